What follows belongs to an exercise in optimizing a design on an open flow for small area; a production flow would make more cautious choices.
RTL that was checked went through simulation tests only; none was proved equivalent to the original.
Runs are listed by start time; runs that overlapped did not see each other's results, and the first one shown may already differ from the original design.
The series may have gaps, and a smaller design here may also do less where the tests do not look.
The RTL of runs 11 and 12 was laid out without a check of its function.
No driver is modelled on the clock port, so clocking that relies on it looks cheaper here than on a real chip.
Power and IR drop assume default switching activity.

File: design/flow/run.sh
#!/bin/bash
# synth_recipe.tcl (not shown) runs the flow's synth.tcl, then flattens the netlist and writes it again
# the make line also repeats each setting of config.mk as NAME=value (left out here)
make -C /OpenROAD-flow-scripts/flow DESIGN_CONFIG=/design/flow/config.mk WORK_HOME=/design/flow/orfs CLKGATE_MAP_FILE= SYNTH_SCRIPT=/design/flow/synth_recipe.tcl finish
File: design/flow/config.mk
export PLATFORM = sky130hd
export DESIGN_NAME = median_filter
export DESIGN_NICKNAME = median_filter
export VERILOG_FILES = /design/flow/design.v
export SDC_FILE = /design/flow/constraint.sdc
export NUM_CORES = 8
export LEC_CHECK = 0
export CAP_MARGIN = 20
export CORE_MARGIN = 2
export CORE_UTILIZATION = 15
export PLACE_DENSITY = 0.25
export SLEW_MARGIN = 20
File: design/flow/constraint.sdc
create_clock -name core_clock -period 50.0 [get_ports {clk}]
set_input_delay 10.0000 -clock core_clock [delete_from_list [all_inputs] [get_ports {clk}]]
set_output_delay 10.0000 -clock core_clock [all_outputs]
set_load 0.01 [all_outputs]
File: design/flow/design.v
module median_filter (
    input rst,
    input [7:0] image_input,
    input enable,
    input enable_process,
    input clk,
    output [7:0] image_output
);
    parameter [31:0] Depth = 8;  
    parameter [31:0] Width = 6;  
    parameter [31:0] filter_size = Width*Depth;
    reg [7:0] filtered_image [0:filter_size-1];
    reg [31:0] bits_in_filter;  
    reg [31:0] bit_to_return;  
    reg [7:0] replacement;
    reg [7:0] window [0:8];
    reg [7:0] pos_filled;
    reg [7:0] swap_in;
    integer i, j;
    always @(posedge clk, posedge rst) begin
        if(rst) begin 
            bits_in_filter = 0;
            bit_to_return = 0;
            pos_filled = 0;
        end else if (enable) begin
            pos_filled = 0;
            if(bits_in_filter < filter_size) begin
                filtered_image[bits_in_filter] = image_input;
                bits_in_filter = bits_in_filter + 1;
            end
        end else if (enable_process) begin
            if(bits_in_filter == filter_size) begin  
                window[0] = filtered_image[bit_to_return]; 
                pos_filled = 0;
                if((bit_to_return %  Depth) == 0) begin
                    window[1] = 0;
                    window[2] = 0;
                    window[3] = 0;
                    pos_filled[0] = 1;
                    pos_filled[1] = 1;
                    pos_filled[2] = 1;
                end
                if(bit_to_return < Depth) begin
                    window[1] = 0;
                    window[4] = 0;
                    window[6] = 0;
                    pos_filled[0] = 1;
                    pos_filled[3] = 1;
                    pos_filled[5] = 1;
                end
                if(bit_to_return > (filter_size - 1 - Depth)) begin
                    window[3] = 0;
                    window[5] = 0;
                    window[8] = 0;
                    pos_filled[2] = 1;
                    pos_filled[4] = 1;
                    pos_filled[7] = 1;
                end
                if((bit_to_return % Depth) == (Depth - 1)) begin
                    window[6] = 0;
                    window[7] = 0;
                    window[8] = 0;
                    pos_filled[5] = 1;
                    pos_filled[6] = 1;
                    pos_filled[7] = 1;
                end
                if(pos_filled[0] == 1'b0) begin
                    window[1] = filtered_image[bit_to_return-1-Depth];
                end
                if(pos_filled[1] == 1'b0) begin
                    window[2] = filtered_image[bit_to_return-1];
                end
                if(pos_filled[2] == 1'b0) begin
                    window[3] = filtered_image[bit_to_return-1+Depth];
                end
                if(pos_filled[3] == 1'b0) begin
                    window[4] = filtered_image[bit_to_return-Depth];
                end
                if(pos_filled[4] == 1'b0) begin
                    window[5] = filtered_image[bit_to_return+Depth];
                end
                if(pos_filled[5] == 1'b0) begin
                    window[6] = filtered_image[bit_to_return+1-Depth];
                end
                if(pos_filled[6] == 1'b0) begin
                    window[7] = filtered_image[bit_to_return+1];
                end
                if(pos_filled[7] == 1'b0) begin
                    window[8] = filtered_image[bit_to_return+1+Depth];
                end
                for(i = 0; i < 8; i = i+1) begin
                    for(j = 0; j < 8-i; j = j+1) begin
                        if(window[j] > window[j+1]) begin
                            swap_in = window[j];
                            window[j] = window[j+1];
                            window[j+1] = swap_in;
                        end
                    end
                end
                replacement = window[4];  
            end
            bit_to_return = bit_to_return + 1;
        end
    end
    assign image_output = replacement;
endmodule
==> flow_summary.ini, run 1 <==
[worst_setup_path]
slowest_stage = nand3_1
worst_ep_arrival_time_ns = 35.89
crit_end = replacement[3]
r2r_start = bit_to_return[0]
crit_fanout = 41
reg2regPathDepth = 121
startpoint_type = flip-flop
crit_required_ns = 50.56
path_common_cell = ha_1
reg2reg_to = replacement[3]
cpPeakStageDelay_ns = 0.92
criticalPathCategory = flip-flop to flip-flop
cp-end-kind = flip-flop
startpoint = bit_to_return[0]
rrSetupSlack_ns = 14.67

[synth]
synth.distinct_cells = 126
syn_area_mm2 = 0.0510
synth.area.top_cells = edfxtp_1 (23%), a221oi_1 (7.5%), a22oi_1 (7.4%)
synth_cells = 6222
synth-edff-count = 392
synth_nets = 6463
synth_flop_cell = edfxtp_1
ys_seq_area_share_pct = 26.2
yosys_warnings = 3
ys_seq_elements = 456
yosysTopAreaCellShare_pct = 23.1
syn_area_per_cell_um2 = 8.19
async_reset_ff_share_pct = 14.0
synth_top_cell_by_area = edfxtp_1

[placed_design]
place_congestion = 1.12
place.port_buffers = 19
dp_hpwl_um = 505000

[die]
rows = 214
initial_utilization_pct = 15.0
die_w_um = 587
pin_count = 20
die_h_um = 587
design.die.area_mm2 = 0.345
core_mm2 = 0.339

[sta]
finalCriticalPeriod_ns = 35.33
rsz0062_at_grt = no
fin_skew_ns = 0.0946
finalMaxSlewViolations = 0
clock.fmax_mhz = 28.3
final-hold-violation-count = 0
setup_violations = 0
final.period_utilization_pct = 70.7
tightest_slew_ns = 1.41
finalSetupTns_ns = 0
relSlewSlack_pct = 5.30

[global_routing]
gr-total-overflow = 0
antenna_found_initial = 133
grt_busiest_layer = met2
met2_usage_pct = 48.4
grt_start_max_net_pins = 53
met3_usage_pct = 16.0
grt_pass1_vias = 64679
grt_first_pass_wirelength_um = 816000
gr-usage-met1_pct = 46.9
track_usage_pct = 36.8

[flow_run]
maxCapViolCount = 0

[detailed_routing]
via_per_inst = 6.37
wire_per_inst_um = 59.4
ant_nets = 0
vias = 71084
remaining_drc_errors = 0
first_pass_iters = 10
wirelength_um = 662000
drtIter0Drc = 13810

[clock_network]
clkLatencyLatePin_ns = 0.85
cts.repair.resized = 0
cts_tree = done
postCtsHoldBufs = 0
clock_tree.buffer_depth = 4
cts_setup_buffers = 0
root_buffer = clkbuf_16
clock-sinks = 456
path_clk_slew_ns = 0.06
cts_made_buffers = 71
ctsHtreeMaxLevel = 3

[finish]
layout.nets = 6750
final_cell_mix = buf_4 (899), a22oi_1 (502), a221oi_1 (438), a22o_1 (420), edfxtp_1 (392)
syn_to_final_growth_pct = 26.1
drive_gt1_share_pct = 21.0
layout_commonest_cell = buf_4

[worst_hold_path]
hold_path_class = flip-flop to flip-flop

[run_status]
status = finished clean
## how the worst min path moves through the flow
stage | from | end | slack, ns | cells after the start
finish | bits_in_filter[16] | bits_in_filter[16] | 0.37 | 0
global route | bits_in_filter[10] | bits_in_filter[10] | 0.39 | 0
CTS | bits_in_filter[12] | bits_in_filter[12] | 0.38 | 0
detailed placement | bits_in_filter[21] | bits_in_filter[21] | 0.37 | 0
global placement | bits_in_filter[21] | bits_in_filter[21] | 0.37 | 0
floorplan | bits_in_filter[10] | bits_in_filter[10] | 0.43 | 1
## area by class of cell
class                      instances  area [µm²]
antenna                           70         175
clock buffer                      92        1940
clock inverter                    25         349
fill                           38110      275000
inverter                         256         962
multi-input combinational       4806       34900
sequential                       456       13400
tap                             4536        5680
timing repair buffer             918        6940
## stage by stage
| step | hold slack [ns] | cell area, µm² | instances | utilization (%) | worst slack (ns) |
|---|---|---|---|---|---|
| detailed placement | 0.366 | 61800 | 10972 | 18.2 | 14.79 |
| global route | 0.387 | 64200 | 11116 | 18.9 | 11.89 |
| finish | 0.374 | 64300 | 11159 | 19.0 | 14.67 |
| CTS | 0.380 | 64100 | 11089 | 18.9 | 14.62 |
| floorplan | 0.429 | 51000 | 6222 | - | 20.38 |
| global placement | 0.366 | 61700 | 10969 | 18.2 | 14.65 |
## kinds of logic after synthesis
| logic type | share of synthesized area [%] |
|---|---|
| flip-flops | 26.2 |
| adder cells (fa/ha/maj) | 5.70 |
| buffers and inverters | 7.23 |
| multiplexers | 5.29 |
| XOR/XNOR | 1.07 |
| AND/OR/NAND/NOR | 17.6 |
| AO/OA/AOI/OAI | 36.8 |
## cell usage after synthesis, drive strengths merged, types with 64 or more instances
library cell,number
edfxtp,392
nand3,198
a222oi,92
nor2,507
dfrtp,64
nor3,165
a22o,420
nand4,200
nor4,84
nand2,387
a21oi,257
inv,255
o21ai,234
clkbuf,439
ha,229
buf,265
a22oi,502
a21o,66
mux2i,207
a221oi,442
## critical path, delay by kind of cell, from the launching register on
kind	cells	cell delay, ns
AO/OA/AOI/OAI	54	15.48
adder cells (fa/ha/maj)	13	4.15
flip-flops	1	0.73
AND/OR/NAND/NOR	34	8.52
XOR/XNOR	1	0.67
multiplexers	9	3.54
buffers and inverters	10	1.87
## sequential cells by signal, indices dropped and copies added (netlist names)
signal,cells
replacement,8
bits_in_filter,32
filtered_image,384
bit_to_return,32
## layer usage
layer	part of all wire, %	wire [µm]
met2	37	247000
met4	8.9	58900
met1	42	275000
met3	12	81000
met5	0.096	635
Power of run 1 is left out: the tool's default activity adds up to more than one toggle a clock period on the data nets, which glitch-free logic cannot reach.
==> inputs of run 2 (changes only) <==
==> design/flow/design.v (replaced) <==
module median_filter (
    input rst,
    input [7:0] image_input,
    input enable,
    input enable_process,
    input clk,
    output [7:0] image_output
);
    localparam Depth = 8;  
    localparam Width = 6;  
    localparam N = Depth*Width;
    reg [7:0] ring [0:N-1];
    reg [5:0] k;
    integer j;
    always @(posedge clk) begin
        if (enable | enable_process) begin
            ring[0] <= enable ? image_input : ring[N-1];
            for (j = 1; j < N; j = j + 1)
                ring[j] <= ring[j-1];
        end
    end
    always @(posedge clk, posedge rst) begin
        if (rst)
            k <= 6'b111111;
        else if (enable_process)
            k <= k + 6'd1;
    end
    wire top    = (k[2:0] == 3'd0);
    wire bottom = (k[2:0] == 3'd7);
    wire left   = (k[5:3] == 3'd0);
    wire right  = (k[5:3] == 3'd5);
    wire [7:0] x [0:8];
    wire [8:0] valid;
    assign x[0] = ring[0];  assign valid[0] = 1'b1;               
    assign x[1] = ring[1];  assign valid[1] = ~top;               
    assign x[2] = ring[47]; assign valid[2] = ~bottom;            
    assign x[3] = ring[8];  assign valid[3] = ~left;              
    assign x[4] = ring[40]; assign valid[4] = ~right;             
    assign x[5] = ring[9];  assign valid[5] = ~(top | left);      
    assign x[6] = ring[7];  assign valid[6] = ~(bottom | left);   
    assign x[7] = ring[41]; assign valid[7] = ~(top | right);     
    assign x[8] = ring[39]; assign valid[8] = ~(bottom | right);  
    function maj9(input [8:0] v);
        reg lo0, lo1, lo2, me0, me1, me2, hi0, hi1, hi2;
        begin
            lo0 = v[0] & v[1] & v[2]; me0 = (v[0] & v[1]) | (v[0] & v[2]) | (v[1] & v[2]); hi0 = v[0] | v[1] | v[2];
            lo1 = v[3] & v[4] & v[5]; me1 = (v[3] & v[4]) | (v[3] & v[5]) | (v[4] & v[5]); hi1 = v[3] | v[4] | v[5];
            lo2 = v[6] & v[7] & v[8]; me2 = (v[6] & v[7]) | (v[6] & v[8]) | (v[7] & v[8]); hi2 = v[6] | v[7] | v[8];
            lo0 = lo0 | lo1 | lo2;
            me0 = (me0 & me1) | (me0 & me2) | (me1 & me2);
            hi0 = hi0 & hi1 & hi2;
            maj9 = (lo0 & me0) | (lo0 & hi0) | (me0 & hi0);
        end
    endfunction
    reg [8:0] e, free;
    reg [7:0] m;
    integer b, i;
    always @* begin
        free = valid;
        e = 9'd0;
        for (b = 7; b >= 0; b = b - 1) begin
            for (i = 0; i < 9; i = i + 1)
                if (free[i]) e[i] = x[i][b];
            m[b] = maj9(e);
            free = free & ~(e ^ {9{m[b]}});
        end
    end
    assign image_output = m;
endmodule
--- a/design/flow/config.mk
+++ b/design/flow/config.mk
@@ -5,8 +5,9 @@
 export SDC_FILE = /design/flow/constraint.sdc
 export NUM_CORES = 8
 export LEC_CHECK = 0
+export ABC_AREA = 1
 export CAP_MARGIN = 20
 export CORE_MARGIN = 2
-export CORE_UTILIZATION = 15
-export PLACE_DENSITY = 0.25
+export CORE_UTILIZATION = 50
+export PLACE_DENSITY = 0.6
 export SLEW_MARGIN = 20
==> run 2 against run 1 <==
Net effect: routed wire length decreased by 96%; critical path depth decreased by 48; synthesized cell count decreased by 79%; clock skew decreased by 0.086 ns; sequential share of layout area increased by 45 points; core utilization increased by 38 points; critical path type is now flip-flop to output pin; critical endpoint is now image_output[0]; worst hold slack improved by 0.038 ns; via count decreased by 87%; area after synthesis decreased by 69%; design area decreased by 72%.
==> flow_summary.ini, run 2 <==
[run_status]
status = finished clean

[clock_network]
path_clk_slew_ns = 0.06
clock_tree.buffer_depth = 3
postCtsHoldBufs = 0
cts_made_buffers = 39
ctsHtreeMaxLevel = 2
root_buffer = clkbuf_16
cts_tree = done
clkLatencyLatePin_ns = 0.53
cts.repair.resized = 0
clock-sinks = 390
cts_setup_buffers = 0

[placed_design]
place_congestion = 0.842
placed_area_mm2 = 0.0165
dp_hpwl_um = 17800
place.port_buffers = 19

[sta]
setup_violations = 0
rsz0062_at_grt = no
finalSetupTns_ns = 0
whs_ns = 0.412
relSlewSlack_pct = 29.4
final-hold-violation-count = 0
fin_skew_ns = 0.00893
finalCriticalPeriod_ns = 21.11
tightest_slew_ns = 1.06
final.period_utilization_pct = 42.2
clock.fmax_mhz = 47.4
finalMaxSlewViolations = 0

[worst_hold_path]
worst_hold_path.endpoint = ring[27][3]
min_path_cells = 0
min_from = ring[26][3]
hold_path_class = flip-flop to flip-flop

[global_routing]
met2_usage_pct = 24.0
gr-usage-met1_pct = 27.0
grt_pass1_vias = 8729
track_usage_pct = 17.1
antenna_found_initial = 0
grt_busiest_layer = met1
gr-total-overflow = 0
met3_usage_pct = 3.29
grt_first_pass_wirelength_um = 44900
grt_start_max_net_pins = 91

[detailed_routing]
vias = 9145
via_per_inst = 5.20
ant_nets = 0
remaining_drc_errors = 0
wirelength_um = 27600
drtIter0Drc = 643
first_pass_iters = 5
wire_per_inst_um = 15.7

[synth]
synth_flop_cell = edfxtp_1
syn_area_per_cell_um2 = 12.4
synth.area.top_cells = edfxtp_1 (73%), nand2_1 (7.6%), nand3_1 (4.2%)
yosys-top-cells-count = edfxtp_1 (384), nand2_1 (323), inv_1 (160)
yosysTopAreaCellShare_pct = 72.7
async_reset_ff_share_pct = 1.54
synth_top_cell_by_area = edfxtp_1
yosys.cell_count.top_type = edfxtp_1
synth-edff-count = 384
ys_seq_area_share_pct = 73.6
yosys_warnings = 2
synth_nets = 1292
ys_seq_elements = 390
synth_cells = 1277
syn_area_mm2 = 0.0159
synth.distinct_cells = 39

[flow_run]
maxCapViolCount = 0

[finish]
syn_to_final_growth_pct = 12.1
final_core_util_pct = 56.7
layout.nets = 1346
layout_commonest_cell = edfxtp_1
finalInstanceArea_mm2 = 0.0178
drive_gt1_share_pct = 9.14
final_cell_mix = edfxtp_1 (384), nand2_1 (322), inv_1 (160), nand3_1 (134), nand4_1 (53)
antenna_cells = 0
largest_reg_flops = 384

[die]
initial_utilization_pct = 50.6
core_mm2 = 0.0314
die_w_um = 182
rows = 65
die_h_um = 182
design.die.area_mm2 = 0.0332
pin_count = 20

[worst_setup_path]
criticalPathCategory = flip-flop to output pin
worst_ep_arrival_time_ns = 11.11
crit_fanout = 19
r2r_start = k[2]
cp-end-kind = output pin
slowest_stage = clkdlybuf4s50_1
crit_required_ns = 40.00
cpPeakStageDelay_ns = 0.55
rrSetupSlack_ns = 48.50
reg2reg_to = k[5]
startpoint_type = flip-flop
path_common_cell = nand2_1
reg2regPathDepth = 4
run 2: area by class of cell:
class                      count  area (µm²)
fill                        2577       13600
sequential                   390       11700
multi-input combinational    708        3460
clock buffer                  48        1010
inverter                     169         634
tap                          402         503
clock inverter                19         269
timing repair buffer          23         220
run 2: how the worst max path moves through the flow:
stage,startpoint,cells after the start,to
3_5_place_dp,k[0],73,image_output[0]
5_1_grt,k[0],75,image_output[0]
2_1_floorplan,enable_process,2,ring[0][0]
3_3_place_gp,k[0],73,image_output[0]
4_1_cts,k[0],73,image_output[0]
6_report,k[0],73,image_output[0]
run 2: per-stage QoR:
stage                     cells  setup WS (ns)
after floorplan            1277          30.96
after CTS                  1759          28.96
after detailed placement   1692          29.57
after global routing       1759          27.47
final                      1759          28.89
after global placement     1692          29.80
run 2: logic make-up (layout without fill, tap and decap cells):
kind of cell / after synthesis / count (layout) / share of synthesized area, %
simple gates: 610 / 610 / 18.1
compound gates: 91 / 91 / 3.22
buf+inv: 179 / 259 / 4.60
xor+xnor: 4 / 4 / 0.221
fa+ha+maj: 3 / 3 / 0.237
flops: 390 / 390 / 73.6
run 2: worst max-delay path, delay by kind of cell (launching register included):
| kind | cells | cell delay (ns) |
|---|---|---|
| adder cells (fa/ha/maj) | 2 | 0.40 |
| buffers and inverters | 8 | 1.22 |
| flip-flops | 1 | 0.38 |
| AO/OA/AOI/OAI | 6 | 1.28 |
| AND/OR/NAND/NOR | 57 | 7.30 |
run 2: layer usage:
| metal | vias up | share of wire (%) |
|---|---|---|
| met5 | - | 0 |
| met4 | 0 | 1.8 |
| met3 | 43 | 4.8 |
| met2 | 189 | 40 |
| met1 | 4356 | 53 |
| li1 | 4557 | - |
Power of run 2 is left out for the same reason.
==> inputs of run 3 (changes only) <==
--- a/design/flow/config.mk
+++ b/design/flow/config.mk
@@ -9,5 +9,6 @@
 export CAP_MARGIN = 20
 export CORE_MARGIN = 2
 export CORE_UTILIZATION = 50
+export CTS_BUF_LIST = sky130_fd_sc_hd__clkbuf_2
 export PLACE_DENSITY = 0.6
 export SLEW_MARGIN = 20
==> run 3 against run 2 <==
Net effect: clock-buffer cell count increased by 86; critical path depth unchanged; critical path type unchanged; sequential share of layout area grew 1.6 points.
==> flow_summary.ini, run 3 <==
[worst_hold_path]
min_from = ring[37][1]
hold_path_class = flip-flop to flip-flop
min_path_cells = 0
worst_hold_path.endpoint = ring[38][1]

[global_routing]
gr-total-overflow = 0
grt_first_pass_wirelength_um = 46100
antenna_found_initial = 2
track_usage_pct = 17.7
grt_start_max_net_pins = 91
grt_pass1_vias = 9261

[synth]
async_reset_ff_share_pct = 1.54
yosys.cell_count.top_type = edfxtp_1
synth.distinct_cells = 39
synth.area.top_cells = edfxtp_1 (73%), nand2_1 (7.6%), nand3_1 (4.2%)
synth_cells = 1277
syn_area_mm2 = 0.0159
yosysTopAreaCellShare_pct = 72.7
yosys-top-cells-count = edfxtp_1 (384), nand2_1 (323), inv_1 (160)
ys_seq_area_share_pct = 73.6
yosys_warnings = 2
synth_top_cell_by_area = edfxtp_1
synth_flop_cell = edfxtp_1
syn_area_per_cell_um2 = 12.4
ys_seq_elements = 390
synth_nets = 1292
synth-edff-count = 384

[sta]
fin_skew_ns = 0.0514
finalCriticalPeriod_ns = 21.59
rsz0062_at_grt = no
final-hold-violation-count = 0
finalMaxSlewViolations = 0
clock.fmax_mhz = 46.3
finalSetupTns_ns = 0
setup_violations = 0
final.period_utilization_pct = 43.2
tightest_slew_ns = 1.06
relSlewSlack_pct = 29.3

[clock_network]
clkLatencyLatePin_ns = 0.99
postCtsHoldBufs = 0
ctsHtreeMaxLevel = 3
cts.repair.resized = 0
cts_tree = done
root_buffer = clkbuf_2
clock_tree.buffer_depth = 3
cts_setup_buffers = 0
path_clk_slew_ns = 0.09
cts_made_buffers = 95
clock-sinks = 390

[placed_design]
dp_hpwl_um = 17800
place_congestion = 0.842
place.port_buffers = 19

[worst_setup_path]
reg2regPathDepth = 4
crit_required_ns = 40.00
rrSetupSlack_ns = 48.49
startpoint_type = flip-flop
worst_ep_arrival_time_ns = 11.59
cp-end-kind = output pin
r2r_start = k[2]
cpPeakStageDelay_ns = 0.55
path_common_cell = nand2_1
reg2reg_to = k[5]
slowest_stage = clkdlybuf4s50_1
crit_fanout = 19
criticalPathCategory = flip-flop to output pin

[finish]
syn_to_final_growth_pct = 9.32
regArea_mm2 = 0.0117
fill_cells = 2697
drive_gt1_share_pct = 14.9
largest_reg_flops = 384
layout_commonest_cell = edfxtp_1
final_cell_mix = edfxtp_1 (384), nand2_1 (322), inv_1 (160), nand3_1 (134), clkbuf_2 (134)
layout.nets = 1402
multi_input_area_mm2 = 0.00346

[die]
initial_utilization_pct = 50.6
die_w_um = 182
pin_count = 20
core_mm2 = 0.0314
rows = 65
die_h_um = 182
design.die.area_mm2 = 0.0332

[detailed_routing]
wire_per_inst_um = 15.3
vias = 9510
wirelength_um = 28300
remaining_drc_errors = 0
via_per_inst = 5.15
dr.max_layer_used = met4
drtIter0Drc = 678
first_pass_iters = 7
wl_met2_um = 11600
ant_nets = 0
wl_met1_um = 14600
dr_wl_met3_um = 1590

[run_status]
status = finished clean

[flow_run]
maxCapViolCount = 0
-- run 3: cell counts after synthesis --
Identical to the previous run, type by type.
-- run 3: cell families after synthesis --
kind of cell               synth area share, %
buffers and inverters                     4.60
adders and majority gates                0.237
xor gates and xnor gates                 0.221
and+or+nand+nor                           18.1
AOI/OAI and AO/OA                         3.22
DFF                                       73.6
-- run 3: stage by stage --
step	hold WS (ns)	util [%]	setup slack (ns)	cells	instance area, µm²
6_report	0.374	55.3	28.41	1848	17400
5_1_grt	0.375	55.3	26.91	1848	17400
4_1_cts	0.358	55.2	28.43	1844	17300
3_5_place_dp	0.405	52.6	29.57	1692	16500
3_3_place_gp	0.400	52.6	29.80	1692	16500
2_1_floorplan	0.400	-	30.96	1277	15900
-- run 3: critical path, delay by kind of cell (launching register included) --
| family | cells | cell delay (ns) |
|---|---|---|
| DFF | 1 | 0.39 |
| and+or+nand+nor | 57 | 7.30 |
| adders and majority gates | 2 | 0.41 |
| AOI/OAI and AO/OA | 6 | 1.30 |
| buffers and inverters | 8 | 1.22 |
-- run 3: worst max path at each step --
stage	from	to	slack [ns]	cells past startpoint
2_1_floorplan	enable_process	ring[0][0]	30.96	2
3_3_place_gp	k[0]	image_output[0]	29.80	73
3_5_place_dp	k[0]	image_output[0]	29.57	73
4_1_cts	k[0]	image_output[0]	28.43	74
5_1_grt	k[0]	image_output[0]	26.91	75
6_report	k[0]	image_output[0]	28.41	73
-- run 3: final cells by class --
type	instances	share of cell area [%]
sequential	390	67.4
multi-input combinational	708	19.9
clock buffer	134	3.87
inverter	169	3.66
tap	402	2.90
timing repair buffer	23	1.27
clock inverter	18	0.937
antenna	4	0.0577
-- run 3: metal layers --
metal / vias up / track usage (%)
met3: 56 / 4.63
li1: 4731 / -
met5: - / 0
met2: 265 / 24.3
met1: 4458 / 27.1
met4: 0 / 6.74
Power of run 3 is left out for the same reason.
==> inputs of run 4 (changes only) <==
--- a/design/flow/config.mk
+++ b/design/flow/config.mk
@@ -9,6 +9,6 @@
 export CAP_MARGIN = 20
 export CORE_MARGIN = 2
 export CORE_UTILIZATION = 50
-export CTS_BUF_LIST = sky130_fd_sc_hd__clkbuf_2
+export CTS_BUF_LIST = sky130_fd_sc_hd__clkbuf_4
 export PLACE_DENSITY = 0.6
 export SLEW_MARGIN = 20
==> run 4 against run 3 <==
Net effect: clock-buffer cell count is 8 higher; design area rose by 2.5%; via count is 0.78% higher; largest cell class unchanged.
==> flow_summary.ini, run 4 <==
[worst_setup_path]
r2r_start = k[2]
cp-end-kind = output pin
startpoint_type = flip-flop
startpoint = k[0]
slowest_stage = clkdlybuf4s50_1
worst_ep_arrival_time_ns = 11.35
crit_required_ns = 40.00
crit_fanout = 19
criticalPathCategory = flip-flop to output pin
path_common_cell = nand2_1
cpPeakStageDelay_ns = 0.55

[detailed_routing]
via_per_inst = 5.12
ant_nets = 0
first_pass_iters = 5
wirelength_um = 28400
drtIter0Drc = 657
wire_per_inst_um = 15.2
vias = 9584
remaining_drc_errors = 0

[sta]
relSlewSlack_pct = 28.1
final.period_utilization_pct = 42.7
tightest_slew_ns = 1.08
rsz0062_at_grt = no
finalMaxSlewViolations = 0
fin_skew_ns = 0.0263
final-hold-violation-count = 0
setup_violations = 0
finalSetupTns_ns = 0
worst_slack_ns = 28.65
finalCriticalPeriod_ns = 21.35
clock.fmax_mhz = 46.8

[synth]
ys_seq_area_share_pct = 73.6
yosys.cell_count.top_type = edfxtp_1
syn_area_mm2 = 0.0159
async_reset_ff_share_pct = 1.54
yosys-top-cells-count = edfxtp_1 (384), nand2_1 (323), inv_1 (160)
synth_nets = 1292
synth-edff-count = 384
syn_area_per_cell_um2 = 12.4
synth.distinct_cells = 39
yosysTopAreaCellShare_pct = 72.7
synth_cells = 1277
synth.area.top_cells = edfxtp_1 (73%), nand2_1 (7.6%), nand3_1 (4.2%)
ys_seq_elements = 390
yosys_warnings = 2
synth_flop_cell = edfxtp_1
synth_top_cell_by_area = edfxtp_1

[clock_network]
cts_made_buffers = 98
ctsHtreeMaxLevel = 3
postCtsHoldBufs = 0
clock-sinks = 390
clkLatencyLatePin_ns = 0.77
cts_setup_buffers = 0
cts.repair.resized = 0
root_buffer = clkbuf_4
cts_tree = done
path_clk_slew_ns = 0.07
clock_tree.buffer_depth = 3

[die]
pin_count = 20
core_mm2 = 0.0314
rows = 65
die_w_um = 182
initial_utilization_pct = 50.6
design.die.area_mm2 = 0.0332
die_h_um = 182

[placed_design]
dp_hpwl_um = 17800
dp_slack_ns = 29.57
place.port_buffers = 19
place_congestion = 0.842

[run_status]
status = finished clean

[worst_hold_path]
min_from = ring[32][6]
hold_path_class = flip-flop to flip-flop

[global_routing]
grt_first_pass_wirelength_um = 46300
track_usage_pct = 17.8
antenna_found_initial = 2
gr-total-overflow = 0
grt_pass1_vias = 9358
grt_start_max_net_pins = 91

[finish]
final_cell_mix = edfxtp_1 (384), nand2_1 (322), inv_1 (160), clkbuf_4 (142), nand3_1 (134)
layout_commonest_cell = edfxtp_1
layout.nets = 1405
drive_gt1_share_pct = 15.3
syn_to_final_growth_pct = 12.1
largest_reg_flops = 384

[flow_run]
maxCapViolCount = 0
-- run 4: changes by cell type in the layout (fill, tap and decap cells not counted), moves of 2 or more --
cell	before	now
clkbuf_4	0	142
clkbuf_2	134	0
clkinv_1	9	24
diode_2	4	2
clkinv_2	2	4
-- run 4: per-stage QoR --
stage          cells  hold slack, ns  util, %  cell area, µm²
2_1_floorplan   1277           0.400        -           15900
3_3_place_gp    1692           0.400     52.6           16500
3_5_place_dp    1692           0.405     52.6           16500
4_1_cts         1869           0.394     56.7           17800
5_1_grt         1871           0.394     56.7           17800
6_report        1871           0.401     56.7           17800
-- run 4: cells by family (layout without fill, tap and decap cells) --
| family | after synthesis | in the layout | share of synthesized area (%) |
|---|---|---|---|
| AOI/OAI and AO/OA | 91 | 91 | 3.22 |
| and+or+nand+nor | 610 | 610 | 18.1 |
| buffers and inverters | 179 | 369 | 4.60 |
| xor gates and xnor gates | 4 | 4 | 0.221 |
| other | 0 | 2 | 0 |
| adders and majority gates | 3 | 3 | 0.237 |
| DFF | 390 | 390 | 73.6 |
-- run 4: final timing paths --
kind,to,cells past startpoint,slack [ns]
worst max-delay path,image_output[0],73,28.65
worst min register to register,ring[33][6],0,0.40
worst max register to register,k[5],4,48.50
min in group asynchronous,k[2],2,9.69
worst min-delay path,ring[33][6],0,0.40
max in group asynchronous,k[4],2,40.28
-- run 4: cell type report --
cell class | instances | area (µm²)
Multi-Input combinational cell | 708 | 3460
Fill cell | 2636 | 13600
Sequential cell | 390 | 11700
Clock buffer | 142 | 1070
Inverter | 169 | 634
Tap cell | 402 | 503
Clock inverter | 35 | 213
Timing Repair Buffer | 23 | 220
Antenna cell | 2 | 5.00
-- run 4: layer usage --
metal	vias to the layer above	global-route usage [%]	part of all wire, %
met2	225	24.5	41
met1	4550	27.0	52
met5	-	0	0
met3	52	4.57	5.1
li1	4757	-	-
met4	0	7.58	2.2
-- run 4: critical path: cells and delay by family, from the launching register on --
kind,cells,cell delay (ns)
AND/OR/NAND/NOR,57,7.32
AO/OA/AOI/OAI,6,1.28
adder cells (fa/ha/maj),2,0.41
flip-flops,1,0.38
buffers and inverters,8,1.21
Power of run 4 is left out for the same reason.
==> inputs of run 5 (changes only) <==
--- a/design/flow/config.mk
+++ b/design/flow/config.mk
@@ -10,5 +10,7 @@
 export CORE_MARGIN = 2
 export CORE_UTILIZATION = 50
 export CTS_BUF_LIST = sky130_fd_sc_hd__clkbuf_4
+export CTS_CLUSTER_DIAMETER = 50
+export CTS_CLUSTER_SIZE = 12
 export PLACE_DENSITY = 0.6
 export SLEW_MARGIN = 20
==> run 5 against run 4 <==
Net effect: die area unchanged; fmax up 0.13%; core utilization down 2.5 points; first-iteration DRC count down 5.9%; clock-buffer cell count down 99; clock skew up 0.012 ns; area after synthesis unchanged; non-clock buffer count unchanged; worst setup slack better by 0.029 ns; design area down 4.4%; critical path depth unchanged; sequential cell count unchanged.
==> flow_summary.ini, run 5 <==
[worst_hold_path]
hold_path_class = flip-flop to flip-flop
min_from = ring[18][3]

[synth]
yosys_warnings = 2
synth_top_cell_by_area = edfxtp_1
yosys.cell_count.top_type = edfxtp_1
synth_cells = 1277
yosysTopAreaCellShare_pct = 72.7
yosys-top-cells-count = edfxtp_1 (384), nand2_1 (323), inv_1 (160)
synth_top_family_by_area = simple AND/OR/NAND/NOR gates
synth.distinct_cells = 39
async_reset_ff_share_pct = 1.54
synth-edff-count = 384
yosys.area_share.xor_xnor_pct = 0.221
ys_seq_elements = 390
ys_seq_area_share_pct = 73.6
synth_adder_area_share_pct = 0.236
synth_flop_cell = edfxtp_1
synth_compound_area_share_pct = 3.22
syn_area_mm2 = 0.0159
muxShareOfSynthArea_pct = 0
synth_nets = 1292
yosys.area_share.simple_pct = 18.1
synth.area.top_cells = edfxtp_1 (73%), nand2_1 (7.6%), nand3_1 (4.2%)
syn_area_per_cell_um2 = 12.4

[worst_setup_path]
rrSetupSlack_ns = 48.50
startpoint_type = flip-flop
criticalPathCategory = flip-flop to output pin
path_common_cell = nand2_1
cp-end-kind = output pin
crit_required_ns = 40.00
reg2reg_to = k[5]
reg2regPathDepth = 4
r2r_start = k[2]
slowest_stage = clkdlybuf4s50_1
worst_ep_arrival_time_ns = 11.32
crit_end = image_output[0]
startpoint = k[0]
cpPeakStageDelay_ns = 0.55
crit_fanout = 19

[clock_network]
cts_setup_buffers = 0
clock_tree.buffer_depth = 3
cts_tree = done
clock-sinks = 390
clkLatencyLatePin_ns = 0.69
cts_made_buffers = 42
cts.repair.resized = 0
path_clk_slew_ns = 0.11
ctsHtreeMaxLevel = 2
postCtsHoldBufs = 0
root_buffer = clkbuf_4

[global_routing]
gr-total-overflow = 0
grt_first_pass_wirelength_um = 44600
track_usage_pct = 16.9
grt_start_max_net_pins = 91
antenna_found_initial = 1
grt_pass1_vias = 8783

[placed_design]
place_congestion = 0.842
place.port_buffers = 19
placed_area_mm2 = 0.0165
dp_hpwl_um = 17800
dp_slack_ns = 29.57

[sta]
finalMaxSlewViolations = 0
tightest_slew_ns = 1.07
relSlewSlack_pct = 28.7
finalCriticalPeriod_ns = 21.32
final.period_utilization_pct = 42.6
fin_skew_ns = 0.0379
finalSetupTns_ns = 0
final-hold-violation-count = 0
rsz0062_at_grt = no
worst_slack_ns = 28.68
setup_violations = 0
clock.fmax_mhz = 46.9

[detailed_routing]
drtIter0Drc = 618
via_per_inst = 5.24
wirelength_um = 27400
vias = 9190
ant_nets = 0
first_pass_iters = 5
wire_per_inst_um = 15.6
remaining_drc_errors = 0

[finish]
layout.nets = 1349
final_cell_mix = edfxtp_1 (384), nand2_1 (322), inv_1 (160), nand3_1 (134), nand4_1 (53)
layout_commonest_cell = edfxtp_1
fill_cells = 2665
drive_gt1_share_pct = 9.12
syn_to_final_growth_pct = 7.13
largest_reg_flops = 384
finalInstanceArea_mm2 = 0.0170
final_core_util_pct = 54.2

[die]
rows = 65
die_h_um = 182
pin_count = 20
core_mm2 = 0.0314
design.die.area_mm2 = 0.0332
die_w_um = 182
initial_utilization_pct = 50.6

[flow_run]
maxCapViolCount = 0

[run_status]
status = finished clean
## run 5: layout make-up
type / instances / area (µm²) / share of cell area [%]
flip-flops and latches: 390 / 11700 / 68.7
multi-input cells: 708 / 3460 / 20.4
inverters: 169 / 634 / 3.73
well taps: 402 / 503 / 2.96
clock buffers: 43 / 323 / 1.90
repair buffers: 23 / 220 / 1.30
clock inverters: 16 / 168 / 0.986
diodes: 2 / 5.00 / 0.0294
## run 5: worst min-delay path by stage
stage	end	slack, ns	depth (start not counted)
2_1_floorplan	ring[11][0]	0.40	0
3_3_place_gp	ring[14][7]	0.40	0
3_5_place_dp	ring[11][2]	0.40	0
4_1_cts	ring[19][3]	0.40	0
5_1_grt	ring[3][0]	0.39	0
6_report	ring[19][3]	0.40	0
## run 5: routing by layer
| metal | global-route usage (%) | share of wire, % | vias up |
|---|---|---|---|
| met4 | 5.03 | 2.1 | 0 |
| met3 | 2.97 | 4.7 | 48 |
| met5 | 0 | 0 | - |
| met2 | 24.0 | 40 | 190 |
| li1 | - | - | 4569 |
| met1 | 26.7 | 53 | 4383 |
## run 5: through the flow
stage | hold WS (ns) | std cells
after CTS | 0.399 | 1751
after global routing | 0.393 | 1753
after global placement | 0.400 | 1692
after detailed placement | 0.405 | 1692
final | 0.405 | 1753
after floorplan | 0.400 | 1277
## run 5: kinds of logic after synthesis
logic type	count (synthesis)
compound gates	91
xor+xnor	4
fa+ha+maj	3
buf+inv	179
flops	390
simple gates	610
## run 5: worst max-delay path, delay by kind of cell, from the launching register on
| family | cells | cell delay, ns |
|---|---|---|
| AND/OR/NAND/NOR | 57 | 7.29 |
| adder cells (fa/ha/maj) | 2 | 0.40 |
| AO/OA/AOI/OAI | 6 | 1.29 |
| flip-flops | 1 | 0.40 |
| buffers and inverters | 8 | 1.22 |
Power of run 5 is left out for the same reason.
==> inputs of run 6 (changes only) <==
--- a/design/flow/design.v
+++ b/design/flow/design.v
@@ -9,16 +9,15 @@
     localparam Depth = 8;  
     localparam Width = 6;  
     localparam N = Depth*Width;
-    reg [7:0] ring [0:N-1];
+    reg [8*N-1:0] ring;
     reg [5:0] k;
-    integer j;
-    always @(posedge clk) begin
-        if (enable | enable_process) begin
-            ring[0] <= enable ? image_input : ring[N-1];
-            for (j = 1; j < N; j = j + 1)
-                ring[j] <= ring[j-1];
-        end
-    end
+    wire [8*N-1:0] ring_next;
+    wire [7:0] first = enable ? image_input : ring[8*N-1 -: 8];
+    wire shift = enable | enable_process;
+    ring_step #(.N(N)) step (.ring(ring), .first(first), .shift(shift),
+        .hold(~shift), .ring_next(ring_next));
+    always @(posedge clk)
+        ring <= ring_next;
     always @(posedge clk, posedge rst) begin
         if (rst)
             k <= 6'b111111;
@@ -31,15 +30,15 @@
     wire right  = (k[5:3] == 3'd5);
     wire [7:0] x [0:8];
     wire [8:0] valid;
-    assign x[0] = ring[0];  assign valid[0] = 1'b1;               
-    assign x[1] = ring[1];  assign valid[1] = ~top;               
-    assign x[2] = ring[47]; assign valid[2] = ~bottom;            
-    assign x[3] = ring[8];  assign valid[3] = ~left;              
-    assign x[4] = ring[40]; assign valid[4] = ~right;             
-    assign x[5] = ring[9];  assign valid[5] = ~(top | left);      
-    assign x[6] = ring[7];  assign valid[6] = ~(bottom | left);   
-    assign x[7] = ring[41]; assign valid[7] = ~(top | right);     
-    assign x[8] = ring[39]; assign valid[8] = ~(bottom | right);  
+    assign x[0] = ring[7:0];  assign valid[0] = 1'b1;               
+    assign x[1] = ring[15:8];  assign valid[1] = ~top;               
+    assign x[2] = ring[383:376]; assign valid[2] = ~bottom;            
+    assign x[3] = ring[71:64];  assign valid[3] = ~left;              
+    assign x[4] = ring[327:320]; assign valid[4] = ~right;             
+    assign x[5] = ring[79:72];  assign valid[5] = ~(top | left);      
+    assign x[6] = ring[63:56];  assign valid[6] = ~(bottom | left);   
+    assign x[7] = ring[335:328]; assign valid[7] = ~(top | right);     
+    assign x[8] = ring[319:312]; assign valid[8] = ~(bottom | right);  
     function maj9(input [8:0] v);
         reg lo0, lo1, lo2, me0, me1, me2, hi0, hi1, hi2;
         begin
@@ -67,3 +66,12 @@
     end
     assign image_output = m;
 endmodule
+module ring_step #(parameter N = 48) (
+    input [8*N-1:0] ring,
+    input [7:0] first,
+    input shift,
+    input hold,
+    output [8*N-1:0] ring_next
+);
+    assign ring_next = ({8*N{shift}} & {ring[8*N-9:0], first}) | ({8*N{hold}} & ring);
+endmodule
==> design/flow/flow/run.sh (new file) <==
#!/bin/bash
# Layout flow: the standard flow (standard.sh) with
#  - synthesis mapped by an area-oriented ABC script (flow/my_synth.tcl),
#  - clock tree synthesis without dummy loads, with small clock buffers,
#  - the smallest buffer for the port buffers.
# Each tool writes its full log under orfs/logs/; make's output goes to run.log.
set -euo pipefail
W=$PWD
export MY_ABC_SCRIPT=$W/flow/area.abc
export FLOW_SYNTH_TCL=$W/synth_recipe.tcl
CTS="-sink_clustering_enable -repair_clock_nets -dont_use_dummy_load -buf_list sky130_fd_sc_hd__clkbuf_4 -sink_clustering_size 12 -sink_clustering_max_diameter 50"
bash standard.sh SYNTH_SCRIPT=$W/flow/my_synth.tcl "CTS_ARGS=$CTS" \
  "BUFFER_PORTS_ARGS=-buffer_cell sky130_fd_sc_hd__buf_1" finish > run.log 2>&1
==> design/flow/flow/area.abc (new file) <==
strash
&get -n
&deepsyn -T 30
&st
&dch
&nf -R 1000
&put
topo
==> design/flow/flow/my_synth.tcl (new file) <==
# The standard synthesis (synth_recipe.tcl, sourced unchanged below) with
# one change: the final technology mapping (the abc command of ORFS's
# synth.tcl) uses the area-oriented ABC script MY_ABC_SCRIPT in place of
# ORFS's, without ABC's buffering and up-sizing. Registers are mapped before
# this step (dfflibmap), so they are the standard synthesis's.
proc abc {args} {
  set i [lsearch -exact $args -script]
  if {$i >= 0} { lset args [expr {$i + 1}] $::env(MY_ABC_SCRIPT) }
  puts "abc with $::env(MY_ABC_SCRIPT): $args"
  yosys abc {*}$args
}
source $::env(FLOW_SYNTH_TCL)
==> design/flow/standard.sh (new file) <==
#!/bin/bash
# synth_recipe.tcl (not shown) runs the flow's synth.tcl, then flattens the netlist and writes it again
# the make line also repeats each setting of config.mk as NAME=value (left out here)
make -C /OpenROAD-flow-scripts/flow DESIGN_CONFIG=/design/flow/config.mk WORK_HOME=/design/flow/orfs CLKGATE_MAP_FILE= SYNTH_SCRIPT=/design/flow/synth_recipe.tcl "${@:-finish}"
==> design/flow/config.mk (replaced) <==
export PLATFORM = sky130hd
export DESIGN_NAME = median_filter
export DESIGN_NICKNAME = median_filter
export VERILOG_FILES = /design/flow/design.v
export SDC_FILE = /design/flow/constraint.sdc
export NUM_CORES = 8
export LEC_CHECK = 0
export ABC_AREA = 1
export CAP_MARGIN = 20
export CORE_MARGIN = 2
export CORE_UTILIZATION = 60
export PLACE_DENSITY = 0.7
export SLEW_MARGIN = 20
export SYNTH_HIERARCHICAL = 1
removed: design/flow/run.sh
==> run 6 against run 5 <==
Net effect: clock skew increased by 0.0028 ns; cell count decreased by 12%; highest routed layer unchanged; routed wire length decreased by 12%; design area decreased by 15%; still clean; critical endpoint unchanged.
==> flow_summary.ini, run 6 <==
[clock_network]
cts_tree = done
cts.repair.resized = 0
clock_tree.buffer_depth = 3
postCtsHoldBufs = 0
clock-sinks = 390
root_buffer = clkbuf_4
cts_made_buffers = 39
clkLatencyLatePin_ns = 0.66
path_clk_slew_ns = 0.12
cts_setup_buffers = 0
ctsHtreeMaxLevel = 2

[sta]
rsz0062_at_grt = no
relSlewSlack_pct = 32.3
final-hold-violation-count = 0
setup_violations = 0
finalCriticalPeriod_ns = 26.19
whs_ns = 0.456
worst_slack_ns = 23.81
finalMaxSlewViolations = 0
tightest_slew_ns = 1.00
final.period_utilization_pct = 52.4
finalSetupTns_ns = 0
clock.fmax_mhz = 38.2
fin_skew_ns = 0.0407

[finish]
fill_cells = 1866
fin_cells = 1546
largest_reg_flops = 384
finalInstanceArea_mm2 = 0.0145
regArea_mm2 = 0.00785
multi_input_area_mm2 = 0.00576
syn_to_final_growth_pct = 5.68
layout_commonest_cell = a22o_1
drive_gt1_share_pct = 4.21
layout.nets = 1277
final_cell_mix = a22o_1 (385), dfxtp_1 (384), nand2_1 (62), nor2_1 (56), a21oi_1 (55)

[synth]
yosys.cell_count.top_type = a22o_1
synth_nets = 1211
async_reset_ff_share_pct = 1.54
yosys-top-cells-count = a22o_1 (385), dfxtp_1 (384), nand2_1 (62)
syn_area_mm2 = 0.0137
synth_cells = 1196
ys_seq_area_share_pct = 57.3
synth.distinct_cells = 45
synth_flop_cell = dfxtp_1
synth.area.top_cells = dfxtp_1 (56%), a22o_1 (25%), a21oi_1 (2.0%)
synth-edff-count = 0
ys_seq_elements = 390
yosysTopAreaCellShare_pct = 56.1
yosys_warnings = 7
synth_top_cell_by_area = dfxtp_1
syn_area_per_cell_um2 = 11.5

[flow_run]
maxCapViolCount = 0

[worst_setup_path]
crit_required_ns = 40.00
path_common_cell = maj3_1
criticalPathCategory = flip-flop to output pin
worst_ep_arrival_time_ns = 16.19
crit_fanout = 27
cp-end-kind = output pin
cpPeakStageDelay_ns = 0.79
startpoint_type = flip-flop
slowest_stage = o21ai_0

[detailed_routing]
via_per_inst = 6.07
vias = 9391
first_pass_iters = 5
remaining_drc_errors = 0
ant_nets = 0
wirelength_um = 24100
drtIter0Drc = 602
wire_per_inst_um = 15.6

[run_status]
status = finished clean

[placed_design]
placed_area_mm2 = 0.0142
dp_hpwl_um = 14500
place.port_buffers = 19
place_congestion = 0.849
dp_cells = 1506
dp_slack_ns = 24.63

[power]
power_frac_comb_pct = 26.8
power_switching_uw = 226
switching_share_pct = 31.6
power_density_mw_per_mm2 = 49.5
p_leak_nw = 5.80
p_clk_share_pct = 17.3
seqPwrFrac_pct = 55.8
p_int_uw = 490
peakVddDrop_mv = 0.0313

[global_routing]
gr-total-overflow = 0
grt_first_pass_wirelength_um = 41700
grt_pass1_vias = 8682
antenna_found_initial = 1
grt_start_max_net_pins = 186
track_usage_pct = 20.2

[worst_hold_path]
hold_path_class = flip-flop to flip-flop

[die]
die_w_um = 155
rows = 55
design.die.area_mm2 = 0.0241
die_h_um = 155
pin_count = 20
initial_utilization_pct = 60.9
core_mm2 = 0.0225
## run 6: changes by cell type after synthesis, sizes merged, moves of 24 or more
| cell | previous run | this run |
|---|---|---|
| inv | 168 | 0 |
| a21oi | 10 | 55 |
| nand4 | 54 | 3 |
| nand2 | 355 | 62 |
| o21ai | 72 | 46 |
| a22o | 0 | 385 |
| edfxtp | 384 | 0 |
| nand3 | 137 | 8 |
| dfxtp | 0 | 384 |
| clkinv | 1 | 25 |
## run 6: routing by layer
metal / track usage, % / share of wire (%) / vias up
li1: - / - / 4805
met1: 30.7 / 54 / 4400
met2: 28.8 / 40 / 127
met3: 3.45 / 3.8 / 59
met4: 7.63 / 2.7 / 0
met5: 0 / 0 / -
## run 6: layout make-up
type                            count  share of cell area (%)
Timing Repair Buffer               25                   0.804
Multi-Input combinational cell    781                    39.8
Sequential cell                   390                    54.2
Clock buffer                       39                    2.02
Tap cell                          285                    2.46
Inverter                           25                   0.700
Antenna cell                        1                  0.0173
## run 6: power by group through the flow
stage	Combinational (mW)	Sequential, mW	Clock [mW]
finish	0.192	0.400	0.124
global route	0.218	0.408	0.142
CTS	0.192	0.400	0.130
detailed placement	0.190	0.406	0
global placement	0.186	0.406	0
floorplan	0.158	0.397	0
## run 6: final timing paths
check | startpoint | endpoint | slack [ns] | cells after the start
worst max-delay path | k[0] | image_output[0] | 23.81 | 57
worst min-delay path | ring[236] | ring[244] | 0.46 | 1
worst max register to register | k[0] | k[2] | 48.66 | 3
worst min register to register | ring[236] | ring[244] | 0.46 | 1
max in group asynchronous | rst | k[5] | 40.58 | 2
min in group asynchronous | rst | k[4] | 9.38 | 2
## run 6: cells by family after synthesis
family / Yosys count / synth area share (%)
AOI/OAI and AO/OA: 535 / 31.1
DFF: 390 / 57.3
and+or+nand+nor: 175 / 5.73
muxes: 30 / 2.37
buffers and inverters: 25 / 0.685
xor gates and xnor gates: 23 / 1.47
adders and majority gates: 18 / 1.37
## run 6: worst max-delay path: cells and delay by family (launching register included)
kind / cells / cell delay [ns]
AOI/OAI and AO/OA: 21 / 4.83
xor gates and xnor gates: 3 / 0.55
adders and majority gates: 15 / 5.84
buffers and inverters: 3 / 0.52
DFF: 1 / 0.58
muxes: 2 / 0.74
and+or+nand+nor: 13 / 2.51
## run 6: stage by stage
stage               power, mW  utilization, %
floorplan               0.555               -
global placement        0.592            63.0
detailed placement      0.597            63.0
CTS                     0.722            64.3
global route            0.768            64.3
finish                  0.716            64.3
==> inputs of run 7 (changes only) <==
--- a/design/flow/flow/run.sh
+++ b/design/flow/flow/run.sh
@@ -8,6 +8,6 @@
 W=$PWD
 export MY_ABC_SCRIPT=$W/flow/area.abc
 export FLOW_SYNTH_TCL=$W/synth_recipe.tcl
-CTS="-sink_clustering_enable -repair_clock_nets -dont_use_dummy_load -buf_list sky130_fd_sc_hd__clkbuf_4 -sink_clustering_size 12 -sink_clustering_max_diameter 50"
+CTS="-sink_clustering_enable -repair_clock_nets -dont_use_dummy_load -buf_list sky130_fd_sc_hd__clkbuf_8 -sink_clustering_size 20 -sink_clustering_max_diameter 50"
 bash standard.sh SYNTH_SCRIPT=$W/flow/my_synth.tcl "CTS_ARGS=$CTS" \
   "BUFFER_PORTS_ARGS=-buffer_cell sky130_fd_sc_hd__buf_1" finish > run.log 2>&1
==> design/flow/flow/area.abc (replaced) <==
strash
&get -n
&deepsyn -I 4 -J 20 -S 1
&st
&dch
&nf -R 1000
&put
topo
==> run 7 against run 6 <==
Net effect: global-route usage shrank 0.59 points; clock-buffer cell count decreased by 10; design area up 0.48%; cell count decreased by 0.45%; critical path type unchanged; combinational power is 16% lower; die area is 0.35% lower; still clean on timing, DRC and antenna; via count decreased by 0.40%; synthesized cell count rose by 0.25%.
==> flow_summary.ini, run 7 <==
[run_status]
status = finished clean

[clock_network]
root_buffer = clkbuf_8
clock_tree.buffer_depth = 3
cts_made_buffers = 29
path_clk_slew_ns = 0.11
cts_setup_buffers = 0
cts.repair.resized = 0
clkLatencyLatePin_ns = 0.60
clock-sinks = 390
ctsHtreeMaxLevel = 1
postCtsHoldBufs = 0
cts_tree = done

[placed_design]
place_congestion = 0.859
placed_area_mm2 = 0.0141
dp_hpwl_um = 14600
dp_slack_ns = 23.63
place.port_buffers = 19

[die]
pin_count = 20
rows = 55
die_h_um = 155
die_w_um = 155
design.die.area_mm2 = 0.0240
core_mm2 = 0.0225
initial_utilization_pct = 60.7

[synth]
yosysTopAreaCellShare_pct = 56.3
synth_flop_cell = dfxtp_1
ys_seq_elements = 390
async_reset_ff_share_pct = 1.54
synth_top_cell_by_area = dfxtp_1
synth-edff-count = 0
yosys_warnings = 7
synth_cells = 1199
ys_seq_area_share_pct = 57.5
synth.distinct_cells = 38
yosys-top-cells-count = a22o_1 (386), dfxtp_1 (384), a21oi_1 (64)
syn_area_mm2 = 0.0137
synth_nets = 1214
synth.area.top_cells = dfxtp_1 (56%), a22o_1 (25%), a21oi_1 (2.3%)
yosys.cell_count.top_type = a22o_1
syn_area_per_cell_um2 = 11.4

[sta]
clock.fmax_mhz = 37.7
finalSetupTns_ns = 0
final.period_utilization_pct = 53.1
relSlewSlack_pct = 27.8
rsz0062_at_grt = no
setup_violations = 0
finalMaxSlewViolations = 0
fin_skew_ns = 0.0805
finalCriticalPeriod_ns = 26.54
tightest_slew_ns = 1.08
worst_slack_ns = 23.46
final-hold-violation-count = 0
whs_ns = 0.420

[detailed_routing]
wirelength_um = 24100
vias = 9353
drtIter0Drc = 726
first_pass_iters = 5
remaining_drc_errors = 0
ant_nets = 0
via_per_inst = 6.08
wire_per_inst_um = 15.7

[global_routing]
grt_pass1_vias = 8291
grt_start_max_net_pins = 199
track_usage_pct = 19.6
gr-total-overflow = 0
antenna_found_initial = 0
grt_first_pass_wirelength_um = 40800

[finish]
antenna_cells = 0
layout_commonest_cell = a22o_1
largest_reg_flops = 384
drive_gt1_share_pct = 3.67
final_cell_mix = a22o_1 (386), dfxtp_1 (384), nand2_1 (63), a21oi_1 (62), nor2_1 (54)
fill_cells = 1879
final_core_util_pct = 64.7
syn_to_final_growth_pct = 6.57
finalInstanceArea_mm2 = 0.0145
layout.nets = 1271

[worst_setup_path]
criticalPathCategory = flip-flop to output pin
crit_fanout = 27
worst_ep_arrival_time_ns = 16.54
startpoint_type = flip-flop
slowest_stage = a21oi_1
rrSetupSlack_ns = 48.66
reg2reg_to = k[2]
crit_required_ns = 40.00
r2r_start = k[0]
cp-end-kind = output pin
path_common_cell = maj3_1
cpPeakStageDelay_ns = 0.83
reg2regPathDepth = 3

[power]
power_density_mw_per_mm2 = 48.1
peakVddDrop_mv = 0.0350
p_leak_nw = 5.82

[flow_run]
maxCapViolCount = 0

[worst_hold_path]
worst_hold_path.endpoint = ring[103]
hold_path_class = flip-flop to flip-flop
min_from = ring[95]
min_path_cells = 1
## run 7: cell types whose count changed after synthesis, moves of 3 or more
cell,delta
nor3_1,+5
nor2b_1,+3
clkinv_1,+4
maj3_1,+3
or2_0,-6
a21oi_1,+9
or3_1,+3
mux2i_1,-4
o21a_1,-3
nand2b_1,-3
nand3_1,+6
## run 7: report_power, final
group	total [mW]	leakage [nW]	switching, mW	internal (mW)
combinational	0.161	2.41	0.0858	0.0756
sequential	0.400	3.20	0.0343	0.365
clock	0.139	0.209	0.0877	0.0516
total	0.700	5.82	0.208	0.493
## run 7: cell type report
type / instances / area [µm²] / area share, %
timing repair buffer: 26 / 124 / 0.851
tap: 285 / 357 / 2.45
multi-input combinational: 780 / 5710 / 39.2
inverter: 29 / 116 / 0.800
clock buffer: 29 / 399 / 2.74
sequential: 390 / 7850 / 53.9
## run 7: worst max-delay path: cells and delay by family (launching register included)
kind | cells | cell delay (ns)
compound gates | 25 | 6.72
fa+ha+maj | 14 | 5.36
flops | 1 | 0.57
xor+xnor | 1 | 0.12
simple gates | 19 | 2.23
buf+inv | 4 | 0.57
mux | 1 | 0.36
## run 7: worst max path at each step
stage | start | end | slack, ns | cells past startpoint
after floorplan | enable | ring[373] | 16.91 | 3
after global placement | k[0] | image_output[0] | 24.10 | 65
after detailed placement | k[0] | image_output[0] | 23.63 | 66
after CTS | k[0] | image_output[0] | 22.90 | 66
after global routing | k[0] | image_output[0] | 21.96 | 67
final | k[0] | image_output[0] | 23.46 | 64
## run 7: metal layers
metal / track usage (%) / routed length [µm]
met2: 27.6 / 9730
met3: 2.61 / 681
met5: 0 / 0
met1: 31.1 / 13100
met4: 6.08 / 602
## run 7: stage by stage
stage | total power [mW] | cells
after floorplan | 0.529 | 1199
after global placement | 0.560 | 1510
after detailed placement | 0.565 | 1510
after CTS | 0.705 | 1539
after global routing | 0.744 | 1539
final | 0.700 | 1539
## run 7: logic make-up (layout without fill, tap and decap cells)
| kind of cell | Yosys count | count (layout) | share of synthesized area [%] |
|---|---|---|---|
| adder cells (fa/ha/maj) | 21 | 21 | 1.59 |
| XOR/XNOR | 23 | 23 | 1.48 |
| AND/OR/NAND/NOR | 175 | 175 | 5.61 |
| AO/OA/AOI/OAI | 535 | 535 | 31.0 |
| multiplexers | 26 | 26 | 2.09 |
| flip-flops | 390 | 390 | 57.5 |
| buffers and inverters | 29 | 84 | 0.797 |
==> inputs of run 8 (changes only) <==
--- a/design/flow/flow/run.sh
+++ b/design/flow/flow/run.sh
@@ -8,6 +8,6 @@
 W=$PWD
 export MY_ABC_SCRIPT=$W/flow/area.abc
 export FLOW_SYNTH_TCL=$W/synth_recipe.tcl
-CTS="-sink_clustering_enable -repair_clock_nets -dont_use_dummy_load -buf_list sky130_fd_sc_hd__clkbuf_8 -sink_clustering_size 20 -sink_clustering_max_diameter 50"
+CTS="-sink_clustering_enable -repair_clock_nets -dont_use_dummy_load -buf_list sky130_fd_sc_hd__clkbuf_16 -sink_clustering_size 40 -sink_clustering_max_diameter 60"
 bash standard.sh SYNTH_SCRIPT=$W/flow/my_synth.tcl "CTS_ARGS=$CTS" \
   "BUFFER_PORTS_ARGS=-buffer_cell sky130_fd_sc_hd__buf_1" finish > run.log 2>&1
==> run 8 against run 7 <==
Net effect: synthesized cell count stayed put; core utilization up 1.1 points; non-clock buffer count is the same; design area is 1.7% higher; via count is 0.28% lower; cell count fell by 0.19%; area after synthesis unchanged; first-iteration DRC count down 5.8%; routed wire length hardly changed; fmax increased by 0.16%; critical endpoint unchanged; clock skew is 0.033 ns lower.
==> flow_summary.ini, run 8 <==
[synth]
yosys-top-cells-count = a22o_1 (386), dfxtp_1 (384), a21oi_1 (64)
synth_top_cell_by_area = dfxtp_1
synth.distinct_cells = 38
synth_flop_cell = dfxtp_1
syn_area_per_cell_um2 = 11.4
ys_seq_area_share_pct = 57.5
async_reset_ff_share_pct = 1.54
syn_area_mm2 = 0.0137
yosys.cell_count.top_type = a22o_1
yosys_warnings = 7
synth_nets = 1214
ys_seq_elements = 390
synth.area.top_cells = dfxtp_1 (56%), a22o_1 (25%), a21oi_1 (2.3%)
synth-edff-count = 0
yosysTopAreaCellShare_pct = 56.3
synth_cells = 1199

[detailed_routing]
via_per_inst = 6.07
ant_nets = 0
first_pass_iters = 4
drtIter0Drc = 684
vias = 9327
remaining_drc_errors = 0
wirelength_um = 24100
wire_per_inst_um = 15.7

[sta]
setup_violations = 0
finalCriticalPeriod_ns = 26.49
finalSetupTns_ns = 0
final-hold-violation-count = 0
relSlewSlack_pct = 29.6
final.period_utilization_pct = 53.0
tightest_slew_ns = 1.06
fin_skew_ns = 0.0475
finalMaxSlewViolations = 0
clock.fmax_mhz = 37.7
rsz0062_at_grt = no

[finish]
finalInstanceArea_mm2 = 0.0148
layout_commonest_cell = a22o_1
syn_to_final_growth_pct = 8.41
drive_gt1_share_pct = 3.44
layout.nets = 1268
final_core_util_pct = 65.8
largest_reg_flops = 384
fill_cells = 1824
antenna_cells = 0
final_cell_mix = a22o_1 (386), dfxtp_1 (384), nand2_1 (63), a21oi_1 (62), nor2_1 (54)

[worst_hold_path]
hold_path_class = flip-flop to flip-flop
min_path_cells = 1

[placed_design]
placed_area_mm2 = 0.0141
dp_hpwl_um = 14600
place.port_buffers = 19
place_congestion = 0.859

[clock_network]
cts_tree = done
path_clk_slew_ns = 0.10
clock_tree.buffer_depth = 3
root_buffer = clkbuf_16
clkLatencyLatePin_ns = 0.54
ctsHtreeMaxLevel = 1
cts.repair.resized = 0
cts_made_buffers = 26
clock-sinks = 390
postCtsHoldBufs = 0
cts_setup_buffers = 0

[run_status]
status = finished clean

[worst_setup_path]
cpPeakStageDelay_ns = 0.81
crit_fanout = 27
cp-end-kind = output pin
slowest_stage = a21oi_1
reg2regPathDepth = 3
worst_ep_arrival_time_ns = 16.49
criticalPathCategory = flip-flop to output pin
crit_required_ns = 40.00
path_common_cell = maj3_1
startpoint_type = flip-flop

[die]
core_mm2 = 0.0225
rows = 55
die_w_um = 155
die_h_um = 155
design.die.area_mm2 = 0.0240
pin_count = 20
initial_utilization_pct = 60.7

[global_routing]
grt_pass1_vias = 8308
track_usage_pct = 19.7
gr-total-overflow = 0
grt_start_max_net_pins = 199
grt_first_pass_wirelength_um = 40900
antenna_found_initial = 0

[power]
peakVddDrop_mv = 0.0375
power_density_mw_per_mm2 = 50.4
p_leak_nw = 5.93

[flow_run]
maxCapViolCount = 0
run 8: cell count changes in the layout (fill, tap and decap cells not counted):
cell,before,now
clkbuf_16,0,26
clkbuf_8,29,0
run 8: cell type report:
cell class / instances / area [µm²] / area share, %
well taps: 285 / 357 / 2.41
inverters: 29 / 116 / 0.786
multi-input cells: 780 / 5710 / 38.6
flip-flops and latches: 390 / 7850 / 53.0
repair buffers: 26 / 124 / 0.837
clock buffers: 26 / 651 / 4.40
run 8: path summary, 6_finish.rpt:
kind | start | end | slack [ns]
min in group asynchronous | rst | k[1] | 9.52
max in group asynchronous | rst | k[5] | 40.46
worst min register to register | ring[269] | ring[277] | 0.42
worst max register to register | k[0] | k[2] | 48.66
worst max-delay path | k[0] | image_output[0] | 23.51
worst min-delay path | ring[269] | ring[277] | 0.42
run 8: cells by family (layout without fill, tap and decap cells):
kind of cell               count (synthesis)  count (layout)  share of synthesized area [%]
xor gates and xnor gates                  23              23                           1.48
DFF                                      390             390                           57.5
AOI/OAI and AO/OA                        535             535                           31.0
adders and majority gates                 21              21                           1.59
buffers and inverters                     29              81                          0.797
muxes                                     26              26                           2.09
and+or+nand+nor                          175             175                           5.61
run 8: critical path: cells and delay by family (launching register included):
family	cells	cell delay [ns]
AOI/OAI and AO/OA	25	6.71
muxes	1	0.36
and+or+nand+nor	19	2.25
DFF	1	0.57
adders and majority gates	14	5.36
xor gates and xnor gates	1	0.12
buffers and inverters	4	0.57
run 8: routing by layer:
layer	wire, µm	global-route usage, %	up-vias
met1	13100	31.3	4407
met5	0	0	-
li1	-	-	4756
met4	371	5.03	0
met3	858	2.80	35
met2	9850	27.9	129
run 8: power by group:
| group | switching (mW) | internal (mW) | total [mW] |
|---|---|---|---|
| Sequential | 0.0343 | 0.366 | 0.400 |
| Clock | 0.0931 | 0.0916 | 0.185 |
| Combinational | 0.0860 | 0.0756 | 0.162 |
| Total | 0.213 | 0.533 | 0.746 |
run 8: stage by stage:
step	setup WS, ns	power, mW	hold WS (ns)	cells
2_1_floorplan	16.91	0.529	0.440	1199
6_report	23.51	0.746	0.421	1536
5_1_grt	22.01	0.790	0.437	1536
3_5_place_dp	23.63	0.565	0.453	1510
3_3_place_gp	24.10	0.560	0.445	1510
4_1_cts	22.97	0.751	0.421	1536
==> inputs of run 9 (changes only) <==
--- a/design/flow/flow/run.sh
+++ b/design/flow/flow/run.sh
@@ -8,6 +8,6 @@
 W=$PWD
 export MY_ABC_SCRIPT=$W/flow/area.abc
 export FLOW_SYNTH_TCL=$W/synth_recipe.tcl
-CTS="-sink_clustering_enable -repair_clock_nets -dont_use_dummy_load -buf_list sky130_fd_sc_hd__clkbuf_16 -sink_clustering_size 40 -sink_clustering_max_diameter 60"
+CTS="-sink_clustering_enable -repair_clock_nets -dont_use_dummy_load -buf_list sky130_fd_sc_hd__clkbuf_8 -sink_clustering_size 16 -sink_clustering_max_diameter 40"
 bash standard.sh SYNTH_SCRIPT=$W/flow/my_synth.tcl "CTS_ARGS=$CTS" \
   "BUFFER_PORTS_ARGS=-buffer_cell sky130_fd_sc_hd__buf_1" finish > run.log 2>&1
==> run 9 against run 8 <==
Net effect: clock power fell by 13%; sequential power barely moved; critical endpoint unchanged; first-iteration DRC count rose by 2.2%; clock skew rose by 0.015 ns; critical path depth did not move; via count rose by 0.40%; worst setup slack improved by 0.064 ns.
==> flow_summary.ini, run 9 <==
[sta]
relSlewSlack_pct = 30.0
clock.fmax_mhz = 37.8
setup_violations = 0
fin_skew_ns = 0.0625
finalMaxSlewViolations = 0
finalCriticalPeriod_ns = 26.43
final-hold-violation-count = 0
rsz0062_at_grt = no
whs_ns = 0.431
tightest_slew_ns = 1.05
final.period_utilization_pct = 52.9
finalSetupTns_ns = 0

[worst_setup_path]
startpoint_type = flip-flop
worst_ep_arrival_time_ns = 16.43
rrSetupSlack_ns = 48.66
cpPeakStageDelay_ns = 0.80
criticalPathCategory = flip-flop to output pin
cp-end-kind = output pin
crit_fanout = 27
path_common_cell = maj3_1
slowest_stage = a21oi_1
crit_required_ns = 40.00

[flow_run]
maxCapViolCount = 0

[clock_network]
path_clk_slew_ns = 0.08
cts_setup_buffers = 0
clkLatencyLatePin_ns = 0.55
root_buffer = clkbuf_8
clock-sinks = 390
cts_tree = done
ctsHtreeMaxLevel = 2
cts.repair.resized = 0
clock_tree.buffer_depth = 3
cts_made_buffers = 39
postCtsHoldBufs = 0

[global_routing]
grt_start_max_net_pins = 199
grt_first_pass_wirelength_um = 41100
track_usage_pct = 20.0
gr-total-overflow = 0
antenna_found_initial = 0
grt_pass1_vias = 8353

[detailed_routing]
wire_per_inst_um = 15.6
ant_nets = 0
first_pass_iters = 5
remaining_drc_errors = 0
via_per_inst = 6.05
drtIter0Drc = 699
vias = 9364
wirelength_um = 24200

[finish]
layout_commonest_cell = a22o_1
drive_gt1_share_pct = 4.43
largest_reg_flops = 384
final_core_util_pct = 65.3
layout.nets = 1281
finalInstanceArea_mm2 = 0.0147
syn_to_final_growth_pct = 7.58
fin_cells = 1549
final_cell_mix = a22o_1 (386), dfxtp_1 (384), nand2_1 (63), a21oi_1 (62), nor2_1 (54)
antenna_cells = 0

[placed_design]
dp_cells = 1510
placed_area_mm2 = 0.0141
place.port_buffers = 19
dp_hpwl_um = 14600
place_congestion = 0.859

[synth]
syn_area_per_cell_um2 = 11.4
yosys.cell_count.top_type = a22o_1
async_reset_ff_share_pct = 1.54
yosysTopAreaCellShare_pct = 56.3
synth_top_cell_by_area = dfxtp_1
synth.area.top_cells = dfxtp_1 (56%), a22o_1 (25%), a21oi_1 (2.3%)
synth_flop_cell = dfxtp_1
synth.distinct_cells = 38
ys_seq_elements = 390
ys_seq_area_share_pct = 57.5
synth_nets = 1214
synth_cells = 1199
yosys-top-cells-count = a22o_1 (386), dfxtp_1 (384), a21oi_1 (64)
syn_area_mm2 = 0.0137
synth-edff-count = 0
yosys_warnings = 7

[run_status]
status = finished clean

[die]
rows = 55
pin_count = 20
design.die.area_mm2 = 0.0240
die_w_um = 155
die_h_um = 155
core_mm2 = 0.0225
initial_utilization_pct = 60.7

[worst_hold_path]
hold_path_class = flip-flop to flip-flop

[power]
power_density_mw_per_mm2 = 49.2
p_leak_nw = 5.89
peakVddDrop_mv = 0.0293
[run 9: area by class of cell]
cell class                      instances  area, µm²
Timing Repair Buffer                   26        124
Fill cell                            1872       7820
Clock buffer                           39        537
Inverter                               29        116
Sequential cell                       390       7850
Tap cell                              285        357
Multi-Input combinational cell        780       5710
[run 9: critical path: cells and delay by family, from the launching register on]
kind | cells | cell delay (ns)
mux | 1 | 0.36
buf+inv | 4 | 0.56
simple gates | 19 | 2.24
compound gates | 25 | 6.67
flops | 1 | 0.57
fa+ha+maj | 14 | 5.36
xor+xnor | 1 | 0.12
[run 9: path summary, 6_finish.rpt]
check,start,end,cells after the start
max,k[0],image_output[0],64
min,ring[34],ring[42],1
max reg2reg,k[0],k[2],3
min reg2reg,ring[34],ring[42],1
max in group asynchronous,rst,k[5],2
min in group asynchronous,rst,k[1],2
[run 9: per-layer routing]
| metal | wire (µm) | share of wire, % | global-route usage [%] |
|---|---|---|---|
| met4 | 464 | 1.9 | 6.61 |
| met2 | 9880 | 41 | 27.7 |
| met5 | 0 | 0 | 0 |
| met3 | 881 | 3.6 | 3.56 |
| met1 | 13000 | 54 | 31.2 |
[run 9: cell families after synthesis]
logic type                 synth area share [%]
buffers and inverters                     0.797
and+or+nand+nor                            5.61
DFF                                        57.5
AOI/OAI and AO/OA                          31.0
muxes                                      2.09
xor gates and xnor gates                   1.48
adders and majority gates                  1.59
[run 9: per-stage QoR]
stage	setup WS [ns]	total power [mW]
finish	23.57	0.722
CTS	22.95	0.728
floorplan	16.91	0.529
detailed placement	23.63	0.565
global placement	24.10	0.560
global route	22.02	0.768
[run 9: report_power, final]
| part | total, mW | switching, mW | internal (mW) | leakage (nW) |
|---|---|---|---|---|
| sequential | 0.400 | 0.0344 | 0.366 | 3.20 |
| combinational | 0.161 | 0.0855 | 0.0756 | 2.41 |
| clock | 0.161 | 0.0914 | 0.0696 | 0.280 |
==> inputs of run 10 (changes only) <==
--- a/design/flow/flow/run.sh
+++ b/design/flow/flow/run.sh
@@ -8,6 +8,6 @@
 W=$PWD
 export MY_ABC_SCRIPT=$W/flow/area.abc
 export FLOW_SYNTH_TCL=$W/synth_recipe.tcl
-CTS="-sink_clustering_enable -repair_clock_nets -dont_use_dummy_load -buf_list sky130_fd_sc_hd__clkbuf_8 -sink_clustering_size 16 -sink_clustering_max_diameter 40"
+CTS="-sink_clustering_enable -repair_clock_nets -dont_use_dummy_load -buf_list sky130_fd_sc_hd__clkbuf_4 -sink_clustering_size 10 -sink_clustering_max_diameter 40"
 bash standard.sh SYNTH_SCRIPT=$W/flow/my_synth.tcl "CTS_ARGS=$CTS" \
   "BUFFER_PORTS_ARGS=-buffer_cell sky130_fd_sc_hd__buf_1" finish > run.log 2>&1
==> run 10 against run 9 <==
Net effect: routed wire length increased by 0.62%; area after synthesis unchanged; clock power decreased by 17%; clock skew increased by 0.0021 ns; critical path depth unchanged; sequential cell count unchanged.
==> flow_summary.ini, run 10 <==
[run_status]
status = finished clean

[die]
die_h_um = 155
pin_count = 20
die_w_um = 155
rows = 55
design.die.area_mm2 = 0.0240
initial_utilization_pct = 60.7
core_mm2 = 0.0225

[clock_network]
cts.repair.resized = 0
clock-sinks = 390
cts_tree = done
root_buffer = clkbuf_4
cts_made_buffers = 47
path_clk_slew_ns = 0.10
ctsHtreeMaxLevel = 2
clock_tree.buffer_depth = 3
cts_setup_buffers = 0
clkLatencyLatePin_ns = 0.69
postCtsHoldBufs = 0

[finish]
final_cell_mix = a22o_1 (386), dfxtp_1 (384), nand2_1 (63), a21oi_1 (62), nor2_1 (54)
largest_reg_flops = 384
multi_input_area_mm2 = 0.00571
fill_cells = 1907
layout_commonest_cell = a22o_1
syn_to_final_growth_pct = 6.25
drive_gt1_share_pct = 5.03
regArea_mm2 = 0.00785
layout.nets = 1289

[detailed_routing]
vias = 9397
first_pass_iters = 5
drtIter0Drc = 675
wirelength_um = 24300
remaining_drc_errors = 0
ant_nets = 0
via_per_inst = 6.03
wire_per_inst_um = 15.6

[synth]
synth_compound_area_share_pct = 31.0
yosys.area_share.xor_xnor_pct = 1.48
ys_seq_elements = 390
yosys-top-cells-count = a22o_1 (386), dfxtp_1 (384), a21oi_1 (64)
muxShareOfSynthArea_pct = 2.09
yosysTopAreaCellShare_pct = 56.3
syn_area_mm2 = 0.0137
synth.area.top_cells = dfxtp_1 (56%), a22o_1 (25%), a21oi_1 (2.3%)
synth-edff-count = 0
yosys.area_share.simple_pct = 5.61
ys_seq_area_share_pct = 57.5
synth_nets = 1214
synth_cells = 1199
synth_top_family_by_area = compound AO/OA/AOI/OAI gates
syn_area_per_cell_um2 = 11.4
synth_top_cell_by_area = dfxtp_1
synth_flop_cell = dfxtp_1
synth.distinct_cells = 38
async_reset_ff_share_pct = 1.54
synth_adder_area_share_pct = 1.59
yosys_warnings = 7
yosys.cell_count.top_type = a22o_1

[sta]
finalSetupTns_ns = 0
fin_skew_ns = 0.0646
final-hold-violation-count = 0
setup_violations = 0
finalMaxSlewViolations = 0
clock.fmax_mhz = 37.6
relSlewSlack_pct = 30.4
whs_ns = 0.417
finalCriticalPeriod_ns = 26.58
rsz0062_at_grt = no
tightest_slew_ns = 1.04
final.period_utilization_pct = 53.2

[placed_design]
place_congestion = 0.859
dp_hpwl_um = 14600
place.port_buffers = 19

[global_routing]
antenna_found_initial = 1
track_usage_pct = 20.2
grt_first_pass_wirelength_um = 41400
gr-total-overflow = 0
grt_pass1_vias = 8474
grt_start_max_net_pins = 199

[worst_setup_path]
criticalPathCategory = flip-flop to output pin
cpPeakStageDelay_ns = 0.80
worst_ep_arrival_time_ns = 16.58
rrSetupSlack_ns = 48.66
reg2regPathDepth = 3
reg2reg_to = k[2]
cp-end-kind = output pin
r2r_start = k[0]
crit_fanout = 27
path_common_cell = maj3_1
startpoint_type = flip-flop
slowest_stage = a21oi_1
crit_required_ns = 40.00

[flow_run]
maxCapViolCount = 0

[worst_hold_path]
min_from = ring[347]
hold_path_class = flip-flop to flip-flop
worst_hold_path.endpoint = ring[355]
min_path_cells = 1

[power]
peakVddDrop_mv = 0.0271
power_density_mw_per_mm2 = 47.8
p_leak_nw = 5.83
==> run 10: cell counts after synthesis <==
Identical to the previous run, type by type.
==> run 10: final cells by class <==
type | instances | area share (%)
Tap cell | 285 | 2.46
Sequential cell | 390 | 54.1
Timing Repair Buffer | 26 | 0.854
Antenna cell | 1 | 0.0173
Inverter | 29 | 0.802
Multi-Input combinational cell | 780 | 39.4
Clock buffer | 47 | 2.43
==> run 10: worst max path at each step <==
stage | start | end | slack (ns) | cells past startpoint
after floorplan | enable | ring[373] | 16.91 | 3
after global placement | k[0] | image_output[0] | 24.10 | 65
after detailed placement | k[0] | image_output[0] | 23.63 | 66
after CTS | k[0] | image_output[0] | 22.80 | 66
after global routing | k[0] | image_output[0] | 21.88 | 67
final | k[0] | image_output[0] | 23.42 | 64
==> run 10: where the power goes <==
part	total, mW	switching [mW]	leakage [nW]	internal (mW)
registers	0.400	0.0344	3.20	0.365
clock network	0.133	0.0897	0.216	0.0432
logic	0.161	0.0856	2.41	0.0756
==> run 10: critical path: cells and delay by family, from the launching register on <==
kind                       cells  cell delay (ns)
AOI/OAI and AO/OA             25             6.68
xor gates and xnor gates       1             0.12
adders and majority gates     14             5.37
buffers and inverters          4             0.56
DFF                            1             0.58
muxes                          1             0.36
and+or+nand+nor               19             2.22
==> run 10: metrics by stage <==
stage	utilization (%)	power, mW	worst slack (ns)	instances	instance area (µm²)
final	64.5	0.694	23.42	1558	14500
after detailed placement	62.8	0.565	23.63	1510	14100
after global routing	64.5	0.741	21.88	1558	14500
after CTS	64.4	0.700	22.80	1557	14500
after floorplan	-	0.529	16.91	1199	13700
after global placement	62.8	0.560	24.10	1510	14100
==> run 10: cells by family (layout without fill, tap and decap cells) <==
group / count (synthesis) / after routing
AOI/OAI and AO/OA: 535 / 535
DFF: 390 / 390
and+or+nand+nor: 175 / 175
buffers and inverters: 29 / 102
muxes: 26 / 26
xor gates and xnor gates: 23 / 23
adders and majority gates: 21 / 21
other: 0 / 1
==> run 10: per-layer routing <==
metal / up-vias / part of all wire (%) / track usage [%]
li1: 4812 / - / -
met1: 4395 / 54 / 31.3
met2: 145 / 40 / 27.6
met3: 45 / 3.9 / 3.81
met4: 0 / 2.3 / 7.67
met5: - / 0 / 0
==> inputs of run 11 (changes only) <==
--- a/design/flow/design.v
+++ b/design/flow/design.v
@@ -51,17 +51,18 @@
             maj9 = (lo0 & me0) | (lo0 & hi0) | (me0 & hi0);
         end
     endfunction
-    reg [8:0] e, free;
+    reg [8:0] e, lo, hi;
     reg [7:0] m;
-    integer b, i;
+    integer b;
     always @* begin
-        free = valid;
-        e = 9'd0;
+        lo = ~valid;
+        hi = 9'd0;
         for (b = 7; b >= 0; b = b - 1) begin
-            for (i = 0; i < 9; i = i + 1)
-                if (free[i]) e[i] = x[i][b];
+            e = hi | (~lo & {x[8][b], x[7][b], x[6][b], x[5][b], x[4][b],
+                             x[3][b], x[2][b], x[1][b], x[0][b]});
             m[b] = maj9(e);
-            free = free & ~(e ^ {9{m[b]}});
+            hi = hi | (e & {9{~m[b]}});
+            lo = lo | (~e & {9{m[b]}});
         end
     end
     assign image_output = m;
--- a/design/flow/flow/run.sh
+++ b/design/flow/flow/run.sh
@@ -8,6 +8,6 @@
 W=$PWD
 export MY_ABC_SCRIPT=$W/flow/area.abc
 export FLOW_SYNTH_TCL=$W/synth_recipe.tcl
-CTS="-sink_clustering_enable -repair_clock_nets -dont_use_dummy_load -buf_list sky130_fd_sc_hd__clkbuf_4 -sink_clustering_size 10 -sink_clustering_max_diameter 40"
+CTS="-sink_clustering_enable -repair_clock_nets -dont_use_dummy_load -buf_list sky130_fd_sc_hd__clkbuf_4 -sink_clustering_size 12 -sink_clustering_max_diameter 60"
 bash standard.sh SYNTH_SCRIPT=$W/flow/my_synth.tcl "CTS_ARGS=$CTS" \
   "BUFFER_PORTS_ARGS=-buffer_cell sky130_fd_sc_hd__buf_1" finish > run.log 2>&1
==> run 11 against run 10 <==
Net effect: global-route usage grew 1.3 points; highest routed layer unchanged; cell count rose by 0.51%; still clean; sequential cell count is the same.
==> flow_summary.ini, run 11 <==
[finish]
fill_cells = 1834
multi_input_area_mm2 = 0.00569
final_cell_mix = a22o_1 (390), dfxtp_1 (384), nand2_1 (132), o21ai_0 (41), clkbuf_4 (39)
layout.nets = 1296
final_core_util_pct = 64.4
largest_reg_flops = 384
syn_to_final_growth_pct = 6.13
drive_gt1_share_pct = 4.46
layout_commonest_cell = a22o_1
regArea_mm2 = 0.00785

[global_routing]
grt_first_pass_wirelength_um = 43200
antenna_found_initial = 1
grt_pass1_vias = 8644
grt_start_max_net_pins = 166
track_usage_pct = 21.4
gr-total-overflow = 0

[detailed_routing]
wirelength_um = 25700
ant_nets = 0
drtIter0Drc = 750
wire_per_inst_um = 16.4
remaining_drc_errors = 0
first_pass_iters = 5
via_per_inst = 6.20
vias = 9706

[synth]
ys_seq_area_share_pct = 57.6
synth.area.top_cells = dfxtp_1 (56%), a22o_1 (25%), nand2_1 (3.6%)
synth-edff-count = 0
synth_nets = 1226
synth_cells = 1211
synth_top_cell_by_area = dfxtp_1
muxShareOfSynthArea_pct = 0.579
ys_seq_elements = 390
syn_area_per_cell_um2 = 11.2
synth_adder_area_share_pct = 1.75
synth_top_family_by_area = compound AO/OA/AOI/OAI gates
synth_flop_cell = dfxtp_1
yosys.area_share.xor_xnor_pct = 0.257
yosys_warnings = 7
yosys.cell_count.top_type = a22o_1
synth_compound_area_share_pct = 32.1
syn_area_mm2 = 0.0136
yosysTopAreaCellShare_pct = 56.4
synth.distinct_cells = 38
yosys.area_share.simple_pct = 7.08
yosys-top-cells-count = a22o_1 (390), dfxtp_1 (384), nand2_1 (132)
async_reset_ff_share_pct = 1.54

[die]
pin_count = 20
die_w_um = 155
initial_utilization_pct = 60.7
design.die.area_mm2 = 0.0239
core_mm2 = 0.0224
rows = 55
die_h_um = 155

[clock_network]
cts_made_buffers = 39
clock-sinks = 390
cts_setup_buffers = 0
ctsHtreeMaxLevel = 2
path_clk_slew_ns = 0.12
clkLatencyLatePin_ns = 0.68
postCtsHoldBufs = 0
clock_tree.buffer_depth = 3
cts.repair.resized = 0
cts_tree = done
root_buffer = clkbuf_4

[sta]
finalMaxSlewViolations = 0
whs_ns = 0.444
setup_violations = 0
tightest_slew_ns = 1.04
rsz0062_at_grt = no
relSlewSlack_pct = 30.6
finalCriticalPeriod_ns = 25.59
final-hold-violation-count = 0
worst_slack_ns = 24.41
final.period_utilization_pct = 51.2
clock.fmax_mhz = 39.1
finalSetupTns_ns = 0
fin_skew_ns = 0.0589

[worst_setup_path]
path_buf_inv = 8
path_common_cell = maj3_1
rrSetupSlack_ns = 48.66
crit_fanout = 19
crit_family = compound AO/OA/AOI/OAI gates
slowest_stage = a31oi_1
cpPeakStageDelay_ns = 0.63
reg2reg_to = k[2]
startpoint_type = flip-flop
criticalPathCategory = flip-flop to output pin
r2r_start = k[0]
worst_ep_arrival_time_ns = 15.59
cp-end-kind = output pin
reg2regPathDepth = 3
crit_required_ns = 40.00

[power]
total_power_uw = 759
power_density_mw_per_mm2 = 52.5
p_leak_nw = 5.79
peakVddDrop_mv = 0.0309

[worst_hold_path]
worst_hold_path.endpoint = ring[51]
min_path_cells = 1
hold_path_class = flip-flop to flip-flop
min_from = ring[43]

[run_status]
status = finished clean

[placed_design]
place_congestion = 0.855
dp_hpwl_um = 15900
place.port_buffers = 19
dp_slack_ns = 25.29

[flow_run]
maxCapViolCount = 0
-- run 11: cell count changes after synthesis, moves of 9 or more --
cell and delta:
o211ai_1 +17, mux2_1 -13, a32oi_1 +9, nand2_1 +69, a31oi_1 +11, a21oi_1 -43, xnor2_1 -13, nor2_1 -22
-- run 11: report_power, final --
part	internal, mW	switching, mW	leakage (nW)
Clock	0.0362	0.0885	0.179
Combinational	0.0965	0.140	2.41
Sequential	0.365	0.0332	3.20
Total	0.498	0.261	5.79
-- run 11: kinds of logic after synthesis --
logic type | after synthesis
buffers and inverters | 23
DFF | 390
adders and majority gates | 23
muxes | 7
xor gates and xnor gates | 4
AOI/OAI and AO/OA | 536
and+or+nand+nor | 228
-- run 11: layout make-up --
type	instances	area share, %
clock buffers	39	2.03
flip-flops and latches	390	54.3
inverters	23	0.649
diodes	2	0.0346
multi-input cells	798	39.4
well taps	285	2.47
repair buffers	29	1.18
-- run 11: metal layers --
metal / vias up / GRT usage, % / wire length, µm
met5: - / 0 / 0
met3: 57 / 3.42 / 1130
li1: 4893 / - / -
met2: 180 / 30.1 / 10400
met4: 0 / 7.05 / 631
met1: 4576 / 33.5 / 13500
-- run 11: how the worst max path moves through the flow --
| stage | cells after the start | endpoint | slack [ns] | from |
|---|---|---|---|---|
| 2_1_floorplan | 3 | ring[373] | 16.91 | enable |
| 4_1_cts | 60 | image_output[0] | 24.56 | k[0] |
| 3_3_place_gp | 60 | image_output[0] | 25.49 | k[0] |
| 5_1_grt | 62 | image_output[0] | 22.77 | k[0] |
| 6_report | 60 | image_output[0] | 24.41 | k[0] |
| 3_5_place_dp | 60 | image_output[0] | 25.29 | k[0] |
-- run 11: through the flow --
stage	std cells	instance area, µm²
3_3_place_gp	1524	14100
3_5_place_dp	1524	14100
2_1_floorplan	1211	13600
6_report	1566	14500
4_1_cts	1563	14400
5_1_grt	1566	14500
-- run 11: worst reg2reg max path, delay by kind of cell, from the launching register on --
| family | cells | cell delay, ns |
|---|---|---|
| flops | 1 | 0.58 |
| fa+ha+maj | 2 | 0.43 |
| mux | 1 | 0.29 |
==> inputs of run 12 (changes only) <==
--- a/design/flow/flow/run.sh
+++ b/design/flow/flow/run.sh
@@ -8,6 +8,6 @@
 W=$PWD
 export MY_ABC_SCRIPT=$W/flow/area.abc
 export FLOW_SYNTH_TCL=$W/synth_recipe.tcl
-CTS="-sink_clustering_enable -repair_clock_nets -dont_use_dummy_load -buf_list sky130_fd_sc_hd__clkbuf_4 -sink_clustering_size 12 -sink_clustering_max_diameter 60"
+CTS="-sink_clustering_enable -repair_clock_nets -dont_use_dummy_load -buf_list sky130_fd_sc_hd__clkbuf_4 "
 bash standard.sh SYNTH_SCRIPT=$W/flow/my_synth.tcl "CTS_ARGS=$CTS" \
   "BUFFER_PORTS_ARGS=-buffer_cell sky130_fd_sc_hd__buf_1" finish > run.log 2>&1
==> run 12 against run 11 <==
Net effect: still clean; critical endpoint unchanged; first-iteration DRC count is 0.27% lower; worst setup slack better by 0.11 ns; clock-buffer cell count grew 55; combinational power barely moved.
==> flow_summary.ini, run 12 <==
[finish]
drive_gt1_share_pct = 8.33
layout_commonest_cell = a22o_1
layout.nets = 1350
final_cell_mix = a22o_1 (390), dfxtp_1 (384), nand2_1 (132), clkbuf_4 (94), o21ai_0 (41)
final_core_util_pct = 66.1
largest_reg_flops = 384
syn_to_final_growth_pct = 8.96

[synth]
synth.area.top_cells = dfxtp_1 (56%), a22o_1 (25%), nand2_1 (3.6%)
synth-edff-count = 0
yosys.cell_count.top_type = a22o_1
ys_seq_elements = 390
synth_top_family_by_area = compound AO/OA/AOI/OAI gates
synth_adder_area_share_pct = 1.75
yosys.area_share.xor_xnor_pct = 0.257
yosysTopAreaCellShare_pct = 56.4
synth_flop_cell = dfxtp_1
yosys.area_share.simple_pct = 7.08
syn_area_mm2 = 0.0136
synth_top_cell_by_area = dfxtp_1
yosys-top-cells-count = a22o_1 (390), dfxtp_1 (384), nand2_1 (132)
yosys_warnings = 7
synth_nets = 1226
synth_compound_area_share_pct = 32.1
ys_seq_area_share_pct = 57.6
muxShareOfSynthArea_pct = 0.579
async_reset_ff_share_pct = 1.54
syn_area_per_cell_um2 = 11.2
synth_cells = 1211
synth.distinct_cells = 38

[placed_design]
place.port_buffers = 19
dp_slack_ns = 25.29
dp_hpwl_um = 15900
place_congestion = 0.855

[sta]
finalSetupTns_ns = 0
final.period_utilization_pct = 51.0
finalCriticalPeriod_ns = 25.48
clock.fmax_mhz = 39.2
fin_skew_ns = 0.0859
tightest_slew_ns = 1.04
relSlewSlack_pct = 30.4
finalMaxSlewViolations = 0
final-hold-violation-count = 0
rsz0062_at_grt = no
worst_slack_ns = 24.52
setup_violations = 0

[power]
p_int_uw = 547
p_clk_share_pct = 22.6
total_power_uw = 821
power_density_mw_per_mm2 = 55.3
power_switching_uw = 273
switching_share_pct = 33.3
peakVddDrop_mv = 0.0289
p_leak_nw = 6.03
power_frac_comb_pct = 28.7
seqPwrFrac_pct = 48.7

[worst_setup_path]
crit_required_ns = 40.00
startpoint = k[0]
crit_fanout = 19
startpoint_type = flip-flop
worst_ep_arrival_time_ns = 15.48
path_common_cell = maj3_1
r2r_start = k[0]
rrSetupSlack_ns = 48.70
cpPeakStageDelay_ns = 0.62
cp-end-kind = output pin
slowest_stage = a31oi_1
criticalPathCategory = flip-flop to output pin

[run_status]
status = finished clean

[clock_network]
root_buffer = clkbuf_4
clock-sinks = 390
postCtsHoldBufs = 0
cts_made_buffers = 94
clock_tree.buffer_depth = 3
cts_setup_buffers = 0
ctsHtreeMaxLevel = 3
path_clk_slew_ns = 0.07
cts.repair.resized = 0
cts_tree = done
clkLatencyLatePin_ns = 0.68

[flow_run]
maxCapViolCount = 0

[global_routing]
grt_pass1_vias = 9146
grt_start_max_net_pins = 166
grt_first_pass_wirelength_um = 44200
gr-total-overflow = 0
antenna_found_initial = 1
track_usage_pct = 22.0

[worst_hold_path]
min_from = ring[31]
hold_path_class = flip-flop to flip-flop

[detailed_routing]
first_pass_iters = 5
via_per_inst = 6.13
ant_nets = 0
wire_per_inst_um = 16.1
vias = 9937
wirelength_um = 26100
remaining_drc_errors = 0
drtIter0Drc = 748

[die]
rows = 55
design.die.area_mm2 = 0.0239
initial_utilization_pct = 60.7
die_h_um = 155
core_mm2 = 0.0224
pin_count = 20
die_w_um = 155
-- run 12: cells by family after synthesis --
| group | Yosys count |
|---|---|
| simple gates | 228 |
| mux | 7 |
| compound gates | 536 |
| buf+inv | 23 |
| flops | 390 |
| fa+ha+maj | 23 |
| xor+xnor | 4 |
-- run 12: stage by stage --
stage,instance area (µm²),instances,hold WS [ns]
finish,14800,1620,0.401
global route,14800,1620,0.415
CTS,14800,1618,0.410
detailed placement,14100,1524,0.450
global placement,14100,1524,0.447
floorplan,13600,1211,0.440
-- run 12: final timing paths --
path,to,cells past startpoint
worst max-delay path,image_output[0],60
worst min-delay path,ring[39],1
worst max register to register,k[2],3
worst min register to register,ring[39],1
max in group asynchronous,k[0],2
min in group asynchronous,k[5],2
-- run 12: per-layer routing --
metal | global-route usage, % | up-vias | share of wire, %
li1 | - | 5017 | -
met1 | 33.2 | 4675 | 53
met2 | 30.7 | 196 | 41
met3 | 4.26 | 49 | 3.9
met4 | 9.30 | 0 | 2.1
met5 | 0 | - | 0
-- run 12: cell type report --
cell class	instances	area, µm²
Fill cell	1818	7600
Timing Repair Buffer	28	143
Antenna cell	2	5.00
Sequential cell	390	7850
Inverter	23	93.8
Clock buffer	94	706
Tap cell	285	357
Multi-Input combinational cell	798	5690
-- run 12: power groups by stage --
stage          combinational (mW)  clock [mW]  sequential (mW)
2_1_floorplan               0.186           0            0.395
3_3_place_gp                0.232           0            0.404
3_5_place_dp                0.233           0            0.405
4_1_cts                     0.235       0.194            0.399
5_1_grt                     0.269       0.209            0.406
6_report                    0.236       0.185            0.400
-- run 12: worst max-delay path: cells and delay by family, from the launching register on --
family                   cells  cell delay, ns
AO/OA/AOI/OAI               23            5.70
adder cells (fa/ha/maj)     12            4.29
buffers and inverters        8            2.08
flip-flops                   1            0.56
AND/OR/NAND/NOR             17            2.25
==> inputs of run 13 (changes only) <==
--- a/design/flow/design.v
+++ b/design/flow/design.v
@@ -12,10 +12,11 @@
     reg [8*N-1:0] ring;
     reg [5:0] k;
     wire [8*N-1:0] ring_next;
-    wire [7:0] first = enable ? image_input : ring[8*N-1 -: 8];
+    wire rotate = enable_process & ~enable;  
     wire shift = enable | enable_process;
-    ring_step #(.N(N)) step (.ring(ring), .first(first), .shift(shift),
-        .hold(~shift), .ring_next(ring_next));
+    ring_step #(.N(N)) step (.ring(ring), .image_input(image_input),
+        .load(enable), .rotate(rotate), .shift(shift), .hold(~shift),
+        .ring_next(ring_next));
     always @(posedge clk)
         ring <= ring_next;
     always @(posedge clk, posedge rst) begin
@@ -69,10 +70,14 @@
 endmodule
 module ring_step #(parameter N = 48) (
     input [8*N-1:0] ring,
-    input [7:0] first,
+    input [7:0] image_input,
+    input load,
+    input rotate,
     input shift,
     input hold,
     output [8*N-1:0] ring_next
 );
-    assign ring_next = ({8*N{shift}} & {ring[8*N-9:0], first}) | ({8*N{hold}} & ring);
+    assign ring_next[7:0] = ({8{load}} & image_input) | ({8{rotate}} & ring[8*N-1 -: 8]) |
+                            ({8{hold}} & ring[7:0]);
+    assign ring_next[8*N-1:8] = ({8*N-8{shift}} & ring[8*N-9:0]) | ({8*N-8{hold}} & ring[8*N-1:8]);
 endmodule
--- a/design/flow/flow/run.sh
+++ b/design/flow/flow/run.sh
@@ -8,6 +8,6 @@
 W=$PWD
 export MY_ABC_SCRIPT=$W/flow/area.abc
 export FLOW_SYNTH_TCL=$W/synth_recipe.tcl
-CTS="-sink_clustering_enable -repair_clock_nets -dont_use_dummy_load -buf_list sky130_fd_sc_hd__clkbuf_4 "
+CTS="-sink_clustering_enable -repair_clock_nets -dont_use_dummy_load -buf_list sky130_fd_sc_hd__clkbuf_16 -sink_clustering_size 30 -sink_clustering_max_diameter 100"
 bash standard.sh SYNTH_SCRIPT=$W/flow/my_synth.tcl "CTS_ARGS=$CTS" \
   "BUFFER_PORTS_ARGS=-buffer_cell sky130_fd_sc_hd__buf_1" finish > run.log 2>&1
--- a/design/flow/config.mk
+++ b/design/flow/config.mk
@@ -9,6 +9,8 @@
 export CAP_MARGIN = 20
 export CORE_MARGIN = 2
 export CORE_UTILIZATION = 60
+export GPL_ROUTABILITY_DRIVEN = 0
+export GPL_TIMING_DRIVEN = 0
 export PLACE_DENSITY = 0.7
 export SLEW_MARGIN = 20
 export SYNTH_HIERARCHICAL = 1
==> run 13 against run 12 <==
Net effect: worst hold slack better by 0.053 ns; power about the same; synthesized cell count down 1.2%; sequential power about the same; worst setup slack worse by 0.71 ns; sequential share of layout area up 0.70 points; routed wire length down 7.1%; register-to-register slack worse by 0.06 ns.
==> flow_summary.ini, run 13 <==
[sta]
finalMaxSlewViolations = 0
finalSetupTns_ns = 0
setup_violations = 0
clock.fmax_mhz = 38.2
finalCriticalPeriod_ns = 26.20
relSlewSlack_pct = 43.2
tightest_slew_ns = 0.850
fin_skew_ns = 0.0295
worst_slack_ns = 23.80
final.period_utilization_pct = 52.4
rsz0062_at_grt = no
final-hold-violation-count = 0

[synth]
ys_seq_area_share_pct = 58.0
syn_area_per_cell_um2 = 11.3
synth.distinct_cells = 36
yosys-top-cells-count = dfxtp_1 (384), a22o_1 (383), nand2_1 (106)
synth_cells = 1196
synth_nets = 1211
synth-edff-count = 0
async_reset_ff_share_pct = 1.54
syn_area_mm2 = 0.0135
yosys.cell_count.top_type = dfxtp_1
synth.area.top_cells = dfxtp_1 (57%), a22o_1 (25%), nand2_1 (2.9%)
ys_seq_elements = 390
yosys_warnings = 7
synth_flop_cell = dfxtp_1
yosysTopAreaCellShare_pct = 56.8
synth_top_cell_by_area = dfxtp_1

[finish]
fill_cells = 1749
layout.nets = 1260
largest_reg_flops = 384
regArea_mm2 = 0.00785
layout_commonest_cell = dfxtp_1
drive_gt1_share_pct = 3.06
final_cell_mix = dfxtp_1 (384), a22o_1 (383), nand2_1 (106), o21ai_0 (42), clkinv_1 (34)
syn_to_final_growth_pct = 8.26
antenna_cells = 0
multi_input_area_mm2 = 0.00556

[die]
rows = 54
core_mm2 = 0.0220
die_w_um = 154
initial_utilization_pct = 61.6
die_h_um = 154
design.die.area_mm2 = 0.0238
pin_count = 20

[clock_network]
path_clk_slew_ns = 0.11
clkLatencyLatePin_ns = 0.52
cts.repair.resized = 0
clock_tree.buffer_depth = 3
cts_setup_buffers = 0
clock-sinks = 390
cts_tree = done
ctsHtreeMaxLevel = 1
postCtsHoldBufs = 0
cts_made_buffers = 16
root_buffer = clkbuf_16

[global_routing]
track_usage_pct = 20.5
grt_pass1_vias = 8644
grt_first_pass_wirelength_um = 42000
antenna_found_initial = 0
grt_start_max_net_pins = 112
gr-total-overflow = 0

[worst_setup_path]
worst_ep_arrival_time_ns = 16.20
criticalPathCategory = flip-flop to output pin
rrSetupSlack_ns = 48.64
path_common_cell = maj3_1
cpPeakStageDelay_ns = 0.71
crit_fanout = 18
crit_required_ns = 40.00
slowest_stage = a21boi_1
cp-end-kind = output pin
startpoint_type = flip-flop
reg2regPathDepth = 3

[placed_design]
dp_hpwl_um = 15300
dp_slack_ns = 24.61
place.port_buffers = 19

[power]
power_frac_comb_pct = 33.3
p_int_uw = 537
power_switching_uw = 283
p_leak_nw = 5.89
seqPwrFrac_pct = 48.9
switching_share_pct = 34.5
peakVddDrop_mv = 0.0372
p_clk_share_pct = 17.8
power_density_mw_per_mm2 = 56.0

[detailed_routing]
remaining_drc_errors = 0
drtIter0Drc = 668
wirelength_um = 24300
wire_per_inst_um = 15.9
first_pass_iters = 6
ant_nets = 0
vias = 9414
via_per_inst = 6.18

[worst_hold_path]
min_path_cells = 1
hold_path_class = flip-flop to flip-flop

[run_status]
status = finished clean

[flow_run]
maxCapViolCount = 0
[run 13: changes by cell type after synthesis, sizes merged, moves of 3 or more]
cell and change:
a21oi +7, o21a +11, a222oi +8, mux2 -6
nand2 -26, and2 -3, a31oi +3, a22o -7
clkinv +12, or2 -3, a21o +7, o211ai -9
[run 13: cells by family (layout without fill, tap and decap cells)]
kind of cell,Yosys count,count (layout),synth area share (%)
AOI/OAI and AO/OA,549,549,32.9
DFF,390,390,58.0
and+or+nand+nor,194,194,6.03
buffers and inverters,35,82,0.971
adders and majority gates,23,23,1.76
xor gates and xnor gates,4,4,0.259
muxes,1,1,0.0832
[run 13: per-stage QoR]
stage / total power, mW / hold slack [ns] / instance area, µm² / cells / util, %
floorplan: 0.610 / 0.440 / 13500 / 1196 / -
global placement: 0.665 / 0.446 / 13900 / 1495 / 63.5
detailed placement: 0.678 / 0.448 / 14200 / 1507 / 64.9
CTS: 0.825 / 0.446 / 14600 / 1523 / 66.7
global route: 0.876 / 0.478 / 14600 / 1523 / 66.7
finish: 0.820 / 0.454 / 14600 / 1523 / 66.7
[run 13: area by class of cell]
type,instances,share of cell area (%)
Clock buffer,16,2.73
Inverter,35,0.931
Multi-Input combinational cell,771,38.0
Sequential cell,390,53.6
Timing Repair Buffer,31,2.39
Tap cell,280,2.39
[run 13: metal layers]
layer	global-route usage [%]	part of all wire, %	up-vias
li1	-	-	4787
met1	31.7	54	4483
met2	30.8	41	114
met3	2.06	2.4	30
met4	5.03	2.3	0
met5	0	0	-
[run 13: worst paths after layout]
path                       startpoint         endpoint
setup / recovery                 k[0]  image_output[0]
hold / removal              ring[298]        ring[306]
setup reg to reg                 k[0]             k[2]
hold reg to reg             ring[298]        ring[306]
max in group asynchronous         rst             k[2]
min in group asynchronous         rst             k[3]
[run 13: power by group through the flow]
stage / logic (mW) / registers [mW] / clock network, mW
floorplan: 0.212 / 0.398 / 0
global placement: 0.258 / 0.406 / 0
detailed placement: 0.270 / 0.407 / 0
global route: 0.307 / 0.409 / 0.160
CTS: 0.272 / 0.401 / 0.152
finish: 0.273 / 0.401 / 0.146
[run 13: worst max-delay path, delay by kind of cell (launching register included)]
| kind | cells | cell delay, ns |
|---|---|---|
| AOI/OAI and AO/OA | 25 | 6.83 |
| adders and majority gates | 11 | 3.99 |
| and+or+nand+nor | 15 | 2.17 |
| buffers and inverters | 8 | 2.11 |
| DFF | 1 | 0.58 |
==> inputs of run 14 (changes only) <==
--- a/design/flow/flow/run.sh
+++ b/design/flow/flow/run.sh
@@ -8,6 +8,6 @@
 W=$PWD
 export MY_ABC_SCRIPT=$W/flow/area.abc
 export FLOW_SYNTH_TCL=$W/synth_recipe.tcl
-CTS="-sink_clustering_enable -repair_clock_nets -dont_use_dummy_load -buf_list sky130_fd_sc_hd__clkbuf_16 -sink_clustering_size 30 -sink_clustering_max_diameter 100"
+CTS="-sink_clustering_enable -repair_clock_nets -dont_use_dummy_load -buf_list sky130_fd_sc_hd__clkbuf_8 -sink_clustering_size 18 -sink_clustering_max_diameter 80"
 bash standard.sh SYNTH_SCRIPT=$W/flow/my_synth.tcl "CTS_ARGS=$CTS" \
   "BUFFER_PORTS_ARGS=-buffer_cell sky130_fd_sc_hd__buf_1" finish > run.log 2>&1
==> run 14 against run 13 <==
Net effect: critical endpoint unchanged; sequential share of layout area is 0.21 points higher; largest cell class unchanged; routed wire length fell by 0.28%; clock power decreased by 9.6%; power shrank 1.6%; worst hold slack worse by 0.0036 ns; synthesized cell count unchanged; fmax is 0.36% lower.
==> flow_summary.ini, run 14 <==
[worst_setup_path]
path_common_cell = maj3_1
cpPeakStageDelay_ns = 0.72
path_buf_inv = 9
r2r_start = k[0]
crit_fanout = 18
worst_ep_arrival_time_ns = 16.29
rrSetupSlack_ns = 48.64
reg2reg_to = k[2]
crit_family = compound AO/OA/AOI/OAI gates
slowest_stage = a21boi_1
reg2regPathDepth = 3
cp-end-kind = output pin
criticalPathCategory = flip-flop to output pin
crit_required_ns = 40.00
startpoint_type = flip-flop

[sta]
setup_violations = 0
finalMaxSlewViolations = 0
finalSetupTns_ns = 0
fin_skew_ns = 0.0232
clock.fmax_mhz = 38.0
rsz0062_at_grt = no
finalCriticalPeriod_ns = 26.29
relSlewSlack_pct = 42.8
final-hold-violation-count = 0
final.period_utilization_pct = 52.6
tightest_slew_ns = 0.856
worst_slack_ns = 23.71

[synth]
synth_cells = 1196
syn_area_per_cell_um2 = 11.3
yosysTopAreaCellShare_pct = 56.8
ys_seq_area_share_pct = 58.0
yosys_warnings = 7
synth.distinct_cells = 36
synth_top_cell_by_area = dfxtp_1
yosys-top-cells-count = dfxtp_1 (384), a22o_1 (383), nand2_1 (106)
synth_top_family_by_area = compound AO/OA/AOI/OAI gates
yosys.area_share.xor_xnor_pct = 0.259
yosys.area_share.simple_pct = 6.03
syn_area_mm2 = 0.0135
muxShareOfSynthArea_pct = 0.0832
synth_compound_area_share_pct = 32.9
async_reset_ff_share_pct = 1.54
synth-edff-count = 0
ys_seq_elements = 390
synth.area.top_cells = dfxtp_1 (57%), a22o_1 (25%), nand2_1 (2.9%)
synth_flop_cell = dfxtp_1
yosys.cell_count.top_type = dfxtp_1
synth_nets = 1211
synth_adder_area_share_pct = 1.76

[worst_hold_path]
hold_path_class = flip-flop to flip-flop
min_path_cells = 1
worst_hold_path.endpoint = ring[199]
min_from = ring[191]

[finish]
layout.nets = 1269
largest_reg_flops = 384
antenna_cells = 0
regArea_mm2 = 0.00785
drive_gt1_share_pct = 3.75
multi_input_area_mm2 = 0.00556
fill_cells = 1744
final_cell_mix = dfxtp_1 (384), a22o_1 (383), nand2_1 (106), o21ai_0 (42), clkinv_1 (34)
layout_commonest_cell = dfxtp_1
syn_to_final_growth_pct = 7.84

[global_routing]
grt_start_max_net_pins = 112
grt_pass1_vias = 8650
antenna_found_initial = 0
track_usage_pct = 20.4
grt_first_pass_wirelength_um = 41900
gr-total-overflow = 0

[power]
power_density_mw_per_mm2 = 55.3
power_switching_uw = 283
p_leak_nw = 5.88
seqPwrFrac_pct = 49.7
switching_share_pct = 35.0
power_frac_comb_pct = 33.9
p_int_uw = 524
p_clk_share_pct = 16.4
peakVddDrop_mv = 0.0349

[clock_network]
cts_setup_buffers = 0
clock-sinks = 390
ctsHtreeMaxLevel = 1
cts.repair.resized = 0
root_buffer = clkbuf_8
cts_made_buffers = 25
path_clk_slew_ns = 0.11
cts_tree = done
postCtsHoldBufs = 0
clock_tree.buffer_depth = 3
clkLatencyLatePin_ns = 0.55

[detailed_routing]
vias = 9421
drtIter0Drc = 647
wirelength_um = 24200
wire_per_inst_um = 15.8
first_pass_iters = 5
ant_nets = 0
remaining_drc_errors = 0
via_per_inst = 6.15

[placed_design]
place.port_buffers = 19
dp_hpwl_um = 15300
dp_slack_ns = 24.61

[die]
pin_count = 20
die_h_um = 154
die_w_um = 154
design.die.area_mm2 = 0.0238
rows = 54
core_mm2 = 0.0220
initial_utilization_pct = 61.6

[flow_run]
maxCapViolCount = 0

[run_status]
status = finished clean
-- run 14: cell counts after synthesis --
Identical to the previous run, type by type.
-- run 14: per-stage QoR --
stage,power [mW],area (µm²),util (%),instances,hold WS [ns]
final,0.807,14600,66.4,1532,0.450
after global routing,0.863,14600,66.4,1532,0.470
after CTS,0.812,14600,66.4,1532,0.453
after detailed placement,0.678,14200,64.9,1507,0.448
after global placement,0.665,13900,63.5,1495,0.446
after floorplan,0.610,13500,-,1196,0.440
-- run 14: cells by family (layout without fill, tap and decap cells) --
logic type	Yosys count	after routing
AOI/OAI and AO/OA	549	549
xor gates and xnor gates	4	4
adders and majority gates	23	23
buffers and inverters	35	91
DFF	390	390
muxes	1	1
and+or+nand+nor	194	194
-- run 14: cell type report --
class / count / area share [%]
clock buffer: 25 / 2.36
inverter: 35 / 0.935
multi-input combinational: 771 / 38.1
sequential: 390 / 53.8
tap: 280 / 2.40
timing repair buffer: 31 / 2.40
-- run 14: power groups by stage --
stage	Combinational, mW	Clock, mW	Sequential (mW)
floorplan	0.212	0	0.398
global placement	0.258	0	0.406
detailed placement	0.270	0	0.407
CTS	0.272	0.139	0.401
global route	0.306	0.148	0.409
finish	0.273	0.132	0.401
-- run 14: worst max-delay path by stage --
stage / cells past startpoint / endpoint / startpoint
2_1_floorplan: 4 / ring[0] / enable
4_1_cts: 58 / image_output[0] / k[0]
3_5_place_dp: 60 / image_output[0] / k[0]
5_1_grt: 63 / image_output[0] / k[0]
6_report: 61 / image_output[0] / k[0]
3_3_place_gp: 5 / ring[6] / enable
-- run 14: routing by layer --
metal	global-route usage, %	part of all wire (%)	up-vias
met4	4.45	1.4	0
li1	-	-	4809
met5	0	0	-
met2	30.3	40	141
met1	31.6	54	4442
met3	2.79	3.8	29
==> inputs of run 15 (changes only) <==
==> design/flow/flow/run.sh (replaced) <==
#!/bin/bash
# Layout flow: the standard flow (standard.sh) with
#  - synthesis mapped by an area-oriented ABC script (flow/my_synth.tcl,
#    flow/area.abc); registers are the standard synthesis's,
#  - clock tree synthesis without dummy loads, with small clock buffers,
#  - the smallest buffer for the port buffers,
#  - no large buffers or inverters in the resizer's repairs (flow/small_bufs.tcl).
# Each tool writes its full log under orfs/logs/; make's output goes to run.log.
set -euo pipefail
W=$PWD
export MY_ABC_SCRIPT=$W/flow/area.abc
export FLOW_SYNTH_TCL=$W/synth_recipe.tcl
CTS="-sink_clustering_enable -repair_clock_nets -dont_use_dummy_load -buf_list sky130_fd_sc_hd__clkbuf_4 -sink_clustering_size 11 -sink_clustering_max_diameter 45"
HOOK=$W/flow/small_bufs.tcl
bash standard.sh SYNTH_SCRIPT=$W/flow/my_synth.tcl "CTS_ARGS=$CTS" \
  "BUFFER_PORTS_ARGS=-buffer_cell sky130_fd_sc_hd__buf_1" \
  PRE_GLOBAL_PLACE_TCL=$HOOK PRE_RESIZE_TCL=$HOOK PRE_CTS_TCL=$HOOK \
  PRE_GLOBAL_ROUTE_TCL=$HOOK PRE_DETAIL_ROUTE_TCL=$HOOK finish > run.log 2>&1
==> design/flow/flow/small_bufs.tcl (new file) <==
set_dont_use [get_lib_cells {sky130_fd_sc_hd__buf_6 sky130_fd_sc_hd__buf_8 sky130_fd_sc_hd__buf_12 sky130_fd_sc_hd__buf_16 sky130_fd_sc_hd__bufinv_8 sky130_fd_sc_hd__bufinv_16 sky130_fd_sc_hd__bufbuf_8 sky130_fd_sc_hd__bufbuf_16 sky130_fd_sc_hd__inv_8 sky130_fd_sc_hd__inv_12 sky130_fd_sc_hd__inv_16}]
--- a/design/flow/config.mk
+++ b/design/flow/config.mk
@@ -9,8 +9,6 @@
 export CAP_MARGIN = 20
 export CORE_MARGIN = 2
 export CORE_UTILIZATION = 60
-export GPL_ROUTABILITY_DRIVEN = 0
-export GPL_TIMING_DRIVEN = 0
 export PLACE_DENSITY = 0.7
 export SLEW_MARGIN = 20
 export SYNTH_HIERARCHICAL = 1
==> run 15 against run 14 <==
Net effect: routed wire length rose by 4.6%; still clean on timing, DRC and antenna; highest routed layer unchanged; critical path depth rose by 1; largest power group unchanged; cell count rose by 1.1%; clock skew rose by 0.033 ns.
==> flow_summary.ini, run 15 <==
[run_status]
status = finished clean

[synth]
synth_top_family_by_area = compound AO/OA/AOI/OAI gates
synth.distinct_cells = 36
yosys.area_share.simple_pct = 6.03
synth_cells = 1196
synth-edff-count = 0
syn_area_per_cell_um2 = 11.3
synth.area.top_cells = dfxtp_1 (57%), a22o_1 (25%), nand2_1 (2.9%)
synth_adder_area_share_pct = 1.76
synth_flop_cell = dfxtp_1
ys_seq_elements = 390
yosys_warnings = 7
async_reset_ff_share_pct = 1.54
yosysTopAreaCellShare_pct = 56.8
syn_area_mm2 = 0.0135
synth_nets = 1211
synth_compound_area_share_pct = 32.9
yosys.cell_count.top_type = dfxtp_1
muxShareOfSynthArea_pct = 0.0832
synth_top_cell_by_area = dfxtp_1
yosys-top-cells-count = dfxtp_1 (384), a22o_1 (383), nand2_1 (106)
ys_seq_area_share_pct = 58.0
yosys.area_share.xor_xnor_pct = 0.259

[clock_network]
path_clk_slew_ns = 0.11
postCtsHoldBufs = 0
cts.repair.resized = 0
cts_setup_buffers = 0
cts_made_buffers = 43
cts_tree = done
clock-sinks = 390
clkLatencyLatePin_ns = 0.67

[placed_design]
place.port_buffers = 19
dp_cells = 1504
dp_hpwl_um = 15700
place_congestion = 0.846

[finish]
final_cell_mix = dfxtp_1 (384), a22o_1 (383), nand2_1 (106), o21ai_0 (43), clkbuf_4 (43)
fill_cells = 1788
syn_to_final_growth_pct = 6.34
largest_reg_flops = 384
fin_cells = 1549
layout_commonest_cell = dfxtp_1
layout.nets = 1285
drive_gt1_share_pct = 4.73

[sta]
tightest_slew_ns = 1.02
final-hold-violation-count = 0
fin_skew_ns = 0.0561
relSlewSlack_pct = 32.2
clock.fmax_mhz = 39.0
finalMaxSlewViolations = 0
final.period_utilization_pct = 51.2
finalSetupTns_ns = 0
setup_violations = 0
rsz0062_at_grt = no
finalCriticalPeriod_ns = 25.62

[die]
core_mm2 = 0.0220
die_h_um = 154
design.die.area_mm2 = 0.0238
pin_count = 20
die_w_um = 154
rows = 54
initial_utilization_pct = 61.6

[global_routing]
grt_pass1_vias = 8669
track_usage_pct = 21.2
antenna_found_initial = 1
grt_start_max_net_pins = 131
gr-total-overflow = 0
grt_first_pass_wirelength_um = 42800

[power]
p_leak_nw = 5.81
power_density_mw_per_mm2 = 55.7
peakVddDrop_mv = 0.0286

[worst_hold_path]
min_from = ring[196]
hold_path_class = flip-flop to flip-flop

[detailed_routing]
ant_nets = 0
first_pass_iters = 5
remaining_drc_errors = 0
via_per_inst = 6.16
wirelength_um = 25300
drtIter0Drc = 755
vias = 9541
wire_per_inst_um = 16.3

[worst_setup_path]
path_common_cell = o21ai_0
r2r_start = k[0]
crit_required_ns = 40.00
crit_fanout = 19
startpoint_type = flip-flop
cp-end-kind = output pin
worst_ep_arrival_time_ns = 15.62
slowest_stage = o31ai_4
rrSetupSlack_ns = 48.59
criticalPathCategory = flip-flop to output pin
cpPeakStageDelay_ns = 0.62
startpoint = k[0]

[flow_run]
maxCapViolCount = 0
-- run 15: through the flow --
step	cell area [µm²]	setup slack [ns]	power, mW	hold WS (ns)	utilization [%]
floorplan	13500	17.15	0.610	0.440	-
global placement	14000	25.21	0.670	0.446	63.8
detailed placement	14000	24.95	0.674	0.451	63.8
CTS	14300	24.14	0.805	0.449	65.3
global route	14400	22.61	0.861	0.462	65.5
finish	14400	24.38	0.801	0.450	65.5
-- run 15: final timing paths --
path / endpoint / depth (start not counted)
max in group asynchronous: k[4] / 2
hold / removal: ring[204] / 1
hold reg to reg: ring[204] / 1
min in group asynchronous: k[0] / 2
setup reg to reg: k[2] / 3
setup / recovery: image_output[0] / 62
-- run 15: per-layer routing --
layer	part of all wire, %	global-route usage (%)	wire length [µm]	vias up
met3	3.9	3.35	985	53
met2	41	29.9	10400	144
li1	-	-	-	4849
met5	0	0	0	-
met1	53	32.9	13300	4495
met4	2.3	7.08	581	0
-- run 15: final cells by class --
| type | instances | area (µm²) | area share (%) |
|---|---|---|---|
| multi-input cells | 771 | 5570 | 38.7 |
| repair buffers | 29 | 156 | 1.09 |
| diodes | 1 | 2.50 | 0.0174 |
| clock buffers | 43 | 323 | 2.24 |
| inverters | 35 | 136 | 0.948 |
| flip-flops and latches | 390 | 7850 | 54.5 |
| well taps | 280 | 350 | 2.44 |
-- run 15: cell families (layout without fill, tap and decap cells) --
family / count (synthesis) / in the layout
AO/OA/AOI/OAI: 549 / 549
XOR/XNOR: 4 / 4
adder cells (fa/ha/maj): 23 / 23
buffers and inverters: 35 / 107
flip-flops: 390 / 390
multiplexers: 1 / 1
other: 0 / 1
AND/OR/NAND/NOR: 194 / 194
-- run 15: worst max-delay path, delay by kind of cell, from the launching register on --
family          cells  cell delay [ns]
compound gates     30             6.69
fa+ha+maj           9             3.24
buf+inv             8             2.38
flops               1             0.59
simple gates       15             2.03
-- run 15: where the power goes --
group | internal, mW | total (mW) | leakage [nW] | switching [mW]
clock network | 0.0397 | 0.129 | 0.198 | 0.0890
registers | 0.367 | 0.402 | 3.21 | 0.0349
logic | 0.109 | 0.270 | 2.40 | 0.161
==> inputs of run 16 (changes only) <==
--- a/design/flow/flow/run.sh
+++ b/design/flow/flow/run.sh
@@ -14,5 +14,5 @@
 HOOK=$W/flow/small_bufs.tcl
 bash standard.sh SYNTH_SCRIPT=$W/flow/my_synth.tcl "CTS_ARGS=$CTS" \
   "BUFFER_PORTS_ARGS=-buffer_cell sky130_fd_sc_hd__buf_1" \
-  PRE_GLOBAL_PLACE_TCL=$HOOK PRE_RESIZE_TCL=$HOOK PRE_CTS_TCL=$HOOK \
-  PRE_GLOBAL_ROUTE_TCL=$HOOK PRE_DETAIL_ROUTE_TCL=$HOOK finish > run.log 2>&1
+  \
+  finish > run.log 2>&1
==> run 16 against run 15 <==
Net effect: routed wire length is 0.62% higher; via count grew 0.34%; non-clock buffer count is 3 lower; critical path depth is 4 lower.
==> flow_summary.ini, run 16 <==
[detailed_routing]
via_per_inst = 6.19
first_pass_iters = 6
remaining_drc_errors = 0
ant_nets = 0
wire_per_inst_um = 16.5
drtIter0Drc = 638
wirelength_um = 25500
vias = 9573

[clock_network]
path_clk_slew_ns = 0.11
clkLatencyLatePin_ns = 0.66
cts.repair.resized = 0
ctsHtreeMaxLevel = 2
clock-sinks = 390
cts_setup_buffers = 0
root_buffer = clkbuf_4
cts_made_buffers = 43
postCtsHoldBufs = 0
clock_tree.buffer_depth = 3
cts_tree = done

[sta]
relSlewSlack_pct = 30.7
finalCriticalPeriod_ns = 25.36
setup_violations = 0
whs_ns = 0.464
final.period_utilization_pct = 50.7
rsz0062_at_grt = no
fin_skew_ns = 0.0484
finalSetupTns_ns = 0
finalMaxSlewViolations = 0
clock.fmax_mhz = 39.4
tightest_slew_ns = 1.04
final-hold-violation-count = 0

[finish]
layout.nets = 1282
final_cell_mix = dfxtp_1 (384), a22o_1 (383), nand2_1 (106), o21ai_0 (43), clkbuf_4 (43)
drive_gt1_share_pct = 4.74
largest_reg_flops = 384
fill_cells = 1826
layout_commonest_cell = dfxtp_1
syn_to_final_growth_pct = 6.11

[worst_hold_path]
hold_path_class = flip-flop to flip-flop

[worst_setup_path]
crit_required_ns = 40.00
cp-end-kind = output pin
crit_fanout = 19
worst_ep_arrival_time_ns = 15.36
criticalPathCategory = flip-flop to output pin
cpPeakStageDelay_ns = 0.67
path_common_cell = maj3_1
slowest_stage = a21boi_1
startpoint_type = flip-flop

[global_routing]
grt_start_max_net_pins = 188
grt_pass1_vias = 8679
gr-total-overflow = 0
track_usage_pct = 21.2
grt_first_pass_wirelength_um = 42800
antenna_found_initial = 1

[die]
design.die.area_mm2 = 0.0238
pin_count = 20
initial_utilization_pct = 61.6
die_w_um = 154
die_h_um = 154
core_mm2 = 0.0220
rows = 54

[synth]
synth.distinct_cells = 36
syn_area_per_cell_um2 = 11.3
yosys-top-cells-count = dfxtp_1 (384), a22o_1 (383), nand2_1 (106)
synth.area.top_cells = dfxtp_1 (57%), a22o_1 (25%), nand2_1 (2.9%)
synth_top_cell_by_area = dfxtp_1
yosys_warnings = 7
ys_seq_area_share_pct = 58.0
syn_area_mm2 = 0.0135
synth-edff-count = 0
synth_cells = 1196
ys_seq_elements = 390
yosysTopAreaCellShare_pct = 56.8
async_reset_ff_share_pct = 1.54
yosys.cell_count.top_type = dfxtp_1
synth_nets = 1211
synth_flop_cell = dfxtp_1

[power]
power_density_mw_per_mm2 = 55.8
p_leak_nw = 5.80
seqPwrFrac_pct = 50.2
power_frac_comb_pct = 33.7
peakVddDrop_mv = 0.0297
power_switching_uw = 286
p_int_uw = 515
p_clk_share_pct = 16.1
switching_share_pct = 35.7

[flow_run]
maxCapViolCount = 0

[placed_design]
place_congestion = 0.862
place.port_buffers = 19
dp_hpwl_um = 15800

[run_status]
status = finished clean
-- run 16: power by group through the flow --
stage	registers, mW	clock network, mW	logic [mW]
after floorplan	0.398	0	0.212
after global placement	0.407	0	0.261
after detailed placement	0.408	0	0.265
after CTS	0.402	0.136	0.267
after global routing	0.409	0.146	0.304
final	0.402	0.129	0.270
-- run 16: cells by family (layout without fill, tap and decap cells) --
group | after synthesis | after routing | share of synthesized area [%]
other | 0 | 1 | 0
XOR/XNOR | 4 | 4 | 0.259
buffers and inverters | 35 | 104 | 0.971
multiplexers | 1 | 1 | 0.0832
AO/OA/AOI/OAI | 549 | 549 | 32.9
adder cells (fa/ha/maj) | 23 | 23 | 1.76
AND/OR/NAND/NOR | 194 | 194 | 6.03
flip-flops | 390 | 390 | 58.0
-- run 16: layer usage --
metal	routed length (µm)	vias to the layer above	part of all wire [%]	global-route usage (%)
li1	-	4850	-	-
met1	13600	4537	53	32.8
met2	10500	148	41	30.2
met3	931	38	3.7	3.58
met4	430	0	1.7	6.68
met5	0	-	0	0
-- run 16: final cells by class --
cell class	instances	area, µm²	area share [%]
multi-input combinational	771	5570	38.8
clock buffer	43	323	2.25
timing repair buffer	26	124	0.863
inverter	35	139	0.967
sequential	390	7850	54.7
tap	280	350	2.44
antenna	1	2.50	0.0174
-- run 16: worst max-delay path: cells and delay by family, from the launching register on --
kind | cells | cell delay, ns
AOI/OAI and AO/OA | 24 | 6.15
adders and majority gates | 12 | 4.10
and+or+nand+nor | 15 | 2.05
buffers and inverters | 7 | 1.81
DFF | 1 | 0.58
-- run 16: final timing paths --
| path | startpoint | to | slack, ns | cells after the start |
|---|---|---|---|---|
| worst max-delay path | k[0] | image_output[0] | 24.64 | 58 |
| worst min-delay path | ring[45] | ring[53] | 0.46 | 1 |
| worst max register to register | k[0] | k[2] | 48.66 | 3 |
| worst min register to register | ring[45] | ring[53] | 0.46 | 1 |
| max in group asynchronous | rst | k[3] | 40.53 | 2 |
| min in group asynchronous | rst | k[2] | 9.39 | 2 |
-- run 16: through the flow --
step / area [µm²] / power (mW) / utilization [%] / std cells / worst slack (ns)
5_1_grt: 14400 / 0.860 / 65.4 / 1546 / 23.11
6_report: 14400 / 0.801 / 65.4 / 1546 / 24.64
3_3_place_gp: 14000 / 0.668 / 63.8 / 1502 / 25.01
4_1_cts: 14300 / 0.804 / 65.3 / 1545 / 23.92
3_5_place_dp: 14000 / 0.673 / 63.8 / 1502 / 24.69
2_1_floorplan: 13500 / 0.610 / - / 1196 / 17.15
==> inputs of run 17 (changes only) <==
==> design/flow/flow/run.sh (replaced) <==
#!/bin/bash
# Layout flow: the standard flow (standard.sh) with
#  - synthesis mapped by an area-oriented ABC script (flow/my_synth.tcl,
#    flow/area.abc); registers are the standard synthesis's,
#  - clock tree synthesis without dummy loads, with small clock buffers,
#  - the smallest buffer for the port buffers,
# Each tool writes its full log under orfs/logs/; make's output goes to run.log.
set -euo pipefail
W=$PWD
export MY_ABC_SCRIPT=$W/flow/area.abc
export FLOW_SYNTH_TCL=$W/synth_recipe.tcl
CTS="-sink_clustering_enable -repair_clock_nets -dont_use_dummy_load -buf_list sky130_fd_sc_hd__clkbuf_4 -sink_clustering_size 11 -sink_clustering_max_diameter 45"
bash standard.sh SYNTH_SCRIPT=$W/flow/my_synth.tcl "CTS_ARGS=$CTS" \
  "BUFFER_PORTS_ARGS=-buffer_cell sky130_fd_sc_hd__buf_1" \
  finish > run.log 2>&1
removed: design/flow/flow/small_bufs.tcl
==> run 17 against run 16 <==
Net effect: sequential share of layout area did not move; fmax did not move; critical path depth did not move; still clean on timing, DRC and antenna; design area did not move; cell count did not move; critical endpoint unchanged; largest cell class unchanged; synthesized cell count did not move.
==> flow_summary.ini, run 17 <==
[run_status]
status = finished clean

[detailed_routing]
ant_nets = 0
first_pass_iters = 6
remaining_drc_errors = 0
vias = 9573
drtIter0Drc = 638
via_per_inst = 6.19
wirelength_um = 25500
wire_per_inst_um = 16.5

[clock_network]
cts_setup_buffers = 0
cts.repair.resized = 0
clock_tree.buffer_depth = 3
postCtsHoldBufs = 0
clock-sinks = 390
cts_made_buffers = 43
cts_tree = done
ctsHtreeMaxLevel = 2
clkLatencyLatePin_ns = 0.66
path_clk_slew_ns = 0.11
root_buffer = clkbuf_4

[synth]
ys_seq_area_share_pct = 58.0
syn_area_per_cell_um2 = 11.3
yosys_warnings = 7
synth_flop_cell = dfxtp_1
synth_adder_area_share_pct = 1.76
yosys.area_share.simple_pct = 6.03
yosys-top-cells-count = dfxtp_1 (384), a22o_1 (383), nand2_1 (106)
synth_top_cell_by_area = dfxtp_1
synth_nets = 1211
yosys.cell_count.top_type = dfxtp_1
synth_top_family_by_area = compound AO/OA/AOI/OAI gates
synth_compound_area_share_pct = 32.9
synth-edff-count = 0
muxShareOfSynthArea_pct = 0.0832
yosysTopAreaCellShare_pct = 56.8
synth.distinct_cells = 36
ys_seq_elements = 390
synth_cells = 1196
syn_area_mm2 = 0.0135
synth.area.top_cells = dfxtp_1 (57%), a22o_1 (25%), nand2_1 (2.9%)
yosys.area_share.xor_xnor_pct = 0.259
async_reset_ff_share_pct = 1.54

[global_routing]
grt_start_max_net_pins = 188
grt_first_pass_wirelength_um = 42800
track_usage_pct = 21.2
antenna_found_initial = 1
gr-total-overflow = 0
grt_pass1_vias = 8679

[die]
design.die.area_mm2 = 0.0238
rows = 54
pin_count = 20
die_w_um = 154
core_mm2 = 0.0220
initial_utilization_pct = 61.6
die_h_um = 154

[flow_run]
maxCapViolCount = 0

[sta]
whs_ns = 0.464
finalCriticalPeriod_ns = 25.36
tightest_slew_ns = 1.04
relSlewSlack_pct = 30.7
setup_violations = 0
fin_skew_ns = 0.0484
worst_slack_ns = 24.64
rsz0062_at_grt = no
final-hold-violation-count = 0
final.period_utilization_pct = 50.7
finalMaxSlewViolations = 0
clock.fmax_mhz = 39.4
finalSetupTns_ns = 0

[power]
p_leak_nw = 5.80
power_density_mw_per_mm2 = 55.8
peakVddDrop_mv = 0.0297

[worst_setup_path]
cpPeakStageDelay_ns = 0.67
cp-end-kind = output pin
path_common_cell = maj3_1
crit_fanout = 19
criticalPathCategory = flip-flop to output pin
startpoint_type = flip-flop
worst_ep_arrival_time_ns = 15.36
crit_required_ns = 40.00
slowest_stage = a21boi_1

[finish]
largest_reg_flops = 384
finalInstanceArea_mm2 = 0.0144
final_cell_mix = dfxtp_1 (384), a22o_1 (383), nand2_1 (106), o21ai_0 (43), clkbuf_4 (43)
syn_to_final_growth_pct = 6.11
layout.nets = 1282
drive_gt1_share_pct = 4.74
layout_commonest_cell = dfxtp_1

[placed_design]
place_congestion = 0.862
dp_hpwl_um = 15800
dp_slack_ns = 24.69
place.port_buffers = 19
placed_area_mm2 = 0.0140

[worst_hold_path]
hold_path_class = flip-flop to flip-flop
run 17: worst paths after layout:
path | start | endpoint | slack, ns | cells past startpoint
max in group asynchronous | rst | k[3] | 40.53 | 2
worst max-delay path | k[0] | image_output[0] | 24.64 | 58
worst min-delay path | ring[45] | ring[53] | 0.46 | 1
worst min register to register | ring[45] | ring[53] | 0.46 | 1
min in group asynchronous | rst | k[2] | 9.39 | 2
worst max register to register | k[0] | k[2] | 48.66 | 3
run 17: cells by family after synthesis:
logic type / after synthesis
buf+inv: 35
mux: 1
simple gates: 194
flops: 390
xor+xnor: 4
compound gates: 549
fa+ha+maj: 23
run 17: critical path: cells and delay by family (launching register included):
kind	cells	cell delay [ns]
AO/OA/AOI/OAI	24	6.15
adder cells (fa/ha/maj)	12	4.10
buffers and inverters	7	1.81
flip-flops	1	0.58
AND/OR/NAND/NOR	15	2.05
run 17: metrics by stage:
| stage | instances | power [mW] | utilization, % |
|---|---|---|---|
| 6_report | 1546 | 0.801 | 65.4 |
| 4_1_cts | 1545 | 0.804 | 65.3 |
| 3_3_place_gp | 1502 | 0.668 | 63.8 |
| 5_1_grt | 1546 | 0.860 | 65.4 |
| 2_1_floorplan | 1196 | 0.610 | - |
| 3_5_place_dp | 1502 | 0.673 | 63.8 |
run 17: cell type report:
type                    count  area (µm²)
repair buffers             26         124
inverters                  35         139
clock buffers              43         323
diodes                      1        2.50
well taps                 280         350
fillers                  1826        7600
multi-input cells         771        5570
flip-flops and latches    390        7850
run 17: report_power, final:
| part | total [mW] | switching [mW] | internal [mW] |
|---|---|---|---|
| Combinational | 0.270 | 0.162 | 0.108 |
| Clock | 0.129 | 0.0890 | 0.0398 |
| Sequential | 0.402 | 0.0348 | 0.367 |
run 17: layer usage:
| layer | routed length [µm] | vias up | global-route usage (%) |
|---|---|---|---|
| li1 | - | 4850 | - |
| met1 | 13600 | 4537 | 32.8 |
| met2 | 10500 | 148 | 30.2 |
| met3 | 931 | 38 | 3.58 |
| met4 | 430 | 0 | 6.68 |
| met5 | 0 | - | 0 |
==> inputs of run 18 (changes only) <==
--- a/design/flow/flow/run.sh
+++ b/design/flow/flow/run.sh
@@ -9,7 +9,7 @@
 W=$PWD
 export MY_ABC_SCRIPT=$W/flow/area.abc
 export FLOW_SYNTH_TCL=$W/synth_recipe.tcl
-CTS="-sink_clustering_enable -repair_clock_nets -dont_use_dummy_load -buf_list sky130_fd_sc_hd__clkbuf_4 -sink_clustering_size 11 -sink_clustering_max_diameter 45"
+CTS="-sink_clustering_enable -repair_clock_nets -dont_use_dummy_load -buf_list sky130_fd_sc_hd__clkbuf_8 -sink_clustering_size 20 -sink_clustering_max_diameter 60"
 bash standard.sh SYNTH_SCRIPT=$W/flow/my_synth.tcl "CTS_ARGS=$CTS" \
   "BUFFER_PORTS_ARGS=-buffer_cell sky130_fd_sc_hd__buf_1" \
   finish > run.log 2>&1
==> run 18 against run 17 <==
Net effect: highest routed layer unchanged; still clean on timing, DRC and antenna; first-iteration DRC count is 6.0% lower; critical path type unchanged; power is 0.57% higher; worst hold slack worse by 0.034 ns; global-route usage fell by 0.33 points; via count down 1.7%; clock-buffer cell count fell by 17; non-clock buffer count stayed put; area after synthesis unchanged; sequential cell count is the same; sequential power about the same.
==> flow_summary.ini, run 18 <==
[run_status]
status = finished clean

[synth]
synth_top_cell_by_area = dfxtp_1
synth_nets = 1211
synth.distinct_cells = 36
synth.area.top_cells = dfxtp_1 (57%), a22o_1 (25%), nand2_1 (2.9%)
syn_area_mm2 = 0.0135
synth_cells = 1196
ys_seq_area_share_pct = 58.0
yosys_warnings = 7
synth_flop_cell = dfxtp_1
syn_area_per_cell_um2 = 11.3
synth-edff-count = 0
yosysTopAreaCellShare_pct = 56.8
yosys.cell_count.top_type = dfxtp_1
async_reset_ff_share_pct = 1.54
ys_seq_elements = 390
yosys-top-cells-count = dfxtp_1 (384), a22o_1 (383), nand2_1 (106)

[finish]
multi_input_area_mm2 = 0.00557
fin_cells = 1528
drive_gt1_share_pct = 3.45
finalInstanceArea_mm2 = 0.0144
final_cell_mix = dfxtp_1 (384), a22o_1 (383), nand2_1 (106), o21ai_0 (43), clkinv_1 (34)
largest_reg_flops = 384
fill_cells = 1818
syn_to_final_growth_pct = 6.35
layout_commonest_cell = dfxtp_1
antenna_cells = 0
layout.nets = 1265
regArea_mm2 = 0.00785

[placed_design]
place_congestion = 0.862
place.port_buffers = 19
dp_hpwl_um = 15800
placed_area_mm2 = 0.0140
dp_cells = 1502
dp_slack_ns = 24.69

[clock_network]
clock_tree.buffer_depth = 3
clock-sinks = 390
cts_made_buffers = 26
root_buffer = clkbuf_8
ctsHtreeMaxLevel = 1
cts_setup_buffers = 0
cts.repair.resized = 0
cts_tree = done
clkLatencyLatePin_ns = 0.60
path_clk_slew_ns = 0.11
postCtsHoldBufs = 0

[sta]
rsz0062_at_grt = no
tightest_slew_ns = 1.04
final-hold-violation-count = 0
clock.fmax_mhz = 39.6
worst_slack_ns = 24.78
finalMaxSlewViolations = 0
fin_skew_ns = 0.108
whs_ns = 0.431
final.period_utilization_pct = 50.4
relSlewSlack_pct = 30.8
finalCriticalPeriod_ns = 25.22
finalSetupTns_ns = 0
setup_violations = 0

[global_routing]
grt_pass1_vias = 8496
track_usage_pct = 20.9
antenna_found_initial = 0
grt_first_pass_wirelength_um = 42400
gr-total-overflow = 0
grt_start_max_net_pins = 188

[worst_setup_path]
rrSetupSlack_ns = 48.67
slowest_stage = a21boi_1
worst_ep_arrival_time_ns = 15.22
reg2reg_to = k[2]
crit_end = image_output[0]
cp-end-kind = output pin
startpoint = k[0]
path_common_cell = maj3_1
cpPeakStageDelay_ns = 0.67
r2r_start = k[0]
criticalPathCategory = flip-flop to output pin
startpoint_type = flip-flop
crit_fanout = 19
crit_required_ns = 40.00
reg2regPathDepth = 3

[worst_hold_path]
hold_path_class = flip-flop to flip-flop

[power]
p_leak_nw = 5.79
power_density_mw_per_mm2 = 56.0
peakVddDrop_mv = 0.0300

[detailed_routing]
remaining_drc_errors = 0
drtIter0Drc = 600
first_pass_iters = 5
via_per_inst = 6.16
wirelength_um = 25300
ant_nets = 0
wire_per_inst_um = 16.5
vias = 9415

[die]
initial_utilization_pct = 61.6
core_mm2 = 0.0220
die_w_um = 154
pin_count = 20
design.die.area_mm2 = 0.0238
die_h_um = 154
rows = 54

[flow_run]
maxCapViolCount = 0
[run 18: cell counts after synthesis]
Identical to the previous run, type by type.
[run 18: critical path, delay by kind of cell (launching register included)]
family / cells / cell delay (ns)
and+or+nand+nor: 15 / 2.06
DFF: 1 / 0.58
AOI/OAI and AO/OA: 24 / 6.17
buffers and inverters: 7 / 1.80
adders and majority gates: 12 / 4.08
[run 18: logic make-up (layout without fill, tap and decap cells)]
family / after synthesis / count (layout) / synth area share [%]
AOI/OAI and AO/OA: 549 / 549 / 32.9
DFF: 390 / 390 / 58.0
and+or+nand+nor: 194 / 194 / 6.03
buffers and inverters: 35 / 87 / 0.971
adders and majority gates: 23 / 23 / 1.76
xor gates and xnor gates: 4 / 4 / 0.259
muxes: 1 / 1 / 0.0832
[run 18: worst min path at each step]
stage	startpoint	to	slack, ns	depth (start not counted)
after floorplan	ring[92]	ring[100]	0.44	1
after global placement	ring[39]	ring[47]	0.45	1
after detailed placement	ring[310]	ring[318]	0.45	1
after CTS	ring[310]	ring[318]	0.43	1
after global routing	ring[310]	ring[318]	0.45	1
final	ring[198]	ring[206]	0.43	1
[run 18: layer usage]
layer / GRT usage [%] / routed length (µm) / up-vias
met2: 30.1 / 10300 / 121
met5: 0 / 0 / -
met1: 33.1 / 13700 / 4465
met3: 2.65 / 668 / 37
li1: - / - / 4792
met4: 5.21 / 550 / 0
[run 18: area by class of cell]
| type | count | share of cell area, % |
|---|---|---|
| Sequential cell | 390 | 54.5 |
| Tap cell | 280 | 2.44 |
| Multi-Input combinational cell | 771 | 38.7 |
| Inverter | 35 | 0.965 |
| Timing Repair Buffer | 26 | 0.861 |
| Clock buffer | 26 | 2.49 |
[run 18: power breakdown]
part	leakage, nW	internal [mW]	switching, mW
combinational	2.39	0.108	0.161
clock	0.187	0.0466	0.0870
sequential	3.21	0.367	0.0350
total	5.79	0.522	0.283
[run 18: stage by stage]
| step | util, % | total power, mW |
|---|---|---|
| 6_report | 65.5 | 0.806 |
| 2_1_floorplan | - | 0.610 |
| 4_1_cts | 65.5 | 0.808 |
| 3_3_place_gp | 63.8 | 0.668 |
| 3_5_place_dp | 63.8 | 0.673 |
| 5_1_grt | 65.5 | 0.863 |
==> inputs of run 19 (changes only) <==
--- a/design/flow/flow/run.sh
+++ b/design/flow/flow/run.sh
@@ -9,7 +9,7 @@
 W=$PWD
 export MY_ABC_SCRIPT=$W/flow/area.abc
 export FLOW_SYNTH_TCL=$W/synth_recipe.tcl
-CTS="-sink_clustering_enable -repair_clock_nets -dont_use_dummy_load -buf_list sky130_fd_sc_hd__clkbuf_8 -sink_clustering_size 20 -sink_clustering_max_diameter 60"
+CTS="-sink_clustering_enable -repair_clock_nets -dont_use_dummy_load -buf_list sky130_fd_sc_hd__clkbuf_4 -sink_clustering_size 12 -sink_clustering_max_diameter 55"
 bash standard.sh SYNTH_SCRIPT=$W/flow/my_synth.tcl "CTS_ARGS=$CTS" \
   "BUFFER_PORTS_ARGS=-buffer_cell sky130_fd_sc_hd__buf_1" \
   finish > run.log 2>&1
==> run 19 against run 18 <==
Net effect: sequential cell count unchanged; core utilization down 0.28 points; synthesized cell count unchanged; sequential power about the same; critical path depth unchanged; fmax down 0.67%; design area down 0.43%; area after synthesis unchanged; worst hold slack better by 0.024 ns; routed wire length up 0.82%; worst setup slack worse by 0.17 ns; sequential share of layout area up 0.24 points; still clean; critical endpoint unchanged.
==> flow_summary.ini, run 19 <==
[global_routing]
track_usage_pct = 21.2
grt_pass1_vias = 8630
grt_start_max_net_pins = 188
gr-total-overflow = 0
antenna_found_initial = 1
grt_first_pass_wirelength_um = 42600

[worst_setup_path]
cpPeakStageDelay_ns = 0.67
startpoint_type = flip-flop
crit_fanout = 19
cp-end-kind = output pin
crit_required_ns = 40.00
criticalPathCategory = flip-flop to output pin
slowest_stage = a21boi_1
rrSetupSlack_ns = 48.63
path_common_cell = maj3_1
worst_ep_arrival_time_ns = 15.39

[sta]
finalMaxSlewViolations = 0
setup_violations = 0
fin_skew_ns = 0.0777
whs_ns = 0.455
tightest_slew_ns = 1.01
finalSetupTns_ns = 0
clock.fmax_mhz = 39.4
finalCriticalPeriod_ns = 25.39
worst_slack_ns = 24.61
rsz0062_at_grt = no
relSlewSlack_pct = 32.6
final.period_utilization_pct = 50.8
final-hold-violation-count = 0

[finish]
largest_reg_flops = 384
syn_to_final_growth_pct = 5.89
final_core_util_pct = 65.2
final_cell_mix = dfxtp_1 (384), a22o_1 (383), nand2_1 (106), o21ai_0 (43), clkbuf_4 (39)
drive_gt1_share_pct = 4.44
layout_commonest_cell = dfxtp_1
fill_cells = 1834
fin_cells = 1542
layout.nets = 1278
finalInstanceArea_mm2 = 0.0143

[synth]
synth.area.top_cells = dfxtp_1 (57%), a22o_1 (25%), nand2_1 (2.9%)
yosys.cell_count.top_type = dfxtp_1
async_reset_ff_share_pct = 1.54
synth.distinct_cells = 36
syn_area_per_cell_um2 = 11.3
yosysTopAreaCellShare_pct = 56.8
ys_seq_area_share_pct = 58.0
synth_flop_cell = dfxtp_1
synth_top_cell_by_area = dfxtp_1
yosys_warnings = 7
ys_seq_elements = 390
synth-edff-count = 0
synth_cells = 1196
syn_area_mm2 = 0.0135
synth_nets = 1211
yosys-top-cells-count = dfxtp_1 (384), a22o_1 (383), nand2_1 (106)

[detailed_routing]
first_pass_iters = 5
drtIter0Drc = 614
vias = 9538
wire_per_inst_um = 16.5
ant_nets = 0
wirelength_um = 25500
remaining_drc_errors = 0
via_per_inst = 6.19

[power]
power_density_mw_per_mm2 = 55.7
switching_share_pct = 35.8
p_int_uw = 512
peakVddDrop_mv = 0.0309
total_power_uw = 797
p_clk_share_pct = 15.7
seqPwrFrac_pct = 50.4
p_leak_nw = 5.78
power_switching_uw = 285
power_frac_comb_pct = 33.9

[die]
design.die.area_mm2 = 0.0238
pin_count = 20
rows = 54
die_h_um = 154
core_mm2 = 0.0220
initial_utilization_pct = 61.6
die_w_um = 154

[clock_network]
clock-sinks = 390
path_clk_slew_ns = 0.12
cts_tree = done
cts_setup_buffers = 0
clock_tree.buffer_depth = 3
ctsHtreeMaxLevel = 2
clkLatencyLatePin_ns = 0.68
cts.repair.resized = 0
postCtsHoldBufs = 0
root_buffer = clkbuf_4
cts_made_buffers = 39

[placed_design]
place.port_buffers = 19
dp_slack_ns = 24.69
place_congestion = 0.862
placed_area_mm2 = 0.0140
dp_hpwl_um = 15800
dp_cells = 1502

[worst_hold_path]
hold_path_class = flip-flop to flip-flop

[run_status]
status = finished clean

[flow_run]
maxCapViolCount = 0
-- run 19: cell counts after synthesis --
No cell type changed its count.
-- run 19: path summary, 6_finish.rpt --
kind	cells past startpoint	start	end
max in group asynchronous	2	rst	k[4]
hold reg to reg	1	ring[207]	ring[215]
min in group asynchronous	2	rst	k[0]
setup reg to reg	3	k[0]	k[2]
hold / removal	1	ring[207]	ring[215]
setup / recovery	58	k[0]	image_output[0]
-- run 19: critical path, delay by kind of cell, from the launching register on --
| family | cells | cell delay, ns |
|---|---|---|
| AOI/OAI and AO/OA | 24 | 6.24 |
| adders and majority gates | 12 | 4.08 |
| buffers and inverters | 7 | 1.79 |
| DFF | 1 | 0.59 |
| and+or+nand+nor | 15 | 2.05 |
-- run 19: metal layers --
metal / GRT usage (%) / wire (µm) / vias up
met4: 6.59 / 531 / 0
li1: - / - / 4850
met2: 30.1 / 10400 / 126
met1: 32.8 / 13700 / 4514
met5: 0 / 0 / -
met3: 3.61 / 869 / 48
-- run 19: cell families after synthesis --
kind of cell,synth area share (%)
AOI/OAI and AO/OA,32.9
xor gates and xnor gates,0.259
and+or+nand+nor,6.03
DFF,58.0
adders and majority gates,1.76
buffers and inverters,0.971
muxes,0.0832
-- run 19: cell type report --
class	instances	area (µm²)	area share [%]
tap	280	350	2.45
timing repair buffer	26	124	0.865
clock buffer	39	293	2.04
sequential	390	7850	54.8
multi-input combinational	771	5570	38.9
antenna	1	2.50	0.0175
inverter	35	139	0.970
-- run 19: power groups by stage --
| stage | Clock (mW) | Sequential (mW) | Combinational (mW) |
|---|---|---|---|
| after floorplan | 0 | 0.398 | 0.212 |
| after global placement | 0 | 0.407 | 0.261 |
| after detailed placement | 0 | 0.408 | 0.265 |
| after CTS | 0.131 | 0.402 | 0.267 |
| after global routing | 0.142 | 0.409 | 0.304 |
| final | 0.125 | 0.402 | 0.270 |
==> inputs of run 20 (changes only) <==
--- a/design/flow/design.v
+++ b/design/flow/design.v
@@ -10,7 +10,8 @@
     localparam Width = 6;  
     localparam N = Depth*Width;
     reg [8*N-1:0] ring;
-    reg [5:0] k;
+    reg [3:0] row;
+    reg [2:0] col;
     wire [8*N-1:0] ring_next;
     wire rotate = enable_process & ~enable;  
     wire shift = enable | enable_process;
@@ -19,16 +20,20 @@
         .ring_next(ring_next));
     always @(posedge clk)
         ring <= ring_next;
+    wire top    = ~row[3] & ~row[0];
+    wire bottom = row[3] & ~row[2];
+    wire left   = ~col[2] & ~col[0];
+    wire right  = col[2] & ~col[1];
     always @(posedge clk, posedge rst) begin
-        if (rst)
-            k <= 6'b111111;
-        else if (enable_process)
-            k <= k + 6'd1;
+        if (rst) begin
+            row <= 4'b1000;
+            col <= 3'b100;
+        end else if (enable_process) begin
+            row <= {row[2:0], ~row[3]};
+            if (bottom)
+                col <= {col[1:0], ~col[2]};
+        end
     end
-    wire top    = (k[2:0] == 3'd0);
-    wire bottom = (k[2:0] == 3'd7);
-    wire left   = (k[5:3] == 3'd0);
-    wire right  = (k[5:3] == 3'd5);
     wire [7:0] x [0:8];
     wire [8:0] valid;
     assign x[0] = ring[7:0];  assign valid[0] = 1'b1;               
--- a/design/flow/flow/run.sh
+++ b/design/flow/flow/run.sh
@@ -9,7 +9,7 @@
 W=$PWD
 export MY_ABC_SCRIPT=$W/flow/area.abc
 export FLOW_SYNTH_TCL=$W/synth_recipe.tcl
-CTS="-sink_clustering_enable -repair_clock_nets -dont_use_dummy_load -buf_list sky130_fd_sc_hd__clkbuf_4 -sink_clustering_size 12 -sink_clustering_max_diameter 55"
+CTS="-sink_clustering_enable -repair_clock_nets -dont_use_dummy_load -buf_list sky130_fd_sc_hd__clkbuf_4 -sink_clustering_size 11 -sink_clustering_max_diameter 45"
 bash standard.sh SYNTH_SCRIPT=$W/flow/my_synth.tcl "CTS_ARGS=$CTS" \
   "BUFFER_PORTS_ARGS=-buffer_cell sky130_fd_sc_hd__buf_1" \
   finish > run.log 2>&1
==> run 20 against run 19 <==
Net effect: sequential cell count rose by 1; design area down 0.36%; via count down 0.61%; cell count shrank 0.32%; non-clock buffer count fell by 1; worst setup slack got worse by 0.020 ns; critical path depth up 5; die area decreased by 0.58%; fmax barely moved; combinational power fell by 22%; critical endpoint unchanged; largest power group unchanged.
==> flow_summary.ini, run 20 <==
[power]
total_power_uw = 743
peakVddDrop_mv = 0.0268
p_leak_nw = 5.70
power_density_mw_per_mm2 = 52.0

[clock_network]
clock-sinks = 391
path_clk_slew_ns = 0.11
cts_made_buffers = 44
cts_setup_buffers = 0
clkLatencyLatePin_ns = 0.63
root_buffer = clkbuf_4
cts.repair.resized = 0
postCtsHoldBufs = 0
clock_tree.buffer_depth = 3
cts_tree = done
ctsHtreeMaxLevel = 2

[finish]
finalInstanceArea_mm2 = 0.0143
syn_to_final_growth_pct = 6.14
final_core_util_pct = 65.2
final_cell_mix = dfxtp_1 (384), a22o_1 (379), nand2_1 (115), clkbuf_4 (44), a21oi_1 (38)
layout_commonest_cell = dfxtp_1
drive_gt1_share_pct = 4.30
largest_reg_flops = 384
fin_cells = 1537
layout.nets = 1270

[synth]
ys_seq_area_share_pct = 58.5
yosys.area_share.xor_xnor_pct = 0
synth_nets = 1199
synth.area.top_cells = dfxtp_1 (57%), a22o_1 (25%), nand2_1 (3.2%)
synth.distinct_cells = 35
syn_area_mm2 = 0.0134
yosys-top-cells-count = dfxtp_1 (384), a22o_1 (379), nand2_1 (115)
synth_top_family_by_area = compound AO/OA/AOI/OAI gates
synth_adder_area_share_pct = 1.19
yosysTopAreaCellShare_pct = 57.2
async_reset_ff_share_pct = 1.79
synth-edff-count = 0
muxShareOfSynthArea_pct = 0.419
synth_flop_cell = dfxtp_1
ys_seq_elements = 391
yosys_warnings = 7
synth_compound_area_share_pct = 32.9
yosys.cell_count.top_type = dfxtp_1
syn_area_per_cell_um2 = 11.3
synth_top_cell_by_area = dfxtp_1
synth_cells = 1187
yosys.area_share.simple_pct = 6.25

[sta]
worst_slack_ns = 24.59
finalSetupTns_ns = 0
finalCriticalPeriod_ns = 25.41
final.period_utilization_pct = 50.8
relSlewSlack_pct = 29.1
rsz0062_at_grt = no
clock.fmax_mhz = 39.3
tightest_slew_ns = 1.06
finalMaxSlewViolations = 0
final-hold-violation-count = 0
setup_violations = 0
whs_ns = 0.404
fin_skew_ns = 0.0622

[worst_setup_path]
path_buf_inv = 10
crit_required_ns = 40.00
worst_ep_arrival_time_ns = 15.41
startpoint_type = flip-flop
rrSetupSlack_ns = 48.65
r2r_start = row[3]
slowest_stage = a21oi_1
cpPeakStageDelay_ns = 0.81
criticalPathCategory = flip-flop to output pin
path_depth = 63
path_common_cell = maj3_1
reg2reg_to = col[1]
crit_end = image_output[0]
startpoint = row[3]
reg2regPathDepth = 3
cp-end-kind = output pin
crit_fanout = 19
crit_family = compound AO/OA/AOI/OAI gates

[die]
core_mm2 = 0.0219
design.die.area_mm2 = 0.0236
die_h_um = 154
pin_count = 20
die_w_um = 154
rows = 54
initial_utilization_pct = 61.4

[detailed_routing]
drtIter0Drc = 771
vias = 9480
wirelength_um = 25300
first_pass_iters = 7
wire_per_inst_um = 16.5
via_per_inst = 6.17
ant_nets = 0
remaining_drc_errors = 0

[global_routing]
gr-total-overflow = 0
grt_first_pass_wirelength_um = 43400
antenna_found_initial = 1
grt_start_max_net_pins = 259
track_usage_pct = 21.4
grt_pass1_vias = 8755

[placed_design]
dp_slack_ns = 25.35
place_congestion = 0.829
dp_hpwl_um = 15400
placed_area_mm2 = 0.0139
place.port_buffers = 19
dp_cells = 1492

[worst_hold_path]
hold_path_class = flip-flop to flip-flop

[flow_run]
maxCapViolCount = 0

[run_status]
status = finished clean
## run 20: changes by cell type after synthesis, moves of 5 or more
cell / previous run / this run
o21ai_0: 43 / 35
a21boi_0: 4 / 9
o221a_1: 0 / 7
a21o_1: 12 / 5
dfrtp_1: 0 / 5
nor3_1: 19 / 13
a21oi_1: 28 / 38
clkinv_1: 35 / 26
nand2_1: 106 / 115
## run 20: layout make-up
type                            count  area [µm²]
Sequential cell                   391        7870
Fill cell                        1793        7620
Clock buffer                       44         330
Antenna cell                        1        2.50
Tap cell                          280         350
Timing Repair Buffer               25         133
Multi-Input combinational cell    770        5490
Inverter                           26         105
## run 20: kinds of logic after synthesis
logic type               after synthesis
AO/OA/AOI/OAI                        547
buffers and inverters                 26
AND/OR/NAND/NOR                      202
adder cells (fa/ha/maj)               16
flip-flops                           391
multiplexers                           5
## run 20: power breakdown
group / switching, mW / internal [mW]
combinational: 0.121 / 0.0896
sequential: 0.0338 / 0.367
clock: 0.0901 / 0.0406
total: 0.245 / 0.497
## run 20: layer usage
metal / share of wire, % / track usage, % / vias to the layer above / routed length (µm)
met5: 0 / 0 / - / 0
met4: 2.1 / 6.29 / 0 / 531
met3: 3.5 / 3.58 / 45 / 891
met1: 54 / 33.5 / 4461 / 13600
li1: - / - / 4815 / -
met2: 41 / 30.2 / 159 / 10300
## run 20: worst min-delay path by stage
| stage | cells after the start | endpoint | slack (ns) | start |
|---|---|---|---|---|
| final | 1 | ring[198] | 0.40 | ring[190] |
| after global routing | 1 | ring[174] | 0.42 | ring[166] |
| after CTS | 1 | ring[174] | 0.42 | ring[166] |
| after detailed placement | 1 | ring[141] | 0.45 | ring[133] |
| after global placement | 1 | ring[223] | 0.45 | ring[215] |
| after floorplan | 1 | ring[100] | 0.44 | ring[92] |
==> inputs of run 21 (changes only) <==
--- a/design/flow/flow/run.sh
+++ b/design/flow/flow/run.sh
@@ -9,7 +9,7 @@
 W=$PWD
 export MY_ABC_SCRIPT=$W/flow/area.abc
 export FLOW_SYNTH_TCL=$W/synth_recipe.tcl
-CTS="-sink_clustering_enable -repair_clock_nets -dont_use_dummy_load -buf_list sky130_fd_sc_hd__clkbuf_4 -sink_clustering_size 11 -sink_clustering_max_diameter 45"
+CTS="-sink_clustering_enable -repair_clock_nets -dont_use_dummy_load -buf_list sky130_fd_sc_hd__clkbuf_8 -sink_clustering_size 16 -sink_clustering_max_diameter 35"
 bash standard.sh SYNTH_SCRIPT=$W/flow/my_synth.tcl "CTS_ARGS=$CTS" \
   "BUFFER_PORTS_ARGS=-buffer_cell sky130_fd_sc_hd__buf_1" \
   finish > run.log 2>&1
==> run 21 against run 20 <==
Net effect: clock power increased by 36%; clock-buffer cell count rose by 2; power is 6.5% higher; critical path type unchanged; worst setup slack better by 0.13 ns; still clean on timing, DRC and antenna; register-to-register slack better by 0.02 ns; largest power group unchanged; design area increased by 2.1%; core utilization is 1.4 points higher.
==> flow_summary.ini, run 21 <==
[worst_setup_path]
crit_required_ns = 40.00
path_depth = 61
cpPeakStageDelay_ns = 0.81
slowest_stage = a21oi_1
path_buf_inv = 10
worst_ep_arrival_time_ns = 15.29
path_common_cell = maj3_1
crit_family = compound AO/OA/AOI/OAI gates
startpoint_type = flip-flop
r2r_start = row[3]
cp-end-kind = output pin
crit_fanout = 19
reg2reg_to = col[1]
criticalPathCategory = flip-flop to output pin
rrSetupSlack_ns = 48.67
reg2regPathDepth = 3

[synth]
syn_area_mm2 = 0.0134
synth_flop_cell = dfxtp_1
yosys_warnings = 7
yosys-top-cells-count = dfxtp_1 (384), a22o_1 (379), nand2_1 (115)
synth.area.top_cells = dfxtp_1 (57%), a22o_1 (25%), nand2_1 (3.2%)
yosysTopAreaCellShare_pct = 57.2
syn_area_per_cell_um2 = 11.3
synth-edff-count = 0
synth_top_cell_by_area = dfxtp_1
yosys.cell_count.top_type = dfxtp_1
synth_nets = 1199
synth_cells = 1187
async_reset_ff_share_pct = 1.79
ys_seq_elements = 391
ys_seq_area_share_pct = 58.5
synth.distinct_cells = 35

[finish]
final_cell_mix = dfxtp_1 (384), a22o_1 (379), nand2_1 (115), clkbuf_8 (46), a21oi_1 (38)
regArea_mm2 = 0.00787
drive_gt1_share_pct = 4.45
antenna_cells = 0
multi_input_area_mm2 = 0.00549
syn_to_final_growth_pct = 8.37
largest_reg_flops = 384
layout_commonest_cell = dfxtp_1
layout.nets = 1272
fin_cells = 1538
fill_cells = 1756
finalInstanceArea_mm2 = 0.0146

[detailed_routing]
drtIter0Drc = 772
via_per_inst = 6.19
remaining_drc_errors = 0
first_pass_iters = 6
vias = 9515
wire_per_inst_um = 16.6
ant_nets = 0
wirelength_um = 25500

[clock_network]
postCtsHoldBufs = 0
root_buffer = clkbuf_8
cts.repair.resized = 0
path_clk_slew_ns = 0.09
cts_made_buffers = 46
clkLatencyLatePin_ns = 0.57
cts_setup_buffers = 0
clock-sinks = 391
ctsHtreeMaxLevel = 2
clock_tree.buffer_depth = 3
cts_tree = done

[die]
die_w_um = 154
pin_count = 20
die_h_um = 154
design.die.area_mm2 = 0.0236
rows = 54
initial_utilization_pct = 61.4
core_mm2 = 0.0219

[global_routing]
track_usage_pct = 21.6
met2_usage_pct = 31.1
grt_first_pass_wirelength_um = 43700
grt_busiest_layer = met1
antenna_found_initial = 0
met3_usage_pct = 3.72
grt_start_max_net_pins = 259
gr-usage-met1_pct = 33.2
gr-total-overflow = 0
grt_pass1_vias = 8832

[worst_hold_path]
worst_hold_path.endpoint = ring[305]
hold_path_class = flip-flop to flip-flop
min_from = ring[297]
min_path_cells = 1

[sta]
worst_slack_ns = 24.71
finalMaxSlewViolations = 0
final.period_utilization_pct = 50.6
relSlewSlack_pct = 28.8
final-hold-violation-count = 0
finalCriticalPeriod_ns = 25.29
whs_ns = 0.436
finalSetupTns_ns = 0
clock.fmax_mhz = 39.5
rsz0062_at_grt = no
fin_skew_ns = 0.0686
setup_violations = 0
tightest_slew_ns = 1.07

[placed_design]
dp_slack_ns = 25.35
placed_area_mm2 = 0.0139
dp_hpwl_um = 15400
place.port_buffers = 19
dp_cells = 1492
place_congestion = 0.829

[power]
p_leak_nw = 5.83
peakVddDrop_mv = 0.0315
power_density_mw_per_mm2 = 54.3

[run_status]
status = finished clean

[flow_run]
maxCapViolCount = 0
## run 21: changes by cell type in the layout (fill, tap and decap cells not counted), sizes merged
cell and delta:
clkbuf +2, diode -1
## run 21: routing by layer
metal / wire, µm / share of wire, %
met1: 13500 / 53
met3: 977 / 3.8
met4: 504 / 2.0
met5: 0 / 0
met2: 10500 / 41
## run 21: power by group
part | internal [mW] | total, mW | switching, mW
combinational | 0.0896 | 0.211 | 0.122
sequential | 0.367 | 0.401 | 0.0339
clock | 0.0814 | 0.178 | 0.0964
total | 0.539 | 0.791 | 0.252
## run 21: metrics by stage
step                      total power [mW]  utilization (%)
after global placement               0.611             63.7
after floorplan                      0.566                -
final                                0.791             66.6
after detailed placement             0.616             63.7
after CTS                            0.796             66.6
after global routing                 0.842             66.6
## run 21: layout make-up
type | instances | share of cell area, %
sequential | 391 | 54.0
multi-input combinational | 770 | 37.7
clock buffer | 46 | 4.34
tap | 280 | 2.40
timing repair buffer | 25 | 0.910
inverter | 26 | 0.721
## run 21: logic make-up after synthesis
group / share of synthesized area, %
multiplexers: 0.419
buffers and inverters: 0.726
AO/OA/AOI/OAI: 32.9
flip-flops: 58.5
AND/OR/NAND/NOR: 6.25
adder cells (fa/ha/maj): 1.19
## run 21: how the worst max path moves through the flow
stage | endpoint | slack, ns | startpoint
after global placement | image_output[0] | 25.69 | row[3]
final | image_output[0] | 24.71 | col[0]
after CTS | image_output[0] | 24.75 | row[3]
after global routing | image_output[0] | 22.95 | row[3]
after floorplan | ring[0] | 17.15 | enable
after detailed placement | image_output[0] | 25.35 | row[3]
==> inputs of run 22 (changes only) <==
--- a/design/flow/flow/run.sh
+++ b/design/flow/flow/run.sh
@@ -9,7 +9,7 @@
 W=$PWD
 export MY_ABC_SCRIPT=$W/flow/area.abc
 export FLOW_SYNTH_TCL=$W/synth_recipe.tcl
-CTS="-sink_clustering_enable -repair_clock_nets -dont_use_dummy_load -buf_list sky130_fd_sc_hd__clkbuf_8 -sink_clustering_size 16 -sink_clustering_max_diameter 35"
+CTS="-sink_clustering_enable -repair_clock_nets -dont_use_dummy_load -buf_list sky130_fd_sc_hd__clkbuf_8 -sink_clustering_size 20 -sink_clustering_max_diameter 40"
 bash standard.sh SYNTH_SCRIPT=$W/flow/my_synth.tcl "CTS_ARGS=$CTS" \
   "BUFFER_PORTS_ARGS=-buffer_cell sky130_fd_sc_hd__buf_1" \
   finish > run.log 2>&1
--- a/design/flow/config.mk
+++ b/design/flow/config.mk
@@ -8,7 +8,7 @@
 export ABC_AREA = 1
 export CAP_MARGIN = 20
 export CORE_MARGIN = 2
-export CORE_UTILIZATION = 60
-export PLACE_DENSITY = 0.7
+export CORE_UTILIZATION = 70
+export PLACE_DENSITY = 0.8
 export SLEW_MARGIN = 20
 export SYNTH_HIERARCHICAL = 1
==> run 22 against run 21 <==
Net effect: critical path type unchanged; cell count decreased by 3.9%; design area decreased by 1.9%; largest power group unchanged; non-clock buffer count increased by 1; largest cell class unchanged; sequential share of layout area increased by 1.0 points; sequential cell count unchanged; first-iteration DRC count decreased by 10%.
==> flow_summary.ini, run 22 <==
[synth]
ys_seq_elements = 391
synth_flop_cell = dfxtp_1
syn_area_mm2 = 0.0134
synth_top_cell_by_area = dfxtp_1
async_reset_ff_share_pct = 1.79
synth_cells = 1187
syn_area_per_cell_um2 = 11.3
synth.area.top_cells = dfxtp_1 (57%), a22o_1 (25%), nand2_1 (3.2%)
yosys.cell_count.top_type = dfxtp_1
yosysTopAreaCellShare_pct = 57.2
synth.distinct_cells = 35
synth-edff-count = 0
ys_seq_area_share_pct = 58.5
yosys_warnings = 7
yosys-top-cells-count = dfxtp_1 (384), a22o_1 (379), nand2_1 (115)
synth_nets = 1199

[clock_network]
clock_tree.buffer_depth = 3
postCtsHoldBufs = 0
ctsHtreeMaxLevel = 1
cts_setup_buffers = 0
root_buffer = clkbuf_8
clkLatencyLatePin_ns = 0.61
cts.repair.resized = 0
path_clk_slew_ns = 0.10
cts_made_buffers = 31
clock-sinks = 391
cts_tree = done

[worst_setup_path]
crit_required_ns = 40.00
crit_fanout = 19
cp-end-kind = output pin
path_common_cell = maj3_1
criticalPathCategory = flip-flop to output pin
startpoint_type = flip-flop
cpPeakStageDelay_ns = 0.82
slowest_stage = a21oi_1
worst_ep_arrival_time_ns = 15.91

[finish]
antenna_cells = 0
drive_gt1_share_pct = 3.38
finalInstanceArea_mm2 = 0.0143
syn_to_final_growth_pct = 6.35
layout_commonest_cell = dfxtp_1
largest_reg_flops = 384
layout.nets = 1258
final_cell_mix = dfxtp_1 (384), a22o_1 (379), nand2_1 (115), a21oi_1 (38), nor2_1 (37)
fill_cells = 1275

[global_routing]
grt_first_pass_wirelength_um = 41800
antenna_found_initial = 0
grt_pass1_vias = 8706
gr-total-overflow = 0
grt_start_max_net_pins = 180
track_usage_pct = 24.3

[flow_run]
maxCapViolCount = 0

[sta]
clock.fmax_mhz = 38.6
relSlewSlack_pct = 28.9
final-hold-violation-count = 0
tightest_slew_ns = 1.07
setup_violations = 0
finalCriticalPeriod_ns = 25.91
finalSetupTns_ns = 0
fin_skew_ns = 0.0928
finalMaxSlewViolations = 0
final.period_utilization_pct = 51.8
rsz0062_at_grt = no

[placed_design]
place_congestion = 0.881
place.port_buffers = 19
dp_hpwl_um = 15900
placed_area_mm2 = 0.0139

[power]
power_density_mw_per_mm2 = 52.9
peakVddDrop_mv = 0.0342
p_leak_nw = 5.72

[die]
rows = 50
core_mm2 = 0.0188
die_w_um = 143
pin_count = 20
initial_utilization_pct = 71.7
die_h_um = 143
design.die.area_mm2 = 0.0203

[detailed_routing]
drtIter0Drc = 694
first_pass_iters = 5
vias = 9555
wire_per_inst_um = 17.0
remaining_drc_errors = 0
via_per_inst = 6.46
ant_nets = 0
wirelength_um = 25100

[run_status]
status = finished clean

[worst_hold_path]
hold_path_class = flip-flop to flip-flop
run 22: cell count changes in the layout (fill, tap and decap cells not counted), sizes merged:
cell,before,now
clkbuf,46,31
buf,25,26
run 22: metrics by stage:
step	utilization (%)	instances	hold slack (ns)	power, mW	setup slack, ns
after floorplan	-	1187	0.440	0.566	17.15
after global placement	73.9	1447	0.446	0.608	25.27
after detailed placement	73.9	1447	0.450	0.616	24.87
after CTS	76.2	1478	0.430	0.757	24.22
after global routing	76.2	1478	0.426	0.801	22.57
final	76.2	1478	0.425	0.756	24.09
run 22: report_power, final:
part	internal [mW]	leakage [nW]	switching [mW]
clock	0.0550	0.223	0.0871
sequential	0.367	3.22	0.0347
combinational	0.0896	2.27	0.123
total	0.512	5.72	0.244
run 22: final cells by class:
cell class	count	area (µm²)	area share [%]
multi-input combinational	770	5490	38.4
sequential	391	7870	55.0
inverter	26	105	0.735
clock buffer	31	427	2.98
tap	234	293	2.05
timing repair buffer	26	124	0.866
run 22: worst max-delay path, delay by kind of cell (launching register included):
| family | cells | cell delay (ns) |
|---|---|---|
| fa+ha+maj | 10 | 3.58 |
| compound gates | 25 | 6.59 |
| simple gates | 16 | 2.06 |
| buf+inv | 9 | 2.54 |
| flops | 1 | 0.57 |
run 22: path summary, 6_finish.rpt:
path	start	end	slack [ns]	cells past startpoint
max reg2reg	row[3]	col[1]	48.64	3
min reg2reg	ring[45]	ring[53]	0.42	1
min	ring[45]	ring[53]	0.42	1
max in group asynchronous	rst	row[3]	40.44	2
max	col[2]	image_output[0]	24.09	60
min in group asynchronous	rst	col[1]	9.31	2
run 22: routing by layer:
metal / global-route usage, % / vias up / part of all wire (%)
met5: 0 / - / 0
met4: 6.88 / 0 / 2.2
met3: 3.33 / 47 / 3.3
met2: 36.9 / 173 / 44
met1: 36.5 / 4552 / 51
li1: - / 4783 / -
run 22: logic make-up after synthesis:
| group | after synthesis | synth area share [%] |
|---|---|---|
| fa+ha+maj | 16 | 1.19 |
| mux | 5 | 0.419 |
| buf+inv | 26 | 0.726 |
| compound gates | 547 | 32.9 |
| simple gates | 202 | 6.25 |
| flops | 391 | 58.5 |
==> inputs of run 23 (changes only) <==
--- a/design/flow/flow/run.sh
+++ b/design/flow/flow/run.sh
@@ -9,7 +9,7 @@
 W=$PWD
 export MY_ABC_SCRIPT=$W/flow/area.abc
 export FLOW_SYNTH_TCL=$W/synth_recipe.tcl
-CTS="-sink_clustering_enable -repair_clock_nets -dont_use_dummy_load -buf_list sky130_fd_sc_hd__clkbuf_8 -sink_clustering_size 20 -sink_clustering_max_diameter 40"
+CTS="-sink_clustering_enable -repair_clock_nets -dont_use_dummy_load -buf_list sky130_fd_sc_hd__clkbuf_4 -sink_clustering_size 12 -sink_clustering_max_diameter 40"
 bash standard.sh SYNTH_SCRIPT=$W/flow/my_synth.tcl "CTS_ARGS=$CTS" \
   "BUFFER_PORTS_ARGS=-buffer_cell sky130_fd_sc_hd__buf_1" \
   finish > run.log 2>&1
==> run 23 against run 22 <==
Net effect: critical endpoint unchanged; synthesized cell count stayed put; fmax is 0.76% lower; clock power is 12% lower; critical path depth stayed put.
==> flow_summary.ini, run 23 <==
[finish]
drive_gt1_share_pct = 4.15
largest_reg_flops = 384
layout.nets = 1268
syn_to_final_growth_pct = 5.48
fin_cells = 1489
layout_commonest_cell = dfxtp_1
final_cell_mix = dfxtp_1 (384), a22o_1 (379), nand2_1 (115), clkbuf_4 (41), a21oi_1 (38)

[global_routing]
grt_start_max_net_pins = 180
grt_first_pass_wirelength_um = 42000
antenna_found_initial = 1
track_usage_pct = 24.8
grt_pass1_vias = 8806
gr-total-overflow = 0

[die]
die_h_um = 143
die_w_um = 143
core_mm2 = 0.0188
pin_count = 20
design.die.area_mm2 = 0.0203
rows = 50
initial_utilization_pct = 71.7

[placed_design]
dp_cells = 1447
place_congestion = 0.881
dp_hpwl_um = 15900
place.port_buffers = 19

[detailed_routing]
remaining_drc_errors = 0
vias = 9601
ant_nets = 0
first_pass_iters = 5
drtIter0Drc = 653
via_per_inst = 6.45
wirelength_um = 25200
wire_per_inst_um = 16.9

[worst_setup_path]
cpPeakStageDelay_ns = 0.85
criticalPathCategory = flip-flop to output pin
crit_fanout = 19
startpoint_type = flip-flop
cp-end-kind = output pin
worst_ep_arrival_time_ns = 16.11
slowest_stage = a21oi_1
crit_required_ns = 40.00
path_common_cell = maj3_1

[synth]
synth_nets = 1199
synth_flop_cell = dfxtp_1
async_reset_ff_share_pct = 1.79
yosys.cell_count.top_type = dfxtp_1
synth-edff-count = 0
ys_seq_area_share_pct = 58.5
synth.area.top_cells = dfxtp_1 (57%), a22o_1 (25%), nand2_1 (3.2%)
synth_cells = 1187
synth.distinct_cells = 35
yosys_warnings = 7
syn_area_mm2 = 0.0134
ys_seq_elements = 391
synth_top_cell_by_area = dfxtp_1
yosysTopAreaCellShare_pct = 57.2
yosys-top-cells-count = dfxtp_1 (384), a22o_1 (379), nand2_1 (115)
syn_area_per_cell_um2 = 11.3

[sta]
setup_violations = 0
final.period_utilization_pct = 52.2
fin_skew_ns = 0.0692
finalSetupTns_ns = 0
finalCriticalPeriod_ns = 26.11
rsz0062_at_grt = no
final-hold-violation-count = 0
relSlewSlack_pct = 26.1
finalMaxSlewViolations = 0
tightest_slew_ns = 1.11
clock.fmax_mhz = 38.3

[clock_network]
root_buffer = clkbuf_4
postCtsHoldBufs = 0
cts_setup_buffers = 0
cts.repair.resized = 0
cts_tree = done
path_clk_slew_ns = 0.12
cts_made_buffers = 41
clock_tree.buffer_depth = 3
clock-sinks = 391
clkLatencyLatePin_ns = 0.65
ctsHtreeMaxLevel = 2

[flow_run]
maxCapViolCount = 0

[power]
peakVddDrop_mv = 0.0338
p_leak_nw = 5.69
power_density_mw_per_mm2 = 52.1

[run_status]
status = finished clean

[worst_hold_path]
hold_path_class = flip-flop to flip-flop
run 23: per-stage QoR:
step / cell area, µm² / setup WS (ns) / hold WS [ns] / total power [mW] / util, %
global placement: 13900 / 25.27 / 0.446 / 0.608 / 73.9
detailed placement: 13900 / 24.87 / 0.450 / 0.616 / 73.9
finish: 14200 / 23.89 / 0.404 / 0.738 / 75.6
floorplan: 13400 / 17.15 / 0.440 / 0.566 / -
CTS: 14200 / 24.06 / 0.403 / 0.741 / 75.6
global route: 14200 / 22.47 / 0.414 / 0.786 / 75.6
run 23: report_power, final:
group,switching (mW),total [mW],internal [mW]
Sequential,0.0345,0.402,0.367
Combinational,0.122,0.212,0.0896
Clock,0.0871,0.125,0.0379
run 23: logic make-up (layout without fill, tap and decap cells):
group / Yosys count / after routing / share of synthesized area (%)
AND/OR/NAND/NOR: 202 / 202 / 6.25
buffers and inverters: 26 / 93 / 0.726
flip-flops: 391 / 391 / 58.5
multiplexers: 5 / 5 / 0.419
other: 0 / 1 / 0
adder cells (fa/ha/maj): 16 / 16 / 1.19
AO/OA/AOI/OAI: 547 / 547 / 32.9
run 23: final cells by class:
type                       count  area (µm²)
antenna                        1        2.50
multi-input combinational    770        5490
timing repair buffer          26         124
sequential                   391        7870
inverter                      26         105
fill                        1309        4580
clock buffer                  41         308
tap                          234         293
run 23: worst max-delay path, delay by kind of cell (launching register included):
kind	cells	cell delay, ns
AO/OA/AOI/OAI	25	6.65
adder cells (fa/ha/maj)	10	3.58
buffers and inverters	9	2.56
AND/OR/NAND/NOR	16	2.06
flip-flops	1	0.59
run 23: path summary, 6_finish.rpt:
| kind | start | end | depth (start not counted) | slack [ns] |
|---|---|---|---|---|
| setup reg to reg | row[3] | col[1] | 3 | 48.69 |
| min in group asynchronous | rst | col[0] | 2 | 9.19 |
| max in group asynchronous | rst | row[3] | 2 | 40.52 |
| setup / recovery | col[2] | image_output[0] | 60 | 23.89 |
| hold reg to reg | ring[230] | ring[238] | 1 | 0.40 |
| hold / removal | ring[230] | ring[238] | 1 | 0.40 |
run 23: routing by layer:
layer	GRT usage, %	up-vias	part of all wire, %
met5	0	-	0
met4	8.39	0	1.9
met3	4.37	40	4.2
met2	37.1	184	44
met1	36.5	4559	50
li1	-	4818	-
==> inputs of run 24 (changes only) <==
--- a/design/flow/flow/run.sh
+++ b/design/flow/flow/run.sh
@@ -9,7 +9,7 @@
 W=$PWD
 export MY_ABC_SCRIPT=$W/flow/area.abc
 export FLOW_SYNTH_TCL=$W/synth_recipe.tcl
-CTS="-sink_clustering_enable -repair_clock_nets -dont_use_dummy_load -buf_list sky130_fd_sc_hd__clkbuf_4 -sink_clustering_size 12 -sink_clustering_max_diameter 40"
+CTS="-sink_clustering_enable -repair_clock_nets -dont_use_dummy_load -buf_list sky130_fd_sc_hd__clkbuf_4 -sink_clustering_size 12 -sink_clustering_max_diameter 35"
 bash standard.sh SYNTH_SCRIPT=$W/flow/my_synth.tcl "CTS_ARGS=$CTS" \
   "BUFFER_PORTS_ARGS=-buffer_cell sky130_fd_sc_hd__buf_1" \
   finish > run.log 2>&1
--- a/design/flow/config.mk
+++ b/design/flow/config.mk
@@ -8,7 +8,7 @@
 export ABC_AREA = 1
 export CAP_MARGIN = 20
 export CORE_MARGIN = 2
-export CORE_UTILIZATION = 70
-export PLACE_DENSITY = 0.8
+export CORE_UTILIZATION = 75
+export PLACE_DENSITY = 0.85
 export SLEW_MARGIN = 20
 export SYNTH_HIERARCHICAL = 1
==> run 24 against run 23 <==
Net effect: highest routed layer unchanged; combinational power increased by 2%; clock-buffer cell count up 2; first-iteration DRC count is 28% higher; sequential power grew 1%; still clean; design area increased by 0.16%; critical path depth rose by 1; sequential share of layout area shrank 0.088 points; sequential cell count unchanged; via count up 4.6%.
==> flow_summary.ini, run 24 <==
[detailed_routing]
first_pass_iters = 5
via_per_inst = 6.77
ant_nets = 0
remaining_drc_errors = 0
vias = 10044
drtIter0Drc = 834
wire_per_inst_um = 19.4
wirelength_um = 28700

[synth]
syn_area_mm2 = 0.0134
yosys-top-cells-count = dfxtp_1 (384), a22o_1 (379), nand2_1 (115)
synth_cells = 1187
ys_seq_elements = 391
synth.distinct_cells = 35
synth.area.top_cells = dfxtp_1 (57%), a22o_1 (25%), nand2_1 (3.2%)
synth_nets = 1199
synth-edff-count = 0
yosys_warnings = 7
synth_flop_cell = dfxtp_1
yosys.cell_count.top_type = dfxtp_1
async_reset_ff_share_pct = 1.79
yosysTopAreaCellShare_pct = 57.2
syn_area_per_cell_um2 = 11.3
ys_seq_area_share_pct = 58.5
synth_top_cell_by_area = dfxtp_1

[placed_design]
place.port_buffers = 19
dp_hpwl_um = 18100
place_congestion = 0.858
dp_cells = 1440

[clock_network]
postCtsHoldBufs = 0
clkLatencyLatePin_ns = 0.67
cts_setup_buffers = 0
clock-sinks = 391
root_buffer = clkbuf_4
clock_tree.buffer_depth = 3
cts.repair.resized = 0
cts_made_buffers = 43
ctsHtreeMaxLevel = 2
path_clk_slew_ns = 0.11
cts_tree = done

[finish]
layout.nets = 1272
fin_cells = 1484
layout_commonest_cell = dfxtp_1
largest_reg_flops = 384
drive_gt1_share_pct = 4.45
final_cell_mix = dfxtp_1 (384), a22o_1 (379), nand2_1 (115), clkbuf_4 (43), a21oi_1 (38)
syn_to_final_growth_pct = 5.65

[worst_setup_path]
worst_ep_arrival_time_ns = 15.27
cp-end-kind = output pin
crit_required_ns = 40.00
r2r_start = row[3]
crit_family = compound AO/OA/AOI/OAI gates
reg2regPathDepth = 3
crit_fanout = 19
path_buf_inv = 9
slowest_stage = a21oi_1
startpoint_type = flip-flop
startpoint = col[2]
cpPeakStageDelay_ns = 0.77
criticalPathCategory = flip-flop to output pin
path_depth = 61

[sta]
finalCriticalPeriod_ns = 25.27
setup_violations = 0
finalSetupTns_ns = 0
clock.fmax_mhz = 39.6
tightest_slew_ns = 0.991
fin_skew_ns = 0.0649
rsz0062_at_grt = no
final-hold-violation-count = 0
final.period_utilization_pct = 50.5
finalMaxSlewViolations = 0
relSlewSlack_pct = 34.0

[global_routing]
grt_pass1_vias = 9417
grt_first_pass_wirelength_um = 46100
track_usage_pct = 30.0
gr-total-overflow = 0
antenna_found_initial = 1
grt_start_max_net_pins = 139

[die]
design.die.area_mm2 = 0.0190
initial_utilization_pct = 77.2
rows = 48
pin_count = 20
die_h_um = 138
die_w_um = 138
core_mm2 = 0.0174

[run_status]
status = finished clean

[power]
p_leak_nw = 5.71
peakVddDrop_mv = 0.0415
total_power_uw = 751
power_density_mw_per_mm2 = 52.9

[worst_hold_path]
min_from = ring[342]
hold_path_class = flip-flop to flip-flop
min_path_cells = 1

[flow_run]
maxCapViolCount = 0
run 24: routing by layer:
layer | GRT usage (%) | routed length, µm | vias to the layer above
met2 | 47.9 | 13500 | 261
li1 | - | - | 4840
met4 | 9.81 | 597 | 0
met1 | 41.9 | 13300 | 4884
met3 | 5.15 | 1340 | 59
met5 | 0 | 0 | -
run 24: worst paths after layout:
path                                   end  slack, ns
min reg2reg                      ring[350]       0.42
max                        image_output[0]      24.73
max in group asynchronous           row[3]      40.50
max reg2reg                         col[1]      48.70
min                              ring[350]       0.42
min in group asynchronous           col[0]       9.23
run 24: per-stage QoR:
step | hold slack (ns) | setup slack (ns) | util [%] | cell area [µm²]
finish | 0.422 | 24.73 | 81.6 | 14200
global route | 0.444 | 23.34 | 81.6 | 14200
CTS | 0.419 | 24.77 | 81.5 | 14200
detailed placement | 0.452 | 25.48 | 79.7 | 13900
global placement | 0.445 | 25.88 | 79.7 | 13900
floorplan | 0.440 | 17.15 | - | 13400
run 24: where the power goes:
part	total, mW	leakage, nW	switching (mW)	internal [mW]
sequential	0.406	3.22	0.0390	0.367
combinational	0.216	2.29	0.125	0.0904
clock	0.129	0.198	0.0895	0.0397
run 24: area by class of cell:
class,instances,area (µm²)
timing repair buffer,28,143
inverter,26,105
sequential,391,7870
multi-input combinational,770,5490
fill,935,3210
antenna,1,2.50
clock buffer,43,323
tap,225,282
run 24: cells by family (layout without fill, tap and decap cells):
logic type | count (synthesis) | after routing | share of synthesized area (%)
compound gates | 547 | 547 | 32.9
fa+ha+maj | 16 | 16 | 1.19
buf+inv | 26 | 97 | 0.726
flops | 391 | 391 | 58.5
mux | 5 | 5 | 0.419
other cells | 0 | 1 | 0
simple gates | 202 | 202 | 6.25
==> inputs of run 25 (changes only) <==
--- a/design/flow/flow/run.sh
+++ b/design/flow/flow/run.sh
@@ -9,7 +9,7 @@
 W=$PWD
 export MY_ABC_SCRIPT=$W/flow/area.abc
 export FLOW_SYNTH_TCL=$W/synth_recipe.tcl
-CTS="-sink_clustering_enable -repair_clock_nets -dont_use_dummy_load -buf_list sky130_fd_sc_hd__clkbuf_4 -sink_clustering_size 12 -sink_clustering_max_diameter 35"
+CTS="-sink_clustering_enable -repair_clock_nets -dont_use_dummy_load -buf_list sky130_fd_sc_hd__clkbuf_4 -sink_clustering_size 11 -sink_clustering_max_diameter 35"
 bash standard.sh SYNTH_SCRIPT=$W/flow/my_synth.tcl "CTS_ARGS=$CTS" \
   "BUFFER_PORTS_ARGS=-buffer_cell sky130_fd_sc_hd__buf_1" \
   finish > run.log 2>&1
--- a/design/flow/config.mk
+++ b/design/flow/config.mk
@@ -8,7 +8,7 @@
 export ABC_AREA = 1
 export CAP_MARGIN = 20
 export CORE_MARGIN = 2
-export CORE_UTILIZATION = 75
-export PLACE_DENSITY = 0.85
+export CORE_UTILIZATION = 70
+export PLACE_DENSITY = 0.8
 export SLEW_MARGIN = 20
 export SYNTH_HIERARCHICAL = 1
==> run 25 against run 24 <==
Net effect: die area up 6.9%; synthesized cell count unchanged; clock-buffer cell count rose by 3; critical endpoint unchanged; largest cell class unchanged.
==> flow_summary.ini, run 25 <==
[global_routing]
met2_usage_pct = 37.1
track_usage_pct = 24.7
met3_usage_pct = 4.17
gr-total-overflow = 0
grt_busiest_layer = met2
gr-usage-met1_pct = 36.4
antenna_found_initial = 1
grt_first_pass_wirelength_um = 42000
grt_start_max_net_pins = 180
grt_pass1_vias = 8837

[finish]
syn_to_final_growth_pct = 5.76
fin_cells = 1494
layout.nets = 1273
final_cell_mix = dfxtp_1 (384), a22o_1 (379), nand2_1 (115), clkbuf_4 (46), a21oi_1 (38)
drive_gt1_share_pct = 4.53
largest_reg_flops = 384
layout_commonest_cell = dfxtp_1

[clock_network]
clock_tree.buffer_depth = 3
cts_tree = done
cts.repair.resized = 0
ctsHtreeMaxLevel = 2
root_buffer = clkbuf_4
postCtsHoldBufs = 0
path_clk_slew_ns = 0.11
clkLatencyLatePin_ns = 0.68
clock-sinks = 391
cts_made_buffers = 46
cts_setup_buffers = 0

[worst_setup_path]
reg2reg_to = col[1]
startpoint_type = flip-flop
cpPeakStageDelay_ns = 0.82
r2r_start = row[3]
slowest_stage = a21oi_1
rrSetupSlack_ns = 48.67
reg2regPathDepth = 3
crit_fanout = 19
crit_required_ns = 40.00
path_buf_inv = 9
path_common_cell = maj3_1
crit_family = compound AO/OA/AOI/OAI gates
criticalPathCategory = flip-flop to output pin
cp-end-kind = output pin
worst_ep_arrival_time_ns = 15.99

[synth]
synth_nets = 1199
ys_seq_area_share_pct = 58.5
yosys-top-cells-count = dfxtp_1 (384), a22o_1 (379), nand2_1 (115)
ys_seq_elements = 391
yosys.cell_count.top_type = dfxtp_1
syn_area_mm2 = 0.0134
synth-edff-count = 0
async_reset_ff_share_pct = 1.79
syn_area_per_cell_um2 = 11.3
yosysTopAreaCellShare_pct = 57.2
synth.distinct_cells = 35
yosys_warnings = 7
synth.area.top_cells = dfxtp_1 (57%), a22o_1 (25%), nand2_1 (3.2%)
synth_top_cell_by_area = dfxtp_1
synth_cells = 1187
synth_flop_cell = dfxtp_1

[worst_hold_path]
hold_path_class = flip-flop to flip-flop
worst_hold_path.endpoint = ring[222]
min_path_cells = 1
min_from = ring[214]

[placed_design]
dp_hpwl_um = 15900
place_congestion = 0.881
dp_slack_ns = 24.87
dp_cells = 1447
place.port_buffers = 19

[sta]
worst_slack_ns = 24.01
finalSetupTns_ns = 0
final.period_utilization_pct = 52.0
relSlewSlack_pct = 28.7
fin_skew_ns = 0.0741
finalMaxSlewViolations = 0
tightest_slew_ns = 1.07
whs_ns = 0.429
finalCriticalPeriod_ns = 25.99
final-hold-violation-count = 0
rsz0062_at_grt = no
setup_violations = 0
clock.fmax_mhz = 38.5

[die]
rows = 50
pin_count = 20
design.die.area_mm2 = 0.0203
initial_utilization_pct = 71.7
die_h_um = 143
die_w_um = 143
core_mm2 = 0.0188

[detailed_routing]
ant_nets = 0
wirelength_um = 25100
first_pass_iters = 5
via_per_inst = 6.40
wire_per_inst_um = 16.8
remaining_drc_errors = 0
vias = 9563
drtIter0Drc = 703

[power]
seqPwrFrac_pct = 54.0
p_int_uw = 499
p_leak_nw = 5.71
power_density_mw_per_mm2 = 52.3
power_frac_comb_pct = 28.5
peakVddDrop_mv = 0.0368
p_clk_share_pct = 17.6
power_switching_uw = 245
switching_share_pct = 32.9

[flow_run]
maxCapViolCount = 0

[run_status]
status = finished clean
-- run 25: cell counts after synthesis --
Identical to the previous run, type by type.
-- run 25: how the worst max path moves through the flow --
stage	from	to	slack, ns	cells after the start
6_report	col[2]	image_output[0]	24.01	60
5_1_grt	row[3]	image_output[0]	22.47	62
4_1_cts	col[2]	image_output[0]	24.07	60
3_5_place_dp	col[2]	image_output[0]	24.87	60
3_3_place_gp	row[3]	image_output[0]	25.27	62
2_1_floorplan	enable	ring[0]	17.15	4
-- run 25: logic make-up (layout without fill, tap and decap cells) --
group                    Yosys count  after routing  synth area share, %
AND/OR/NAND/NOR                  202            202                 6.25
multiplexers                       5              5                0.419
buffers and inverters             26             98                0.726
adder cells (fa/ha/maj)           16             16                 1.19
flip-flops                       391            391                 58.5
AO/OA/AOI/OAI                    547            547                 32.9
other                              0              1                    0
-- run 25: power by group through the flow --
stage	registers, mW	clock network, mW	logic, mW
2_1_floorplan	0.397	0	0.169
3_3_place_gp	0.405	0	0.203
3_5_place_dp	0.408	0	0.209
4_1_cts	0.401	0.136	0.210
5_1_grt	0.408	0.147	0.236
6_report	0.401	0.131	0.212
-- run 25: metal layers --
metal / up-vias / routed length (µm)
li1: 4828 / -
met1: 4515 / 12700
met2: 174 / 10900
met3: 46 / 1010
met4: 0 / 508
met5: - / 0
-- run 25: area by class of cell --
class / instances / area, µm²
well taps: 234 / 293
fillers: 1308 / 4550
flip-flops and latches: 391 / 7870
clock buffers: 46 / 345
repair buffers: 26 / 124
diodes: 1 / 2.50
multi-input cells: 770 / 5490
inverters: 26 / 105
-- run 25: worst register-to-register path, stage by stage (launching register included) --
cell and delay, ns:
dfstp_2 0.57, nor2b_1 0.17, nand2_1 0.14, mux2_1 0.36
-- run 25: stage by stage --
| step | util, % | instance area [µm²] | power (mW) |
|---|---|---|---|
| detailed placement | 73.9 | 13900 | 0.616 |
| floorplan | - | 13400 | 0.566 |
| global placement | 73.9 | 13900 | 0.608 |
| finish | 75.8 | 14200 | 0.744 |
| global route | 75.8 | 14200 | 0.791 |
| CTS | 75.8 | 14200 | 0.747 |
==> inputs of run 26 (changes only) <==
--- a/design/flow/flow/run.sh
+++ b/design/flow/flow/run.sh
@@ -9,7 +9,7 @@
 W=$PWD
 export MY_ABC_SCRIPT=$W/flow/area.abc
 export FLOW_SYNTH_TCL=$W/synth_recipe.tcl
-CTS="-sink_clustering_enable -repair_clock_nets -dont_use_dummy_load -buf_list sky130_fd_sc_hd__clkbuf_4 -sink_clustering_size 11 -sink_clustering_max_diameter 35"
+CTS="-sink_clustering_enable -repair_clock_nets -dont_use_dummy_load -buf_list sky130_fd_sc_hd__clkbuf_4 -sink_clustering_size 12 -sink_clustering_max_diameter 40"
 bash standard.sh SYNTH_SCRIPT=$W/flow/my_synth.tcl "CTS_ARGS=$CTS" \
   "BUFFER_PORTS_ARGS=-buffer_cell sky130_fd_sc_hd__buf_1" \
   finish > run.log 2>&1
==> design/flow/flow/area.abc (replaced) <==
strash
&get -n
&deepsyn -I 4 -J 20 -S 1
&st
&dch
&nf -R 1000 -C 32 -F 8
&put
topo
==> run 26 against run 25 <==
Net effect: non-clock buffer count shrank 3; sequential cell count is the same; critical path depth shrank 8; first-iteration DRC count decreased by 11%; critical path type unchanged; largest power group unchanged; highest routed layer unchanged.
==> flow_summary.ini, run 26 <==
[detailed_routing]
remaining_drc_errors = 0
via_per_inst = 6.47
first_pass_iters = 5
wirelength_um = 24900
ant_nets = 0
wire_per_inst_um = 17.0
vias = 9466
drtIter0Drc = 625

[global_routing]
met3_usage_pct = 3.97
grt_first_pass_wirelength_um = 41200
gr-usage-met1_pct = 36.2
gr-total-overflow = 0
grt_pass1_vias = 8593
antenna_found_initial = 1
grt_busiest_layer = met1
track_usage_pct = 24.3
met2_usage_pct = 36.1
grt_start_max_net_pins = 235

[finish]
fin_cells = 1462
syn_to_final_growth_pct = 5.62
largest_reg_flops = 384
layout.nets = 1241
finalInstanceArea_mm2 = 0.0141
final_cell_mix = dfxtp_1 (384), a22o_1 (377), a21oi_1 (56), nand2_1 (52), o21ai_0 (52)
layout_commonest_cell = dfxtp_1
drive_gt1_share_pct = 4.32

[clock_network]
cts_tree = done
cts_setup_buffers = 0
root_buffer = clkbuf_4
path_clk_slew_ns = 0.12
postCtsHoldBufs = 0
clock_tree.buffer_depth = 3
clock-sinks = 391
cts_made_buffers = 42
ctsHtreeMaxLevel = 2
clkLatencyLatePin_ns = 0.67
cts.repair.resized = 0

[worst_setup_path]
reg2reg_to = col[1]
criticalPathCategory = flip-flop to output pin
crit_fanout = 19
r2r_start = row[3]
cpPeakStageDelay_ns = 0.57
rrSetupSlack_ns = 48.31
reg2regPathDepth = 3
path_common_cell = maj3_1
crit_required_ns = 40.00
crit_family = compound AO/OA/AOI/OAI gates
worst_ep_arrival_time_ns = 15.33
slowest_stage = a21oi_2
path_buf_inv = 7
startpoint_type = flip-flop
cp-end-kind = output pin

[flow_run]
maxCapViolCount = 0

[synth]
synth_top_cell_by_area = dfxtp_1
async_reset_ff_share_pct = 1.79
ys_seq_area_share_pct = 58.8
synth.distinct_cells = 39
yosys_warnings = 7
syn_area_per_cell_um2 = 11.5
synth.area.top_cells = dfxtp_1 (57%), a22o_1 (25%), a21oi_1 (2.2%)
ys_seq_elements = 391
synth-edff-count = 0
yosysTopAreaCellShare_pct = 57.4
synth_flop_cell = dfxtp_1
yosys-top-cells-count = dfxtp_1 (384), a22o_1 (377), a21oi_1 (58)
syn_area_mm2 = 0.0134
yosys.cell_count.top_type = dfxtp_1
synth_cells = 1162
synth_nets = 1174

[worst_hold_path]
min_path_cells = 1
worst_hold_path.endpoint = ring[60]
hold_path_class = flip-flop to flip-flop
min_from = ring[52]

[die]
pin_count = 20
die_w_um = 142
design.die.area_mm2 = 0.0202
die_h_um = 142
initial_utilization_pct = 71.5
core_mm2 = 0.0187
rows = 50

[placed_design]
dp_hpwl_um = 15600
dp_slack_ns = 24.81
place_congestion = 0.838
place.port_buffers = 19
dp_cells = 1419
placed_area_mm2 = 0.0138

[power]
power_density_mw_per_mm2 = 52.0
p_leak_nw = 5.64
peakVddDrop_mv = 0.0330
total_power_uw = 735

[sta]
rsz0062_at_grt = no
relSlewSlack_pct = 38.4
finalCriticalPeriod_ns = 25.33
setup_violations = 0
worst_slack_ns = 24.67
final.period_utilization_pct = 50.7
tightest_slew_ns = 0.923
finalSetupTns_ns = 0
final-hold-violation-count = 0
clock.fmax_mhz = 39.5
fin_skew_ns = 0.117
finalMaxSlewViolations = 0

[run_status]
status = finished clean
==> run 26: changes by cell type in the layout (fill, tap and decap cells not counted), moves of 4 or more <==
cell | before | now
nand2_1 | 115 | 52
a21oi_1 | 38 | 56
o21ai_0 | 34 | 52
o21a_1 | 21 | 10
o211ai_1 | 10 | 0
a21o_1 | 5 | 14
nand3_1 | 22 | 14
clkinv_1 | 25 | 32
o221a_1 | 7 | 0
a21boi_0 | 9 | 15
buf_4 | 7 | 2
o21bai_1 | 0 | 5
clkbuf_4 | 46 | 42
==> run 26: worst max path at each step <==
stage	startpoint	to	slack (ns)	depth (start not counted)
6_report	row[3]	image_output[0]	24.67	52
5_1_grt	row[3]	image_output[0]	23.24	53
4_1_cts	row[3]	image_output[0]	23.99	52
3_5_place_dp	row[3]	image_output[0]	24.81	52
3_3_place_gp	row[3]	image_output[0]	25.50	54
2_1_floorplan	enable	ring[0]	17.15	4
==> run 26: report_power, final <==
part           switching (mW)  internal, mW
Sequential             0.0343         0.367
Clock                  0.0872        0.0388
Combinational           0.122        0.0863
==> run 26: metrics by stage <==
stage	hold slack [ns]	utilization (%)
after floorplan	0.440	-
after global placement	0.447	73.8
after detailed placement	0.451	73.8
after CTS	0.376	75.5
after global routing	0.416	75.6
final	0.403	75.6
==> run 26: cells by family (layout without fill, tap and decap cells) <==
kind of cell,after synthesis,in the layout,share of synthesized area [%]
AOI/OAI and AO/OA,581,581,34.2
DFF,391,391,58.8
and+or+nand+nor,134,134,4.30
buffers and inverters,33,98,0.926
adders and majority gates,18,18,1.35
muxes,5,5,0.421
other,0,1,0
==> run 26: layout make-up <==
| class | count | area [µm²] |
|---|---|---|
| repair buffers | 23 | 118 |
| diodes | 1 | 2.50 |
| inverters | 33 | 131 |
| fillers | 1309 | 4570 |
| multi-input cells | 738 | 5410 |
| clock buffers | 42 | 315 |
| well taps | 234 | 293 |
| flip-flops and latches | 391 | 7870 |
==> run 26: routing by layer <==
metal	routed length [µm]	up-vias
met5	0	-
met4	479	0
met3	990	46
met2	10800	181
met1	12600	4495
li1	-	4744
==> inputs of run 27 (changes only) <==
--- a/design/flow/config.mk
+++ b/design/flow/config.mk
@@ -7,6 +7,8 @@
 export LEC_CHECK = 0
 export ABC_AREA = 1
 export CAP_MARGIN = 20
+export CELL_PAD_IN_SITES_DETAIL_PLACEMENT = 0
+export CELL_PAD_IN_SITES_GLOBAL_PLACEMENT = 0
 export CORE_MARGIN = 2
 export CORE_UTILIZATION = 70
 export PLACE_DENSITY = 0.8
==> run 27 against run 26 <==
Net effect: global-route usage is the same; critical path depth is the same; worst hold slack is the same; clock skew is the same; worst setup slack is the same; highest routed layer unchanged; core utilization is the same; sequential cell count is the same; routed wire length is the same; largest power group unchanged.
==> flow_summary.ini, run 27 <==
[run_status]
status = finished clean

[synth]
synth_cells = 1162
synth_nets = 1174
syn_area_per_cell_um2 = 11.5
synth-edff-count = 0
yosys.area_share.xor_xnor_pct = 0
muxShareOfSynthArea_pct = 0.421
syn_area_mm2 = 0.0134
synth.distinct_cells = 39
ys_seq_area_share_pct = 58.8
synth_flop_cell = dfxtp_1
synth_adder_area_share_pct = 1.35
ys_seq_elements = 391
yosys.cell_count.top_type = dfxtp_1
synth.area.top_cells = dfxtp_1 (57%), a22o_1 (25%), a21oi_1 (2.2%)
yosys-top-cells-count = dfxtp_1 (384), a22o_1 (377), a21oi_1 (58)
synth_top_family_by_area = compound AO/OA/AOI/OAI gates
synth_top_cell_by_area = dfxtp_1
async_reset_ff_share_pct = 1.79
yosysTopAreaCellShare_pct = 57.4
synth_compound_area_share_pct = 34.2
yosys_warnings = 7
yosys.area_share.simple_pct = 4.30

[sta]
fin_skew_ns = 0.117
whs_ns = 0.403
final.period_utilization_pct = 50.7
clock.fmax_mhz = 39.5
tightest_slew_ns = 0.923
rsz0062_at_grt = no
finalMaxSlewViolations = 0
finalCriticalPeriod_ns = 25.33
relSlewSlack_pct = 38.4
finalSetupTns_ns = 0
final-hold-violation-count = 0
setup_violations = 0

[die]
die_w_um = 142
core_mm2 = 0.0187
design.die.area_mm2 = 0.0202
initial_utilization_pct = 71.5
rows = 50
pin_count = 20
die_h_um = 142

[placed_design]
dp_cells = 1419
placed_area_mm2 = 0.0138
place.port_buffers = 19
dp_hpwl_um = 15600
place_congestion = 0.838

[finish]
drive_gt1_share_pct = 4.32
largest_reg_flops = 384
layout_commonest_cell = dfxtp_1
syn_to_final_growth_pct = 5.62
final_cell_mix = dfxtp_1 (384), a22o_1 (377), a21oi_1 (56), nand2_1 (52), o21ai_0 (52)
finalInstanceArea_mm2 = 0.0141
fin_cells = 1462
layout.nets = 1241

[power]
power_density_mw_per_mm2 = 52.0
p_int_uw = 492
power_frac_comb_pct = 28.3
power_switching_uw = 243
switching_share_pct = 33.1
p_leak_nw = 5.64
p_clk_share_pct = 17.1
seqPwrFrac_pct = 54.6
peakVddDrop_mv = 0.0330
total_power_uw = 735

[detailed_routing]
remaining_drc_errors = 0
drtIter0Drc = 625
ant_nets = 0
wirelength_um = 24900
first_pass_iters = 5
via_per_inst = 6.47
wire_per_inst_um = 17.0
vias = 9466

[global_routing]
gr-total-overflow = 0
grt_pass1_vias = 8593
grt_start_max_net_pins = 235
antenna_found_initial = 1
track_usage_pct = 24.3
grt_first_pass_wirelength_um = 41200

[worst_setup_path]
startpoint = row[3]
crit_required_ns = 40.00
startpoint_type = flip-flop
crit_fanout = 19
worst_ep_arrival_time_ns = 15.33
criticalPathCategory = flip-flop to output pin
cpPeakStageDelay_ns = 0.57
path_common_cell = maj3_1
slowest_stage = a21oi_2
cp-end-kind = output pin
r2r_start = row[3]

[clock_network]
clkLatencyLatePin_ns = 0.67
clock_tree.buffer_depth = 3
postCtsHoldBufs = 0
cts_tree = done
clock-sinks = 391
path_clk_slew_ns = 0.12
ctsHtreeMaxLevel = 2
root_buffer = clkbuf_4
cts.repair.resized = 0
cts_made_buffers = 42
cts_setup_buffers = 0

[worst_hold_path]
min_from = ring[52]
hold_path_class = flip-flop to flip-flop

[flow_run]
maxCapViolCount = 0
[run 27: cell counts in the layout (fill, tap and decap cells not counted)]
Identical to the previous run, type by type.
[run 27: power by group through the flow]
| stage | sequential [mW] | clock [mW] | combinational [mW] |
|---|---|---|---|
| after floorplan | 0.397 | 0 | 0.164 |
| after global placement | 0.405 | 0 | 0.200 |
| after detailed placement | 0.408 | 0 | 0.204 |
| after CTS | 0.401 | 0.131 | 0.206 |
| after global routing | 0.408 | 0.143 | 0.233 |
| final | 0.401 | 0.126 | 0.208 |
[run 27: worst paths after layout]
path | slack [ns] | end | depth (start not counted)
setup / recovery | 24.67 | image_output[0] | 52
setup reg to reg | 48.31 | col[1] | 3
hold / removal | 0.40 | ring[60] | 1
max in group asynchronous | 40.55 | col[2] | 2
hold reg to reg | 0.40 | ring[60] | 1
min in group asynchronous | 9.22 | col[1] | 2
[run 27: area by class of cell]
cell class	count	area (µm²)
Inverter	33	131
Antenna cell	1	2.50
Clock buffer	42	315
Tap cell	234	293
Sequential cell	391	7870
Fill cell	1309	4570
Timing Repair Buffer	23	118
Multi-Input combinational cell	738	5410
[run 27: through the flow]
step                setup slack, ns  util [%]
floorplan                     17.15         -
global placement              25.50      73.8
detailed placement            24.81      73.8
CTS                           23.99      75.5
global route                  23.24      75.6
finish                        24.67      75.6
[run 27: critical path: cells and delay by family, from the launching register on]
kind                     cells  cell delay, ns
adder cells (fa/ha/maj)      9            3.88
flip-flops                   1            0.40
AND/OR/NAND/NOR              7            1.39
AO/OA/AOI/OAI               29            7.68
buffers and inverters        7            1.35
[run 27: logic make-up (layout without fill, tap and decap cells)]
kind of cell             after synthesis  in the layout
multiplexers                           5              5
other                                  0              1
AO/OA/AOI/OAI                        581            581
flip-flops                           391            391
buffers and inverters                 33             98
AND/OR/NAND/NOR                      134            134
adder cells (fa/ha/maj)               18             18
[run 27: layer usage]
| metal | share of wire [%] | global-route usage (%) |
|---|---|---|
| met1 | 51 | 36.2 |
| met2 | 43 | 36.1 |
| met3 | 4.0 | 3.97 |
| met4 | 1.9 | 8.00 |
| met5 | 0 | 0 |
==> inputs of run 28 (changes only) <==
--- a/design/flow/config.mk
+++ b/design/flow/config.mk
@@ -6,11 +6,11 @@
 export NUM_CORES = 8
 export LEC_CHECK = 0
 export ABC_AREA = 1
-export CAP_MARGIN = 20
+export CAP_MARGIN = 0
 export CELL_PAD_IN_SITES_DETAIL_PLACEMENT = 0
 export CELL_PAD_IN_SITES_GLOBAL_PLACEMENT = 0
 export CORE_MARGIN = 2
 export CORE_UTILIZATION = 70
 export PLACE_DENSITY = 0.8
-export SLEW_MARGIN = 20
+export SLEW_MARGIN = 0
 export SYNTH_HIERARCHICAL = 1
==> run 28 against run 27 <==
Net effect: sequential share of layout area is 0.069 points higher; still clean; clock power hardly changed; synthesized cell count stayed put; highest routed layer unchanged; via count is 0.39% higher; area after synthesis stayed put; sequential cell count stayed put.
==> flow_summary.ini, run 28 <==
[finish]
final_cell_mix = dfxtp_1 (384), a22o_1 (377), a21oi_1 (58), nand2_1 (52), o21ai_0 (52)
fill_cells = 1310
finalInstanceArea_mm2 = 0.0141
syn_to_final_growth_pct = 5.49
regArea_mm2 = 0.00787
largest_reg_flops = 384
layout.nets = 1241
multi_input_area_mm2 = 0.00540
drive_gt1_share_pct = 4.07
layout_commonest_cell = dfxtp_1

[sta]
finalSetupTns_ns = 0
fin_skew_ns = 0.113
rsz0062_at_grt = no
finalMaxSlewViolations = 0
whs_ns = 0.409
setup_violations = 0
final.period_utilization_pct = 52.4
clock.fmax_mhz = 38.2
relSlewSlack_pct = 15.3
finalCriticalPeriod_ns = 26.19
tightest_slew_ns = 1.27
final-hold-violation-count = 0

[clock_network]
cts_setup_buffers = 0
cts_made_buffers = 42
postCtsHoldBufs = 0
cts.repair.resized = 0
ctsHtreeMaxLevel = 2
clkLatencyLatePin_ns = 0.67
root_buffer = clkbuf_4
cts_tree = done
clock-sinks = 391
path_clk_slew_ns = 0.12
clock_tree.buffer_depth = 3

[power]
power_density_mw_per_mm2 = 52.0
p_leak_nw = 5.63
peakVddDrop_mv = 0.0329
total_power_uw = 734

[detailed_routing]
drtIter0Drc = 624
remaining_drc_errors = 0
via_per_inst = 6.50
vias = 9503
wirelength_um = 24800
first_pass_iters = 5
ant_nets = 0
wire_per_inst_um = 17.0

[synth]
synth_top_cell_by_area = dfxtp_1
synth.area.top_cells = dfxtp_1 (57%), a22o_1 (25%), a21oi_1 (2.2%)
async_reset_ff_share_pct = 1.79
yosys_warnings = 7
synth_nets = 1174
syn_area_mm2 = 0.0134
ys_seq_area_share_pct = 58.8
synth-edff-count = 0
yosys.cell_count.top_type = dfxtp_1
yosysTopAreaCellShare_pct = 57.4
synth.distinct_cells = 39
syn_area_per_cell_um2 = 11.5
synth_flop_cell = dfxtp_1
ys_seq_elements = 391
synth_cells = 1162
yosys-top-cells-count = dfxtp_1 (384), a22o_1 (377), a21oi_1 (58)

[flow_run]
maxCapViolCount = 0

[die]
die_h_um = 142
design.die.area_mm2 = 0.0202
pin_count = 20
rows = 50
die_w_um = 142
initial_utilization_pct = 71.5
core_mm2 = 0.0187

[placed_design]
dp_hpwl_um = 15600
placed_area_mm2 = 0.0138
place_congestion = 0.838
place.port_buffers = 19

[global_routing]
antenna_found_initial = 1
grt_pass1_vias = 8593
grt_start_max_net_pins = 235
grt_first_pass_wirelength_um = 41200
track_usage_pct = 24.3
gr-total-overflow = 0

[worst_setup_path]
crit_required_ns = 40.00
crit_fanout = 19
criticalPathCategory = flip-flop to output pin
slowest_stage = a21oi_1
cp-end-kind = output pin
cpPeakStageDelay_ns = 0.96
startpoint_type = flip-flop
worst_ep_arrival_time_ns = 16.19

[run_status]
status = finished clean

[worst_hold_path]
hold_path_class = flip-flop to flip-flop
==> run 28: cell count changes in the layout (fill, tap and decap cells not counted) <==
cell	previous run	this run
a21oi_1	56	58
a21oi_2	2	0
a2bb2oi_1	0	1
a2bb2oi_2	1	0
buf_4	2	3
buf_6	1	0
==> run 28: path summary, 6_finish.rpt <==
check                          from         endpoint  slack (ns)  cells past startpoint
setup / recovery             row[3]  image_output[0]       23.81                     53
hold / removal             ring[52]         ring[60]        0.41                      1
setup reg to reg             row[3]           col[1]       48.33                      3
hold reg to reg            ring[52]         ring[60]        0.41                      1
max in group asynchronous       rst           col[2]       40.55                      2
min in group asynchronous       rst           col[1]        9.21                      2
==> run 28: layer usage <==
| layer | GRT usage [%] | share of wire, % | vias to the layer above |
|---|---|---|---|
| met5 | 0 | 0 | - |
| met1 | 36.2 | 50 | 4552 |
| li1 | - | - | 4745 |
| met3 | 3.97 | 3.9 | 44 |
| met4 | 8.00 | 1.9 | 0 |
| met2 | 36.1 | 44 | 162 |
==> run 28: worst max-delay path, delay by kind of cell (launching register included) <==
kind | cells | cell delay (ns)
and+or+nand+nor | 8 | 1.56
DFF | 1 | 0.40
buffers and inverters | 7 | 1.42
adders and majority gates | 9 | 3.83
AOI/OAI and AO/OA | 29 | 8.31
==> run 28: where the power goes <==
part / internal [mW] / switching, mW / total (mW) / leakage [nW]
registers: 0.367 / 0.0342 / 0.401 / 3.22
logic: 0.0861 / 0.121 / 0.207 / 2.22
clock network: 0.0388 / 0.0874 / 0.126 / 0.193
total: 0.492 / 0.242 / 0.734 / 5.63
==> run 28: logic make-up after synthesis <==
family	synth area share [%]
AO/OA/AOI/OAI	34.2
flip-flops	58.8
AND/OR/NAND/NOR	4.30
buffers and inverters	0.926
adder cells (fa/ha/maj)	1.35
multiplexers	0.421
==> run 28: layout make-up <==
class | instances | area share [%]
Antenna cell | 1 | 0.0177
Clock buffer | 42 | 2.23
Multi-Input combinational cell | 738 | 38.2
Timing Repair Buffer | 23 | 0.807
Sequential cell | 391 | 55.7
Inverter | 33 | 0.931
Tap cell | 234 | 2.07
==> run 28: through the flow <==
step	setup slack [ns]	utilization (%)	std cells
floorplan	17.15	-	1162
global placement	25.50	73.8	1419
detailed placement	24.81	73.8	1419
CTS	23.99	75.5	1461
global route	22.25	75.5	1462
finish	23.81	75.5	1462
==> inputs of run 29 (changes only) <==
--- a/design/flow/flow/run.sh
+++ b/design/flow/flow/run.sh
@@ -9,7 +9,7 @@
 W=$PWD
 export MY_ABC_SCRIPT=$W/flow/area.abc
 export FLOW_SYNTH_TCL=$W/synth_recipe.tcl
-CTS="-sink_clustering_enable -repair_clock_nets -dont_use_dummy_load -buf_list sky130_fd_sc_hd__clkbuf_4 -sink_clustering_size 12 -sink_clustering_max_diameter 40"
+CTS="-sink_clustering_enable -repair_clock_nets -dont_use_dummy_load -buf_list {sky130_fd_sc_hd__clkbuf_2 sky130_fd_sc_hd__clkbuf_4 sky130_fd_sc_hd__clkbuf_8} -sink_clustering_size 12 -sink_clustering_max_diameter 40"
 bash standard.sh SYNTH_SCRIPT=$W/flow/my_synth.tcl "CTS_ARGS=$CTS" \
   "BUFFER_PORTS_ARGS=-buffer_cell sky130_fd_sc_hd__buf_1" \
   finish > run.log 2>&1
--- a/design/flow/config.mk
+++ b/design/flow/config.mk
@@ -7,8 +7,6 @@
 export LEC_CHECK = 0
 export ABC_AREA = 1
 export CAP_MARGIN = 0
-export CELL_PAD_IN_SITES_DETAIL_PLACEMENT = 0
-export CELL_PAD_IN_SITES_GLOBAL_PLACEMENT = 0
 export CORE_MARGIN = 2
 export CORE_UTILIZATION = 70
 export PLACE_DENSITY = 0.8
==> run 29 against run 28 <==
Net effect: first-iteration DRC count shrank 17%; critical path depth shrank 1; non-clock buffer count is the same; global-route usage grew 0.37 points; critical endpoint unchanged; largest power group unchanged; highest routed layer unchanged.
==> flow_summary.ini, run 29 <==
[die]
initial_utilization_pct = 71.5
design.die.area_mm2 = 0.0202
die_h_um = 142
die_w_um = 142
core_mm2 = 0.0187
rows = 50
pin_count = 20

[power]
peakVddDrop_mv = 0.0387
p_leak_nw = 5.74
power_density_mw_per_mm2 = 54.1
total_power_uw = 778

[clock_network]
cts.repair.resized = 0
clkLatencyLatePin_ns = 0.56
cts_tree = done
ctsHtreeMaxLevel = 2
root_buffer = clkbuf_8
cts_made_buffers = 42
clock_tree.buffer_depth = 3
cts_setup_buffers = 0
path_clk_slew_ns = 0.08
clock-sinks = 391
postCtsHoldBufs = 0

[synth]
synth_top_cell_by_area = dfxtp_1
yosys-top-cells-count = dfxtp_1 (384), a22o_1 (377), a21oi_1 (58)
yosys.area_share.xor_xnor_pct = 0
yosysTopAreaCellShare_pct = 57.4
yosys_warnings = 7
ys_seq_elements = 391
yosys.area_share.simple_pct = 4.30
synth_cells = 1162
syn_area_per_cell_um2 = 11.5
muxShareOfSynthArea_pct = 0.421
synth_top_family_by_area = compound AO/OA/AOI/OAI gates
synth_compound_area_share_pct = 34.2
synth_nets = 1174
syn_area_mm2 = 0.0134
synth_adder_area_share_pct = 1.35
synth.area.top_cells = dfxtp_1 (57%), a22o_1 (25%), a21oi_1 (2.2%)
synth.distinct_cells = 39
yosys.cell_count.top_type = dfxtp_1
ys_seq_area_share_pct = 58.8
async_reset_ff_share_pct = 1.79
synth-edff-count = 0
synth_flop_cell = dfxtp_1

[worst_setup_path]
crit_fanout = 19
cp-end-kind = output pin
cpPeakStageDelay_ns = 0.95
startpoint_type = flip-flop
criticalPathCategory = flip-flop to output pin
worst_ep_arrival_time_ns = 16.04
path_common_cell = maj3_1
slowest_stage = a21oi_1
crit_required_ns = 40.00

[worst_hold_path]
hold_path_class = flip-flop to flip-flop

[finish]
fill_cells = 1259
fin_cells = 1461
largest_reg_flops = 384
drive_gt1_share_pct = 4.07
antenna_cells = 0
multi_input_area_mm2 = 0.00540
finalInstanceArea_mm2 = 0.0144
layout.nets = 1241
layout_commonest_cell = dfxtp_1
regArea_mm2 = 0.00787
final_cell_mix = dfxtp_1 (384), a22o_1 (377), a21oi_1 (58), nand2_1 (52), o21ai_0 (52)
syn_to_final_growth_pct = 7.43
final_core_util_pct = 76.9

[global_routing]
track_usage_pct = 24.6
grt_first_pass_wirelength_um = 41700
antenna_found_initial = 0
grt_start_max_net_pins = 235
gr-total-overflow = 0
grt_pass1_vias = 8666

[placed_design]
dp_cells = 1419
dp_slack_ns = 24.81
place.port_buffers = 19
dp_hpwl_um = 15600
placed_area_mm2 = 0.0138
place_congestion = 0.838

[flow_run]
maxCapViolCount = 0

[sta]
fin_skew_ns = 0.0873
setup_violations = 0
finalCriticalPeriod_ns = 26.04
finalSetupTns_ns = 0
worst_slack_ns = 23.96
rsz0062_at_grt = no
finalMaxSlewViolations = 0
clock.fmax_mhz = 38.4
whs_ns = 0.404
relSlewSlack_pct = 17.0
final.period_utilization_pct = 52.1
final-hold-violation-count = 0
tightest_slew_ns = 1.25

[detailed_routing]
drtIter0Drc = 518
via_per_inst = 6.49
vias = 9485
remaining_drc_errors = 0
first_pass_iters = 5
wire_per_inst_um = 17.3
ant_nets = 0
wirelength_um = 25300

[run_status]
status = finished clean
-- run 29: worst paths after layout --
kind | cells after the start | slack, ns | end | startpoint
min reg2reg | 1 | 0.40 | ring[60] | ring[52]
min | 1 | 0.40 | ring[60] | ring[52]
max in group asynchronous | 2 | 40.42 | col[2] | rst
min in group asynchronous | 2 | 9.34 | col[1] | rst
max | 52 | 23.96 | image_output[0] | row[3]
max reg2reg | 3 | 48.33 | col[1] | row[3]
-- run 29: logic make-up (layout without fill, tap and decap cells) --
group                      Yosys count  after routing
buffers and inverters               33             98
AOI/OAI and AO/OA                  581            581
adders and majority gates           18             18
muxes                                5              5
and+or+nand+nor                    134            134
DFF                                391            391
-- run 29: routing by layer --
| metal | global-route usage (%) | up-vias | share of wire, % |
|---|---|---|---|
| met2 | 36.7 | 182 | 43 |
| li1 | - | 4735 | - |
| met3 | 4.04 | 46 | 3.7 |
| met5 | 0 | - | 0 |
| met1 | 36.8 | 4522 | 51 |
| met4 | 8.11 | 0 | 2.0 |
-- run 29: power breakdown --
group          switching, mW  internal [mW]
Clock                 0.0939         0.0746
Combinational          0.121         0.0861
Sequential            0.0348          0.367
Total                  0.250          0.528
-- run 29: area by class of cell --
class / instances / area share, %
sequential: 391 / 54.7
tap: 234 / 2.04
clock buffer: 42 / 4.02
timing repair buffer: 23 / 0.792
multi-input combinational: 738 / 37.5
inverter: 33 / 0.914
-- run 29: worst max-delay path, delay by kind of cell (launching register included) --
kind                     cells  cell delay, ns
AO/OA/AOI/OAI               29            8.51
flip-flops                   1            0.39
AND/OR/NAND/NOR              7            1.31
buffers and inverters        7            1.45
adder cells (fa/ha/maj)      9            3.88
==> inputs of run 30 (changes only) <==
--- a/design/flow/flow/run.sh
+++ b/design/flow/flow/run.sh
@@ -9,7 +9,7 @@
 W=$PWD
 export MY_ABC_SCRIPT=$W/flow/area.abc
 export FLOW_SYNTH_TCL=$W/synth_recipe.tcl
-CTS="-sink_clustering_enable -repair_clock_nets -dont_use_dummy_load -buf_list {sky130_fd_sc_hd__clkbuf_2 sky130_fd_sc_hd__clkbuf_4 sky130_fd_sc_hd__clkbuf_8} -sink_clustering_size 12 -sink_clustering_max_diameter 40"
+CTS="-sink_clustering_enable -repair_clock_nets -dont_use_dummy_load -buf_list {sky130_fd_sc_hd__clkbuf_4 sky130_fd_sc_hd__clkbuf_8} -sink_clustering_size 12 -sink_clustering_max_diameter 40"
 bash standard.sh SYNTH_SCRIPT=$W/flow/my_synth.tcl "CTS_ARGS=$CTS" \
   "BUFFER_PORTS_ARGS=-buffer_cell sky130_fd_sc_hd__buf_1" \
   finish > run.log 2>&1
==> run 30 against run 29 <==
Net effect: combinational power hardly changed; cell count stayed put; first-iteration DRC count stayed put.
==> flow_summary.ini, run 30 <==
[global_routing]
grt_start_max_net_pins = 235
track_usage_pct = 24.6
antenna_found_initial = 0
gr-total-overflow = 0
grt_first_pass_wirelength_um = 41700
grt_pass1_vias = 8666

[power]
p_clk_share_pct = 21.7
seqPwrFrac_pct = 51.7
p_int_uw = 528
p_leak_nw = 5.74
total_power_uw = 778
power_switching_uw = 250
peakVddDrop_mv = 0.0387
power_frac_comb_pct = 26.6
switching_share_pct = 32.1
power_density_mw_per_mm2 = 54.1

[finish]
syn_to_final_growth_pct = 7.43
fill_cells = 1259
antenna_cells = 0
layout.nets = 1241
drive_gt1_share_pct = 4.07
final_cell_mix = dfxtp_1 (384), a22o_1 (377), a21oi_1 (58), nand2_1 (52), o21ai_0 (52)
layout_commonest_cell = dfxtp_1
largest_reg_flops = 384

[die]
core_mm2 = 0.0187
die_h_um = 142
rows = 50
initial_utilization_pct = 71.5
pin_count = 20
die_w_um = 142
design.die.area_mm2 = 0.0202

[synth]
synth_cells = 1162
yosys-top-cells-count = dfxtp_1 (384), a22o_1 (377), a21oi_1 (58)
syn_area_mm2 = 0.0134
syn_area_per_cell_um2 = 11.5
yosys_warnings = 7
async_reset_ff_share_pct = 1.79
synth.area.top_cells = dfxtp_1 (57%), a22o_1 (25%), a21oi_1 (2.2%)
ys_seq_elements = 391
synth_nets = 1174
synth-edff-count = 0
ys_seq_area_share_pct = 58.8
synth.distinct_cells = 39
synth_flop_cell = dfxtp_1
yosys.cell_count.top_type = dfxtp_1
yosysTopAreaCellShare_pct = 57.4
synth_top_cell_by_area = dfxtp_1

[clock_network]
clkLatencyLatePin_ns = 0.56
postCtsHoldBufs = 0
root_buffer = clkbuf_8
clock-sinks = 391
ctsHtreeMaxLevel = 2
cts_tree = done
cts_setup_buffers = 0
clock_tree.buffer_depth = 3
cts.repair.resized = 0
cts_made_buffers = 42
path_clk_slew_ns = 0.08

[worst_setup_path]
crit_fanout = 19
cpPeakStageDelay_ns = 0.95
path_buf_inv = 7
cp-end-kind = output pin
rrSetupSlack_ns = 48.33
path_depth = 52
startpoint_type = flip-flop
slowest_stage = a21oi_1
crit_required_ns = 40.00
path_common_cell = maj3_1
crit_family = compound AO/OA/AOI/OAI gates
reg2regPathDepth = 3
criticalPathCategory = flip-flop to output pin
worst_ep_arrival_time_ns = 16.04

[detailed_routing]
wirelength_um = 25300
remaining_drc_errors = 0
vias = 9485
drtIter0Drc = 518
first_pass_iters = 5
ant_nets = 0
via_per_inst = 6.49
wire_per_inst_um = 17.3

[sta]
final-hold-violation-count = 0
relSlewSlack_pct = 17.0
setup_violations = 0
finalMaxSlewViolations = 0
rsz0062_at_grt = no
fin_skew_ns = 0.0873
worst_slack_ns = 23.96
final.period_utilization_pct = 52.1
finalSetupTns_ns = 0
tightest_slew_ns = 1.25
clock.fmax_mhz = 38.4
finalCriticalPeriod_ns = 26.04

[placed_design]
place_congestion = 0.838
dp_slack_ns = 24.81
dp_hpwl_um = 15600
place.port_buffers = 19

[worst_hold_path]
min_path_cells = 1
hold_path_class = flip-flop to flip-flop

[run_status]
status = finished clean

[flow_run]
maxCapViolCount = 0
==> run 30: power groups by stage <==
stage	sequential [mW]	clock [mW]	combinational (mW)
6_report	0.402	0.168	0.207
5_1_grt	0.408	0.184	0.232
4_1_cts	0.402	0.173	0.206
3_5_place_dp	0.408	0	0.204
3_3_place_gp	0.405	0	0.200
2_1_floorplan	0.397	0	0.164
==> run 30: stage by stage <==
stage          util (%)  area (µm²)  hold slack (ns)  std cells
2_1_floorplan         -       13400            0.440       1162
3_3_place_gp       73.8       13800            0.447       1419
3_5_place_dp       73.8       13800            0.451       1419
4_1_cts            76.9       14400            0.398       1461
5_1_grt            76.9       14400            0.426       1461
6_report           76.9       14400            0.404       1461
==> run 30: metal layers <==
layer	up-vias	wire (µm)	track usage, %
li1	4735	-	-
met5	-	0	0
met2	182	11000	36.7
met1	4522	12900	36.8
met4	0	498	8.11
met3	46	945	4.04
==> run 30: worst paths after layout <==
kind                       startpoint              end
max                            row[3]  image_output[0]
min                          ring[52]         ring[60]
max reg2reg                    row[3]           col[1]
min reg2reg                  ring[52]         ring[60]
max in group asynchronous         rst           col[2]
min in group asynchronous         rst           col[1]
==> run 30: area by class of cell <==
type,instances,area [µm²],area share (%)
multi-input cells,738,5400,37.5
repair buffers,23,114,0.792
flip-flops and latches,391,7870,54.7
inverters,33,131,0.914
well taps,234,293,2.04
clock buffers,42,578,4.02
==> run 30: worst reg2reg max path, delay by kind of cell, from the launching register on <==
family | cells | cell delay (ns)
flip-flops | 1 | 0.56
multiplexers | 1 | 0.36
AND/OR/NAND/NOR | 2 | 0.63
==> run 30: cells by family (layout without fill, tap and decap cells) <==
| logic type | after synthesis | count (layout) | synth area share [%] |
|---|---|---|---|
| and+or+nand+nor | 134 | 134 | 4.30 |
| buffers and inverters | 33 | 98 | 0.926 |
| AOI/OAI and AO/OA | 581 | 581 | 34.2 |
| DFF | 391 | 391 | 58.8 |
| adders and majority gates | 18 | 18 | 1.35 |
| muxes | 5 | 5 | 0.421 |
==> inputs of run 31 (changes only) <==
--- a/design/flow/flow/run.sh
+++ b/design/flow/flow/run.sh
@@ -9,7 +9,7 @@
 W=$PWD
 export MY_ABC_SCRIPT=$W/flow/area.abc
 export FLOW_SYNTH_TCL=$W/synth_recipe.tcl
-CTS="-sink_clustering_enable -repair_clock_nets -dont_use_dummy_load -buf_list {sky130_fd_sc_hd__clkbuf_4 sky130_fd_sc_hd__clkbuf_8} -sink_clustering_size 12 -sink_clustering_max_diameter 40"
+CTS="-sink_clustering_enable -repair_clock_nets -dont_use_dummy_load -buf_list {sky130_fd_sc_hd__clkbuf_2 sky130_fd_sc_hd__clkbuf_4} -sink_clustering_size 12 -sink_clustering_max_diameter 40"
 bash standard.sh SYNTH_SCRIPT=$W/flow/my_synth.tcl "CTS_ARGS=$CTS" \
   "BUFFER_PORTS_ARGS=-buffer_cell sky130_fd_sc_hd__buf_1" \
   finish > run.log 2>&1
==> run 31 against run 30 <==
Net effect: first-iteration DRC count increased by 20%; design area decreased by 1.8%; non-clock buffer count unchanged; combinational power about the same; routed wire length decreased by 2.0%; die area unchanged; worst setup slack got worse by 0.15 ns; register-to-register slack about the same; fmax decreased by 0.58%; power decreased by 5.6%; clock power decreased by 25%; largest cell class unchanged; largest power group unchanged.
==> flow_summary.ini, run 31 <==
[synth]
yosys_warnings = 7
synth_cells = 1162
ys_seq_elements = 391
yosysTopAreaCellShare_pct = 57.4
async_reset_ff_share_pct = 1.79
synth_flop_cell = dfxtp_1
yosys.area_share.simple_pct = 4.30
synth_nets = 1174
synth_top_family_by_area = compound AO/OA/AOI/OAI gates
ys_seq_area_share_pct = 58.8
synth_compound_area_share_pct = 34.2
synth_top_cell_by_area = dfxtp_1
yosys.area_share.xor_xnor_pct = 0
muxShareOfSynthArea_pct = 0.421
yosys-top-cells-count = dfxtp_1 (384), a22o_1 (377), a21oi_1 (58)
synth-edff-count = 0
synth.distinct_cells = 39
synth.area.top_cells = dfxtp_1 (57%), a22o_1 (25%), a21oi_1 (2.2%)
synth_adder_area_share_pct = 1.35
syn_area_per_cell_um2 = 11.5
syn_area_mm2 = 0.0134
yosys.cell_count.top_type = dfxtp_1

[worst_setup_path]
cp-end-kind = output pin
crit_required_ns = 40.00
worst_ep_arrival_time_ns = 16.19
path_buf_inv = 7
crit_family = compound AO/OA/AOI/OAI gates
cpPeakStageDelay_ns = 0.96
startpoint_type = flip-flop
criticalPathCategory = flip-flop to output pin
slowest_stage = a21oi_1
crit_fanout = 19

[clock_network]
ctsHtreeMaxLevel = 2
postCtsHoldBufs = 0
cts_tree = done
path_clk_slew_ns = 0.12
root_buffer = clkbuf_4
cts_made_buffers = 42
clock-sinks = 391
clock_tree.buffer_depth = 3
clkLatencyLatePin_ns = 0.67
cts_setup_buffers = 0
cts.repair.resized = 0

[detailed_routing]
first_pass_iters = 5
drtIter0Drc = 624
wirelength_um = 24800
ant_nets = 0
remaining_drc_errors = 0
wire_per_inst_um = 17.0
via_per_inst = 6.50
vias = 9503

[power]
switching_share_pct = 33.0
peakVddDrop_mv = 0.0329
seqPwrFrac_pct = 54.6
p_clk_share_pct = 17.2
power_frac_comb_pct = 28.2
total_power_uw = 734
p_int_uw = 492
power_switching_uw = 242
p_leak_nw = 5.63
power_density_mw_per_mm2 = 52.0

[die]
rows = 50
initial_utilization_pct = 71.5
pin_count = 20
die_w_um = 142
die_h_um = 142
design.die.area_mm2 = 0.0202
core_mm2 = 0.0187

[sta]
final.period_utilization_pct = 52.4
rsz0062_at_grt = no
finalSetupTns_ns = 0
finalMaxSlewViolations = 0
setup_violations = 0
tightest_slew_ns = 1.27
relSlewSlack_pct = 15.3
final-hold-violation-count = 0
clock.fmax_mhz = 38.2
fin_skew_ns = 0.113
finalCriticalPeriod_ns = 26.19

[placed_design]
placed_area_mm2 = 0.0138
dp_cells = 1419
place_congestion = 0.838
dp_hpwl_um = 15600
place.port_buffers = 19

[run_status]
status = finished clean

[flow_run]
maxCapViolCount = 0

[global_routing]
track_usage_pct = 24.3
gr-total-overflow = 0
grt_first_pass_wirelength_um = 41200
grt_pass1_vias = 8593
grt_start_max_net_pins = 235
antenna_found_initial = 1

[finish]
drive_gt1_share_pct = 4.07
regArea_mm2 = 0.00787
syn_to_final_growth_pct = 5.49
layout.nets = 1241
fill_cells = 1310
final_cell_mix = dfxtp_1 (384), a22o_1 (377), a21oi_1 (58), nand2_1 (52), o21ai_0 (52)
fin_cells = 1462
layout_commonest_cell = dfxtp_1
finalInstanceArea_mm2 = 0.0141
largest_reg_flops = 384
multi_input_area_mm2 = 0.00540

[worst_hold_path]
hold_path_class = flip-flop to flip-flop
-- run 31: cells by family (layout without fill, tap and decap cells) --
family / Yosys count / after routing
compound gates: 581 / 581
fa+ha+maj: 18 / 18
buf+inv: 33 / 98
flops: 391 / 391
mux: 5 / 5
other cells: 0 / 1
simple gates: 134 / 134
-- run 31: final cells by class --
cell class	count	share of cell area, %
sequential	391	55.7
tap	234	2.07
timing repair buffer	23	0.807
antenna	1	0.0177
inverter	33	0.931
multi-input combinational	738	38.2
clock buffer	42	2.23
-- run 31: path summary, 6_finish.rpt --
kind,endpoint,from,slack [ns],depth (start not counted)
max,image_output[0],row[3],23.81,53
min,ring[60],ring[52],0.41,1
max reg2reg,col[1],row[3],48.33,3
min reg2reg,ring[60],ring[52],0.41,1
max in group asynchronous,col[2],rst,40.55,2
min in group asynchronous,col[1],rst,9.21,2
-- run 31: routing by layer --
layer | vias up | wire length [µm] | share of wire, % | track usage (%)
met5 | - | 0 | 0 | 0
met4 | 0 | 470 | 1.9 | 8.00
met3 | 44 | 960 | 3.9 | 3.97
met2 | 162 | 10900 | 44 | 36.1
met1 | 4552 | 12500 | 50 | 36.2
li1 | 4745 | - | - | -
-- run 31: through the flow --
step                      utilization, %  worst slack [ns]  hold WS (ns)
final                               75.5             23.81         0.409
after floorplan                        -             17.15         0.440
after global routing                75.5             22.25         0.416
after global placement              73.8             25.50         0.447
after detailed placement            73.8             24.81         0.451
after CTS                           75.5             23.99         0.376
-- run 31: power groups by stage --
| stage | Clock [mW] | Sequential [mW] | Combinational, mW |
|---|---|---|---|
| global placement | 0 | 0.405 | 0.200 |
| floorplan | 0 | 0.397 | 0.164 |
| CTS | 0.131 | 0.401 | 0.206 |
| finish | 0.126 | 0.401 | 0.207 |
| global route | 0.143 | 0.408 | 0.232 |
| detailed placement | 0 | 0.408 | 0.204 |
==> inputs of run 32 (changes only) <==
--- a/design/flow/flow/run.sh
+++ b/design/flow/flow/run.sh
@@ -9,7 +9,7 @@
 W=$PWD
 export MY_ABC_SCRIPT=$W/flow/area.abc
 export FLOW_SYNTH_TCL=$W/synth_recipe.tcl
-CTS="-sink_clustering_enable -repair_clock_nets -dont_use_dummy_load -buf_list {sky130_fd_sc_hd__clkbuf_2 sky130_fd_sc_hd__clkbuf_4} -sink_clustering_size 12 -sink_clustering_max_diameter 40"
+CTS="-sink_clustering_enable -repair_clock_nets -dont_use_dummy_load -buf_list sky130_fd_sc_hd__clkbuf_4 -sink_clustering_size 12 -sink_clustering_max_diameter 40"
 bash standard.sh SYNTH_SCRIPT=$W/flow/my_synth.tcl "CTS_ARGS=$CTS" \
   "BUFFER_PORTS_ARGS=-buffer_cell sky130_fd_sc_hd__buf_1" \
   finish > run.log 2>&1
==> run 32 against run 31 <==
Net effect: combinational power about the same; synthesized cell count stayed put; sequential power hardly changed; cell count unchanged; design area stayed put; clock-buffer cell count is the same; critical path depth unchanged.
==> flow_summary.ini, run 32 <==
[finish]
multi_input_area_mm2 = 0.00540
layout_commonest_cell = dfxtp_1
final_cell_mix = dfxtp_1 (384), a22o_1 (377), a21oi_1 (58), nand2_1 (52), o21ai_0 (52)
drive_gt1_share_pct = 4.07
layout.nets = 1241
fin_cells = 1462
regArea_mm2 = 0.00787
largest_reg_flops = 384
fill_cells = 1310
syn_to_final_growth_pct = 5.49

[detailed_routing]
via_per_inst = 6.50
wire_per_inst_um = 17.0
wirelength_um = 24800
ant_nets = 0
vias = 9503
first_pass_iters = 5
remaining_drc_errors = 0
drtIter0Drc = 624

[sta]
whs_ns = 0.409
relSlewSlack_pct = 15.3
final-hold-violation-count = 0
worst_slack_ns = 23.81
setup_violations = 0
rsz0062_at_grt = no
finalCriticalPeriod_ns = 26.19
final.period_utilization_pct = 52.4
finalSetupTns_ns = 0
fin_skew_ns = 0.113
finalMaxSlewViolations = 0
tightest_slew_ns = 1.27
clock.fmax_mhz = 38.2

[clock_network]
clock_tree.buffer_depth = 3
clock-sinks = 391
root_buffer = clkbuf_4
cts.repair.resized = 0
path_clk_slew_ns = 0.12
cts_setup_buffers = 0
clkLatencyLatePin_ns = 0.67
cts_made_buffers = 42
ctsHtreeMaxLevel = 2
postCtsHoldBufs = 0
cts_tree = done

[synth]
ys_seq_elements = 391
synth.area.top_cells = dfxtp_1 (57%), a22o_1 (25%), a21oi_1 (2.2%)
ys_seq_area_share_pct = 58.8
synth_flop_cell = dfxtp_1
syn_area_mm2 = 0.0134
syn_area_per_cell_um2 = 11.5
async_reset_ff_share_pct = 1.79
yosys-top-cells-count = dfxtp_1 (384), a22o_1 (377), a21oi_1 (58)
synth_nets = 1174
synth_top_cell_by_area = dfxtp_1
yosysTopAreaCellShare_pct = 57.4
synth-edff-count = 0
synth_cells = 1162
synth.distinct_cells = 39
yosys.cell_count.top_type = dfxtp_1
yosys_warnings = 7

[global_routing]
track_usage_pct = 24.3
gr-total-overflow = 0
grt_pass1_vias = 8593
antenna_found_initial = 1
grt_first_pass_wirelength_um = 41200
grt_start_max_net_pins = 235

[die]
pin_count = 20
die_h_um = 142
die_w_um = 142
core_mm2 = 0.0187
design.die.area_mm2 = 0.0202
initial_utilization_pct = 71.5
rows = 50

[placed_design]
dp_cells = 1419
dp_slack_ns = 24.81
place_congestion = 0.838
place.port_buffers = 19
dp_hpwl_um = 15600

[worst_hold_path]
hold_path_class = flip-flop to flip-flop

[worst_setup_path]
crit_end = image_output[0]
cp-end-kind = output pin
cpPeakStageDelay_ns = 0.96
startpoint_type = flip-flop
slowest_stage = a21oi_1
crit_fanout = 19
reg2reg_to = col[1]
r2r_start = row[3]
crit_required_ns = 40.00
reg2regPathDepth = 3
worst_ep_arrival_time_ns = 16.19
rrSetupSlack_ns = 48.33
startpoint = row[3]
criticalPathCategory = flip-flop to output pin

[power]
power_density_mw_per_mm2 = 52.0
p_leak_nw = 5.63
peakVddDrop_mv = 0.0329

[run_status]
status = finished clean

[flow_run]
maxCapViolCount = 0
## run 32: kinds of logic (layout without fill, tap and decap cells)
family	after synthesis	after routing	synth area share, %
compound gates	581	581	34.2
flops	391	391	58.8
simple gates	134	134	4.30
buf+inv	33	98	0.926
fa+ha+maj	18	18	1.35
mux	5	5	0.421
other cells	0	1	0
## run 32: how the worst min path moves through the flow
| stage | from | end | depth (start not counted) |
|---|---|---|---|
| 6_report | ring[52] | ring[60] | 1 |
| 5_1_grt | ring[52] | ring[60] | 1 |
| 4_1_cts | ring[52] | ring[60] | 1 |
| 3_5_place_dp | ring[26] | ring[34] | 1 |
| 3_3_place_gp | ring[21] | ring[29] | 1 |
| 2_1_floorplan | ring[92] | ring[100] | 1 |
## run 32: layout make-up
type / count / area share [%]
sequential: 391 / 55.7
multi-input combinational: 738 / 38.2
clock buffer: 42 / 2.23
tap: 234 / 2.07
inverter: 33 / 0.931
timing repair buffer: 23 / 0.807
antenna: 1 / 0.0177
## run 32: report_power, final
part | internal (mW) | total, mW | switching, mW
combinational | 0.0861 | 0.207 | 0.121
sequential | 0.367 | 0.401 | 0.0342
clock | 0.0388 | 0.126 | 0.0874
total | 0.492 | 0.734 | 0.242
## run 32: critical path: cells and delay by family (launching register included)
family | cells | cell delay (ns)
buffers and inverters | 7 | 1.42
flip-flops | 1 | 0.40
AND/OR/NAND/NOR | 8 | 1.56
adder cells (fa/ha/maj) | 9 | 3.83
AO/OA/AOI/OAI | 29 | 8.31
## run 32: metal layers
metal / wire length, µm / vias to the layer above / track usage [%]
li1: - / 4745 / -
met1: 12500 / 4552 / 36.2
met2: 10900 / 162 / 36.1
met3: 960 / 44 / 3.97
met4: 470 / 0 / 8.00
met5: 0 / - / 0
## run 32: stage by stage
step / util [%] / power [mW] / instance area (µm²)
6_report: 75.5 / 0.734 / 14100
5_1_grt: 75.5 / 0.783 / 14100
4_1_cts: 75.5 / 0.737 / 14100
3_5_place_dp: 73.8 / 0.612 / 13800
3_3_place_gp: 73.8 / 0.605 / 13800
2_1_floorplan: - / 0.561 / 13400
==> inputs of run 33 (changes only) <==
--- a/design/flow/flow/run.sh
+++ b/design/flow/flow/run.sh
@@ -9,7 +9,7 @@
 W=$PWD
 export MY_ABC_SCRIPT=$W/flow/area.abc
 export FLOW_SYNTH_TCL=$W/synth_recipe.tcl
-CTS="-sink_clustering_enable -repair_clock_nets -dont_use_dummy_load -buf_list sky130_fd_sc_hd__clkbuf_4 -sink_clustering_size 12 -sink_clustering_max_diameter 40"
+CTS="-sink_clustering_enable -repair_clock_nets -dont_use_dummy_load -buf_list sky130_fd_sc_hd__clkbuf_4 -sink_clustering_size 12 -sink_clustering_max_diameter 40 -clustering_unbalance_ratio 0.1"
 bash standard.sh SYNTH_SCRIPT=$W/flow/my_synth.tcl "CTS_ARGS=$CTS" \
   "BUFFER_PORTS_ARGS=-buffer_cell sky130_fd_sc_hd__buf_1" \
   finish > run.log 2>&1
==> run 33 against run 32 <==
Net effect: still clean; sequential cell count did not move; non-clock buffer count stayed put; sequential share of layout area about the same; sequential power hardly changed; combinational power barely moved; routed wire length about the same; worst hold slack worse by 0.25 ns; core utilization is essentially flat; worst setup slack worse by 0.21 ns; via count shrank 0.51%; largest power group unchanged.
==> flow_summary.ini, run 33 <==
[finish]
largest_reg_flops = 384
final_cell_mix = dfxtp_1 (384), a22o_1 (377), a21oi_1 (58), nand2_1 (52), o21ai_0 (52)
drive_gt1_share_pct = 4.00
fin_cells = 1461
layout.nets = 1240
layout_commonest_cell = dfxtp_1
multi_input_area_mm2 = 0.00540
regArea_mm2 = 0.00787
fill_cells = 1308
syn_to_final_growth_pct = 5.43

[detailed_routing]
drtIter0Drc = 597
first_pass_iters = 5
wirelength_um = 24800
via_per_inst = 6.47
ant_nets = 0
vias = 9455
remaining_drc_errors = 0
wire_per_inst_um = 17.0

[placed_design]
place_congestion = 0.838
place.port_buffers = 19
dp_cells = 1419
dp_hpwl_um = 15600

[global_routing]
gr-total-overflow = 0
grt_pass1_vias = 8564
track_usage_pct = 24.1
antenna_found_initial = 1
grt_first_pass_wirelength_um = 41100
grt_start_max_net_pins = 235

[power]
power_density_mw_per_mm2 = 52.0
peakVddDrop_mv = 0.0310
total_power_uw = 734
p_leak_nw = 5.63

[synth]
synth_nets = 1174
synth_top_cell_by_area = dfxtp_1
synth_cells = 1162
async_reset_ff_share_pct = 1.79
ys_seq_elements = 391
ys_seq_area_share_pct = 58.8
synth-edff-count = 0
yosysTopAreaCellShare_pct = 57.4
yosys.cell_count.top_type = dfxtp_1
yosys_warnings = 7
syn_area_mm2 = 0.0134
synth.area.top_cells = dfxtp_1 (57%), a22o_1 (25%), a21oi_1 (2.2%)
synth.distinct_cells = 39
yosys-top-cells-count = dfxtp_1 (384), a22o_1 (377), a21oi_1 (58)
syn_area_per_cell_um2 = 11.5
synth_flop_cell = dfxtp_1

[worst_setup_path]
slowest_stage = a21oi_1
reg2regPathDepth = 3
startpoint_type = flip-flop
cp-end-kind = output pin
worst_ep_arrival_time_ns = 16.40
cpPeakStageDelay_ns = 0.96
crit_required_ns = 40.00
crit_fanout = 19
criticalPathCategory = flip-flop to output pin

[clock_network]
cts_made_buffers = 41
cts_setup_buffers = 0
cts.repair.resized = 0
clkLatencyLatePin_ns = 0.85
clock_tree.buffer_depth = 3
postCtsHoldBufs = 0
cts_tree = done
path_clk_slew_ns = 0.12
clock-sinks = 391
root_buffer = clkbuf_4
ctsHtreeMaxLevel = 2

[die]
initial_utilization_pct = 71.5
core_mm2 = 0.0187
design.die.area_mm2 = 0.0202
pin_count = 20
rows = 50
die_w_um = 142
die_h_um = 142

[sta]
final.period_utilization_pct = 52.8
tightest_slew_ns = 1.26
setup_violations = 0
clock.fmax_mhz = 37.9
relSlewSlack_pct = 15.8
rsz0062_at_grt = no
finalMaxSlewViolations = 0
finalSetupTns_ns = 0
finalCriticalPeriod_ns = 26.40
final-hold-violation-count = 0
fin_skew_ns = 0.317

[worst_hold_path]
min_path_cells = 1
hold_path_class = flip-flop to flip-flop

[flow_run]
maxCapViolCount = 0

[run_status]
status = finished clean
## run 33: kinds of logic after synthesis
logic type / share of synthesized area (%)
muxes: 0.421
DFF: 58.8
AOI/OAI and AO/OA: 34.2
buffers and inverters: 0.926
adders and majority gates: 1.35
and+or+nand+nor: 4.30
## run 33: area by class of cell
type | count | share of cell area, %
Sequential cell | 391 | 55.7
Multi-Input combinational cell | 738 | 38.2
Clock buffer | 41 | 2.18
Tap cell | 234 | 2.08
Inverter | 33 | 0.931
Timing Repair Buffer | 23 | 0.807
Antenna cell | 1 | 0.0177
## run 33: per-stage QoR
stage	utilization, %	hold slack [ns]	area (µm²)	setup slack, ns
after floorplan	-	0.440	13400	17.15
after global placement	73.8	0.447	13800	25.50
after detailed placement	73.8	0.451	13800	24.81
after CTS	75.4	0.121	14100	23.77
after global routing	75.4	0.165	14100	22.00
final	75.4	0.163	14100	23.60
## run 33: worst paths after layout
kind | slack (ns) | to | startpoint
min in group asynchronous | 9.00 | col[1] | rst
setup / recovery | 23.60 | image_output[0] | row[3]
hold / removal | 0.16 | ring[347] | ring[339]
hold reg to reg | 0.16 | ring[347] | ring[339]
setup reg to reg | 48.31 | col[1] | row[3]
max in group asynchronous | 40.76 | col[2] | rst
## run 33: worst max-delay path, delay by kind of cell (launching register included)
kind                       cells  cell delay (ns)
AOI/OAI and AO/OA             29             8.51
adders and majority gates      9             3.87
buffers and inverters          7             1.40
and+or+nand+nor                7             1.33
DFF                            1             0.40
## run 33: metal layers
| layer | part of all wire, % | wire, µm | vias up | GRT usage (%) |
|---|---|---|---|---|
| li1 | - | - | 4741 | - |
| met1 | 50 | 12500 | 4483 | 36.2 |
| met2 | 43 | 10700 | 191 | 36.1 |
| met3 | 4.8 | 1190 | 40 | 4.24 |
| met4 | 1.8 | 451 | 0 | 6.37 |
| met5 | 0 | 0 | - | 0 |
## run 33: report_power, final
| part | internal, mW | switching (mW) |
|---|---|---|
| registers | 0.367 | 0.0343 |
| clock network | 0.0376 | 0.0881 |
| logic | 0.0861 | 0.121 |
| total | 0.491 | 0.243 |
==> inputs of run 34 (changes only) <==
--- a/design/flow/flow/run.sh
+++ b/design/flow/flow/run.sh
@@ -9,7 +9,7 @@
 W=$PWD
 export MY_ABC_SCRIPT=$W/flow/area.abc
 export FLOW_SYNTH_TCL=$W/synth_recipe.tcl
-CTS="-sink_clustering_enable -repair_clock_nets -dont_use_dummy_load -buf_list sky130_fd_sc_hd__clkbuf_4 -sink_clustering_size 12 -sink_clustering_max_diameter 40 -clustering_unbalance_ratio 0.1"
+CTS="-sink_clustering_enable -repair_clock_nets -dont_use_dummy_load -buf_list sky130_fd_sc_hd__clkbuf_4 -sink_clustering_size 12 -sink_clustering_max_diameter 40 -clustering_exponent 2"
 bash standard.sh SYNTH_SCRIPT=$W/flow/my_synth.tcl "CTS_ARGS=$CTS" \
   "BUFFER_PORTS_ARGS=-buffer_cell sky130_fd_sc_hd__buf_1" \
   finish > run.log 2>&1
==> run 34 against run 33 <==
Net effect: synthesized cell count unchanged; sequential share of layout area about the same; critical path depth increased by 1; design area about the same; critical path type unchanged; largest power group unchanged.
==> flow_summary.ini, run 34 <==
[run_status]
status = finished clean

[detailed_routing]
dr.max_layer_used = met4
vias = 9503
wl_met2_um = 10900
wirelength_um = 24800
first_pass_iters = 5
ant_nets = 0
wire_per_inst_um = 17.0
via_per_inst = 6.50
remaining_drc_errors = 0
wl_met1_um = 12500
dr_wl_met3_um = 960
drtIter0Drc = 624

[worst_setup_path]
path_buf_inv = 7
crit_family = compound AO/OA/AOI/OAI gates
reg2reg_to = col[1]
crit_required_ns = 40.00
slowest_stage = a21oi_1
rrSetupSlack_ns = 48.33
crit_fanout = 19
cpPeakStageDelay_ns = 0.96
cp-end-kind = output pin
crit_end = image_output[0]
worst_ep_arrival_time_ns = 16.19
startpoint = row[3]
startpoint_type = flip-flop
path_depth = 53
r2r_start = row[3]
criticalPathCategory = flip-flop to output pin
reg2regPathDepth = 3

[placed_design]
dp_hpwl_um = 15600
placed_area_mm2 = 0.0138
place.port_buffers = 19
place_congestion = 0.838

[synth]
synth.area.top_cells = dfxtp_1 (57%), a22o_1 (25%), a21oi_1 (2.2%)
yosysTopAreaCellShare_pct = 57.4
ys_seq_elements = 391
synth.distinct_cells = 39
synth_nets = 1174
yosys-top-cells-count = dfxtp_1 (384), a22o_1 (377), a21oi_1 (58)
async_reset_ff_share_pct = 1.79
ys_seq_area_share_pct = 58.8
synth-edff-count = 0
yosys_warnings = 7
synth_top_cell_by_area = dfxtp_1
syn_area_mm2 = 0.0134
synth_cells = 1162
synth_flop_cell = dfxtp_1
syn_area_per_cell_um2 = 11.5
yosys.cell_count.top_type = dfxtp_1

[die]
die_w_um = 142
die_h_um = 142
initial_utilization_pct = 71.5
design.die.area_mm2 = 0.0202
rows = 50
core_mm2 = 0.0187
pin_count = 20

[sta]
fin_skew_ns = 0.113
finalMaxSlewViolations = 0
tightest_slew_ns = 1.27
finalSetupTns_ns = 0
setup_violations = 0
rsz0062_at_grt = no
finalCriticalPeriod_ns = 26.19
clock.fmax_mhz = 38.2
relSlewSlack_pct = 15.3
final.period_utilization_pct = 52.4
final-hold-violation-count = 0

[clock_network]
cts_tree = done
clkLatencyLatePin_ns = 0.67
cts.repair.resized = 0
path_clk_slew_ns = 0.12
clock-sinks = 391
ctsHtreeMaxLevel = 2
cts_made_buffers = 42
clock_tree.buffer_depth = 3
root_buffer = clkbuf_4
cts_setup_buffers = 0
postCtsHoldBufs = 0

[global_routing]
gr-total-overflow = 0
grt_first_pass_wirelength_um = 41200
grt_start_max_net_pins = 235
track_usage_pct = 24.3
antenna_found_initial = 1
grt_pass1_vias = 8593

[finish]
fill_cells = 1310
layout_commonest_cell = dfxtp_1
syn_to_final_growth_pct = 5.49
final_cell_mix = dfxtp_1 (384), a22o_1 (377), a21oi_1 (58), nand2_1 (52), o21ai_0 (52)
layout.nets = 1241
drive_gt1_share_pct = 4.07
largest_reg_flops = 384
finalInstanceArea_mm2 = 0.0141

[power]
p_leak_nw = 5.63
power_density_mw_per_mm2 = 52.0
peakVddDrop_mv = 0.0329

[flow_run]
maxCapViolCount = 0

[worst_hold_path]
hold_path_class = flip-flop to flip-flop
## run 34: cell counts after synthesis
No cell type changed its count.
## run 34: layout make-up
cell class                      instances  area, µm²  area share [%]
Antenna cell                            1       2.50          0.0177
Timing Repair Buffer                   23        114           0.807
Sequential cell                       391       7870            55.7
Multi-Input combinational cell        738       5400            38.2
Clock buffer                           42        315            2.23
Inverter                               33        131           0.931
Tap cell                              234        293            2.07
## run 34: worst register-to-register path, stage by stage, from the launching register on
cell     delay (ns)
dfstp_2        0.57
nor2b_1        0.40
nand2_1        0.22
mux2_1         0.36
## run 34: worst min-delay path by stage
stage / slack (ns) / cells past startpoint / from / to
2_1_floorplan: 0.44 / 1 / ring[92] / ring[100]
3_3_place_gp: 0.45 / 1 / ring[21] / ring[29]
3_5_place_dp: 0.45 / 1 / ring[26] / ring[34]
4_1_cts: 0.38 / 1 / ring[52] / ring[60]
5_1_grt: 0.42 / 1 / ring[52] / ring[60]
6_report: 0.41 / 1 / ring[52] / ring[60]
## run 34: metrics by stage
stage / worst slack (ns) / power (mW) / hold WS (ns) / instances / util, %
floorplan: 17.15 / 0.561 / 0.440 / 1162 / -
global placement: 25.50 / 0.605 / 0.447 / 1419 / 73.8
detailed placement: 24.81 / 0.612 / 0.451 / 1419 / 73.8
CTS: 23.99 / 0.737 / 0.376 / 1461 / 75.5
global route: 22.25 / 0.783 / 0.416 / 1462 / 75.5
finish: 23.81 / 0.734 / 0.409 / 1462 / 75.5
## run 34: where the power goes
group / switching, mW / internal (mW) / leakage, nW
clock: 0.0874 / 0.0388 / 0.193
sequential: 0.0342 / 0.367 / 3.22
combinational: 0.121 / 0.0861 / 2.22
## run 34: metal layers
metal | global-route usage [%] | vias up
met2 | 36.1 | 162
met3 | 3.97 | 44
li1 | - | 4745
met5 | 0 | -
met4 | 8.00 | 0
met1 | 36.2 | 4552
## run 34: logic make-up (layout without fill, tap and decap cells)
| group | Yosys count | in the layout | share of synthesized area, % |
|---|---|---|---|
| AOI/OAI and AO/OA | 581 | 581 | 34.2 |
| DFF | 391 | 391 | 58.8 |
| and+or+nand+nor | 134 | 134 | 4.30 |
| buffers and inverters | 33 | 98 | 0.926 |
| adders and majority gates | 18 | 18 | 1.35 |
| muxes | 5 | 5 | 0.421 |
| other | 0 | 1 | 0 |
==> inputs of run 35 (changes only) <==
--- a/design/flow/flow/run.sh
+++ b/design/flow/flow/run.sh
@@ -9,7 +9,7 @@
 W=$PWD
 export MY_ABC_SCRIPT=$W/flow/area.abc
 export FLOW_SYNTH_TCL=$W/synth_recipe.tcl
-CTS="-sink_clustering_enable -repair_clock_nets -dont_use_dummy_load -buf_list sky130_fd_sc_hd__clkbuf_4 -sink_clustering_size 12 -sink_clustering_max_diameter 40 -clustering_exponent 2"
+CTS="-sink_clustering_enable -repair_clock_nets -dont_use_dummy_load -buf_list sky130_fd_sc_hd__clkbuf_4 -sink_clustering_size 12 -sink_clustering_max_diameter 40 -sink_clustering_levels 1"
 bash standard.sh SYNTH_SCRIPT=$W/flow/my_synth.tcl "CTS_ARGS=$CTS" \
   "BUFFER_PORTS_ARGS=-buffer_cell sky130_fd_sc_hd__buf_1" \
   finish > run.log 2>&1
==> run 35 against run 34 <==
Net effect: global-route usage unchanged; largest power group unchanged; combinational power about the same; cell count did not move; register-to-register slack about the same; area after synthesis stayed put; clock-buffer cell count is the same; critical path depth unchanged; routed wire length stayed put; via count is the same; die area unchanged.
==> flow_summary.ini, run 35 <==
[clock_network]
root_buffer = clkbuf_4
ctsHtreeMaxLevel = 2
cts.repair.resized = 0
cts_tree = done
clock_tree.buffer_depth = 3
cts_setup_buffers = 0
clock-sinks = 391
cts_made_buffers = 42
path_clk_slew_ns = 0.12
clkLatencyLatePin_ns = 0.67
postCtsHoldBufs = 0

[die]
initial_utilization_pct = 71.5
rows = 50
core_mm2 = 0.0187
pin_count = 20
die_h_um = 142
die_w_um = 142
design.die.area_mm2 = 0.0202

[synth]
synth_nets = 1174
yosys-top-cells-count = dfxtp_1 (384), a22o_1 (377), a21oi_1 (58)
syn_area_per_cell_um2 = 11.5
synth_top_cell_by_area = dfxtp_1
async_reset_ff_share_pct = 1.79
synth.distinct_cells = 39
yosys.cell_count.top_type = dfxtp_1
ys_seq_area_share_pct = 58.8
syn_area_mm2 = 0.0134
synth.area.top_cells = dfxtp_1 (57%), a22o_1 (25%), a21oi_1 (2.2%)
synth-edff-count = 0
yosysTopAreaCellShare_pct = 57.4
yosys_warnings = 7
ys_seq_elements = 391
synth_cells = 1162
synth_flop_cell = dfxtp_1

[sta]
whs_ns = 0.409
finalSetupTns_ns = 0
relSlewSlack_pct = 15.3
final-hold-violation-count = 0
rsz0062_at_grt = no
setup_violations = 0
tightest_slew_ns = 1.27
fin_skew_ns = 0.113
finalCriticalPeriod_ns = 26.19
clock.fmax_mhz = 38.2
finalMaxSlewViolations = 0
final.period_utilization_pct = 52.4

[global_routing]
met2_usage_pct = 36.1
grt_pass1_vias = 8593
gr-usage-met1_pct = 36.2
met3_usage_pct = 3.97
grt_busiest_layer = met1
antenna_found_initial = 1
grt_first_pass_wirelength_um = 41200
track_usage_pct = 24.3
grt_start_max_net_pins = 235
gr-total-overflow = 0

[worst_setup_path]
crit_family = compound AO/OA/AOI/OAI gates
cp-end-kind = output pin
crit_fanout = 19
cpPeakStageDelay_ns = 0.96
slowest_stage = a21oi_1
reg2regPathDepth = 3
worst_ep_arrival_time_ns = 16.19
path_buf_inv = 7
path_depth = 53
criticalPathCategory = flip-flop to output pin
startpoint_type = flip-flop
crit_required_ns = 40.00

[flow_run]
maxCapViolCount = 0

[placed_design]
placed_area_mm2 = 0.0138
place.port_buffers = 19
dp_hpwl_um = 15600
place_congestion = 0.838

[run_status]
status = finished clean

[finish]
layout_commonest_cell = dfxtp_1
final_cell_mix = dfxtp_1 (384), a22o_1 (377), a21oi_1 (58), nand2_1 (52), o21ai_0 (52)
finalInstanceArea_mm2 = 0.0141
drive_gt1_share_pct = 4.07
largest_reg_flops = 384
layout.nets = 1241
fill_cells = 1310
syn_to_final_growth_pct = 5.49

[power]
power_density_mw_per_mm2 = 52.0
peakVddDrop_mv = 0.0329
total_power_uw = 734
p_leak_nw = 5.63

[detailed_routing]
first_pass_iters = 5
ant_nets = 0
wire_per_inst_um = 17.0
drtIter0Drc = 624
vias = 9503
wirelength_um = 24800
remaining_drc_errors = 0
via_per_inst = 6.50

[worst_hold_path]
hold_path_class = flip-flop to flip-flop
min_path_cells = 1
-- run 35: cell counts after synthesis --
Identical to the previous run, type by type.
-- run 35: cell type report --
cell class / instances / area (µm²) / area share (%)
multi-input combinational: 738 / 5400 / 38.2
inverter: 33 / 131 / 0.931
clock buffer: 42 / 315 / 2.23
timing repair buffer: 23 / 114 / 0.807
tap: 234 / 293 / 2.07
antenna: 1 / 2.50 / 0.0177
sequential: 391 / 7870 / 55.7
-- run 35: kinds of logic (layout without fill, tap and decap cells) --
group                    count (synthesis)  in the layout  share of synthesized area [%]
other                                    0              1                              0
AND/OR/NAND/NOR                        134            134                           4.30
adder cells (fa/ha/maj)                 18             18                           1.35
multiplexers                             5              5                          0.421
AO/OA/AOI/OAI                          581            581                           34.2
flip-flops                             391            391                           58.8
buffers and inverters                   33             98                          0.926
-- run 35: layer usage --
metal  wire, µm  part of all wire, %  vias up
met1      12500                   50     4552
met4        470                  1.9        0
met5          0                    0        -
met3        960                  3.9       44
li1           -                    -     4745
met2      10900                   44      162
-- run 35: where the power goes --
group	total, mW	internal [mW]	switching [mW]
Clock	0.126	0.0388	0.0874
Sequential	0.401	0.367	0.0342
Combinational	0.207	0.0861	0.121
Total	0.734	0.492	0.242
-- run 35: per-stage QoR --
step	util, %	setup slack [ns]	cells
CTS	75.5	23.99	1461
floorplan	-	17.15	1162
detailed placement	73.8	24.81	1419
finish	75.5	23.81	1462
global route	75.5	22.25	1462
global placement	73.8	25.50	1419
-- run 35: worst paths after layout --
path / slack, ns / endpoint / from
max reg2reg: 48.33 / col[1] / row[3]
min: 0.41 / ring[60] / ring[52]
min in group asynchronous: 9.21 / col[1] / rst
max in group asynchronous: 40.55 / col[2] / rst
max: 23.81 / image_output[0] / row[3]
min reg2reg: 0.41 / ring[60] / ring[52]
==> inputs of run 36 (changes only) <==
--- a/design/flow/flow/run.sh
+++ b/design/flow/flow/run.sh
@@ -9,7 +9,7 @@
 W=$PWD
 export MY_ABC_SCRIPT=$W/flow/area.abc
 export FLOW_SYNTH_TCL=$W/synth_recipe.tcl
-CTS="-sink_clustering_enable -repair_clock_nets -dont_use_dummy_load -buf_list sky130_fd_sc_hd__clkbuf_4 -sink_clustering_size 12 -sink_clustering_max_diameter 40 -sink_clustering_levels 1"
+CTS="-sink_clustering_enable -repair_clock_nets -dont_use_dummy_load -buf_list sky130_fd_sc_hd__clkbuf_4 -sink_clustering_size 12 -sink_clustering_max_diameter 40 -balance_levels"
 bash standard.sh SYNTH_SCRIPT=$W/flow/my_synth.tcl "CTS_ARGS=$CTS" \
   "BUFFER_PORTS_ARGS=-buffer_cell sky130_fd_sc_hd__buf_1" \
   finish > run.log 2>&1
==> run 36 against run 35 <==
Net effect: still clean on timing, DRC and antenna; first-iteration DRC count unchanged; area after synthesis unchanged; worst setup slack unchanged; core utilization unchanged; critical path depth unchanged; routed wire length unchanged; via count unchanged.
==> flow_summary.ini, run 36 <==
[synth]
syn_area_mm2 = 0.0134
yosys_warnings = 7
synth.distinct_cells = 39
syn_area_per_cell_um2 = 11.5
ys_seq_elements = 391
synth_nets = 1174
synth_cells = 1162
synth_flop_cell = dfxtp_1
synth.area.top_cells = dfxtp_1 (57%), a22o_1 (25%), a21oi_1 (2.2%)
yosys-top-cells-count = dfxtp_1 (384), a22o_1 (377), a21oi_1 (58)
ys_seq_area_share_pct = 58.8
synth-edff-count = 0
yosys.cell_count.top_type = dfxtp_1
async_reset_ff_share_pct = 1.79
yosysTopAreaCellShare_pct = 57.4
synth_top_cell_by_area = dfxtp_1

[run_status]
status = finished clean

[global_routing]
antenna_found_initial = 1
grt_start_max_net_pins = 235
grt_first_pass_wirelength_um = 41200
gr-total-overflow = 0
track_usage_pct = 24.3
grt_pass1_vias = 8593

[clock_network]
clock-sinks = 391
ctsHtreeMaxLevel = 2
cts_made_buffers = 42
cts_setup_buffers = 0
cts.repair.resized = 0
root_buffer = clkbuf_4
clkLatencyLatePin_ns = 0.67
clock_tree.buffer_depth = 3
cts_tree = done
path_clk_slew_ns = 0.12
postCtsHoldBufs = 0

[worst_setup_path]
r2r_start = row[3]
criticalPathCategory = flip-flop to output pin
worst_ep_arrival_time_ns = 16.19
cp-end-kind = output pin
reg2regPathDepth = 3
reg2reg_to = col[1]
cpPeakStageDelay_ns = 0.96
crit_required_ns = 40.00
startpoint_type = flip-flop
rrSetupSlack_ns = 48.33
crit_fanout = 19
slowest_stage = a21oi_1

[finish]
final_cell_mix = dfxtp_1 (384), a22o_1 (377), a21oi_1 (58), nand2_1 (52), o21ai_0 (52)
syn_to_final_growth_pct = 5.49
largest_reg_flops = 384
layout.nets = 1241
drive_gt1_share_pct = 4.07
layout_commonest_cell = dfxtp_1

[detailed_routing]
wire_per_inst_um = 17.0
via_per_inst = 6.50
first_pass_iters = 5
vias = 9503
wirelength_um = 24800
remaining_drc_errors = 0
ant_nets = 0
dr_wl_met3_um = 960
dr.max_layer_used = met4
drtIter0Drc = 624
wl_met1_um = 12500
wl_met2_um = 10900

[die]
die_h_um = 142
rows = 50
core_mm2 = 0.0187
initial_utilization_pct = 71.5
die_w_um = 142
pin_count = 20
design.die.area_mm2 = 0.0202

[placed_design]
place_congestion = 0.838
place.port_buffers = 19
dp_hpwl_um = 15600
dp_slack_ns = 24.81

[sta]
rsz0062_at_grt = no
relSlewSlack_pct = 15.3
final.period_utilization_pct = 52.4
fin_skew_ns = 0.113
whs_ns = 0.409
finalMaxSlewViolations = 0
final-hold-violation-count = 0
clock.fmax_mhz = 38.2
finalSetupTns_ns = 0
setup_violations = 0
finalCriticalPeriod_ns = 26.19
worst_slack_ns = 23.81
tightest_slew_ns = 1.27

[power]
p_leak_nw = 5.63
p_int_uw = 492
power_frac_comb_pct = 28.2
power_density_mw_per_mm2 = 52.0
seqPwrFrac_pct = 54.6
total_power_uw = 734
switching_share_pct = 33.0
power_switching_uw = 242
peakVddDrop_mv = 0.0329
p_clk_share_pct = 17.2

[worst_hold_path]
worst_hold_path.endpoint = ring[60]
min_from = ring[52]
min_path_cells = 1
hold_path_class = flip-flop to flip-flop

[flow_run]
maxCapViolCount = 0
[run 36: cell counts after synthesis]
Identical to the previous run, type by type.
[run 36: per-stage QoR]
step | std cells | util, % | cell area, µm²
2_1_floorplan | 1162 | - | 13400
3_3_place_gp | 1419 | 73.8 | 13800
3_5_place_dp | 1419 | 73.8 | 13800
4_1_cts | 1461 | 75.5 | 14100
5_1_grt | 1462 | 75.5 | 14100
6_report | 1462 | 75.5 | 14100
[run 36: power groups by stage]
| stage | logic, mW | clock network [mW] | registers (mW) |
|---|---|---|---|
| 6_report | 0.207 | 0.126 | 0.401 |
| 5_1_grt | 0.232 | 0.143 | 0.408 |
| 4_1_cts | 0.206 | 0.131 | 0.401 |
| 3_5_place_dp | 0.204 | 0 | 0.408 |
| 3_3_place_gp | 0.200 | 0 | 0.405 |
| 2_1_floorplan | 0.164 | 0 | 0.397 |
[run 36: cell families (layout without fill, tap and decap cells)]
group                    count (synthesis)  count (layout)  share of synthesized area (%)
multiplexers                             5               5                          0.421
AND/OR/NAND/NOR                        134             134                           4.30
flip-flops                             391             391                           58.8
AO/OA/AOI/OAI                          581             581                           34.2
buffers and inverters                   33              98                          0.926
other                                    0               1                              0
adder cells (fa/ha/maj)                 18              18                           1.35
[run 36: how the worst max path moves through the flow]
stage	from	to	slack, ns
2_1_floorplan	enable	ring[0]	17.15
3_3_place_gp	row[3]	image_output[0]	25.50
3_5_place_dp	row[3]	image_output[0]	24.81
4_1_cts	row[3]	image_output[0]	23.99
5_1_grt	row[3]	image_output[0]	22.25
6_report	row[3]	image_output[0]	23.81
[run 36: final cells by class]
cell class                      count  area [µm²]
Tap cell                          234         293
Sequential cell                   391        7870
Fill cell                        1310        4590
Antenna cell                        1        2.50
Multi-Input combinational cell    738        5400
Clock buffer                       42         315
Inverter                           33         131
Timing Repair Buffer               23         114
[run 36: per-layer routing]
| layer | track usage [%] | up-vias |
|---|---|---|
| met3 | 3.97 | 44 |
| met5 | 0 | - |
| met1 | 36.2 | 4552 |
| met4 | 8.00 | 0 |
| li1 | - | 4745 |
| met2 | 36.1 | 162 |
[run 36: worst max-delay path: cells and delay by family (launching register included)]
family	cells	cell delay [ns]
AO/OA/AOI/OAI	29	8.31
adder cells (fa/ha/maj)	9	3.83
buffers and inverters	7	1.42
flip-flops	1	0.40
AND/OR/NAND/NOR	8	1.56

## re-timing with driven ports
The results above use ideal ports. As a check the final layouts listed here were re-extracted and re-timed, cells and wires unchanged. Step 1: set_driving_cell puts a clkbuf_16 on clk and a buf_2 on each other input, an assumption about the parent block. Step 2, shift: input delay + t, output delay - t, t = (earliest + latest rising clock arrival at the registers) / 2. This alone moves slack from input paths to output paths. a / b / c = ideal ports / drivers / drivers and shift; a / b = the first two.
run	t, ns	setup slack, ns	clock arrival spread, ns	worst data-port slew with drivers (ns)	pins driven straight from the clock port
run 1	0.925	14.670 / 14.670 / 14.670	0.106 / 0.106	0.04	1
run 2	0.577	28.889 / 28.835 / 29.412	0.012 / 0.012	0.03	1
run 3	1.006	28.405 / 28.357 / 29.364	0.076 / 0.077	0.03	1
run 4	0.810	28.649 / 28.599 / 29.409	0.047 / 0.047	0.03	1
run 5	0.722	28.678 / 28.629 / 29.350	0.045 / 0.045	0.03	1
run 6	0.678	23.811 / 23.773 / 24.451	0.041 / 0.041	0.03	1
run 7	0.605	23.465 / 23.421 / 24.026	0.091 / 0.091	0.03	1
run 8	0.559	23.506 / 23.461 / 24.020	0.051 / 0.051	0.03	1
run 9	0.554	23.570 / 23.527 / 24.081	0.086 / 0.085	0.03	1
run 10	0.676	23.415 / 23.373 / 24.049	0.105 / 0.105	0.03	1
run 11	0.685	24.408 / 24.368 / 25.053	0.063 / 0.063	0.03	1
run 12	0.690	24.515 / 24.476 / 25.166	0.114 / 0.114	0.03	1
run 13	0.549	23.805 / 23.757 / 24.306	0.033 / 0.034	0.03	1
run 14	0.589	23.711 / 23.671 / 24.260	0.035 / 0.034	0.03	1
run 15	0.681	24.376 / 24.332 / 25.014	0.058 / 0.057	0.03	1
run 16	0.681	24.637 / 24.595 / 25.276	0.051 / 0.050	0.03	1
run 17	0.681	24.637 / 24.595 / 25.276	0.051 / 0.050	0.03	1
run 18	0.584	24.777 / 24.735 / 25.318	0.117 / 0.117	0.03	1
run 19	0.679	24.606 / 24.564 / 25.243	0.080 / 0.080	0.03	1
run 20	0.660	24.586 / 24.545 / 25.205	0.096 / 0.095	0.03	1
run 21	0.579	24.714 / 24.672 / 25.251	0.076 / 0.076	0.03	1
run 22	0.604	24.091 / 24.049 / 24.653	0.093 / 0.093	0.04	1
run 23	0.675	23.894 / 23.851 / 24.526	0.099 / 0.099	0.04	1
run 24	0.677	24.726 / 24.682 / 25.359	0.083 / 0.083	0.04	1
run 25	0.680	24.006 / 23.966 / 24.647	0.087 / 0.087	0.04	1
run 26	0.657	24.673 / 24.630 / 25.288	0.125 / 0.125	0.03	1
run 27	0.657	24.673 / 24.630 / 25.288	0.125 / 0.125	0.03	1
run 28	0.656	23.811 / 23.769 / 24.425	0.123 / 0.123	0.03	1
run 29	0.560	23.964 / 23.919 / 24.479	0.094 / 0.093	0.03	1
run 30	0.560	23.964 / 23.919 / 24.479	0.094 / 0.093	0.03	1
run 31	0.656	23.811 / 23.769 / 24.425	0.123 / 0.123	0.03	1
run 32	0.656	23.811 / 23.769 / 24.425	0.123 / 0.123	0.03	1
run 33	0.732	23.603 / 23.563 / 24.295	0.324 / 0.324	0.03	1
run 34	0.656	23.811 / 23.769 / 24.425	0.123 / 0.123	0.03	1
run 35	0.656	23.811 / 23.769 / 24.425	0.123 / 0.123	0.03	1
run 36	0.656	23.811 / 23.769 / 24.425	0.123 / 0.123	0.03	1
Clock arrivals are far apart in run 33, so t is only a midpoint there and step 2 fits no single register.
